What follows belongs to an exercise in optimizing a design on an open flow for small area; a production flow would make more cautious choices. RTL that was checked went through simulation tests only; none was proved equivalent to the original. The runs stand in the order in which they began. Some may have run side by side, so a run need not build on the results above it, and the first need not be the original design. Not every run is shown, and edits may drop behaviour that the tests do not exercise. Function not checked in runs 3 to 6: the RTL went through the layout flow alone. In runs 4 to 8 and 10 to 15 the design's own scripts or RTL, not TritonCTS, make the clock network. The flow treats the clock pin as an ideal source. Dropping or thinning the clock tree relies on that and would not hold on a real chip. Power figures rest on the tool's default switching activity, not on a simulated workload.

==> design/flow/design.v <==
module lfsr (
    input  wire        clk,
    input  wire        rst,
    output reg  [15:0] random
);
    always @(posedge clk) begin
        if (rst)
            random <= 16'hACE1;
        else
            random <= {random[14:0], random[15] ^ random[13] ^ random[12] ^ random[10]};
    end
endmodule
module uart_rx (
    input  wire       clk,
    input  wire       rst,
    input  wire       rx,
    output reg  [7:0] data,
    output wire       data_valid
);
    reg       rx_sync1, rx_sync2;
    reg [3:0] ph;
    reg [6:0] cnt;
    wire idle = ~ph[3] & ~ph[2] & (ph[1] | ph[0]);
    wire tick = &cnt;
    wire [10:0] nxt = {ph, cnt} + 11'd1;
    assign data_valid = (ph == 4'd1);
    always @(posedge clk) begin
        if (rst) begin
            rx_sync1 <= 1'b1;
            rx_sync2 <= 1'b1;
            ph <= 4'd3;
        end else begin
            rx_sync1 <= rx;
            rx_sync2 <= rx_sync1;
            if (idle) begin
                ph <= rx_sync2 ? 4'd3 : 4'd7;
                cnt <= 7'd76;
            end else if (tick && ph == 4'd7 && rx_sync2) begin
                ph <= 4'd3;
            end else begin
                ph <= nxt[10:7];
                cnt <= nxt[6:0] | {2'b00, tick, tick, 3'b000};
            end
            if (tick && ph[3])
                data <= {rx_sync2, data[7:1]};
        end
    end
endmodule
module top (
    input  wire CLK,
    input  wire RST,
    input  wire RX,
    output wire TX,
    output wire CONTROL_PIN,
    output wire LED1
);
    localparam [15:0] SECRET_KEY = 16'hA5C3;
    localparam [1:0] S_IDLE = 2'd0;
    localparam [1:0] S_SEND = 2'd1;
    localparam [1:0] S_WAIT = 2'd2;
    localparam [1:0] S_VERIFY = 2'd3;
    wire [7:0] rx_data;
    wire       rx_valid;
    uart_rx uart_receiver (
        .clk(CLK),
        .rst(RST),
        .rx(RX),
        .data(rx_data),
        .data_valid(rx_valid)
    );
    wire [15:0] challenge;
    lfsr challenge_gen (
        .clk(CLK),
        .rst(RST),
        .random(challenge)
    );
    reg [1:0]  state;
    reg [15:0] timer;
    reg [10:0] auth_timer;
    reg [15:0] snap;
    reg [3:0]  recv_index;
    reg        resp_ok;
    reg        authenticated;
    reg        control_state;
    wire sending = (state == S_SEND);
    wire waiting = (state == S_WAIT);
    wire period_done = timer[15] & timer[14] & timer[13] & timer[11] & timer[9] & timer[6] & timer[5];
    wire [15:0] timer_inc = timer + 16'd1;
    wire c7  = &timer[6:0];
    wire c11 = &timer[10:0];
    wire [15:0] timer_seq = timer_inc | (c11 ? 16'h0314 : (c7 ? 16'h0018 : 16'h0000));
    wire send_end = timer[14] & timer[12] & timer[6] & timer[5] & timer[4] & timer[3] & timer[2] & timer[0];
    wire [3:0] ch_idx = timer[14:11];
    wire [2:0] bit_idx = timer[9:7];
    reg  [3:0] nib;
    always @(*) begin
        case (ch_idx[1:0])
            2'd1: nib = snap[15:12];
            2'd2: nib = snap[11:8];
            2'd3: nib = snap[7:4];
            default: nib = snap[3:0];
        endcase
    end
    wire [7:0] hexch = (nib < 4'd10) ? {4'h3, nib} : {4'h4, nib - 4'd9};
    reg  [7:0] tx_ch;
    always @(*) begin
        case (ch_idx)
            4'd0: tx_ch = 8'h43;   
            4'd1: tx_ch = 8'h48;   
            4'd2: tx_ch = 8'h41;   
            4'd3: tx_ch = 8'h4C;   
            4'd4: tx_ch = 8'h3A;   
            4'd5, 4'd6, 4'd7, 4'd8: tx_ch = hexch;
            default: tx_ch = 8'h0A;   
        endcase
    end
    assign TX = ~sending | (timer[10] ? tx_ch[bit_idx] : ~timer[7]);
    wire [15:0] expected = (snap ^ SECRET_KEY) + SECRET_KEY;
    reg  [3:0] exp_nib;
    always @(*) begin
        case (recv_index[1:0])
            2'd1: exp_nib = expected[15:12];
            2'd2: exp_nib = expected[11:8];
            2'd3: exp_nib = expected[7:4];
            default: exp_nib = expected[3:0];
        endcase
    end
    reg [3:0] rx_nib;
    always @(*) begin
        if (rx_data >= 8'h30 && rx_data <= 8'h39)
            rx_nib = rx_data[3:0];
        else if ((rx_data >= 8'h41 && rx_data <= 8'h46) || (rx_data >= 8'h61 && rx_data <= 8'h66))
            rx_nib = rx_data[3:0] + 4'd9;
        else
            rx_nib = 4'd0;
    end
    reg rx_match;
    always @(*) begin
        case (recv_index)
            4'd0: rx_match = (rx_data == 8'h52);   
            4'd1: rx_match = (rx_data == 8'h45);   
            4'd2: rx_match = (rx_data == 8'h53);   
            4'd3: rx_match = (rx_data == 8'h50);   
            4'd4: rx_match = (rx_data == 8'h3A);   
            4'd9: rx_match = 1'b1;
            default: rx_match = (rx_nib == exp_nib);
        endcase
    end
    wire collecting = ~(recv_index[3] & recv_index[1]);   
    always @(posedge CLK) begin
        if (RST) begin
            state <= S_IDLE;
            timer <= 16'd0;
            authenticated <= 1'b0;
            control_state <= 1'b1;
        end else begin
            auth_timer <= auth_timer + 11'd1;
            if (authenticated && rx_valid && !(waiting && collecting)) begin
                if (rx_data == 8'h59 || rx_data == 8'h79)
                    control_state <= 1'b0;
                if (rx_data == 8'h4E || rx_data == 8'h6E)
                    control_state <= 1'b1;
            end
            case (state)
                S_IDLE: begin
                    if (period_done) begin
                        timer <= 16'd893;   
                        snap <= challenge;
                        state <= S_SEND;
                    end else begin
                        timer <= timer_inc;
                    end
                end
                S_SEND: begin
                    if (send_end) begin
                        timer <= 16'd0;
                        recv_index <= 4'd0;
                        resp_ok <= 1'b1;
                        state <= S_WAIT;
                    end else begin
                        timer <= timer_seq;
                    end
                end
                S_WAIT: begin
                    timer <= timer_inc;
                    if (rx_valid && collecting) begin
                        recv_index <= recv_index + 4'd1;
                        resp_ok <= resp_ok & rx_match;
                        if (rx_data == 8'h0A && recv_index == 4'd9)
                            state <= S_VERIFY;
                    end
                    if (period_done) begin
                        authenticated <= 1'b0;
                        state <= S_IDLE;
                    end
                end
                default: begin   
                    timer <= timer_inc;
                    authenticated <= resp_ok;
                    if (resp_ok)
                        auth_timer <= 11'd0;
                    state <= S_IDLE;
                end
            endcase
        end
    end
    wire send_led = timer[14:0] >= 15'd16329;
    assign LED1 = authenticated ? auth_timer[10] : (sending ? send_led : timer[13]);
    assign CONTROL_PIN = control_state;
endmodule
==> design/flow/run.sh <==
#!/bin/bash
# synth_recipe.tcl (not shown) runs the flow's synth.tcl, then flattens the netlist and writes it again
# the make line also repeats each setting of config.mk as NAME=value (left out here)
make -C /OpenROAD-flow-scripts/flow DESIGN_CONFIG=/design/flow/config.mk WORK_HOME=/design/flow/orfs CLKGATE_MAP_FILE= SYNTH_SCRIPT=/design/flow/synth_recipe.tcl finish
==> design/flow/config.mk <==
export PLATFORM = sky130hd
export DESIGN_NAME = top
export DESIGN_NICKNAME = top
export VERILOG_FILES = /design/flow/design.v
export SDC_FILE = /design/flow/constraint.sdc
export NUM_CORES = 4
export LEC_CHECK = 0
export CAP_MARGIN = 20
export CORE_MARGIN = 2
export CORE_UTILIZATION = 40
export SLEW_MARGIN = 20
==> design/flow/constraint.sdc <==
create_clock -name core_clock -period 10.0 [get_ports {CLK}]
set_input_delay 2.0000 -clock core_clock [delete_from_list [all_inputs] [get_ports {CLK}]]
set_output_delay 2.0000 -clock core_clock [all_outputs]
set_load 0.01 [all_outputs]
==> results.ini, run 1 <==
[clock_network]
cts_sinks = 89
clkTransAtPathRegs_ns = 0.06
clk_latency_ns = 0.35
postCtsSetupBuffers = 0
cts_tree = done
htree_levels = 3
cts-hold-fix-buffers = 0
cts.path.max_buffers = 2
numCtsBuffers = 9
cts_root_buffer = clkbuf_16
cts_resized = 0

[final_layout]
fin_area_sq_um = 5330
nNetsFinal = 527
mostFrequentLayoutCell = nor2_1
multi_input_area_sq_um = 2450
antenna_cells = 0
final_cell_mix = 64 x nor2_1, 47 x edfxtp_1, 43 x nand2_1, 42 x dfxtp_1, 29 x a21oi_1
drive_gt1_frac = 0.0721
synthToLayoutAreaGrowth_pct = 9.79
fillers = 1139
seqCellArea_sq_um = 2250

[synth]
syn_avg_cell_area_sq_um = 9.39
synth_area_leaders = edfxtp_1 29%, dfxtp_1 17%, nor2_1 4.9%
syn_nets = 535
synth_top_area_share = 0.291
ys_ff_latch = 89
async_flop_share = 0
synth_cells = 517
synth_edf_count = 47
synth_warnings = 3
synth_cell_types = 59
synth-seq-area-share = 0.464
synth_top_cell_by_area = edfxtp_1
ys.flop_type = edfxtp_1
synth.cell_area_sq_um = 4860

[pwr]
combinationalPowerShare = 0.031
p_int_uw = 631
netSwitchingPower_uw = 165
power.share.switching = 0.207
p_leak_uw = 0.00182
p_seq_frac = 0.507
power.share.clock = 0.462
p_per_area_nw_per_um2 = 149
ir_worst_vdd_uv = 82.8

[route]
topRoutingLayerUsed = met4
dr.pass1.iters = 4
via_per_inst = 5.52
ant_nets = 0
finalWirelength_um = 9920
wl_met2_um = 4620
dr.first_iter.drc_count = 168
routedWlPerCell_um = 15.0
met3_length_um = 274
wl_met1_um = 4750
num_vias = 3640
drc = 0

[worst_setup_path]
crit_path_end_kind = output port
reg2reg_slack_ns = 7.47
arrival_ns = 3.49
worstSetupStartpointType = flop
startpoint = timer[11]
endpoint = TX
criticalPathCategory = flop to output port
reg2reg_from = recv_index[1]
r2r_end = resp_ok
required_ns = 8.00
worstPathMaxFanout = 15
worst-r2r-cell-count = 8

[sta]
layout_setup_ws_ns = 4.51
hold_viol_final = 0
rsz0062_at_grt = false
tightest_slew_ns = 1.01
final_max_slew_viol_count = 0
period_minus_slack_ns = 5.49
clock.fmax_mhz = 182
finClkSkew_ns = 0.00626
relSlewSlack = 0.327
setup-tns-final_ns = 0
post-route-period-util = 0.549
setup_viol = 0

[place]
place_ws_ns = 4.94
place_area_sq_um = 5000
port_buffers = 5
gp_congestion = 0.929
hpwl_um = 7020

[run]
timing.max_cap.violations = 0

[global_route]
grt_first_pass_wirelength_um = 16600
track_usage = 0.161
overflow = 0
grt_pass1_vias = 3438
antenna_found_initial = 0
grt_max_degree = 28

[min_path]
hold_class = flop to flop

[outcome]
status = timing/DRC/antenna clean

[floorplanning]
die_x_um = 114
die-area_sq_um = 13000
die_y_um = 114
core-area_sq_um = 11900
initial_utilization = 0.408
ios = 6
num_rows = 40

[state kept, by name, indices dropped and copies added (netlist names)]
register	flops
recv_index	4
uart_receiver.ph	4
challenge_gen.random	16
timer	16
snap	16
uart_receiver.data	8
state	2
uart_receiver.rx_sync1	1
uart_receiver.rx_sync2	1
control_state	1
authenticated	1
uart_receiver.cnt	7
resp_ok	1
auth_timer	11
[cell families after synthesis]
group	share of synthesized area
and+or+nand+nor	0.233
AOI/OAI and AO/OA	0.124
DFF	0.464
xor gates and xnor gates	0.0866
buffers and inverters	0.0325
adders and majority gates	0.0386
muxes	0.0214
[worst max-delay path: stages (launching register included)]
cell and delay, ns:
dfxtp_1 0.69, mux4_2 0.60, inv_1 0.10, ha_1 0.14
nand2_1 0.06, nor3_1 0.13, a21oi_1 0.06, nor3_1 0.18
a311oi_1 0.08, or3_1 0.33, a32oi_1 0.19, clkdlybuf4s50_1 0.57
[worst min path at each step]
stage	startpoint	to	slack (ns)	cells after the start
finish	uart_receiver.rx_sync1	uart_receiver.rx_sync2	0.41	1
CTS	uart_receiver.rx_sync1	uart_receiver.rx_sync2	0.41	1
floorplan	uart_receiver.rx_sync1	uart_receiver.rx_sync2	0.39	1
global placement	uart_receiver.rx_sync1	uart_receiver.rx_sync2	0.40	1
detailed placement	uart_receiver.rx_sync1	uart_receiver.rx_sync2	0.39	1
global route	uart_receiver.rx_sync1	uart_receiver.rx_sync2	0.42	1
[cells in the mapped netlist, drive strengths merged (2+ instances only)]
library cell,instances
nor2,64
edfxtp,47
nand2,43
dfxtp,42
a21oi,30
o21ai,30
xnor2,25
nand3,23
xor2,23
clkbuf,20
nor2b,18
ha,15
inv,15
and3,14
nor3,13
nand4,9
or2,9
a31oi,5
and2,5
buf,5
nand3b,5
or3,5
mux4,4
nor3b,4
nor4,4
o31ai,4
nand2b,3
o21a,3
o21bai,3
a211oi,2
a311oi,2
a32oi,2
a41oi,2
and4,2
o211ai,2
or4b,2
[layout make-up]
| type | count | share of cell area |
|---|---|---|
| clock inverters | 4 | 0.0103 |
| repair buffers | 6 | 0.0108 |
| multi-input cells | 388 | 0.460 |
| clock buffers | 11 | 0.0516 |
| well taps | 147 | 0.0345 |
| flip-flops and latches | 89 | 0.422 |
| inverters | 15 | 0.0106 |
[power groups by stage]
stage	registers [uW]	logic, uW	clock network [uW]
after floorplan	409	19.6	0
after global placement	412	24.1	0
after CTS	404	25.0	378
after global routing	405	28.7	392
final	404	24.5	368
after detailed placement	412	24.7	0
[layer usage]
layer	vias up	track usage
met1	1736	0.207
li1	1821	-
met5	-	0
met4	0	0.0870
met3	20	0.0328
met2	63	0.255
[stage by stage]
step	hold slack [ns]	cells	util	total power [uW]
after floorplan	0.389	517	-	429
after global placement	0.396	645	0.420	436
after detailed placement	0.394	645	0.420	437
after CTS	0.409	660	0.447	807
after global routing	0.421	660	0.448	826
final	0.409	660	0.448	797
==> inputs of run 2 (changes only) <==
--- a/design/flow/config.mk
+++ b/design/flow/config.mk
@@ -10,2 +10,5 @@
 export CORE_UTILIZATION = 40
+export CTS_BUF_LIST = sky130_fd_sc_hd__clkbuf_8
+export CTS_CLUSTER_DIAMETER = 100
+export CTS_CLUSTER_SIZE = 30
 export SLEW_MARGIN = 20
==> run 2 against run 1 <==
Against the previous run:
- highest routed layer unchanged
- non-clock buffer count did not move
- largest power group unchanged
- register-to-register slack hardly changed
- critical path depth unchanged
- final cell count did not move
- largest cell class unchanged
- routed wire length about the same
- via count up 0.30%
==> results.ini, run 2 <==
[pwr]
p_per_area_nw_per_um2 = 139  ; -7.0%
p_int_uw = 573  ; -9.3%
power.share.clock = 0.412  ; -0.050
ir_worst_vdd_uv = 80.1  ; -3.3%
power.share.switching = 0.213  ; +0.00571
netSwitchingPower_uw = 155  ; -6.1%
combinationalPowerShare = 0.034  ; +0.003
p_leak_uw = 0.00178  ; -2.3%
p_seq_frac = 0.554  ; +0.047

[synth]
yosysMostFrequentCell = nor2_1
synth_cells = 517  ; unchanged
synth_edf_count = 47  ; unchanged
syn_nets = 535  ; unchanged
ys_ff_latch = 89  ; unchanged
synth_top_area_share = 0.291  ; unchanged
synth_cell_types = 59  ; unchanged
ys_top_cells_by_count = 64 x nor2_1, 47 x edfxtp_1, 43 x nand2_1
synth_top_cell_by_area = edfxtp_1
synth_warnings = 3  ; unchanged
syn_avg_cell_area_sq_um = 9.39  ; unchanged
synth_area_leaders = edfxtp_1 29%, dfxtp_1 17%, nor2_1 4.9%
synth-seq-area-share = 0.464  ; unchanged
async_flop_share = 0  ; unchanged
ys.flop_type = edfxtp_1
synth.cell_area_sq_um = 4860  ; unchanged

[sta]
rsz0062_at_grt = false
setup-tns-final_ns = 0  ; unchanged
post-route-period-util = 0.553  ; +0.00365
period_minus_slack_ns = 5.53  ; +0.0365 ns
hold_viol_final = 0  ; unchanged
tightest_slew_ns = 1.01  ; -0.000246 ns
clock.fmax_mhz = 181  ; -0.66%
layout_setup_ws_ns = 4.47  ; -0.0365 ns
finClkSkew_ns = 0.0110  ; +0.00472 ns
final_max_slew_viol_count = 0  ; unchanged
setup_viol = 0  ; unchanged
relSlewSlack = 0.327  ; about the same

[outcome]
status = timing/DRC/antenna clean

[place]
gp_congestion = 0.929  ; unchanged
port_buffers = 5  ; unchanged
place_ws_ns = 4.94  ; unchanged
hpwl_um = 7020  ; unchanged

[floorplanning]
die_x_um = 114  ; unchanged
ios = 6  ; unchanged
die-area_sq_um = 13000  ; unchanged
initial_utilization = 0.408  ; unchanged
core-area_sq_um = 11900  ; unchanged
num_rows = 40  ; unchanged
die_y_um = 114  ; unchanged

[global_route]
grt_pass1_vias = 3439  ; +0.029%
track_usage = 0.160  ; -0.00148
grt_first_pass_wirelength_um = 16600  ; -0.33%
overflow = 0  ; unchanged
antenna_found_initial = 0  ; unchanged
grt_max_degree = 28  ; unchanged

[route]
dr.pass1.iters = 4  ; unchanged
wl_met2_um = 4650  ; +0.69%
met3_length_um = 340  ; +24%
ant_nets = 0  ; unchanged
finalWirelength_um = 9920  ; about the same
topRoutingLayerUsed = met4
dr.first_iter.drc_count = 178  ; +6.0%
wl_met1_um = 4710  ; -0.80%
drc = 0  ; unchanged
routedWlPerCell_um = 15.0  ; about the same
num_vias = 3651  ; +0.30%
via_per_inst = 5.53  ; +0.30%

[clock_network]
cts.path.max_buffers = 2  ; unchanged
cts_sinks = 89  ; unchanged
cts_tree = done
cts_resized = 0  ; unchanged
clk_latency_ns = 0.38  ; +0.03 ns
htree_levels = 3  ; unchanged
cts_root_buffer = clkbuf_8
postCtsSetupBuffers = 0  ; unchanged
clkTransAtPathRegs_ns = 0.09  ; +0.03 ns
numCtsBuffers = 9  ; unchanged
cts-hold-fix-buffers = 0  ; unchanged

[final_layout]
antenna_cells = 0  ; unchanged
finalCoreUtilization = 0.440  ; -0.00767
final_cell_mix = 64 x nor2_1, 47 x edfxtp_1, 43 x nand2_1, 42 x dfxtp_1, 29 x a21oi_1
multi_input_area_sq_um = 2450  ; unchanged
reg_top3 = challenge_gen.random: 16 flops, snap: 16 flops, timer: 16 flops
fillers = 1155  ; +1.4%
drive_gt1_frac = 0.0721  ; unchanged
seqCellArea_sq_um = 2250  ; unchanged
synthToLayoutAreaGrowth_pct = 7.91
mostFrequentLayoutCell = nor2_1
nNetsFinal = 527  ; unchanged

[worst_setup_path]
critPathTopFamily = flip-flops
reg2reg_from = recv_index[1]
endpoint = TX
arrival_ns = 3.53  ; +0.04 ns
reg2reg_slack_ns = 7.47  ; about the same
worst-r2r-cell-count = 8  ; unchanged
worstPathCellList = mux4_2, inv_1, ha_1, nand2_1, nor3_1, a21oi_1, nor3_1, a311oi_1, or3_1, a32oi_1, clkdlybuf4s50_1
startpoint = timer[11]
criticalPathCategory = flop to output port
crit_path_end_kind = output port
worstPathMaxFanout = 15  ; unchanged
cpPeakStageDelay_ns = 0.70  ; about the same
cp_common_cell = nor3_1
r2r_end = resp_ok
slowest_stage = dfxtp_1
crit_cells = 11  ; unchanged
crit_buf_inv = 2  ; unchanged
required_ns = 8.00  ; about the same
worstSetupStartpointType = flop

[run]
timing.max_cap.violations = 0  ; unchanged

[min_path]
hold_class = flop to flop

## run 2: cell counts after synthesis
No cell type changed its count.
## run 2: area by class of cell
class,instances,area share
Clock buffer,9,0.0236
Clock inverter,6,0.0220
Sequential cell,89,0.430
Multi-Input combinational cell,388,0.468
Timing Repair Buffer,6,0.0110
Tap cell,147,0.0351
Inverter,15,0.0107
## run 2: per-stage QoR
step | total power (uW) | instance area [sq um] | hold slack [ns] | std cells
4_1_cts | 738 | 5240 | 0.415 | 660
2_1_floorplan | 429 | 4860 | 0.389 | 517
5_1_grt | 757 | 5240 | 0.428 | 660
3_3_place_gp | 436 | 5000 | 0.396 | 645
3_5_place_dp | 437 | 5000 | 0.394 | 645
6_report | 728 | 5240 | 0.413 | 660
## run 2: logic make-up (layout without fill, tap and decap cells)
kind of cell	Yosys count	count (layout)	share of synthesized area
simple gates	224	224	0.233
compound gates	96	96	0.124
flops	89	89	0.464
xor+xnor	48	48	0.0866
buf+inv	40	36	0.0325
fa+ha+maj	15	15	0.0386
mux	5	5	0.0214
## run 2: power by group through the flow
stage / clock network (uW) / logic [uW] / registers, uW
after global routing: 323 / 28.5 / 405
after global placement: 0 / 24.1 / 412
after detailed placement: 0 / 24.7 / 412
after floorplan: 0 / 19.6 / 409
after CTS: 310 / 24.9 / 404
final: 300 / 24.5 / 403
## run 2: worst min path at each step
stage                                 startpoint                endpoint  slack [ns]  cells after the start
after floorplan           uart_receiver.rx_sync1  uart_receiver.rx_sync2        0.39                      1
after global placement    uart_receiver.rx_sync1  uart_receiver.rx_sync2        0.40                      1
after detailed placement  uart_receiver.rx_sync1  uart_receiver.rx_sync2        0.39                      1
after CTS                 uart_receiver.rx_sync1  uart_receiver.rx_sync2        0.41                      1
after global routing      uart_receiver.rx_sync1  uart_receiver.rx_sync2        0.43                      1
final                     uart_receiver.rx_sync1  uart_receiver.rx_sync2        0.41                      1
## run 2: routing by layer
layer | vias up | global-route usage
li1 | 1819 | -
met1 | 1738 | 0.207
met2 | 78 | 0.254
met3 | 16 | 0.0307
met4 | 0 | 0.0821
met5 | - | 0
==> inputs of run 3 (changes only) <==
--- a/design/flow/design.v
+++ b/design/flow/design.v
@@ -17,3 +17,5 @@
     output reg  [7:0] data,
-    output wire       data_valid
+    output wire       data_valid,
+    output wire       first_bit_end,   
+    output wire [1:0] step
 );
@@ -24,4 +26,7 @@
     wire tick = &cnt;
+    wire start_fail = tick & (ph == 4'd7) & rx_sync2;
     wire [10:0] nxt = {ph, cnt} + 11'd1;
     assign data_valid = (ph == 4'd1);
+    assign first_bit_end = (ph == 4'd8) & (cnt[6:2] == 5'b11111);
+    assign step = cnt[1:0];
     always @(posedge clk) begin
@@ -34,14 +39,17 @@
             rx_sync2 <= rx_sync1;
-            if (idle) begin
+            if (idle)
                 ph <= rx_sync2 ? 4'd3 : 4'd7;
-                cnt <= 7'd76;
-            end else if (tick && ph == 4'd7 && rx_sync2) begin
+            else if (start_fail)
                 ph <= 4'd3;
-            end else begin
+            else
                 ph <= nxt[10:7];
-                cnt <= nxt[6:0] | {2'b00, tick, tick, 3'b000};
-            end
-            if (tick && ph[3])
-                data <= {rx_sync2, data[7:1]};
-        end
+        end
+    end
+    always @(posedge clk) begin
+        if (idle)
+            cnt <= 7'd76;
+        else
+            cnt <= nxt[6:0] | {2'b00, tick, tick, 3'b000};
+        if (tick && ph[3])
+            data <= {rx_sync2, data[7:1]};
     end
@@ -56,3 +64,2 @@
 );
-    localparam [15:0] SECRET_KEY = 16'hA5C3;
     localparam [1:0] S_IDLE = 2'd0;
@@ -63,2 +70,4 @@
     wire       rx_valid;
+    wire       rx_rot;
+    wire [1:0] rx_step;
     uart_rx uart_receiver (
@@ -68,3 +77,5 @@
         .data(rx_data),
-        .data_valid(rx_valid)
+        .data_valid(rx_valid),
+        .first_bit_end(rx_rot),
+        .step(rx_step)
     );
@@ -78,6 +89,5 @@
     reg [15:0] timer;
-    reg [10:0] auth_timer;
     reg [15:0] snap;
     reg [3:0]  recv_index;
-    reg        resp_ok;
+    reg        ok_c0, ok_c1;
     reg        authenticated;
@@ -86,3 +96,4 @@
     wire waiting = (state == S_WAIT);
-    wire period_done = timer[15] & timer[14] & timer[13] & timer[11] & timer[9] & timer[6] & timer[5];
+    wire late = timer[15] & timer[14] & timer[13] & timer[11];
+    wire period_done = late & timer[9] & timer[6] & timer[5];
     wire [15:0] timer_inc = timer + 16'd1;
@@ -94,11 +105,3 @@
     wire [2:0] bit_idx = timer[9:7];
-    reg  [3:0] nib;
-    always @(*) begin
-        case (ch_idx[1:0])
-            2'd1: nib = snap[15:12];
-            2'd2: nib = snap[11:8];
-            2'd3: nib = snap[7:4];
-            default: nib = snap[3:0];
-        endcase
-    end
+    wire [3:0] nib = snap[15:12];
     wire [7:0] hexch = (nib < 4'd10) ? {4'h3, nib} : {4'h4, nib - 4'd9};
@@ -117,11 +120,11 @@
     assign TX = ~sending | (timer[10] ? tx_ch[bit_idx] : ~timer[7]);
-    wire [15:0] expected = (snap ^ SECRET_KEY) + SECRET_KEY;
-    reg  [3:0] exp_nib;
-    always @(*) begin
-        case (recv_index[1:0])
-            2'd1: exp_nib = expected[15:12];
-            2'd2: exp_nib = expected[11:8];
-            2'd3: exp_nib = expected[7:4];
-            default: exp_nib = expected[3:0];
-        endcase
+    wire track = ~state[0] & ~(state[1] & ~late);   
+    wire send_rot = sending & (timer[10:7] == 4'd6) & (timer[6:2] == 5'b01000) &
+                    ((~ch_idx[3] & ch_idx[2] & ch_idx[1]) | (ch_idx[3] & ~ch_idx[1]));
+    wire wait_rot = waiting & rx_rot & (recv_index >= 4'd6) & (recv_index <= 4'd9);
+    always @(posedge CLK) begin
+        if (track)
+            snap <= {snap[14:0], challenge[0]};   
+        else if (send_rot | wait_rot)
+            snap <= {snap[14:0], snap[15]};
     end
@@ -136,12 +139,11 @@
     end
-    reg rx_match;
+    reg pre_ok;
     always @(*) begin
         case (recv_index)
-            4'd0: rx_match = (rx_data == 8'h52);   
-            4'd1: rx_match = (rx_data == 8'h45);   
-            4'd2: rx_match = (rx_data == 8'h53);   
-            4'd3: rx_match = (rx_data == 8'h50);   
-            4'd4: rx_match = (rx_data == 8'h3A);   
-            4'd9: rx_match = 1'b1;
-            default: rx_match = (rx_nib == exp_nib);
+            4'd0: pre_ok = (rx_data == 8'h52);   
+            4'd1: pre_ok = (rx_data == 8'h45);   
+            4'd2: pre_ok = (rx_data == 8'h53);   
+            4'd3: pre_ok = (rx_data == 8'h50);   
+            4'd4: pre_ok = (rx_data == 8'h3A);   
+            default: pre_ok = 1'b1;
         endcase
@@ -149,2 +151,35 @@
     wire collecting = ~(recv_index[3] & recv_index[1]);   
+    wire [1:0] step = rx_step;
+    wire       dbit = rx_nib[~step];
+    reg  [3:0] key_nib;
+    always @(*) begin
+        case (recv_index[1:0])
+            2'd2: key_nib = 4'hA;   
+            2'd3: key_nib = 4'h5;
+            2'd0: key_nib = 4'hC;
+            default: key_nib = 4'h3;
+        endcase
+    end
+    wire kbit = key_nib[~step];
+    wire sbit = snap[15];
+    wire same = ~(dbit ^ sbit);
+    wire nxt_ok0 = same & (kbit ? (sbit ? ok_c0 : ok_c1) : ok_c0);
+    wire nxt_ok1 = ~same & (kbit ? ok_c1 : (sbit ? ok_c1 : ok_c0));
+    always @(posedge CLK) begin
+        if (sending) begin
+            recv_index <= 4'd0;
+            ok_c0 <= 1'b1;
+            ok_c1 <= 1'b1;
+        end else begin
+            if (wait_rot) begin
+                ok_c0 <= nxt_ok0;
+                ok_c1 <= nxt_ok1;
+            end
+            if (waiting && rx_valid && collecting) begin
+                recv_index <= recv_index + 4'd1;
+                ok_c0 <= ok_c0 & pre_ok;
+                ok_c1 <= ok_c1 & pre_ok;
+            end
+        end
+    end
     always @(posedge CLK) begin
@@ -156,3 +191,2 @@
         end else begin
-            auth_timer <= auth_timer + 11'd1;
             if (authenticated && rx_valid && !(waiting && collecting)) begin
@@ -167,3 +201,2 @@
                         timer <= 16'd893;   
-                        snap <= challenge;
                         state <= S_SEND;
@@ -176,4 +209,2 @@
                         timer <= 16'd0;
-                        recv_index <= 4'd0;
-                        resp_ok <= 1'b1;
                         state <= S_WAIT;
@@ -185,8 +216,4 @@
                     timer <= timer_inc;
-                    if (rx_valid && collecting) begin
-                        recv_index <= recv_index + 4'd1;
-                        resp_ok <= resp_ok & rx_match;
-                        if (rx_data == 8'h0A && recv_index == 4'd9)
-                            state <= S_VERIFY;
-                    end
+                    if (rx_valid && collecting && rx_data == 8'h0A && recv_index == 4'd9)
+                        state <= S_VERIFY;
                     if (period_done) begin
@@ -198,5 +225,3 @@
                     timer <= timer_inc;
-                    authenticated <= resp_ok;
-                    if (resp_ok)
-                        auth_timer <= 11'd0;
+                    authenticated <= ok_c0;
                     state <= S_IDLE;
@@ -206,4 +231,17 @@
     end
+    reg [9:0] auth_lfsr;   
+    reg       auth_blink;
+    wire auth_zero = ~|auth_lfsr[8:0];
+    wire auth_clear = (state == S_VERIFY) & ok_c0;
+    always @(posedge CLK) begin
+        if (auth_clear) begin
+            auth_lfsr <= 10'd0;
+            auth_blink <= 1'b0;
+        end else begin
+            auth_lfsr <= {auth_lfsr[8:0], auth_lfsr[9] ^ auth_lfsr[6] ^ auth_zero};
+            auth_blink <= auth_blink ^ (auth_lfsr[9] & auth_zero);
+        end
+    end
     wire send_led = timer[14:0] >= 15'd16329;
-    assign LED1 = authenticated ? auth_timer[10] : (sending ? send_led : timer[13]);
+    assign LED1 = authenticated ? auth_blink : (sending ? send_led : timer[13]);
     assign CONTROL_PIN = control_state;
==> design/flow/flow/run.sh (new file) <==
#!/bin/bash
# Own layout flow: the standard ORFS flow (standard.sh), with
#  - an area-oriented ABC mapping script in place of ORFS's speed script
#    (flip-flops are mapped before ABC runs, so registers are unchanged),
#  - clock tree synthesis without dummy loads and with fewer, smaller buffers,
#  - port buffers of the smallest buffer cell.
# Each tool's full output is in the ORFS logs under orfs/logs; the make output
# is in standard.log.
set -euo pipefail
W=$(pwd)
rm -rf "$W/scripts_own"
cp -r "$FLOW_HOME/scripts" "$W/scripts_own"
cp "$W/flow/abc_speed.script" "$W/scripts_own/abc_speed.script"
export SCRIPTS_DIR="$W/scripts_own"
export CTS_ARGS="${CTS_ARGS_OWN:--sink_clustering_enable -repair_clock_nets -dont_use_dummy_load -buf_list sky130_fd_sc_hd__clkbuf_8 -root_buf sky130_fd_sc_hd__clkbuf_8 -sink_clustering_size 50 -sink_clustering_max_diameter 300}"
export BUFFER_PORTS_ARGS="-buffer_cell sky130_fd_sc_hd__buf_1"
bash standard.sh > "$W/standard.log" 2>&1
==> design/flow/flow/abc_speed.script (new file) <==
strash
&get -n
&fraig -x
&put
scorr
dc2
strash
&get -n
&dch -f
&nf -R 1000 -p
&put
topo
==> design/flow/standard.sh (new file) <==
#!/bin/bash
# synth_recipe.tcl (not shown) runs the flow's synth.tcl, then flattens the netlist and writes it again
# the make line also repeats each setting of config.mk as NAME=value (left out here)
make -C /OpenROAD-flow-scripts/flow DESIGN_CONFIG=/design/flow/config.mk WORK_HOME=/design/flow/orfs CLKGATE_MAP_FILE= SYNTH_SCRIPT=/design/flow/synth_recipe.tcl "${@:-finish}"
--- a/design/flow/config.mk
+++ b/design/flow/config.mk
@@ -10,5 +10,2 @@
 export CORE_UTILIZATION = 40
-export CTS_BUF_LIST = sky130_fd_sc_hd__clkbuf_8
-export CTS_CLUSTER_DIAMETER = 100
-export CTS_CLUSTER_SIZE = 30
 export SLEW_MARGIN = 20
removed: design/flow/run.sh
==> run 3 against run 2 <==
Against the previous run:
- still clean
- cell area is 18% lower
- final cell count is 16% lower
- maximum frequency is 11% higher
- worst hold slack better by 0.00093 ns
==> results.ini, run 3 <==
[global_route]
grt_max_degree = 27  ; -3.6%
antenna_found_initial = 0  ; unchanged
global_route.usage.met1 = 0.213  ; +0.00673
grt_use_met3 = 0.0264  ; -0.00427
grt_first_pass_wirelength_um = 13100  ; -21%
grt.busiest_layer = met2
overflow = 0  ; unchanged
grt_use_met2 = 0.216  ; -0.0382
grt_pass1_vias = 2743  ; -20%
track_usage = 0.150  ; -0.00980

[worst_setup_path]
reg2reg_slack_ns = 7.33  ; -0.14 ns
criticalPathCategory = flop to output port
arrival_ns = 2.96  ; -0.57 ns
startpoint = timer[14]
worstPathMaxFanout = 13  ; -2
r2r_end = ok_c0
worstSetupStartpointType = flop
crit_path_end_kind = output port
worst-r2r-cell-count = 11  ; +3
reg2reg_from = uart_receiver.data[0]
required_ns = 8.00  ; about the same

[route]
routedWlPerCell_um = 13.7  ; -9.0%
dr.first_iter.drc_count = 120  ; -33%
dr.pass1.iters = 5  ; +1
drc = 0  ; unchanged
via_per_inst = 5.30  ; -4.2%
ant_nets = 0  ; unchanged
finalWirelength_um = 7570  ; -24%
num_vias = 2937  ; -20%

[floorplanning]
ios = 6  ; unchanged
die-area_sq_um = 10700  ; -18%
initial_utilization = 0.409  ; +0.00140
num_rows = 36  ; -10%
die_x_um = 104  ; -9.3%
core-area_sq_um = 9680  ; -19%
die_y_um = 104  ; -9.3%

[clock_network]
cts_root_buffer = clkbuf_8
numCtsBuffers = 9  ; unchanged
cts_resized = 0  ; unchanged
cts_tree = done
cts-hold-fix-buffers = 0  ; unchanged
clkTransAtPathRegs_ns = 0.09  ; about the same
cts.path.max_buffers = 2  ; unchanged
postCtsSetupBuffers = 0  ; unchanged
htree_levels = 3  ; unchanged
cts_sinks = 90  ; +1.1%
clk_latency_ns = 0.36  ; -0.02 ns

[sta]
post-route-period-util = 0.496  ; -0.0565
tightest_slew_ns = 0.815  ; -0.191 ns
setup_viol = 0  ; unchanged
relSlewSlack = 0.455  ; +0.128
final_max_slew_viol_count = 0  ; unchanged
period_minus_slack_ns = 4.96  ; -0.565 ns
setup-tns-final_ns = 0  ; unchanged
clock.fmax_mhz = 202  ; +11%
rsz0062_at_grt = false
hold_viol_final = 0  ; unchanged
finClkSkew_ns = 0.0261  ; +0.0152 ns

[final_layout]
reg_top3 = challenge_gen.random: 16 flops, snap: 16 flops, timer: 16 flops
final_cell_mix = 66 x dfxtp_1, 38 x nor2_1, 31 x nand2_1, 27 x a21oi_1, 24 x edfxtp_1
antenna_cells = 0  ; unchanged
drive_gt1_frac = 0.0238  ; -0.0484
mostFrequentLayoutCell = dfxtp_1
fin_area_sq_um = 4280  ; -18%
nNetsFinal = 440  ; -17%
synthToLayoutAreaGrowth_pct = 7.99  ; about the same

[pwr]
p_seq_frac = 0.652  ; +0.098
power.share.clock = 0.304  ; -0.108
power.share.switching = 0.220  ; +0.00648
netSwitchingPower_uw = 139  ; -10%
combinationalPowerShare = 0.044  ; +0.010
finalPower_uw = 634  ; -13%
p_int_uw = 495  ; -14%
p_leak_uw = 0.00141  ; -21%
p_per_area_nw_per_um2 = 148  ; +6.7%
ir_worst_vdd_uv = 84.2  ; +5.1%

[synth]
async_flop_share = 0  ; unchanged
synth_top_cell_by_area = dfxtp_1
synth_warnings = 3  ; unchanged
ys_top_cells_by_count = 66 x dfxtp_1, 38 x nor2_1, 31 x nand2_1
synth_area_leaders = dfxtp_1 33%, edfxtp_1 18%, ha_1 4.4%
synth-seq-area-share = 0.515  ; +0.0516
ys_ff_latch = 90  ; +1.1%
synth_cells = 406  ; -21%
syn_nets = 423  ; -21%
ys.flop_type = dfxtp_1
synth_top_area_share = 0.333  ; +0.0429
yosysMostFrequentCell = dfxtp_1
synth.cell_area_sq_um = 3960  ; -18%
synth_cell_types = 51  ; -14%
synth_edf_count = 24  ; -49%
syn_avg_cell_area_sq_um = 9.76  ; +3.9%

[place]
place_area_sq_um = 4160  ; -17%
port_buffers = 5  ; unchanged
hpwl_um = 5160  ; -26%
gp_congestion = 0.819  ; -12%

[min_path]
hold_class = flop to flop
hold_depth = 0  ; -1
hp-start = snap[6]
hold_end = snap[7]

[run]
timing.max_cap.violations = 0  ; unchanged

[outcome]
status = timing/DRC/antenna clean

==> run 3: final cells by class <==
class / instances / area (sq um)
sequential: 90 / 2040
inverter: 11 / 41.3
clock buffer: 9 / 124
multi-input combinational: 305 / 1880
fill: 973 / 5410
timing repair buffer: 6 / 26.3
tap: 133 / 166
==> run 3: logic make-up (layout without fill, tap and decap cells) <==
family / after synthesis / in the layout / share of synthesized area
and+or+nand+nor: 184 / 184 / 0.242
muxes: 2 / 2 / 0.00537
buffers and inverters: 11 / 26 / 0.0104
AOI/OAI and AO/OA: 83 / 83 / 0.135
DFF: 90 / 90 / 0.515
xor gates and xnor gates: 22 / 22 / 0.0486
adders and majority gates: 14 / 14 / 0.0442
==> run 3: metrics by stage <==
| step | util | hold slack [ns] | setup slack [ns] | std cells |
|---|---|---|---|---|
| final | 0.442 | 0.414 | 5.04 | 554 |
| after global routing | 0.442 | 0.414 | 4.75 | 554 |
| after CTS | 0.442 | 0.422 | 5.07 | 554 |
| after detailed placement | 0.429 | 0.400 | 5.43 | 545 |
| after global placement | 0.429 | 0.396 | 5.62 | 545 |
| after floorplan | - | 0.391 | 5.91 | 406 |
==> run 3: power groups by stage <==
stage                     registers [uW]  clock network, uW  logic (uW)
after detailed placement             422                  0        28.5
after CTS                            414                198        28.7
after global placement               422                  0        27.6
after floorplan                      417                  0        22.2
final                                414                193        28.1
after global routing                 417                210        32.6
==> run 3: critical path, stage by stage, from the launching register on <==
cell and delay [ns]:
dfxtp_1 0.44, o32ai_1 0.61, nor2b_1 0.18, nand2_1 0.11
o31ai_1 0.07, a2111oi_0 0.40, a31oi_1 0.07, o311ai_0 0.37
o211ai_1 0.18, buf_1 0.18
==> run 3: worst max path at each step <==
| stage | to | slack, ns | cells after the start |
|---|---|---|---|
| floorplan | TX | 5.91 | 8 |
| global placement | TX | 5.62 | 9 |
| detailed placement | TX | 5.43 | 9 |
| CTS | TX | 5.07 | 9 |
| global route | TX | 4.75 | 9 |
| finish | TX | 5.04 | 9 |
==> run 3: metal layers <==
layer | wire length [um] | vias up
li1 | - | 1509
met1 | 3920 | 1364
met2 | 3240 | 46
met3 | 222 | 18
met4 | 195 | 0
met5 | 0 | -
==> inputs of run 4 (changes only) <==
==> design/flow/flow/run.sh (replaced) <==
#!/bin/bash
# Own layout flow: the standard ORFS flow (standard.sh), with
#  - an area-oriented ABC mapping script in place of ORFS's speed script
#    (flip-flops are mapped before ABC runs, so registers are unchanged),
#  - a small clock tree of our own (clock_tree.tcl) in place of TritonCTS,
#  - port buffers of the smallest buffer cell.
# The ORFS logs of every step are under orfs/logs; the make output is in
# standard.log.
set -euo pipefail
W=$(pwd)
F="$W/flow"
rm -rf "$W/scripts_own"
cp -r "$FLOW_HOME/scripts" "$W/scripts_own"
cp "$F/abc_speed.script" "$W/scripts_own/abc_speed.script"
python3 - "$W/scripts_own/cts.tcl" "$F/clock_tree.tcl" <<'PY'
import sys
p, tree = sys.argv[1], sys.argv[2]
s = open(p).read()
old = "log_cmd clock_tree_synthesis {*}$cts_args"
assert old in s
s = s.replace(old, "source " + tree)
open(p, "w").write(s)
PY
export SCRIPTS_DIR="$W/scripts_own"
export OWN_CLK_BUFS="${OWN_CLK_BUFS:-3}"
export OWN_CLK_BUF="${OWN_CLK_BUF:-sky130_fd_sc_hd__buf_12}"
export BUFFER_PORTS_ARGS="-buffer_cell sky130_fd_sc_hd__buf_1"
bash standard.sh > "$W/standard.log" 2>&1
==> design/flow/flow/clock_tree.tcl (new file) <==
# Own clock tree, in place of TritonCTS: the CLK port drives OWN_CLK_BUFS
# buffers of type OWN_CLK_BUF, each driving one cluster of the clock sinks
# (k-means on the placed sink positions; each buffer at its cluster's centre).
set nbuf $::env(OWN_CLK_BUFS)
set bufcell $::env(OWN_CLK_BUF)
set block [ord::get_db_block]
set clknet [$block findNet CLK]
set master [[ord::get_db] findMaster $bufcell]
set pts {}
foreach it [$clknet getITerms] {
  set bb [[$it getInst] getBBox]
  lappend pts [list [expr {([$bb xMin] + [$bb xMax]) / 2.0}] [expr {([$bb yMin] + [$bb yMax]) / 2.0}] $it]
}
set pts [lsort -real -index 0 $pts]
set n [llength $pts]
# initial clusters: equal slices by x
set assign {}
for {set i 0} {$i < $n} {incr i} { lappend assign [expr {$i * $nbuf / $n}] }
for {set iter 0} {$iter < 30} {incr iter} {
  set cx {}; set cy {}; set cn {}
  for {set b 0} {$b < $nbuf} {incr b} { lappend cx 0.0; lappend cy 0.0; lappend cn 0 }
  for {set i 0} {$i < $n} {incr i} {
    set b [lindex $assign $i]
    lset cx $b [expr {[lindex $cx $b] + [lindex $pts $i 0]}]
    lset cy $b [expr {[lindex $cy $b] + [lindex $pts $i 1]}]
    lset cn $b [expr {[lindex $cn $b] + 1}]
  }
  for {set b 0} {$b < $nbuf} {incr b} {
    set c [expr {max(1, [lindex $cn $b])}]
    lset cx $b [expr {[lindex $cx $b] / $c}]
    lset cy $b [expr {[lindex $cy $b] / $c}]
  }
  # reassign, keeping clusters at most ceil(n / nbuf) + 2 sinks
  set cap [expr {($n + $nbuf - 1) / $nbuf + 2}]
  set cnt {}
  for {set b 0} {$b < $nbuf} {incr b} { lappend cnt 0 }
  set order {}
  for {set i 0} {$i < $n} {incr i} {
    set best 1e30
    for {set b 0} {$b < $nbuf} {incr b} {
      set d [expr {abs([lindex $pts $i 0] - [lindex $cx $b]) + abs([lindex $pts $i 1] - [lindex $cy $b])}]
      if {$d < $best} { set best $d }
    }
    lappend order [list $best $i]
  }
  set newassign $assign
  foreach o [lsort -real -decreasing -index 0 $order] {
    set i [lindex $o 1]
    set best 1e30
    set bb 0
    for {set b 0} {$b < $nbuf} {incr b} {
      if {[lindex $cnt $b] >= $cap} { continue }
      set d [expr {abs([lindex $pts $i 0] - [lindex $cx $b]) + abs([lindex $pts $i 1] - [lindex $cy $b])}]
      if {$d < $best} { set best $d; set bb $b }
    }
    lset newassign $i $bb
    lset cnt $bb [expr {[lindex $cnt $bb] + 1}]
  }
  set assign $newassign
}
puts "own clock tree: $n sinks, $nbuf x $bufcell, cluster sizes $cnt"
for {set b 0} {$b < $nbuf} {incr b} {
  set net [odb::dbNet_create $block "clknet_own_$b"]
  $net setSigType CLOCK
  set inst [odb::dbInst_create $block $master "clkbuf_own_$b"]
  for {set i 0} {$i < $n} {incr i} {
    if {[lindex $assign $i] != $b} { continue }
    set it [lindex $pts $i 2]
    $it disconnect
    $it connect $net
  }
  [$inst findITerm A] connect $clknet
  [$inst findITerm X] connect $net
  set w [[$inst getBBox] getDX]
  $inst setLocation [expr {int([lindex $cx $b]) - $w / 2}] [expr {int([lindex $cy $b])}]
  $inst setPlacementStatus PLACED
}
global_connect
==> run 4 against run 3 <==
Against the previous run:
- register-to-register slack gained 0.02 ns
- via count is 2.7% lower
- core utilization shrank 0.66 points
- final cell count is 1.1% lower
- die area did not move
- routed wire length is 2.7% lower
- largest cell class unchanged
- largest power group unchanged
- highest routed layer unchanged
==> results.ini, run 4 <==
[outcome]
status = timing/DRC/antenna clean

[route]
routedWlPerCell_um = 13.4  ; -1.6%
finalWirelength_um = 7370  ; -2.7%
ant_nets = 0  ; unchanged
via_per_inst = 5.21  ; -1.7%
num_vias = 2857  ; -2.7%
dr.pass1.iters = 4  ; -1
drc = 0  ; unchanged
dr.first_iter.drc_count = 133  ; +11%

[final_layout]
nNetsFinal = 434  ; -1.4%
final_cell_mix = 66 x dfxtp_1, 38 x nor2_1, 31 x nand2_1, 27 x a21oi_1, 24 x edfxtp_1
drive_gt1_frac = 0.00964  ; -0.0141
reg_top3 = challenge_gen.random: 16 flops, snap: 16 flops, timer: 16 flops
antenna_cells = 0  ; unchanged
fillers = 973  ; unchanged
mostFrequentLayoutCell = dfxtp_1
synthToLayoutAreaGrowth_pct = 6.38

[floorplanning]
die_x_um = 104  ; unchanged
ios = 6  ; unchanged
die_y_um = 104  ; unchanged
die-area_sq_um = 10700  ; unchanged
core-area_sq_um = 9680  ; unchanged
initial_utilization = 0.409  ; unchanged
num_rows = 36  ; unchanged

[pwr]
ir_worst_vdd_uv = 140  ; +67%
p_per_area_nw_per_um2 = 138  ; -7.2%
p_leak_uw = 0.00138  ; -2.6%

[synth]
synth_top_cell_by_area = dfxtp_1
synth_area_leaders = dfxtp_1 33%, edfxtp_1 18%, ha_1 4.4%
ys.flop_type = dfxtp_1
synth.cell_area_sq_um = 3960  ; unchanged
async_flop_share = 0  ; unchanged
syn_nets = 423  ; unchanged
synth_top_area_share = 0.333  ; unchanged
yosysMostFrequentCell = dfxtp_1
syn_avg_cell_area_sq_um = 9.76  ; unchanged
synth_cell_types = 51  ; unchanged
synth_warnings = 3  ; unchanged
synth_edf_count = 24  ; unchanged
ys_ff_latch = 90  ; unchanged
synth-seq-area-share = 0.515  ; unchanged
ys_top_cells_by_count = 66 x dfxtp_1, 38 x nor2_1, 31 x nand2_1
synth_cells = 406  ; unchanged

[worst_setup_path]
worstPathMaxFanout = 13  ; unchanged
required_ns = 8.00  ; about the same
worstSetupStartpointType = flop
crit_path_end_kind = output port
slowest_stage = o32ai_1
cpPeakStageDelay_ns = 0.61  ; about the same
critPathTopFamily = compound AO/OA/AOI/OAI gates
worstPathCellList = o32ai_1, nor2b_1, nand2_1, o31ai_1, a2111oi_0, a31oi_1, o311ai_0, o211ai_1, buf_1
worst-r2r-cell-count = 11  ; unchanged
crit_buf_inv = 1  ; unchanged
crit_cells = 9  ; unchanged
criticalPathCategory = flop to output port
arrival_ns = 2.76  ; -0.20 ns

[global_route]
grt_pass1_vias = 2658  ; -3.1%
overflow = 0  ; unchanged
grt_first_pass_wirelength_um = 12800  ; -2.3%
grt_max_degree = 33  ; +22%
antenna_found_initial = 0  ; unchanged
track_usage = 0.136  ; -0.0137

[place]
port_buffers = 5  ; unchanged
gp_congestion = 0.819  ; unchanged
hpwl_um = 5160  ; unchanged
place_ws_ns = 5.43  ; unchanged

[sta]
hold_viol_final = 0  ; unchanged
setup-tns-final_ns = 0  ; unchanged
finClkSkew_ns = 0.0157  ; -0.0104 ns
final_max_slew_viol_count = 0  ; unchanged
period_minus_slack_ns = 4.76  ; -0.202 ns
setup_viol = 0  ; unchanged
post-route-period-util = 0.476  ; -0.0202
layout_setup_ws_ns = 5.24  ; +0.202 ns
rsz0062_at_grt = false
tightest_slew_ns = 0.794  ; -0.0216 ns
clock.fmax_mhz = 210  ; +4.2%
whs_ns = 0.426  ; +0.0117 ns
relSlewSlack = 0.469  ; +0.0144

[clock_network]
clk_latency_ns = 0.15  ; -0.21 ns
cts_resized = 0  ; unchanged
clkTransAtPathRegs_ns = 0.12  ; +0.03 ns
postCtsSetupBuffers = 0  ; unchanged
cts-hold-fix-buffers = 0  ; unchanged

[run]
timing.max_cap.violations = 0  ; unchanged

[min_path]
hold_depth = 1  ; +1
hold_class = flop to flop

[run 4: cell counts after synthesis]
Identical to the previous run, type by type.
[run 4: where the power goes]
group,switching (uW),internal (uW)
Clock,89.2,49.1
Combinational,13.8,14.2
Sequential,13.7,400
Total,117,463
[run 4: logic make-up (layout without fill, tap and decap cells)]
kind of cell,Yosys count,after routing,share of synthesized area
mux,2,2,0.00537
compound gates,83,83,0.135
flops,90,90,0.515
buf+inv,11,20,0.0104
xor+xnor,22,22,0.0486
simple gates,184,184,0.242
fa+ha+maj,14,14,0.0442
[run 4: path summary, 6_finish.rpt]
check,start,endpoint,slack (ns)
hold reg to reg,uart_receiver.rx_sync1,uart_receiver.rx_sync2,0.43
setup reg to reg,uart_receiver.data[0],ok_c0,7.35
hold / removal,uart_receiver.rx_sync1,uart_receiver.rx_sync2,0.43
setup / recovery,timer[14],TX,5.24
[run 4: layer usage]
| metal | global-route usage | vias up | routed length, um |
|---|---|---|---|
| li1 | - | 1497 | - |
| met1 | 0.213 | 1322 | 3920 |
| met2 | 0.211 | 29 | 3180 |
| met3 | 0.00818 | 9 | 158 |
| met4 | 0.0203 | 0 | 108 |
| met5 | 0 | - | 0 |
[run 4: layout make-up]
type / count / area, sq um / share of cell area
multi-input combinational: 305 / 1880 / 0.446
inverter: 11 / 41.3 / 0.00980
sequential: 90 / 2040 / 0.484
tap: 133 / 166 / 0.0395
buffer: 3 / 60.1 / 0.0142
timing repair buffer: 6 / 26.3 / 0.00623
[run 4: through the flow]
step / utilization / power [uW] / area, sq um / std cells
3_5_place_dp: 0.429 / 450 / 4160 / 545
2_1_floorplan: - / 440 / 3960 / 406
3_3_place_gp: 0.429 / 449 / 4160 / 545
6_report: 0.435 / 580 / 4220 / 548
5_1_grt: 0.435 / 604 / 4220 / 548
4_1_cts: 0.435 / 555 / 4220 / 548
==> inputs of run 5 (changes only) <==
--- a/design/flow/flow/run.sh
+++ b/design/flow/flow/run.sh
@@ -24,4 +24,4 @@
 export SCRIPTS_DIR="$W/scripts_own"
-export OWN_CLK_BUFS="${OWN_CLK_BUFS:-3}"
-export OWN_CLK_BUF="${OWN_CLK_BUF:-sky130_fd_sc_hd__buf_12}"
+export OWN_CLK_BUFS="${OWN_CLK_BUFS:-4}"
+export OWN_CLK_BUF="${OWN_CLK_BUF:-sky130_fd_sc_hd__buf_8}"
 export BUFFER_PORTS_ARGS="-buffer_cell sky130_fd_sc_hd__buf_1"
--- a/design/flow/config.mk
+++ b/design/flow/config.mk
@@ -9,3 +9,4 @@
 export CORE_MARGIN = 2
-export CORE_UTILIZATION = 40
+export CORE_UTILIZATION = 70
+export PLACE_DENSITY = 0.8
 export SLEW_MARGIN = 20
==> run 5 against run 4 <==
Against the previous run:
- via count rose by 3.5%
- power fell by 1.2%
- sequential power hardly changed
- critical endpoint unchanged
- clock power down 7%
- still clean on timing, DRC and antenna
==> results.ini, run 5 <==
[clock_network]
cts-hold-fix-buffers = 0  ; unchanged
clk_latency_ns = 0.15  ; about the same
postCtsSetupBuffers = 0  ; unchanged
clkTransAtPathRegs_ns = 0.12  ; about the same
cts_resized = 0  ; unchanged

[worst_setup_path]
arrival_ns = 2.72  ; -0.04 ns
worstSetupStartpointType = flop
cpPeakStageDelay_ns = 0.61  ; about the same
worstPathCellList = o32ai_1, nor2b_1, nand2_1, o31ai_1, a2111oi_0, a31oi_1, o311ai_0, o211ai_1, buf_1
worstPathMaxFanout = 13  ; unchanged
slowest_stage = o32ai_1
required_ns = 8.00  ; about the same
crit_buf_inv = 1  ; unchanged
criticalPathCategory = flop to output port
critPathTopFamily = compound AO/OA/AOI/OAI gates
crit_path_end_kind = output port

[pwr]
p_leak_uw = 0.00138  ; +0.11%
combinationalPowerShare = 0.051  ; +0.003
p_per_area_nw_per_um2 = 138  ; +0.67%
p_seq_frac = 0.723  ; +0.010
power.share.clock = 0.226  ; -0.013
p_int_uw = 460  ; -0.65%
power.share.switching = 0.197  ; -0.00408
netSwitchingPower_uw = 113  ; -3.2%
ir_worst_vdd_uv = 167  ; +19%

[synth]
ys_ff_latch = 90  ; unchanged
synth_edf_count = 24  ; unchanged
yosysMostFrequentCell = dfxtp_1
synth_cells = 406  ; unchanged
syn_nets = 423  ; unchanged
synth_warnings = 3  ; unchanged
synth_area_leaders = dfxtp_1 33%, edfxtp_1 18%, ha_1 4.4%
synth_top_area_share = 0.333  ; unchanged
synth_cell_types = 51  ; unchanged
synth-seq-area-share = 0.515  ; unchanged
async_flop_share = 0  ; unchanged
syn_avg_cell_area_sq_um = 9.76  ; unchanged
synth.cell_area_sq_um = 3960  ; unchanged
ys_top_cells_by_count = 66 x dfxtp_1, 38 x nor2_1, 31 x nand2_1
ys.flop_type = dfxtp_1
synth_top_cell_by_area = dfxtp_1

[sta]
rsz0062_at_grt = false
setup-tns-final_ns = 0  ; unchanged
finClkSkew_ns = 0.0219  ; +0.00614 ns
relSlewSlack = 0.449  ; -0.0204
post-route-period-util = 0.472  ; -0.00384
final_max_slew_viol_count = 0  ; unchanged
hold_viol_final = 0  ; unchanged
clock.fmax_mhz = 212  ; +0.81%
setup_viol = 0  ; unchanged
period_minus_slack_ns = 4.72  ; -0.0384 ns
tightest_slew_ns = 0.824  ; +0.0305 ns
layout_setup_ws_ns = 5.28  ; +0.0384 ns

[outcome]
status = timing/DRC/antenna clean

[floorplanning]
initial_utilization = 0.724  ; +0.315
die-area_sq_um = 6280  ; -41%
die_y_um = 79.2  ; -23%
die_x_um = 79.2  ; -23%
num_rows = 27  ; -25%
ios = 6  ; unchanged
core-area_sq_um = 5470  ; -43%

[place]
place_ws_ns = 5.50  ; +0.0708 ns
port_buffers = 5  ; unchanged
hpwl_um = 5230  ; +1.4%
dp.cells = 484  ; -11%
gp_congestion = 0.921  ; +12%

[final_layout]
synthToLayoutAreaGrowth_pct = 4.45
multi_input_area_sq_um = 1880  ; unchanged
nNetsFinal = 435  ; +0.23%
antenna_cells = 0  ; unchanged
fin_cells = 488  ; -11%
fillers = 406  ; -58%
final_cell_mix = 66 x dfxtp_1, 38 x nor2_1, 31 x nand2_1, 27 x a21oi_1, 24 x edfxtp_1
drive_gt1_frac = 0.0120  ; +0.00238
mostFrequentLayoutCell = dfxtp_1
seqCellArea_sq_um = 2040  ; unchanged
reg_top3 = challenge_gen.random: 16 flops, snap: 16 flops, timer: 16 flops

[route]
drc = 0  ; unchanged
routedWlPerCell_um = 15.2  ; +13%
via_per_inst = 6.06  ; +16%
num_vias = 2958  ; +3.5%
dr.pass1.iters = 4  ; unchanged
topRoutingLayerUsed = met4
wl_met1_um = 3570  ; -9.0%
ant_nets = 0  ; unchanged
dr.first_iter.drc_count = 119  ; -11%
wl_met2_um = 3520  ; +11%
finalWirelength_um = 7430  ; +0.80%
met3_length_um = 206  ; +30%

[global_route]
grt_pass1_vias = 2728  ; +2.6%
grt_max_degree = 28  ; -15%
antenna_found_initial = 0  ; unchanged
track_usage = 0.241  ; +0.105
grt_first_pass_wirelength_um = 12500  ; -2.1%
overflow = 0  ; unchanged

[min_path]
hold_class = flop to flop

[run]
timing.max_cap.violations = 0  ; unchanged

==> run 5: cell counts after synthesis <==
Identical to the previous run, type by type.
==> run 5: logic make-up (layout without fill, tap and decap cells) <==
kind of cell	after synthesis	in the layout	share of synthesized area
and+or+nand+nor	184	184	0.242
DFF	90	90	0.515
AOI/OAI and AO/OA	83	83	0.135
xor gates and xnor gates	22	22	0.0486
adders and majority gates	14	14	0.0442
buffers and inverters	11	21	0.0104
muxes	2	2	0.00537
==> run 5: area by class of cell <==
class                      count  area share
buffer                         4      0.0145
inverter                      11     0.00998
tap                           72      0.0218
timing repair buffer           6     0.00635
sequential                    90       0.493
multi-input combinational    305       0.454
==> run 5: worst register-to-register path, cell delays in order (launching register included) <==
cell	delay, ns
edfxtp_1	0.54
clkinv_1	0.14
ha_1	0.17
clkinv_1	0.06
o211ai_1	0.17
nand4b_1	0.24
or3_1	0.37
a32oi_1	0.18
o21ai_0	0.15
xnor2_1	0.25
a211oi_1	0.09
a211o_1	0.28
==> run 5: worst paths after layout <==
kind | start | end | slack [ns] | cells after the start
worst max register to register | uart_receiver.data[1] | ok_c0 | 7.25 | 11
worst min-delay path | snap[10] | snap[11] | 0.41 | 0
worst max-delay path | timer[14] | TX | 5.28 | 9
worst min register to register | snap[10] | snap[11] | 0.41 | 0
==> run 5: through the flow <==
stage / instance area, sq um / total power, uW / utilization / hold WS (ns)
floorplan: 3960 / 440 / - / 0.391
global placement: 4080 / 449 / 0.745 / 0.395
detailed placement: 4080 / 451 / 0.745 / 0.398
CTS: 4140 / 552 / 0.756 / 0.398
global route: 4140 / 595 / 0.756 / 0.409
finish: 4140 / 573 / 0.756 / 0.409
==> run 5: metal layers <==
metal  up-vias  GRT usage
met3        14     0.0193
met4         0     0.0638
met5         -          0
met2        41      0.403
li1       1496          -
met1      1407      0.342
==> run 5: power groups by stage <==
stage	clock (uW)	combinational, uW	sequential, uW
after global routing	144	33.0	418
after global placement	0	27.3	421
after CTS	99.7	29.2	423
after floorplan	0	22.2	417
after detailed placement	0	28.7	422
final	129	29.0	415
==> inputs of run 6 (changes only) <==
--- a/design/flow/flow/run.sh
+++ b/design/flow/flow/run.sh
@@ -24,4 +24,4 @@
 export SCRIPTS_DIR="$W/scripts_own"
-export OWN_CLK_BUFS="${OWN_CLK_BUFS:-4}"
-export OWN_CLK_BUF="${OWN_CLK_BUF:-sky130_fd_sc_hd__buf_8}"
+export OWN_CLK_BUFS="${OWN_CLK_BUFS:-3}"
+export OWN_CLK_BUF="${OWN_CLK_BUF:-sky130_fd_sc_hd__buf_12}"
 export BUFFER_PORTS_ARGS="-buffer_cell sky130_fd_sc_hd__buf_1"
==> run 6 against run 5 <==
Against the previous run:
- still clean on timing, DRC and antenna
- area after synthesis is the same
- register-to-register slack is essentially flat
- worst setup slack gained 0.0085 ns
- die area is the same
==> results.ini, run 6 <==
[outcome]
status = timing/DRC/antenna clean

[final_layout]
fillers = 409  ; +0.74%
fin_area_sq_um = 4140  ; unchanged
mostFrequentLayoutCell = dfxtp_1
final_cell_mix = 66 x dfxtp_1, 38 x nor2_1, 31 x nand2_1, 27 x a21oi_1, 24 x edfxtp_1
fin_cells = 487  ; -0.20%
antenna_cells = 0  ; unchanged
drive_gt1_frac = 0.00964  ; -0.00238
nNetsFinal = 434  ; -0.23%
synthToLayoutAreaGrowth_pct = 4.45  ; unchanged
reg_top3 = challenge_gen.random: 16 flops, snap: 16 flops, timer: 16 flops

[worst_setup_path]
reg2reg_slack_ns = 7.26  ; about the same
reg2reg_from = uart_receiver.data[1]
crit_path_end_kind = output port
criticalPathCategory = flop to output port
arrival_ns = 2.71  ; about the same
r2r_end = ok_c0
worst-r2r-cell-count = 11  ; unchanged
required_ns = 8.00  ; about the same
worstPathMaxFanout = 13  ; unchanged
startpoint = timer[14]
worstSetupStartpointType = flop
endpoint = TX

[synth]
synth_cells = 406  ; unchanged
synth_edf_count = 24  ; unchanged
syn_nets = 423  ; unchanged
async_flop_share = 0  ; unchanged
yosysMostFrequentCell = dfxtp_1
synth_cell_types = 51  ; unchanged
synth_area_leaders = dfxtp_1 33%, edfxtp_1 18%, ha_1 4.4%
synth-seq-area-share = 0.515  ; unchanged
syn_avg_cell_area_sq_um = 9.76  ; unchanged
synth.cell_area_sq_um = 3960  ; unchanged
ys.flop_type = dfxtp_1
synth_warnings = 3  ; unchanged
synth_top_area_share = 0.333  ; unchanged
ys_top_cells_by_count = 66 x dfxtp_1, 38 x nor2_1, 31 x nand2_1
synth_top_cell_by_area = dfxtp_1
ys_ff_latch = 90  ; unchanged

[sta]
hold_viol_final = 0  ; unchanged
post-route-period-util = 0.471  ; -0.000849
finClkSkew_ns = 0.00812  ; -0.0137 ns
period_minus_slack_ns = 4.71  ; -0.00849 ns
setup-tns-final_ns = 0  ; unchanged
rsz0062_at_grt = false
tightest_slew_ns = 0.840  ; +0.0160 ns
relSlewSlack = 0.438  ; -0.0107
final_max_slew_viol_count = 0  ; unchanged
layout_setup_ws_ns = 5.29  ; +0.00849 ns
clock.fmax_mhz = 212  ; +0.18%
setup_viol = 0  ; unchanged

[global_route]
grt_first_pass_wirelength_um = 12500  ; -0.44%
antenna_found_initial = 0  ; unchanged
grt_max_degree = 33  ; +18%
track_usage = 0.240  ; -0.00122
overflow = 0  ; unchanged
grt_pass1_vias = 2752  ; +0.88%

[clock_network]
clkTransAtPathRegs_ns = 0.10  ; -0.02 ns
clk_latency_ns = 0.14  ; about the same
postCtsSetupBuffers = 0  ; unchanged
cts-hold-fix-buffers = 0  ; unchanged
cts_resized = 0  ; unchanged

[place]
port_buffers = 5  ; unchanged
place_ws_ns = 5.50  ; unchanged
place_area_sq_um = 4080  ; unchanged
hpwl_um = 5230  ; unchanged
dp.cells = 484  ; unchanged
gp_congestion = 0.921  ; unchanged

[floorplanning]
core-area_sq_um = 5470  ; unchanged
num_rows = 27  ; unchanged
die_x_um = 79.2  ; unchanged
die_y_um = 79.2  ; unchanged
ios = 6  ; unchanged
initial_utilization = 0.724  ; unchanged
die-area_sq_um = 6280  ; unchanged

[route]
dr.pass1.iters = 4  ; unchanged
dr.first_iter.drc_count = 156  ; +31%
finalWirelength_um = 7320  ; -1.4%
routedWlPerCell_um = 15.0  ; -1.2%
drc = 0  ; unchanged
num_vias = 2947  ; -0.37%
ant_nets = 0  ; unchanged
via_per_inst = 6.05  ; -0.17%

[pwr]
p_per_area_nw_per_um2 = 139  ; +0.44%
p_leak_uw = 0.00138  ; -0.11%
ir_worst_vdd_uv = 250  ; +50%

[run]
timing.max_cap.violations = 0  ; unchanged

[min_path]
hold_class = flop to flop
hp-start = uart_receiver.rx_sync1

run 6: cell counts after synthesis:
Identical to the previous run, type by type.
run 6: cell families after synthesis:
kind of cell | count (synthesis) | synth area share
AOI/OAI and AO/OA | 83 | 0.135
xor gates and xnor gates | 22 | 0.0486
adders and majority gates | 14 | 0.0442
buffers and inverters | 11 | 0.0104
DFF | 90 | 0.515
muxes | 2 | 0.00537
and+or+nand+nor | 184 | 0.242
run 6: worst max-delay path, cell delays in order (launching register included):
cell	delay (ns)
dfxtp_1	0.46
o32ai_1	0.61
nor2b_1	0.17
nand2_1	0.10
o31ai_1	0.06
a2111oi_0	0.45
a31oi_1	0.08
o311ai_0	0.33
o211ai_1	0.13
buf_1	0.17
run 6: final cells by class:
class	instances	area, sq um	area share
well taps	72	90.1	0.0218
inverters	11	41.3	0.00998
flip-flops and latches	90	2040	0.493
repair buffers	6	26.3	0.00635
plain buffers	3	60.1	0.0145
multi-input cells	305	1880	0.454
run 6: through the flow:
step	hold slack, ns	utilization	power [uW]
3_5_place_dp	0.398	0.745	451
5_1_grt	0.435	0.756	599
6_report	0.422	0.756	576
3_3_place_gp	0.395	0.745	449
2_1_floorplan	0.391	-	440
4_1_cts	0.398	0.756	555
run 6: layer usage:
metal | wire length (um) | GRT usage | share of wire | up-vias
li1 | - | - | - | 1494
met1 | 3490 | 0.341 | 0.48 | 1392
met2 | 3440 | 0.395 | 0.47 | 47
met3 | 252 | 0.0250 | 0.034 | 14
met4 | 140 | 0.0638 | 0.019 | 0
met5 | 0 | 0 | 0 | -
run 6: how the worst min path moves through the flow:
stage                               end  depth (start not counted)
4_1_cts          uart_receiver.rx_sync2                          1
3_5_place_dp     uart_receiver.rx_sync2                          1
5_1_grt                         snap[7]                          0
3_3_place_gp   challenge_gen.random[15]                          1
6_report         uart_receiver.rx_sync2                          1
2_1_floorplan  challenge_gen.random[10]                          1
run 6: power breakdown:
part / switching [uW] / internal [uW] / leakage (uW)
Clock: 83.4 / 49.0 / 0.0000282
Combinational: 14.5 / 14.2 / 0.000582
Sequential: 14.7 / 400 / 0.000766
Total: 113 / 463 / 0.00138
==> inputs of run 7 (changes only) <==
--- a/design/flow/design.v
+++ b/design/flow/design.v
@@ -120,3 +120,3 @@
     assign TX = ~sending | (timer[10] ? tx_ch[bit_idx] : ~timer[7]);
-    wire track = ~state[0] & ~(state[1] & ~late);   
+    wire track = ~sending & ~(waiting & ~late);   
     wire send_rot = sending & (timer[10:7] == 4'd6) & (timer[6:2] == 5'b01000) &
@@ -130,22 +130,19 @@
     end
-    reg [3:0] rx_nib;
+    wire is_dec = (rx_data[7:4] == 4'h3) & (~rx_data[3] | ~(rx_data[2] | rx_data[1]));
+    wire is_let = (rx_data[7:6] == 2'b01) & ~rx_data[4] & (rx_data[3:0] != 4'h0) &
+                  ~rx_data[3] & ~(rx_data[2] & rx_data[1] & rx_data[0]);
+    wire [3:0] let_val = {1'b1, rx_data[2] ^ (rx_data[1] & rx_data[0]), rx_data[1] ^ rx_data[0], ~rx_data[0]};
+    wire [3:0] rx_nib = is_dec ? rx_data[3:0] : (is_let ? let_val : 4'h0);
+    reg [7:0] pre_ch;
     always @(*) begin
-        if (rx_data >= 8'h30 && rx_data <= 8'h39)
-            rx_nib = rx_data[3:0];
-        else if ((rx_data >= 8'h41 && rx_data <= 8'h46) || (rx_data >= 8'h61 && rx_data <= 8'h66))
-            rx_nib = rx_data[3:0] + 4'd9;
-        else
-            rx_nib = 4'd0;
-    end
-    reg pre_ok;
-    always @(*) begin
-        case (recv_index)
-            4'd0: pre_ok = (rx_data == 8'h52);   
-            4'd1: pre_ok = (rx_data == 8'h45);   
-            4'd2: pre_ok = (rx_data == 8'h53);   
-            4'd3: pre_ok = (rx_data == 8'h50);   
-            4'd4: pre_ok = (rx_data == 8'h3A);   
-            default: pre_ok = 1'b1;
+        case (recv_index[2:0])
+            3'd0: pre_ch = 8'h52;   
+            3'd1: pre_ch = 8'h45;   
+            3'd2: pre_ch = 8'h53;   
+            3'd3: pre_ch = 8'h50;   
+            default: pre_ch = 8'h3A;   
         endcase
     end
+    wire prefix = ~recv_index[3] & ~(recv_index[2] & (recv_index[1] | recv_index[0]));   
+    wire pre_ok = ~prefix | (rx_data == pre_ch);
     wire collecting = ~(recv_index[3] & recv_index[1]);   
==> design/flow/flow/abc_speed.script (replaced) <==
strash
&get -n
&fraig -x
&put
scorr
dc2
strash
&get -n
&dch -f
&nf -R 1000 -p -F 8 -A 4
&put
topo
==> run 7 against run 6 <==
Against the previous run:
- critical endpoint unchanged
- sequential cell count stayed put
- critical path depth rose by 1
- clock power up 3%
- global-route usage shrank 0.92 points
- still clean
- die area decreased by 1.3%
- largest power group unchanged
- core utilization down 0.54 points
- critical path type unchanged
==> results.ini, run 7 <==
[sta]
finClkSkew_ns = 0.00687  ; -0.00125 ns
tightest_slew_ns = 0.667  ; -0.173 ns
post-route-period-util = 0.434  ; -0.0377
clock.fmax_mhz = 231  ; +8.7%
setup_viol = 0  ; unchanged
final_max_slew_viol_count = 0  ; unchanged
rsz0062_at_grt = false
relSlewSlack = 0.554  ; +0.116
setup-tns-final_ns = 0  ; unchanged
period_minus_slack_ns = 4.34  ; -0.377 ns
hold_viol_final = 0  ; unchanged

[worst_setup_path]
required_ns = 8.00  ; about the same
crit_path_end_kind = output port
criticalPathCategory = flop to output port
reg2reg_slack_ns = 7.57  ; +0.31 ns
worstSetupStartpointType = flop
arrival_ns = 2.34  ; -0.37 ns
worstPathMaxFanout = 14  ; +1

[final_layout]
nNetsFinal = 428  ; -1.4%
drive_gt1_frac = 0.00978  ; +0.000141
reg_top3 = challenge_gen.random: 16 flops, snap: 16 flops, timer: 16 flops
mostFrequentLayoutCell = dfxtp_1
fin_cells = 481  ; -1.2%
seqCellArea_sq_um = 2040  ; unchanged
fillers = 390  ; -4.6%
final_cell_mix = 66 x dfxtp_1, 34 x nor2_1, 32 x a21oi_1, 32 x nand2_1, 24 x edfxtp_1
antenna_cells = 0  ; unchanged
synthToLayoutAreaGrowth_pct = 4.51  ; about the same
multi_input_area_sq_um = 1820  ; -3.1%

[synth]
syn_avg_cell_area_sq_um = 9.77  ; about the same
synth_edf_count = 24  ; unchanged
ys_top_cells_by_count = 66 x dfxtp_1, 34 x nor2_1, 32 x a21oi_1, 32 x nand2_1, 24 x edfxtp_1
synth_top_family_by_area = simple AND/OR/NAND/NOR gates
async_flop_share = 0  ; unchanged
synth_top_area_share = 0.338  ; +0.00470
synth_top_cell_by_area = dfxtp_1
muxShareOfSynthArea = 0.00544  ; +0.0000756
synthXorXnorAreaFrac = 0.0538  ; +0.00517
yosysMostFrequentCell = dfxtp_1
synth_cells = 400  ; -1.5%
synthSimpleGateAreaFrac = 0.236  ; -0.00524
ys_ff_latch = 90  ; unchanged
synth_warnings = 3  ; unchanged
synth_area_leaders = dfxtp_1 34%, edfxtp_1 18%, ha_1 4.5%
synthAdderAreaFrac = 0.0448  ; +0.000623
synth_cell_types = 45  ; -12%
syn_nets = 417  ; -1.4%
synth-seq-area-share = 0.523  ; +0.00726
synth-compound-area-share = 0.126  ; -0.00899
synth.cell_area_sq_um = 3910  ; -1.4%
ys.flop_type = dfxtp_1

[place]
port_buffers = 5  ; unchanged
hpwl_um = 5030  ; -3.9%
dp.cells = 478  ; -1.2%
gp_congestion = 0.914  ; -0.77%

[floorplanning]
core-area_sq_um = 5440  ; -0.62%
ios = 6  ; unchanged
die_x_um = 78.7  ; -0.66%
initial_utilization = 0.718  ; -0.00562
die-area_sq_um = 6200  ; -1.3%
num_rows = 27  ; unchanged
die_y_um = 78.7  ; -0.66%

[outcome]
status = timing/DRC/antenna clean

[route]
finalWirelength_um = 7110  ; -2.9%
dr.pass1.iters = 13  ; +9
ant_nets = 0  ; unchanged
dr.first_iter.drc_count = 181  ; +16%
num_vias = 2953  ; +0.20%
via_per_inst = 6.14  ; +1.5%
routedWlPerCell_um = 14.8  ; -1.7%
drc = 0  ; unchanged

[clock_network]
cts-hold-fix-buffers = 0  ; unchanged
postCtsSetupBuffers = 0  ; unchanged
cts_resized = 0  ; unchanged
clk_latency_ns = 0.14  ; about the same
clkTransAtPathRegs_ns = 0.11  ; about the same

[global_route]
track_usage = 0.231  ; -0.00923
overflow = 0  ; unchanged
grt_pass1_vias = 2586  ; -6.0%
grt_max_degree = 33  ; unchanged
grt_first_pass_wirelength_um = 12000  ; -4.0%
antenna_found_initial = 0  ; unchanged

[pwr]
ir_worst_vdd_uv = 177  ; -29%
p_leak_uw = 0.00137  ; -0.48%
p_per_area_nw_per_um2 = 138  ; -0.86%

[min_path]
hold_class = flop to flop

[run]
timing.max_cap.violations = 0  ; unchanged

-- run 7: cell count changes after synthesis, sizes merged, moves of 3 or more --
cell / before / now
a2111oi: 4 / 1
nor2: 38 / 34
nor2b: 19 / 15
nand2b: 10 / 6
nor3: 14 / 19
nand4b: 1 / 4
a21oi: 27 / 32
nand3: 17 / 14
-- run 7: cell type report --
type,count,share of cell area
sequential,90,0.500
timing repair buffer,6,0.00643
buffer,3,0.0147
multi-input combinational,298,0.446
tap,72,0.0221
inverter,12,0.0110
-- run 7: worst max-delay path, stage by stage (launching register included) --
cell	delay, ns
dfxtp_1	0.58
nor2b_1	0.12
o32ai_1	0.22
nor2_1	0.15
a22o_1	0.27
a21oi_1	0.15
o31ai_1	0.10
nand2_1	0.09
o211ai_1	0.08
a311o_1	0.33
buf_1	0.13
-- run 7: stage by stage --
stage | hold slack (ns) | area [sq um] | util | total power, uW | worst slack (ns)
after floorplan | 0.391 | 3910 | - | 426 | 6.19
after global placement | 0.394 | 4020 | 0.740 | 433 | 5.99
after detailed placement | 0.400 | 4020 | 0.740 | 435 | 5.90
after CTS | 0.400 | 4080 | 0.751 | 539 | 5.89
after global routing | 0.441 | 4080 | 0.751 | 581 | 5.49
final | 0.425 | 4080 | 0.751 | 563 | 5.66
-- run 7: logic make-up (layout without fill, tap and decap cells) --
family | count (synthesis) | in the layout
buf+inv | 12 | 21
flops | 90 | 90
xor+xnor | 24 | 24
fa+ha+maj | 14 | 14
simple gates | 177 | 177
mux | 2 | 2
compound gates | 81 | 81
-- run 7: report_power, final --
part / internal (uW) / switching [uW]
Sequential: 394 / 11.0
Clock: 49.1 / 87.1
Combinational: 10.5 / 11.2
-- run 7: layer usage --
layer	part of all wire	global-route usage
met1	0.49	0.361
met2	0.45	0.371
met3	0.043	0.0102
met4	0.016	0.0281
met5	0	0
-- run 7: worst paths after layout --
path | startpoint | endpoint | cells past startpoint
worst max-delay path | timer[14] | TX | 10
worst min-delay path | uart_receiver.rx_sync1 | uart_receiver.rx_sync2 | 1
worst max register to register | uart_receiver.data[0] | ok_c1 | 10
worst min register to register | uart_receiver.rx_sync1 | uart_receiver.rx_sync2 | 1
==> inputs of run 8 (changes only) <==
--- a/design/flow/design.v
+++ b/design/flow/design.v
@@ -2,11 +2,8 @@
     input  wire        clk,
-    input  wire        rst,
+    input  wire        init,
+    input  wire        init_bit,
     output reg  [15:0] random
 );
-    always @(posedge clk) begin
-        if (rst)
-            random <= 16'hACE1;
-        else
-            random <= {random[14:0], random[15] ^ random[13] ^ random[12] ^ random[10]};
-    end
+    always @(posedge clk)
+        random <= {random[14:0], init ? init_bit : (random[15] ^ random[13] ^ random[12] ^ random[10])};
 endmodule
@@ -82,9 +79,12 @@
     wire [15:0] challenge;
+    reg [1:0]  state;
+    reg [15:0] timer;
+    wire lfsr_init = (state == S_IDLE) & ~|timer[15:4];
+    wire [15:0] lfsr_seq = 16'b1010_1010_0010_0111;   
     lfsr challenge_gen (
         .clk(CLK),
-        .rst(RST),
+        .init(lfsr_init),
+        .init_bit(lfsr_seq[timer[3:0]]),
         .random(challenge)
     );
-    reg [1:0]  state;
-    reg [15:0] timer;
     reg [15:0] snap;
==> run 8 against run 7 <==
Against the previous run:
- highest routed layer unchanged
- clock power fell by 4%
- largest cell class unchanged
- first-iteration DRC count fell by 22%
- via count barely moved
- worst setup slack got worse by 0.55 ns
- power fell by 1.0%
- synthesized cell count fell by 1.5%
- critical endpoint unchanged
- critical path depth did not move
- still clean on timing, DRC and antenna
==> results.ini, run 8 <==
[pwr]
p_int_uw = 452  ; -0.39%
p_seq_frac = 0.728  ; +0.008
p_leak_uw = 0.00133  ; -2.7%
power.share.clock = 0.235  ; -0.007
netSwitchingPower_uw = 105  ; -3.7%
p_per_area_nw_per_um2 = 138  ; -0.27%
power.share.switching = 0.189  ; -0.00526
ir_worst_vdd_uv = 169  ; -4.7%
combinationalPowerShare = 0.037  ; -0.002

[place]
hpwl_um = 5300  ; +5.4%
port_buffers = 5  ; unchanged
gp_congestion = 0.905  ; -1.1%
dp.cells = 471  ; -1.5%

[route]
finalWirelength_um = 7230  ; +1.7%
dr.first_iter.drc_count = 141  ; -22%
routedWlPerCell_um = 15.3  ; +3.2%
num_vias = 2954  ; +0.034%
via_per_inst = 6.23  ; +1.5%
ant_nets = 0  ; unchanged
dr.pass1.iters = 4  ; -9
drc = 0  ; unchanged

[global_route]
grt_first_pass_wirelength_um = 12300  ; +2.7%
antenna_found_initial = 0  ; unchanged
grt_max_degree = 33  ; unchanged
track_usage = 0.239  ; +0.00797
overflow = 0  ; unchanged
grt_pass1_vias = 2689  ; +4.0%

[sta]
clock.fmax_mhz = 205  ; -11%
setup-tns-final_ns = 0  ; unchanged
period_minus_slack_ns = 4.89  ; +0.550 ns
post-route-period-util = 0.489  ; +0.0550
setup_viol = 0  ; unchanged
finClkSkew_ns = 0.00867  ; +0.00180 ns
hold_viol_final = 0  ; unchanged
final_max_slew_viol_count = 0  ; unchanged
rsz0062_at_grt = false
tightest_slew_ns = 0.938  ; +0.270 ns
relSlewSlack = 0.374  ; -0.180

[clock_network]
clkTransAtPathRegs_ns = 0.11  ; about the same
clk_latency_ns = 0.14  ; about the same
postCtsSetupBuffers = 0  ; unchanged
cts-hold-fix-buffers = 0  ; unchanged
cts_resized = 0  ; unchanged

[final_layout]
nNetsFinal = 422  ; -1.4%
fillers = 383  ; -1.8%
seqCellArea_sq_um = 2040  ; unchanged
final_cell_mix = 66 x dfxtp_1, 34 x nor2_1, 29 x a21oi_1, 29 x nand2_1, 26 x o21ai_0
reg_top3 = challenge_gen.random: 16 flops, snap: 16 flops, timer: 16 flops
synthToLayoutAreaGrowth_pct = 4.35
antenna_cells = 0  ; unchanged
multi_input_area_sq_um = 1780  ; -2.3%
mostFrequentLayoutCell = dfxtp_1
drive_gt1_frac = 0.00746  ; -0.00232
fin_cells = 474  ; -1.5%

[synth]
synth-seq-area-share = 0.526  ; +0.00320
ys.flop_type = dfxtp_1
ys_top_cells_by_count = 66 x dfxtp_1, 34 x nor2_1, 29 x a21oi_1, 29 x nand2_1, 26 x o21ai_0
synth.cell_area_sq_um = 3880  ; -0.61%
synth_edf_count = 24  ; unchanged
syn_nets = 412  ; -1.2%
synth_top_area_share = 0.340  ; +0.00207
async_flop_share = 0  ; unchanged
synth_cells = 394  ; -1.5%
synth_area_leaders = dfxtp_1 34%, edfxtp_1 19%, ha_1 4.8%
yosysMostFrequentCell = dfxtp_1
synth_top_cell_by_area = dfxtp_1
syn_avg_cell_area_sq_um = 9.86  ; +0.91%
synth_warnings = 3  ; unchanged
ys_ff_latch = 90  ; unchanged
synth_cell_types = 43  ; -4.4%

[min_path]
hold_class = flop to flop
hold_end = challenge_gen.random[8]
hold_depth = 0  ; -1
hp-start = challenge_gen.random[7]

[worst_setup_path]
required_ns = 8.00  ; about the same
worstPathMaxFanout = 13  ; -1
worst-r2r-cell-count = 5  ; -5
worstSetupStartpointType = flop
reg2reg_from = state[0]
reg2reg_slack_ns = 7.17  ; -0.40 ns
r2r_end = snap[0]
crit_path_end_kind = output port
arrival_ns = 2.89  ; +0.55 ns
criticalPathCategory = flop to output port

[run]
timing.max_cap.violations = 0  ; unchanged

[floorplanning]
num_rows = 27  ; unchanged
initial_utilization = 0.714  ; -0.00437
ios = 6  ; unchanged
core-area_sq_um = 5440  ; unchanged
die_x_um = 78.5  ; -0.29%
die_y_um = 78.5  ; -0.29%
die-area_sq_um = 6160  ; -0.58%

[outcome]
status = timing/DRC/antenna clean

## run 8: power by group through the flow
| stage | Sequential [uW] | Combinational, uW | Clock [uW] |
|---|---|---|---|
| 3_5_place_dp | 414 | 20.5 | 0 |
| 3_3_place_gp | 413 | 19.6 | 0 |
| 2_1_floorplan | 410 | 16.2 | 0 |
| 4_1_cts | 414 | 20.8 | 103 |
| 5_1_grt | 408 | 24.0 | 150 |
| 6_report | 406 | 20.5 | 131 |
## run 8: per-stage QoR
| step | cell area [sq um] | power, uW | setup WS [ns] | hold WS, ns | utilization |
|---|---|---|---|---|---|
| 2_1_floorplan | 3880 | 426 | 5.78 | 0.310 | - |
| 3_3_place_gp | 3990 | 432 | 5.47 | 0.310 | 0.734 |
| 3_5_place_dp | 3990 | 434 | 5.35 | 0.312 | 0.734 |
| 4_1_cts | 4050 | 538 | 5.33 | 0.312 | 0.745 |
| 5_1_grt | 4050 | 582 | 4.81 | 0.347 | 0.745 |
| 6_report | 4050 | 557 | 5.11 | 0.339 | 0.745 |
## run 8: logic make-up (layout without fill, tap and decap cells)
family / count (synthesis) / in the layout / share of synthesized area
multiplexers: 3 / 3 / 0.00773
AO/OA/AOI/OAI: 93 / 93 / 0.146
XOR/XNOR: 23 / 23 / 0.0519
buffers and inverters: 17 / 25 / 0.0164
flip-flops: 90 / 90 / 0.526
AND/OR/NAND/NOR: 153 / 153 / 0.204
adder cells (fa/ha/maj): 15 / 15 / 0.0483
## run 8: worst max-delay path by stage
| stage | startpoint | end | slack (ns) | cells past startpoint |
|---|---|---|---|---|
| finish | timer[12] | TX | 5.11 | 10 |
| CTS | timer[12] | TX | 5.33 | 10 |
| global placement | timer[12] | TX | 5.47 | 10 |
| global route | timer[12] | TX | 4.81 | 10 |
| floorplan | timer[12] | TX | 5.78 | 9 |
| detailed placement | timer[12] | TX | 5.35 | 10 |
## run 8: routing by layer
metal / share of wire / track usage / vias up
met1: 0.45 / 0.340 / 1408
met2: 0.50 / 0.419 / 75
li1: - / - / 1465
met3: 0.038 / 0.0126 / 6
met5: 0 / 0 / -
met4: 0.0073 / 0.0298 / 0
## run 8: layout make-up
cell class	count	area share
flip-flops and latches	90	0.504
repair buffers	5	0.00463
well taps	72	0.0222
multi-input cells	287	0.439
inverters	17	0.0157
plain buffers	3	0.0148
## run 8: critical path, stage by stage (launching register included)
cell	delay, ns
dfxtp_1	0.43
or2_0	0.33
o21ai_0	0.45
nor2b_1	0.16
nand2_1	0.10
o31ai_1	0.06
a2111oi_0	0.45
a31oi_1	0.11
o311ai_0	0.34
o211ai_1	0.14
buf_1	0.17
==> inputs of run 9 (changes only) <==
--- a/design/flow/flow/run.sh
+++ b/design/flow/flow/run.sh
@@ -2,4 +2,7 @@
 # Own layout flow: the standard ORFS flow (standard.sh), with
-#  - an area-oriented ABC mapping script in place of ORFS's speed script
-#    (flip-flops are mapped before ABC runs, so registers are unchanged),
+#  - an area-oriented ABC mapping script in place of ORFS's speed script:
+#    several runs of ABC's &deepsyn from different seeds, each mapped, the
+#    smallest mapping kept (flip-flops are mapped before ABC runs, so
+#    registers are unchanged),
+#  - adders left to ABC instead of being mapped to half/full-adder cells,
 #  - a small clock tree of our own (clock_tree.tcl) in place of TritonCTS,
@@ -24,2 +27,3 @@
 export SCRIPTS_DIR="$W/scripts_own"
+export ADDER_MAP_FILE=
 export OWN_CLK_BUFS="${OWN_CLK_BUFS:-3}"
==> design/flow/flow/abc_speed.script (replaced) <==
strash
&get -n
&fraig -x
&put
scorr
dc2
strash
&get -n
&saveaig
&dch -f
&nf -R 1000 -p
&put
save -a
&loadaig
&deepsyn -T 20 -S 1
&put
strash
&get -n
&dch -f
&nf -R 1000 -p
&put
save -a
strash
&get -n
&nf -R 1000 -p
&put
save -a
&loadaig
&deepsyn -T 20 -S 2
&put
strash
&get -n
&dch -f
&nf -R 1000 -p
&put
save -a
strash
&get -n
&nf -R 1000 -p
&put
save -a
&loadaig
&deepsyn -T 20 -S 3
&put
strash
&get -n
&dch -f
&nf -R 1000 -p
&put
save -a
strash
&get -n
&nf -R 1000 -p
&put
save -a
&loadaig
&deepsyn -T 20 -S 4
&put
strash
&get -n
&dch -f
&nf -R 1000 -p
&put
save -a
strash
&get -n
&nf -R 1000 -p
&put
save -a
&loadaig
&deepsyn -T 20 -S 5
&put
strash
&get -n
&dch -f
&nf -R 1000 -p
&put
save -a
strash
&get -n
&nf -R 1000 -p
&put
save -a
&loadaig
&deepsyn -T 20 -S 6
&put
strash
&get -n
&dch -f
&nf -R 1000 -p
&put
save -a
strash
&get -n
&nf -R 1000 -p
&put
save -a
&loadaig
&deepsyn -T 20 -S 7
&put
strash
&get -n
&dch -f
&nf -R 1000 -p
&put
save -a
strash
&get -n
&nf -R 1000 -p
&put
save -a
&loadaig
&deepsyn -T 20 -S 8
&put
strash
&get -n
&dch -f
&nf -R 1000 -p
&put
save -a
strash
&get -n
&nf -R 1000 -p
&put
save -a
load
topo
==> run 9 against run 8 <==
Against the previous run:
- the run now fails in synthesis (1_2_yosys)
==> results.ini, run 9 <==
[outcome]
status = aborted with a tool error
stop_stage = synthesis (1_2_yosys)
error_line = ERROR: Syntax error in line 21!

[synth]
synth_warnings = 3  ; unchanged

==> inputs of run 10 (changes only) <==
==> design/flow/flow/run.sh (replaced) <==
#!/bin/bash
# Own layout flow: the standard ORFS flow (standard.sh), with
#  - area-oriented ABC mapping in place of ORFS's speed script: synthesis is
#    run once with abc_speed.script and once per seed with abc_deep.script
#    (ABC's &deepsyn from that seed, then mapping), and the smallest netlist
#    is laid out (flip-flops are mapped before ABC runs, so every run has
#    the same registers),
#  - adders left to ABC instead of being mapped to half/full-adder cells,
#  - a small clock tree of our own (clock_tree.tcl) in place of TritonCTS,
#  - port buffers of the smallest buffer cell.
# The ORFS logs of every step are under orfs/logs (and syn_N/logs for the
# extra synthesis runs); the make output is in standard*.log.
set -euo pipefail
W=$(pwd)
F="$W/flow"
SEEDS="${OWN_SEEDS:-1 2 3 4 5 6 7 8}"
DEEP_T="${OWN_DEEP_T:-20}"

make_scripts() {  # make_scripts DIR ABC_SCRIPT
  rm -rf "$1"
  cp -r "$FLOW_HOME/scripts" "$1"
  cp "$2" "$1/abc_speed.script"
  python3 - "$1/cts.tcl" "$F/clock_tree.tcl" <<'PY'
import sys
p, tree = sys.argv[1], sys.argv[2]
s = open(p).read()
old = "log_cmd clock_tree_synthesis {*}$cts_args"
assert old in s
s = s.replace(old, "source " + tree)
open(p, "w").write(s)
PY
}

export ADDER_MAP_FILE=
export OWN_CLK_BUFS="${OWN_CLK_BUFS:-3}"
export OWN_CLK_BUF="${OWN_CLK_BUF:-sky130_fd_sc_hd__buf_12}"
export BUFFER_PORTS_ARGS="-buffer_cell sky130_fd_sc_hd__buf_1"

make_scripts "$W/scripts_own" "$F/abc_speed.script"
RES="orfs/results/sky130hd/top/base"
REP="orfs/reports/sky130hd/top/base"

# extra synthesis runs, 4 at a time
for s in $SEEDS; do
  sed "s/DEEPSYN_SEED/$s/; s/DEEPSYN_TIME/$DEEP_T/" "$F/abc_deep.script" > "$W/abc_deep_$s.script"
  make_scripts "$W/scripts_$s" "$W/abc_deep_$s.script"
  sed "s#WORK_HOME=$W/orfs #WORK_HOME=$W/syn_$s/orfs #" standard.sh > "$W/standard_$s.sh"
done
run_seed() {
  SCRIPTS_DIR="$W/scripts_$1" bash "$W/standard_$1.sh" synth > "$W/standard_synth_$1.log" 2>&1 || true
}
n=0
for s in $SEEDS; do
  run_seed "$s" &
  n=$((n + 1))
  if [[ $n -ge ${NUM_CORES:-4} ]]; then wait; n=0; fi
done
# the standard-script run in orfs/ itself
SCRIPTS_DIR="$W/scripts_own" bash standard.sh synth > "$W/standard_synth.log" 2>&1 &
wait

area_of() { awk '/Chip area for module/ {print $NF}' "$1/$REP/synth_stat.txt" 2>/dev/null || true; }
best_dir="$W"
best=$(area_of "$W")
echo "synthesis: standard script $best" > "$W/synth_choice.log"
for s in $SEEDS; do
  a=$(area_of "$W/syn_$s")
  echo "synthesis: seed $s $a" >> "$W/synth_choice.log"
  if [[ -n "$a" && -f "$W/syn_$s/$RES/1_2_yosys.v" ]] && python3 -c "import sys; sys.exit(0 if float('$a') < float('$best') else 1)"; then
    best="$a"; best_dir="$W/syn_$s"
  fi
done
echo "chosen: $best_dir $best" >> "$W/synth_choice.log"
if [[ "$best_dir" != "$W" ]]; then
  cp "$best_dir/$RES/1_2_yosys.v" "$W/$RES/1_2_yosys.v"
  touch "$W/$RES/1_2_yosys.v"
fi

SCRIPTS_DIR="$W/scripts_own" bash standard.sh > "$W/standard.log" 2>&1
==> design/flow/flow/abc_deep.script (new file) <==
strash
&get -n
&fraig -x
&put
scorr
dc2
strash
&get -n
&deepsyn -T DEEPSYN_TIME -S DEEPSYN_SEED
&put
strash
&get -n
&dch -f
&nf -R 1000 -p
&put
topo
==> design/flow/flow/abc_speed.script (replaced) <==
strash
&get -n
&fraig -x
&put
scorr
dc2
strash
&get -n
&dch -f
&nf -R 1000 -p -F 8 -A 4
&put
topo
==> run 10 against run 9 <==
Against the previous run:
- the run now finishes clean
==> results.ini, run 10 <==
[outcome]
status = timing/DRC/antenna clean

[route]
ant_nets = 0
drc = 0
via_per_inst = 6.10
dr.first_iter.drc_count = 214
num_vias = 2627
routedWlPerCell_um = 15.0
finalWirelength_um = 6480
dr.pass1.iters = 6

[sta]
tightest_slew_ns = 0.619
rsz0062_at_grt = false
relSlewSlack = 0.587
clock.fmax_mhz = 228
setup_viol = 0
hold_viol_final = 0
period_minus_slack_ns = 4.38
post-route-period-util = 0.438
final_max_slew_viol_count = 0
setup-tns-final_ns = 0
finClkSkew_ns = 0.0143

[synth]
synth_cells = 355
synth_warnings = 3  ; unchanged
syn_nets = 358
synth.cell_area_sq_um = 3510
syn_avg_cell_area_sq_um = 9.88

[final_layout]
fin_cells = 431
mostFrequentLayoutCell = dfxtp_1
antenna_cells = 0
fillers = 355
synthToLayoutAreaGrowth_pct = 4.85
reg_top3 = challenge_gen.random: 16 flops, snap: 16 flops, timer: 16 flops
seqCellArea_sq_um = 2040
fin_area_sq_um = 3680
nNetsFinal = 369
finalCoreUtilization = 0.769
drive_gt1_frac = 0.0110
final_cell_mix = 66 x dfxtp_1, 34 x nand2_1, 33 x nor2_1, 28 x a21oi_1, 24 x edfxtp_1
multi_input_area_sq_um = 1440

[place]
dp.cells = 428
gp_congestion = 0.913
port_buffers = 5
hpwl_um = 4570
place_area_sq_um = 3620

[worst_setup_path]
worst-r2r-cell-count = 8
slowest_stage = dfxtp_1
arrival_ns = 2.38
r2r_end = timer[8]
reg2reg_from = state[0]
crit_path_end_kind = output port
worstPathCellList = nor2_1, mux2_1, or3_1, o21ai_0, o41ai_1, o21ai_0, nand3_1, o21bai_1, o211ai_1, buf_1
endpoint = TX
worstSetupStartpointType = flop
required_ns = 8.00
startpoint = timer[12]
cpPeakStageDelay_ns = 0.51
worstPathMaxFanout = 9
cp_common_cell = o21ai_0
criticalPathCategory = flop to output port
reg2reg_slack_ns = 7.34

[global_route]
overflow = 0
grt_pass1_vias = 2325
antenna_found_initial = 0
track_usage = 0.234
grt_first_pass_wirelength_um = 10500
grt_max_degree = 33

[floorplanning]
die_x_um = 74.8
die-area_sq_um = 5590
ios = 6
core-area_sq_um = 4790
initial_utilization = 0.733
die_y_um = 74.8
num_rows = 25

[pwr]
p_leak_uw = 0.00123
ir_worst_vdd_uv = 137
p_per_area_nw_per_um2 = 163

[run]
timing.max_cap.violations = 0

[clock_network]
clkTransAtPathRegs_ns = 0.11
clk_latency_ns = 0.14
cts-hold-fix-buffers = 0
cts_resized = 0
postCtsSetupBuffers = 0

[min_path]
hold_class = flop to flop

-- run 10: per-layer routing --
metal | global-route usage | wire length [um] | up-vias
li1 | - | - | 1321
met2 | 0.392 | 3010 | 77
met4 | 0.0278 | 75 | 0
met5 | 0 | 0 | -
met1 | 0.347 | 3130 | 1216
met3 | 0.0174 | 271 | 13
-- run 10: critical path, delay by kind of cell (launching register included) --
family          cells  cell delay [ns]
compound gates      5             0.62
buf+inv             1             0.17
flops               1             0.51
mux                 1             0.37
simple gates        3             0.56
-- run 10: per-stage QoR --
stage	power, uW	hold WS [ns]	worst slack, ns
floorplan	460	0.310	6.14
global placement	471	0.310	5.93
detailed placement	474	0.312	5.87
CTS	579	0.312	5.85
global route	623	0.326	5.46
finish	601	0.323	5.62
-- run 10: final cells by class --
class / count / share of cell area
sequential: 90 / 0.555
multi-input combinational: 258 / 0.391
tap: 67 / 0.0228
buffer: 3 / 0.0163
timing repair buffer: 6 / 0.00714
inverter: 7 / 0.00714
-- run 10: how the worst min path moves through the flow --
stage,startpoint,endpoint,depth (start not counted)
3_5_place_dp,challenge_gen.random[7],challenge_gen.random[8],0
6_report,challenge_gen.random[6],challenge_gen.random[7],0
2_1_floorplan,challenge_gen.random[9],challenge_gen.random[10],0
5_1_grt,challenge_gen.random[6],challenge_gen.random[7],0
4_1_cts,challenge_gen.random[7],challenge_gen.random[8],0
3_3_place_gp,challenge_gen.random[6],challenge_gen.random[7],0
-- run 10: report_power, final --
| part | internal [uW] | total (uW) | switching (uW) |
|---|---|---|---|
| logic | 15.5 | 32.8 | 17.3 |
| registers | 413 | 433 | 19.8 |
| clock network | 49.1 | 135 | 85.8 |
==> inputs of run 11 (changes only) <==
--- a/design/flow/design.v
+++ b/design/flow/design.v
@@ -102,2 +102,3 @@
     wire [15:0] timer_seq = timer_inc | (c11 ? 16'h0314 : (c7 ? 16'h0018 : 16'h0000));
+    wire timer_clear = RST | (sending & send_end);
     wire send_end = timer[14] & timer[12] & timer[6] & timer[5] & timer[4] & timer[3] & timer[2] & timer[0];
@@ -182,5 +183,14 @@
     always @(posedge CLK) begin
+        if (timer_clear)
+            timer <= 16'd0;
+        else if (state == S_IDLE && period_done)
+            timer <= 16'd893;   
+        else if (sending)
+            timer <= timer_seq;
+        else
+            timer <= timer_inc;
+    end
+    always @(posedge CLK) begin
         if (RST) begin
             state <= S_IDLE;
-            timer <= 16'd0;
             authenticated <= 1'b0;
@@ -197,6 +207,4 @@
                     if (period_done) begin
-                        timer <= 16'd893;   
                         state <= S_SEND;
                     end else begin
-                        timer <= timer_inc;
                     end
@@ -205,6 +213,4 @@
                     if (send_end) begin
-                        timer <= 16'd0;
                         state <= S_WAIT;
                     end else begin
-                        timer <= timer_seq;
                     end
@@ -212,3 +218,2 @@
                 S_WAIT: begin
-                    timer <= timer_inc;
                     if (rx_valid && collecting && rx_data == 8'h0A && recv_index == 4'd9)
@@ -221,3 +226,2 @@
                 default: begin   
-                    timer <= timer_inc;
                     authenticated <= ok_c0;
==> design/flow/flow/run.sh (replaced) <==
#!/bin/bash
# Own layout flow: the standard ORFS flow (standard.sh), with
#  - area-oriented ABC mapping in place of ORFS's speed script: one ABC
#    session maps the logic once directly and once after each of several
#    runs of &deepsyn (different seeds), and keeps the smallest mapping
#    (flip-flops are mapped before ABC runs, so registers are unchanged),
#  - adders left to ABC instead of being mapped to half/full-adder cells,
#  - a small clock tree of our own (clock_tree.tcl) in place of TritonCTS,
#  - port buffers of the smallest buffer cell.
# The ORFS logs of every step are under orfs/logs (ABC's choice is printed in
# orfs/logs/.../1_2_yosys.log); the make output is in standard.log.
set -euo pipefail
W=$(pwd)
F="$W/flow"
SEEDS="${OWN_SEEDS:-1 2 3 4 5 6 7 8 9 10 11 12}"
DEEP_T="${OWN_DEEP_T:-20}"

rm -rf "$W/scripts_own"
cp -r "$FLOW_HOME/scripts" "$W/scripts_own"
{
  printf 'strash\n&get -n\n&fraig -x\n&put\nscorr\ndc2\nstrash\n&get -n\n&saveaig\n'
  printf '&dch -f\n&nf -R 1000 -p\n&put\nprint_stats\nsave -a\n'
  for s in $SEEDS; do
    printf '&loadaig\n&deepsyn -T %s -S %s\n&put\nstrash\n&get -n\n&dch -f\n&nf -R 1000 -p\n&put\nprint_stats\nsave -a\n' "$DEEP_T" "$s"
    printf 'strash\n&get -n\n&nf -R 1000 -p\n&put\nprint_stats\nsave -a\n'
  done
  # the best mapping, written out and read back to drop the timing data
  # that load attaches (Yosys's BLIF reader does not accept it)
  printf 'load\nwrite_blif %s/abc_best.blif\nread_blif %s/abc_best.blif\nprint_stats\ntopo\n' "$W" "$W"
} > "$W/scripts_own/abc_speed.script"
python3 - "$W/scripts_own/cts.tcl" "$F/clock_tree.tcl" <<'PY'
import sys
p, tree = sys.argv[1], sys.argv[2]
s = open(p).read()
old = "log_cmd clock_tree_synthesis {*}$cts_args"
assert old in s
s = s.replace(old, "source " + tree)
open(p, "w").write(s)
PY
export SCRIPTS_DIR="$W/scripts_own"
export ADDER_MAP_FILE=
export OWN_CLK_BUFS="${OWN_CLK_BUFS:-3}"
export OWN_CLK_BUF="${OWN_CLK_BUF:-sky130_fd_sc_hd__buf_12}"
export BUFFER_PORTS_ARGS="-buffer_cell sky130_fd_sc_hd__buf_1"
bash standard.sh > "$W/standard.log" 2>&1
removed: design/flow/flow/abc_deep.script
removed: design/flow/flow/abc_speed.script
==> run 11 against run 10 <==
Against the previous run:
- clock power about the same
- final cell count fell by 0.70%
- cell area shrank 0.44%
- critical path type unchanged
==> results.ini, run 11 <==
[outcome]
status = timing/DRC/antenna clean

[route]
finalWirelength_um = 6700  ; +3.3%
via_per_inst = 6.16  ; +1.0%
routedWlPerCell_um = 15.6  ; +4.1%
dr.first_iter.drc_count = 271  ; +27%
dr.pass1.iters = 5  ; -1
num_vias = 2635  ; +0.30%
drc = 0  ; unchanged
ant_nets = 0  ; unchanged

[global_route]
grt_max_degree = 33  ; unchanged
grt_first_pass_wirelength_um = 11300  ; +7.3%
overflow = 0  ; unchanged
track_usage = 0.252  ; +0.0178
antenna_found_initial = 0  ; unchanged
grt_pass1_vias = 2457  ; +5.7%

[sta]
post-route-period-util = 0.434  ; -0.00417
whs_ns = 0.340  ; +0.0163 ns
hold_viol_final = 0  ; unchanged
relSlewSlack = 0.290  ; -0.296
clock.fmax_mhz = 231  ; +0.96%
finClkSkew_ns = 0.0134  ; -0.000943 ns
period_minus_slack_ns = 4.34  ; -0.0417 ns
tightest_slew_ns = 1.06  ; +0.443 ns
rsz0062_at_grt = false
setup-tns-final_ns = 0  ; unchanged
setup_viol = 0  ; unchanged
final_max_slew_viol_count = 0  ; unchanged

[min_path]
hold_class = flop to flop

[synth]
ys_ff_latch = 90
syn_nets = 356  ; -0.56%
yosysMostFrequentCell = dfxtp_1
ys.flop_type = dfxtp_1
synth.cell_area_sq_um = 3500  ; -0.25%
async_flop_share = 0
syn_avg_cell_area_sq_um = 9.91  ; +0.32%
synth_cells = 353  ; -0.56%
synth_edf_count = 24
synth_area_leaders = dfxtp_1 38%, edfxtp_1 21%, a21oi_1 4.3%
ys_top_cells_by_count = 66 x dfxtp_1, 38 x nor2_1, 32 x nand2_1
synth_warnings = 3  ; unchanged
synth_top_cell_by_area = dfxtp_1
synth_cell_types = 39
synth_top_area_share = 0.378
synth-seq-area-share = 0.583

[worst_setup_path]
arrival_ns = 2.34  ; -0.04 ns
criticalPathCategory = flop to output port
required_ns = 8.00  ; about the same
crit_path_end_kind = output port
worstPathMaxFanout = 11  ; +2
worstSetupStartpointType = flop

[final_layout]
mostFrequentLayoutCell = dfxtp_1
multi_input_area_sq_um = 1440  ; about the same
fin_area_sq_um = 3660  ; -0.44%
synthToLayoutAreaGrowth_pct = 4.65
fillers = 357  ; +0.56%
seqCellArea_sq_um = 2040  ; unchanged
reg_top3 = challenge_gen.random: 16 flops, snap: 16 flops, timer: 16 flops
drive_gt1_frac = 0.00831  ; -0.00268
nNetsFinal = 366  ; -0.81%
antenna_cells = 0  ; unchanged
final_cell_mix = 66 x dfxtp_1, 38 x nor2_1, 32 x nand2_1, 30 x a21oi_1, 25 x o21ai_0

[clock_network]
clk_latency_ns = 0.14  ; about the same
postCtsSetupBuffers = 0  ; unchanged
cts_resized = 0  ; unchanged
cts-hold-fix-buffers = 0  ; unchanged
clkTransAtPathRegs_ns = 0.11  ; about the same

[floorplanning]
die_y_um = 74.7  ; -0.12%
die_x_um = 74.7  ; -0.12%
ios = 6  ; unchanged
core-area_sq_um = 4790  ; unchanged
die-area_sq_um = 5580  ; -0.24%
initial_utilization = 0.731  ; -0.00183
num_rows = 25  ; unchanged

[pwr]
power.share.switching = 0.183  ; -0.0216
netSwitchingPower_uw = 98.6  ; -20%
p_per_area_nw_per_um2 = 147  ; -9.9%
p_leak_uw = 0.00120  ; -1.9%
combinationalPowerShare = 0.024  ; -0.031
p_seq_frac = 0.730  ; +0.009
ir_worst_vdd_uv = 183  ; +33%
power.share.clock = 0.246  ; +0.022
p_int_uw = 440  ; -7.9%

[run]
timing.max_cap.violations = 0  ; unchanged

[place]
hpwl_um = 4750  ; +3.8%
place_area_sq_um = 3600  ; -0.45%
gp_congestion = 0.901  ; -1.4%
port_buffers = 5  ; unchanged

-- run 11: cell count changes in the layout (fill, tap and decap cells not counted), sizes merged, moves of 3 or more --
cell / before / now
xor2: 4 / 7
nand3: 11 / 14
o211ai: 2 / 6
nor2: 33 / 38
and2: 15 / 12
a21o: 3 / 0
nor3: 21 / 17
-- run 11: power groups by stage --
stage | clock, uW | sequential (uW) | combinational [uW]
2_1_floorplan | 0 | 399 | 9.31
3_3_place_gp | 0 | 401 | 11.9
3_5_place_dp | 0 | 402 | 12.4
4_1_cts | 103 | 402 | 12.6
5_1_grt | 145 | 395 | 14.3
6_report | 133 | 394 | 12.7
-- run 11: logic make-up after synthesis --
group           Yosys count  synth area share
simple gates            157             0.225
xor+xnor                 14            0.0350
compound gates           84             0.142
mux                       3           0.00858
flops                    90             0.583
buf+inv                   5           0.00536
-- run 11: final cells by class --
class / instances / share of cell area
inverters: 5 / 0.00512
multi-input cells: 258 / 0.393
repair buffers: 5 / 0.00512
well taps: 67 / 0.0229
flip-flops and latches: 90 / 0.558
plain buffers: 3 / 0.0164
-- run 11: final timing paths --
kind / from / endpoint / slack [ns] / cells past startpoint
max reg2reg: state[1] / timer[11] / 7.46 / 6
min: challenge_gen.random[11] / challenge_gen.random[12] / 0.34 / 0
max: timer[14] / TX / 5.66 / 9
min reg2reg: challenge_gen.random[11] / challenge_gen.random[12] / 0.34 / 0
-- run 11: per-stage QoR --
stage / utilization / std cells / total power, uW / worst slack [ns]
5_1_grt: 0.765 / 428 / 554 / 5.43
3_5_place_dp: 0.753 / 425 / 414 / 5.88
6_report: 0.765 / 428 / 539 / 5.66
3_3_place_gp: 0.753 / 425 / 413 / 6.00
2_1_floorplan: - / 353 / 408 / 6.30
4_1_cts: 0.765 / 428 / 518 / 5.87
-- run 11: per-layer routing --
| metal | vias up | track usage | wire length [um] |
|---|---|---|---|
| met1 | 1242 | 0.359 | 3110 |
| met5 | - | 0 | 0 |
| li1 | 1308 | - | - |
| met3 | 19 | 0.0120 | 244 |
| met4 | 0 | 0.0536 | 171 |
| met2 | 66 | 0.433 | 3170 |
-- run 11: critical path, cell delays in order, from the launching register on --
cell and delay [ns]:
dfxtp_1 0.42, o31ai_1 0.56, nor2_1 0.12, nor2_1 0.20, o211ai_1 0.13, o2111a_1 0.17, o21ai_0 0.14, o311ai_0 0.15
o211ai_1 0.12, buf_1 0.18
==> inputs of run 12 (changes only) <==
--- a/design/flow/flow/run.sh
+++ b/design/flow/flow/run.sh
@@ -14,3 +14,3 @@
 F="$W/flow"
-SEEDS="${OWN_SEEDS:-1 2 3 4 5 6 7 8 9 10 11 12}"
+SEEDS="${OWN_SEEDS:-1}"
 DEEP_T="${OWN_DEEP_T:-20}"
@@ -42,3 +42,4 @@
 export OWN_CLK_BUFS="${OWN_CLK_BUFS:-3}"
-export OWN_CLK_BUF="${OWN_CLK_BUF:-sky130_fd_sc_hd__buf_12}"
+export OWN_CLK_BUF="${OWN_CLK_BUF:-sky130_fd_sc_hd__inv_12}"
+export OWN_CLK_PRE=sky130_fd_sc_hd__inv_4
 export BUFFER_PORTS_ARGS="-buffer_cell sky130_fd_sc_hd__buf_1"
--- a/design/flow/flow/clock_tree.tcl
+++ b/design/flow/flow/clock_tree.tcl
@@ -3,2 +3,5 @@
 # (k-means on the placed sink positions; each buffer at its cluster's centre).
+# If OWN_CLK_PRE names an inverter, the CLK port drives one such inverter
+# (placed at the sinks' centre) and it drives the cluster cells, which are
+# then inverters too.
 set nbuf $::env(OWN_CLK_BUFS)
@@ -7,2 +10,3 @@
 set clknet [$block findNet CLK]
+set precell [expr {[info exists ::env(OWN_CLK_PRE)] ? $::env(OWN_CLK_PRE) : ""}]
 set master [[ord::get_db] findMaster $bufcell]
@@ -60,3 +64,19 @@
 }
-puts "own clock tree: $n sinks, $nbuf x $bufcell, cluster sizes $cnt"
+puts "own clock tree: $n sinks, $nbuf x $bufcell, cluster sizes $cnt, pre-driver '$precell'"
+set drvnet $clknet
+if {$precell != ""} {
+  set pmaster [[ord::get_db] findMaster $precell]
+  set pinst [odb::dbInst_create $block $pmaster "clkinv_own_pre"]
+  set drvnet [odb::dbNet_create $block "clknet_own_pre"]
+  $drvnet setSigType CLOCK
+  [$pinst findITerm A] connect $clknet
+  [$pinst findITerm Y] connect $drvnet
+  set sx 0.0
+  set sy 0.0
+  foreach p $pts { set sx [expr {$sx + [lindex $p 0]}]; set sy [expr {$sy + [lindex $p 1]}] }
+  set w [[$pinst getBBox] getDX]
+  $pinst setLocation [expr {int($sx / $n) - $w / 2}] [expr {int($sy / $n)}]
+  $pinst setPlacementStatus PLACED
+}
+set outpin [expr {$precell != "" ? "Y" : "X"}]
 for {set b 0} {$b < $nbuf} {incr b} {
@@ -71,4 +91,4 @@
   }
-  [$inst findITerm A] connect $clknet
-  [$inst findITerm X] connect $net
+  [$inst findITerm A] connect $drvnet
+  [$inst findITerm $outpin] connect $net
   set w [[$inst getBBox] getDX]
==> run 12 against run 11 <==
Against the previous run:
- power increased by 3.2%
- critical endpoint unchanged
- clock power decreased by 3%
- worst setup slack got worse by 0.44 ns
- global-route usage decreased by 1.4 points
- synthesized cell count increased by 0.85%
- first-iteration DRC count decreased by 32%
- still clean
- worst hold slack got worse by 0.0026 ns
- clock skew decreased by 0.0061 ns
==> results.ini, run 12 <==
[synth]
async_flop_share = 0  ; unchanged
synth_top_family_by_area = simple AND/OR/NAND/NOR gates
synthAdderAreaFrac = 0  ; unchanged
syn_avg_cell_area_sq_um = 9.92  ; about the same
synth_area_leaders = dfxtp_1 37%, edfxtp_1 20%, nor2_1 4.3%
synth-compound-area-share = 0.139  ; -0.00374
synth-seq-area-share = 0.578  ; -0.00517
synthXorXnorAreaFrac = 0.0372  ; +0.00217
syn_nets = 359  ; +0.84%
muxShareOfSynthArea = 0.00283  ; -0.00575
synth.cell_area_sq_um = 3530  ; +0.89%
synthSimpleGateAreaFrac = 0.237  ; +0.0115
synth_edf_count = 24  ; unchanged
synth_warnings = 3  ; unchanged
synth_cells = 356  ; +0.85%
ys_top_cells_by_count = 66 x dfxtp_1, 40 x nor2_1, 28 x nand2_1
ys_ff_latch = 90  ; unchanged
synth_top_cell_by_area = dfxtp_1
synth_cell_types = 44  ; +13%
yosysMostFrequentCell = dfxtp_1
synth_top_area_share = 0.374  ; -0.00334
ys.flop_type = dfxtp_1

[clock_network]
cts-hold-fix-buffers = 0  ; unchanged
cts_resized = 0  ; unchanged
clk_latency_ns = 0.21  ; +0.07 ns
clkTransAtPathRegs_ns = 0.10  ; about the same
postCtsSetupBuffers = 0  ; unchanged

[route]
via_per_inst = 6.25  ; +1.5%
dr.first_iter.drc_count = 184  ; -32%
drc = 0  ; unchanged
ant_nets = 0  ; unchanged
num_vias = 2699  ; +2.4%
dr.pass1.iters = 5  ; unchanged
routedWlPerCell_um = 15.2  ; -2.6%
finalWirelength_um = 6580  ; -1.7%

[sta]
post-route-period-util = 0.477  ; +0.0436
clock.fmax_mhz = 210  ; -9.1%
hold_viol_final = 0  ; unchanged
finClkSkew_ns = 0.00722  ; -0.00613 ns
tightest_slew_ns = 1.08  ; +0.0179 ns
setup_viol = 0  ; unchanged
setup-tns-final_ns = 0  ; unchanged
rsz0062_at_grt = false
period_minus_slack_ns = 4.77  ; +0.436 ns
whs_ns = 0.337  ; -0.00262 ns
final_max_slew_viol_count = 0  ; unchanged
relSlewSlack = 0.275  ; -0.0159

[pwr]
p_per_area_nw_per_um2 = 151  ; +2.5%
ir_worst_vdd_uv = 155  ; -15%
netSwitchingPower_uw = 135  ; +37%
power.share.clock = 0.233  ; -0.013
p_seq_frac = 0.731  ; about the same
p_int_uw = 421  ; -4.4%
power.share.switching = 0.243  ; +0.0605
combinationalPowerShare = 0.036  ; +0.012
p_leak_uw = 0.00124  ; +2.9%

[final_layout]
reg_top3 = challenge_gen.random: 16 flops, snap: 16 flops, timer: 16 flops
nNetsFinal = 370  ; +1.1%
fin_cells = 432  ; +0.93%
fin_area_sq_um = 3690  ; +0.72%
final_cell_mix = 66 x dfxtp_1, 40 x nor2_1, 28 x nand2_1, 26 x a21oi_1, 24 x edfxtp_1
fillers = 334  ; -6.4%
finalCoreUtilization = 0.771  ; +0.00549
antenna_cells = 0  ; unchanged
drive_gt1_frac = 0.0110  ; +0.00265
mostFrequentLayoutCell = dfxtp_1
synthToLayoutAreaGrowth_pct = 4.46

[global_route]
overflow = 0  ; unchanged
grt_first_pass_wirelength_um = 10600  ; -5.5%
grt_max_degree = 32  ; -3.0%
grt_pass1_vias = 2322  ; -5.5%
track_usage = 0.237  ; -0.0144
antenna_found_initial = 0  ; unchanged

[floorplanning]
core-area_sq_um = 4790  ; unchanged
die_y_um = 75.0  ; +0.42%
die_x_um = 75.0  ; +0.42%
num_rows = 25  ; unchanged
die-area_sq_um = 5630  ; +0.85%
ios = 6  ; unchanged
initial_utilization = 0.738  ; +0.00654

[outcome]
status = timing/DRC/antenna clean

[worst_setup_path]
required_ns = 8.00  ; about the same
criticalPathCategory = flop to output port
crit_path_end_kind = output port
arrival_ns = 2.77  ; +0.43 ns
worstSetupStartpointType = flop
worstPathMaxFanout = 10  ; -1

[place]
dp.cells = 428  ; +0.71%
gp_congestion = 0.860  ; -4.5%
place_area_sq_um = 3630  ; +0.87%
hpwl_um = 4610  ; -3.0%
port_buffers = 5  ; unchanged

[min_path]
hold_class = flop to flop

[run]
timing.max_cap.violations = 0  ; unchanged

[run 12: layout make-up]
| type | count | area [sq um] | area share |
|---|---|---|---|
| inverters | 10 | 77.6 | 0.0210 |
| repair buffers | 5 | 18.8 | 0.00509 |
| multi-input cells | 260 | 1470 | 0.398 |
| well taps | 67 | 83.8 | 0.0227 |
| flip-flops and latches | 90 | 2040 | 0.554 |
[run 12: per-layer routing]
layer	track usage	routed length [um]	up-vias
met1	0.337	3080	1277
met4	0.0476	112	0
met5	0	0	-
li1	-	-	1338
met2	0.401	3110	70
met3	0.0228	280	14
[run 12: power by group through the flow]
stage / clock (uW) / sequential [uW] / combinational (uW)
after floorplan: 0 / 410 / 15.8
after global placement: 0 / 414 / 18.9
after detailed placement: 0 / 415 / 20.0
after CTS: 104 / 415 / 20.1
after global routing: 144 / 409 / 22.8
final: 129 / 407 / 20.0
[run 12: worst paths after layout]
kind	endpoint	from	cells past startpoint	slack, ns
max	TX	timer[14]	10	5.23
min	challenge_gen.random[7]	challenge_gen.random[6]	0	0.34
max reg2reg	timer[15]	state[0]	7	7.03
min reg2reg	challenge_gen.random[7]	challenge_gen.random[6]	0	0.34
[run 12: critical path, stage by stage (launching register included)]
cell     delay [ns]
dfxtp_1        0.51
nor4b_1        0.42
nor2b_1        0.13
or2_0          0.32
or4b_1         0.53
nand3_1        0.10
a31oi_1        0.04
o21ai_0        0.17
nand4_1        0.10
nand3_1        0.09
buf_1          0.15
[run 12: cell families (layout without fill, tap and decap cells)]
kind of cell    Yosys count  count (layout)
flops                    90              90
mux                       1               1
buf+inv                   6              15
xor+xnor                 15              15
simple gates            163             163
compound gates           81              81
[run 12: stage by stage]
step / setup WS [ns] / total power, uW
final: 5.23 / 556
after global routing: 5.02 / 576
after CTS: 5.49 / 539
after detailed placement: 5.52 / 435
after global placement: 5.70 / 433
after floorplan: 5.91 / 426
==> inputs of run 13 (changes only) <==
--- a/design/flow/flow/run.sh
+++ b/design/flow/flow/run.sh
@@ -7,3 +7,5 @@
 #  - adders left to ABC instead of being mapped to half/full-adder cells,
-#  - a small clock tree of our own (clock_tree.tcl) in place of TritonCTS,
+#  - a small clock tree of our own (clock_tree.tcl) in place of TritonCTS:
+#    CLK drives one inverter, which drives three inverters, each driving a
+#    cluster of the flip-flops,
 #  - port buffers of the smallest buffer cell.
@@ -14,3 +16,3 @@
 F="$W/flow"
-SEEDS="${OWN_SEEDS:-1}"
+SEEDS="${OWN_SEEDS:-1 2 3 4 5 6 7 8 9 10 11 12}"
 DEEP_T="${OWN_DEEP_T:-20}"
@@ -43,3 +45,3 @@
 export OWN_CLK_BUF="${OWN_CLK_BUF:-sky130_fd_sc_hd__inv_12}"
-export OWN_CLK_PRE=sky130_fd_sc_hd__inv_4
+export OWN_CLK_PRE="${OWN_CLK_PRE:-sky130_fd_sc_hd__inv_4}"
 export BUFFER_PORTS_ARGS="-buffer_cell sky130_fd_sc_hd__buf_1"
==> run 13 against run 12 <==
Against the previous run:
- still clean
- power shrank 3.0%
- register-to-register slack gained 0.02 ns
- core utilization shrank 0.34 points
- sequential cell count is the same
- highest routed layer unchanged
==> results.ini, run 13 <==
[worst_setup_path]
r2r_end = snap[3]
worstSetupStartpointType = flop
worstPathMaxFanout = 5  ; -5
arrival_ns = 2.32  ; -0.45 ns
startpoint = snap[15]
reg2reg_from = state[1]
required_ns = 8.00  ; about the same
criticalPathCategory = flop to output port
reg2reg_slack_ns = 7.05  ; +0.02 ns
worst-r2r-cell-count = 5  ; -2
crit_path_end_kind = output port

[global_route]
antenna_found_initial = 0  ; unchanged
grt_pass1_vias = 2334  ; +0.52%
global_route.usage.met1 = 0.350  ; +0.0134
track_usage = 0.244  ; +0.00701
overflow = 0  ; unchanged
grt_first_pass_wirelength_um = 10900  ; +2.3%
grt_use_met2 = 0.413  ; +0.0124
grt_use_met3 = 0.0161  ; -0.00669
grt_max_degree = 33  ; +3.1%
grt.busiest_layer = met2

[min_path]
hp-start = challenge_gen.random[3]
hold_end = challenge_gen.random[4]
hold_depth = 0  ; unchanged
hold_class = flop to flop

[floorplanning]
initial_utilization = 0.734  ; -0.00357
core-area_sq_um = 4750  ; -0.65%
die-area_sq_um = 5570  ; -1.1%
num_rows = 25  ; unchanged
die_y_um = 74.6  ; -0.53%
ios = 6  ; unchanged
die_x_um = 74.6  ; -0.53%

[route]
ant_nets = 0  ; unchanged
dr.first_iter.drc_count = 245  ; +33%
routedWlPerCell_um = 15.5  ; +1.8%
finalWirelength_um = 6570  ; -0.29%
via_per_inst = 6.31  ; +0.99%
drc = 0  ; unchanged
dr.pass1.iters = 7  ; +2
num_vias = 2669  ; -1.1%

[place]
port_buffers = 5  ; unchanged
hpwl_um = 4610  ; +0.10%
place_ws_ns = 5.94  ; +0.427 ns
gp_congestion = 0.903  ; +5.0%
dp.cells = 419  ; -2.1%
place_area_sq_um = 3590  ; -1.1%

[synth]
async_flop_share = 0  ; unchanged
synth_cells = 347  ; -2.5%
synth_warnings = 3  ; unchanged
synth_cell_types = 44  ; unchanged
synth_top_area_share = 0.378  ; +0.00429
ys_ff_latch = 90  ; unchanged
yosysMostFrequentCell = dfxtp_1
synth_edf_count = 24  ; unchanged
ys_top_cells_by_count = 66 x dfxtp_1, 37 x a21oi_1, 36 x nor2_1
synth_area_leaders = dfxtp_1 38%, edfxtp_1 21%, a21oi_1 5.3%
syn_nets = 350  ; -2.5%
synth.cell_area_sq_um = 3490  ; -1.1%
synth-seq-area-share = 0.585  ; +0.00663
ys.flop_type = dfxtp_1
synth_top_cell_by_area = dfxtp_1
syn_avg_cell_area_sq_um = 10.1  ; +1.4%

[clock_network]
clkTransAtPathRegs_ns = 0.11  ; about the same
clk_latency_ns = 0.23  ; +0.02 ns
cts-hold-fix-buffers = 0  ; unchanged
cts_resized = 0  ; unchanged
postCtsSetupBuffers = 0  ; unchanged

[sta]
relSlewSlack = 0.473  ; +0.199
layout_setup_ws_ns = 5.68  ; +0.456 ns
finClkSkew_ns = 0.0169  ; +0.00966 ns
final_max_slew_viol_count = 0  ; unchanged
setup-tns-final_ns = 0  ; unchanged
clock.fmax_mhz = 232  ; +11%
period_minus_slack_ns = 4.32  ; -0.456 ns
rsz0062_at_grt = false
post-route-period-util = 0.432  ; -0.0456
tightest_slew_ns = 0.790  ; -0.290 ns
setup_viol = 0  ; unchanged
hold_viol_final = 0  ; unchanged

[pwr]
p_per_area_nw_per_um2 = 148  ; -2.0%
ir_worst_vdd_uv = 145  ; -6.5%
finalPower_uw = 539  ; -3.0%
p_leak_uw = 0.00121  ; -2.0%

[final_layout]
nNetsFinal = 361  ; -2.4%
reg_top3 = challenge_gen.random: 16 flops, snap: 16 flops, timer: 16 flops
fin_cells = 423  ; -2.1%
drive_gt1_frac = 0.0112  ; +0.000277
antenna_cells = 0  ; unchanged
final_cell_mix = 66 x dfxtp_1, 37 x a21oi_1, 36 x nor2_1, 24 x edfxtp_1, 22 x nand2_1
synthToLayoutAreaGrowth_pct = 4.52  ; about the same
fin_area_sq_um = 3650  ; -1.1%
mostFrequentLayoutCell = dfxtp_1

[run]
timing.max_cap.violations = 0  ; unchanged

[outcome]
status = timing/DRC/antenna clean

-- run 13: area by class of cell --
| type | count | area (sq um) |
|---|---|---|
| tap | 67 | 83.8 |
| timing repair buffer | 5 | 18.8 |
| inverter | 12 | 85.1 |
| multi-input combinational | 249 | 1420 |
| sequential | 90 | 2040 |
| fill | 355 | 1110 |
-- run 13: metal layers --
layer / vias up / part of all wire
met5: - / 0
met4: 0 / 0.024
met3: 14 / 0.047
met2: 94 / 0.47
met1: 1249 / 0.46
li1: 1312 / -
-- run 13: cells by family after synthesis --
kind of cell | count (synthesis) | share of synthesized area
AO/OA/AOI/OAI | 86 | 0.150
XOR/XNOR | 14 | 0.0351
buffers and inverters | 8 | 0.00860
flip-flops | 90 | 0.585
multiplexers | 3 | 0.00860
AND/OR/NAND/NOR | 146 | 0.213
-- run 13: worst max-delay path by stage --
stage | to | slack, ns
floorplan | TX | 6.22
global placement | TX | 6.00
detailed placement | TX | 5.94
CTS | TX | 5.93
global route | TX | 5.39
finish | TX | 5.68
-- run 13: where the power goes --
part / total [uW] / internal, uW / switching [uW]
clock network: 132 / 17.3 / 115
logic: 13.2 / 5.35 / 7.86
registers: 394 / 387 / 7.60
total: 539 / 409 / 130
-- run 13: per-stage QoR --
stage                      util  hold WS, ns
after floorplan               -        0.310
after global placement    0.756        0.312
after detailed placement  0.756        0.316
after CTS                 0.767        0.320
after global routing      0.767        0.345
final                     0.767        0.336
-- run 13: critical path, cell delays in order (launching register included) --
cell       delay [ns]
edfxtp_1         0.44
clkinv_1         0.17
nor2_1           0.21
and3_1           0.18
nor4_1           0.05
or3_1            0.31
a221oi_1         0.21
a21oi_1          0.06
o2111ai_1        0.20
nand3_1          0.09
buf_1            0.17
==> inputs of run 14 (changes only) <==
==> design/flow/flow/run.sh (replaced) <==
#!/bin/bash
# Own layout flow: the standard ORFS flow (standard.sh), with
#  - area-oriented ABC mapping in place of ORFS's speed script: synthesis is
#    run once per seed (four at a time, each in syn_N/), its ABC session
#    mapping the logic directly and after ABC's &deepsyn from that seed and
#    keeping the smaller mapping; the smallest netlist of all runs is laid
#    out (flip-flops are mapped before ABC runs, so every run has the same
#    registers as the standard synthesis),
#  - adders left to ABC instead of being mapped to half/full-adder cells,
#  - a small clock tree of our own (clock_tree.tcl) in place of TritonCTS:
#    CLK drives one inverter, which drives three inverters, each driving a
#    cluster of the flip-flops,
#  - port buffers of the smallest buffer cell.
# The ORFS logs of every step are under orfs/logs (syn_N/orfs/logs for the
# synthesis runs); the make output is in standard*.log, the choice of
# netlist in synth_choice.log.
set -euo pipefail
W=$(pwd)
F="$W/flow"
SEEDS="${OWN_SEEDS:-1 2 3 4 5 6 7 8}"
DEEP_T="${OWN_DEEP_T:-120}"
RES="orfs/results/sky130hd/top/base"
REP="orfs/reports/sky130hd/top/base"

make_scripts() {  # make_scripts DIR: ORFS scripts with our clock tree
  rm -rf "$1"
  cp -r "$FLOW_HOME/scripts" "$1"
  python3 - "$1/cts.tcl" "$F/clock_tree.tcl" <<'PY'
import sys
p, tree = sys.argv[1], sys.argv[2]
s = open(p).read()
old = "log_cmd clock_tree_synthesis {*}$cts_args"
assert old in s
s = s.replace(old, "source " + tree)
open(p, "w").write(s)
PY
}
map_script() {  # map_script FILE [SEED OUTDIR]: the ABC script
  {
    printf 'strash\n&get -n\n&fraig -x\n&put\nscorr\ndc2\nstrash\n&get -n\n&saveaig\n'
    printf '&dch -f\n&nf -R 1000 -p\n&put\nsave -a\n'
    if [[ $# -ge 3 ]]; then
      printf '&loadaig\n&deepsyn -T %s -S %s\n&put\nstrash\n&get -n\n&dch -f\n&nf -R 1000 -p\n&put\nsave -a\n' "$DEEP_T" "$2"
      printf 'strash\n&get -n\n&nf -R 1000 -p\n&put\nsave -a\n'
      # the best mapping, written out and read back to drop the timing
      # data that load attaches (Yosys's BLIF reader does not accept it)
      printf 'load\nwrite_blif %s/abc_best.blif\nread_blif %s/abc_best.blif\n' "$3" "$3"
    else
      printf 'load\nwrite_blif %s/abc_best.blif\nread_blif %s/abc_best.blif\n' "$W" "$W"
    fi
    printf 'topo\n'
  } > "$1"
}

export ADDER_MAP_FILE=
export OWN_CLK_BUFS="${OWN_CLK_BUFS:-3}"
export OWN_CLK_BUF="${OWN_CLK_BUF:-sky130_fd_sc_hd__inv_12}"
export OWN_CLK_PRE="${OWN_CLK_PRE:-sky130_fd_sc_hd__inv_4}"
export BUFFER_PORTS_ARGS="-buffer_cell sky130_fd_sc_hd__buf_1"

make_scripts "$W/scripts_own"
map_script "$W/scripts_own/abc_speed.script"
for s in $SEEDS; do
  mkdir -p "$W/syn_$s"
  make_scripts "$W/scripts_$s"
  map_script "$W/scripts_$s/abc_speed.script" "$s" "$W/syn_$s"
  sed "s#WORK_HOME=$W/orfs #WORK_HOME=$W/syn_$s/orfs #" standard.sh > "$W/standard_$s.sh"
done

n=0
for s in $SEEDS; do
  SCRIPTS_DIR="$W/scripts_$s" bash "$W/standard_$s.sh" synth > "$W/standard_synth_$s.log" 2>&1 &
  n=$((n + 1))
  if [[ $n -ge ${NUM_CORES:-4} ]]; then wait || true; n=0; fi
done
wait || true
SCRIPTS_DIR="$W/scripts_own" bash standard.sh synth > "$W/standard_synth.log" 2>&1

area_of() { awk '/Chip area for module/ {print $NF}' "$1/$REP/synth_stat.txt" 2>/dev/null || true; }
best_dir="$W"
best=$(area_of "$W")
echo "synthesis without deepsyn: $best" > "$W/synth_choice.log"
for s in $SEEDS; do
  a=$(area_of "$W/syn_$s")
  echo "synthesis with deepsyn seed $s: $a" >> "$W/synth_choice.log"
  if [[ -n "$a" && -f "$W/syn_$s/$RES/1_2_yosys.v" ]] && python3 -c "import sys; sys.exit(0 if float('$a') < float('$best') else 1)"; then
    best="$a"
    best_dir="$W/syn_$s"
  fi
done
echo "chosen: $best_dir ($best)" >> "$W/synth_choice.log"
if [[ "$best_dir" != "$W" ]]; then
  cp "$best_dir/$RES/1_2_yosys.v" "$W/$RES/1_2_yosys.v"
  touch "$W/$RES/1_2_yosys.v"
fi

SCRIPTS_DIR="$W/scripts_own" bash standard.sh > "$W/standard.log" 2>&1
==> run 14 against run 13 <==
Against the previous run:
- area after synthesis decreased by 0.72%
- sequential power about the same
- critical endpoint unchanged
- highest routed layer unchanged
- largest cell class unchanged
- power increased by 0.41%
==> results.ini, run 14 <==
[place]
port_buffers = 5  ; unchanged
place_area_sq_um = 3570  ; -0.70%
dp.cells = 409  ; -2.4%
hpwl_um = 4680  ; +1.5%
gp_congestion = 0.957  ; +5.9%

[route]
dr.pass1.iters = 5  ; -2
dr.first_iter.drc_count = 245  ; unchanged
via_per_inst = 6.41  ; +1.6%
num_vias = 2647  ; -0.82%
drc = 0  ; unchanged
finalWirelength_um = 6690  ; +2.0%
ant_nets = 0  ; unchanged
routedWlPerCell_um = 16.2  ; +4.4%

[sta]
tightest_slew_ns = 0.715  ; -0.0752 ns
post-route-period-util = 0.428  ; -0.00357
clock.fmax_mhz = 234  ; +0.83%
final_max_slew_viol_count = 0  ; unchanged
hold_viol_final = 0  ; unchanged
whs_ns = 0.336  ; -0.0000120 ns
relSlewSlack = 0.522  ; +0.0488
period_minus_slack_ns = 4.28  ; -0.0357 ns
rsz0062_at_grt = false
finClkSkew_ns = 0.00732  ; -0.00956 ns
setup_viol = 0  ; unchanged
setup-tns-final_ns = 0  ; unchanged

[final_layout]
fin_area_sq_um = 3620  ; -0.69%
drive_gt1_frac = 0.0116  ; +0.000325
mostFrequentLayoutCell = dfxtp_1
synthToLayoutAreaGrowth_pct = 4.55  ; about the same
antenna_cells = 0  ; unchanged
reg_top3 = challenge_gen.random: 16 flops, snap: 16 flops, timer: 16 flops
fin_cells = 413  ; -2.4%
nNetsFinal = 351  ; -2.8%
final_cell_mix = 66 x dfxtp_1, 32 x a21oi_1, 27 x nor2_1, 24 x edfxtp_1

[worst_setup_path]
crit_path_end_kind = output port
required_ns = 8.00  ; about the same
cp_common_cell = or3_1
worstPathCellList = or3_1, o21a_1, nor2_1, a21oi_1, o31ai_1, a221oi_1, or3_1, buf_1
worstSetupStartpointType = flop
slowest_stage = or3_1
arrival_ns = 2.28  ; -0.04 ns
worst-r2r-cell-count = 9  ; +4
cpPeakStageDelay_ns = 0.44  ; about the same
criticalPathCategory = flop to output port
reg2reg_slack_ns = 7.29  ; +0.24 ns
worstPathMaxFanout = 12  ; +7
r2r_end = timer[15]
reg2reg_from = state[0]

[floorplanning]
die_y_um = 74.4  ; -0.34%
ios = 6  ; unchanged
die-area_sq_um = 5530  ; -0.68%
initial_utilization = 0.729  ; -0.00526
core-area_sq_um = 4750  ; unchanged
die_x_um = 74.4  ; -0.34%
num_rows = 25  ; unchanged

[min_path]
hp-start = challenge_gen.random[8]
hold_class = flop to flop
hold_end = challenge_gen.random[9]
hold_depth = 0  ; unchanged

[pwr]
p_per_area_nw_per_um2 = 149  ; +1.1%
power.share.clock = 0.247  ; +0.002
p_seq_frac = 0.728  ; -0.003
power.share.switching = 0.244  ; +0.00255
netSwitchingPower_uw = 132  ; +1.5%
finalPower_uw = 542  ; +0.41%
p_int_uw = 409  ; about the same
ir_worst_vdd_uv = 208  ; +43%
p_leak_uw = 0.00121  ; -0.15%
combinationalPowerShare = 0.025  ; about the same

[outcome]
status = timing/DRC/antenna clean

[synth]
synth.cell_area_sq_um = 3470  ; -0.72%
syn_avg_cell_area_sq_um = 10.3  ; +2.2%
syn_nets = 340  ; -2.9%
synth_cells = 337  ; -2.9%
synth_warnings = 3  ; unchanged

[global_route]
grt_max_degree = 33  ; unchanged
grt_first_pass_wirelength_um = 11000  ; +1.2%
track_usage = 0.246  ; +0.00163
grt_pass1_vias = 2350  ; +0.69%
overflow = 0  ; unchanged
antenna_found_initial = 0  ; unchanged

[clock_network]
clkTransAtPathRegs_ns = 0.11  ; about the same
cts-hold-fix-buffers = 0  ; unchanged
cts_resized = 0  ; unchanged
postCtsSetupBuffers = 0  ; unchanged
clk_latency_ns = 0.22  ; about the same

[run]
timing.max_cap.violations = 0  ; unchanged

==> run 14: area by class of cell <==
| cell class | instances | area [sq um] |
|---|---|---|
| tap | 67 | 83.8 |
| fill | 342 | 1130 |
| timing repair buffer | 5 | 18.8 |
| sequential | 90 | 2040 |
| multi-input combinational | 240 | 1400 |
| inverter | 11 | 81.3 |
==> run 14: worst max-delay path by stage <==
stage / startpoint / end / slack (ns) / depth (start not counted)
3_5_place_dp: timer[13] / TX / 6.02 / 8
4_1_cts: timer[13] / TX / 6.02 / 8
6_report: timer[13] / TX / 5.72 / 8
3_3_place_gp: timer[13] / TX / 6.12 / 8
5_1_grt: timer[13] / TX / 5.56 / 8
2_1_floorplan: timer[13] / TX / 6.26 / 7
==> run 14: power groups by stage <==
stage	clock network [uW]	registers (uW)	logic, uW
2_1_floorplan	0	399	10.0
3_3_place_gp	0	401	12.8
3_5_place_dp	0	402	13.2
4_1_cts	104	403	13.3
5_1_grt	149	396	15.0
6_report	134	394	13.4
==> run 14: worst max-delay path: cells and delay by family, from the launching register on <==
family          cells  cell delay (ns)
simple gates        3             0.92
compound gates      4             0.58
flops               1             0.43
buf+inv             1             0.13
==> run 14: through the flow <==
stage          utilization  setup WS (ns)
6_report             0.762           5.72
5_1_grt              0.762           5.56
4_1_cts              0.762           6.02
3_5_place_dp         0.751           6.02
3_3_place_gp         0.751           6.12
2_1_floorplan            -           6.26
==> run 14: routing by layer <==
layer | track usage | wire length [um] | share of wire | vias to the layer above
met2 | 0.406 | 3100 | 0.46 | 98
met4 | 0.0556 | 148 | 0.022 | 0
met5 | 0 | 0 | 0 | -
met1 | 0.350 | 3030 | 0.45 | 1248
met3 | 0.0298 | 412 | 0.062 | 15
li1 | - | - | - | 1286
==> inputs of run 15 (changes only) <==
--- a/design/flow/design.v
+++ b/design/flow/design.v
@@ -16,3 +16,3 @@
     output wire       first_bit_end,   
-    output wire [1:0] step
+    output wire [1:0] step             
 );
@@ -102,4 +102,4 @@
     wire [15:0] timer_seq = timer_inc | (c11 ? 16'h0314 : (c7 ? 16'h0018 : 16'h0000));
+    wire send_end = timer[14] & timer[12] & timer[6] & timer[5] & timer[4] & timer[3] & timer[2] & timer[0];
     wire timer_clear = RST | (sending & send_end);
-    wire send_end = timer[14] & timer[12] & timer[6] & timer[5] & timer[4] & timer[3] & timer[2] & timer[0];
     wire [3:0] ch_idx = timer[14:11];
@@ -206,12 +206,8 @@
                 S_IDLE: begin
-                    if (period_done) begin
+                    if (period_done)
                         state <= S_SEND;
-                    end else begin
-                    end
                 end
                 S_SEND: begin
-                    if (send_end) begin
+                    if (send_end)
                         state <= S_WAIT;
-                    end else begin
-                    end
                 end
--- a/design/flow/flow/run.sh
+++ b/design/flow/flow/run.sh
@@ -19,3 +19,3 @@
 F="$W/flow"
-SEEDS="${OWN_SEEDS:-1 2 3 4 5 6 7 8}"
+SEEDS="${OWN_SEEDS:-1 2 3 4 5 6 7 8 9 10 11 12 13 14 15 16}"
 DEEP_T="${OWN_DEEP_T:-120}"
==> run 15 against run 14 <==
Against the previous run:
- worst setup slack unchanged
- global-route usage stayed put
- area after synthesis is the same
- largest cell class unchanged
- sequential power about the same
- routed wire length stayed put
- clock skew is the same
- first-iteration DRC count did not move
- synthesized cell count stayed put
- maximum frequency stayed put
- worst hold slack did not move
==> results.ini, run 15 <==
[worst_setup_path]
crit_path_end_kind = output port
worstPathCellList = or3_1, o21a_1, nor2_1, a21oi_1, o31ai_1, a221oi_1, or3_1, buf_1
worstSetupStartpointType = flop
arrival_ns = 2.28  ; about the same
criticalPathCategory = flop to output port
required_ns = 8.00  ; about the same
worst-r2r-cell-count = 9  ; unchanged
critPathTopFamily = simple AND/OR/NAND/NOR gates
r2r_end = timer[15]
worstPathMaxFanout = 12  ; unchanged
crit_buf_inv = 1  ; unchanged
cp_common_cell = or3_1
cpPeakStageDelay_ns = 0.44  ; about the same
reg2reg_from = state[0]
reg2reg_slack_ns = 7.29  ; about the same
slowest_stage = or3_1

[min_path]
hold_end = challenge_gen.random[9]
hold_depth = 0  ; unchanged
hp-start = challenge_gen.random[8]
hold_class = flop to flop

[route]
via_per_inst = 6.41  ; unchanged
ant_nets = 0  ; unchanged
drc = 0  ; unchanged
num_vias = 2647  ; unchanged
routedWlPerCell_um = 16.2  ; unchanged
finalWirelength_um = 6690  ; unchanged
dr.first_iter.drc_count = 245  ; unchanged
dr.pass1.iters = 5  ; unchanged

[final_layout]
reg_top3 = challenge_gen.random: 16 flops, snap: 16 flops, timer: 16 flops
synthToLayoutAreaGrowth_pct = 4.55  ; unchanged
final_cell_mix = 66 x dfxtp_1, 32 x a21oi_1, 27 x nor2_1, 24 x edfxtp_1
finalCoreUtilization = 0.762  ; unchanged
drive_gt1_frac = 0.0116  ; unchanged
nNetsFinal = 351  ; unchanged
antenna_cells = 0  ; unchanged
mostFrequentLayoutCell = dfxtp_1
fin_cells = 413  ; unchanged

[pwr]
netSwitchingPower_uw = 132  ; unchanged
finalPower_uw = 542  ; unchanged
p_seq_frac = 0.728  ; about the same
p_int_uw = 409  ; unchanged
power.share.clock = 0.247  ; about the same
p_leak_uw = 0.00121  ; unchanged
combinationalPowerShare = 0.025  ; about the same
power.share.switching = 0.244  ; unchanged
p_per_area_nw_per_um2 = 149  ; unchanged
ir_worst_vdd_uv = 208  ; unchanged

[sta]
clock.fmax_mhz = 234  ; unchanged
hold_viol_final = 0  ; unchanged
final_max_slew_viol_count = 0  ; unchanged
setup_viol = 0  ; unchanged
setup-tns-final_ns = 0  ; unchanged
rsz0062_at_grt = false
whs_ns = 0.336  ; unchanged
tightest_slew_ns = 0.715  ; unchanged
period_minus_slack_ns = 4.28  ; unchanged
relSlewSlack = 0.522  ; unchanged
finClkSkew_ns = 0.00732  ; unchanged
post-route-period-util = 0.428  ; unchanged

[clock_network]
postCtsSetupBuffers = 0  ; unchanged
clk_latency_ns = 0.22  ; about the same
clkTransAtPathRegs_ns = 0.11  ; about the same
cts-hold-fix-buffers = 0  ; unchanged
cts_resized = 0  ; unchanged

[global_route]
grt_first_pass_wirelength_um = 11000  ; unchanged
grt_pass1_vias = 2350  ; unchanged
overflow = 0  ; unchanged
track_usage = 0.246  ; unchanged
antenna_found_initial = 0  ; unchanged
grt_max_degree = 33  ; unchanged

[floorplanning]
die-area_sq_um = 5530  ; unchanged
num_rows = 25  ; unchanged
die_x_um = 74.4  ; unchanged
core-area_sq_um = 4750  ; unchanged
die_y_um = 74.4  ; unchanged
initial_utilization = 0.729  ; unchanged
ios = 6  ; unchanged

[place]
hpwl_um = 4680  ; unchanged
port_buffers = 5  ; unchanged
dp.cells = 409  ; unchanged
gp_congestion = 0.957  ; unchanged

[outcome]
status = timing/DRC/antenna clean

[synth]
syn_avg_cell_area_sq_um = 10.3  ; unchanged
synth_warnings = 3  ; unchanged
synth.cell_area_sq_um = 3470  ; unchanged
syn_nets = 340  ; unchanged
synth_cells = 337  ; unchanged

[run]
timing.max_cap.violations = 0  ; unchanged

run 15: final cells by class:
cell class,instances,area (sq um)
Sequential cell,90,2040
Multi-Input combinational cell,240,1400
Fill cell,342,1130
Tap cell,67,83.8
Inverter,11,81.3
Timing Repair Buffer,5,18.8
run 15: worst max path at each step:
stage | startpoint | endpoint | slack, ns | cells past startpoint
global route | timer[13] | TX | 5.56 | 8
detailed placement | timer[13] | TX | 6.02 | 8
finish | timer[13] | TX | 5.72 | 8
CTS | timer[13] | TX | 6.02 | 8
global placement | timer[13] | TX | 6.12 | 8
floorplan | timer[13] | TX | 6.26 | 7
run 15: per-stage QoR:
stage	instance area, sq um	setup WS, ns
floorplan	3470	6.26
global placement	3570	6.12
detailed placement	3570	6.02
CTS	3620	6.02
global route	3620	5.56
finish	3620	5.72
run 15: layer usage:
metal  global-route usage  vias to the layer above  wire length [um]
met5                    0                        -                 0
met2                0.406                       98              3100
met1                0.350                     1248              3030
li1                     -                     1286                 -
met4               0.0556                        0               148
met3               0.0298                       15               412
run 15: power by group through the flow:
stage	Clock [uW]	Sequential [uW]	Combinational (uW)
floorplan	0	399	10.0
global placement	0	401	12.8
detailed placement	0	402	13.2
CTS	104	403	13.3
global route	149	396	15.0
finish	134	394	13.4

[static timing again, ports no longer ideal]
How much do the figures lean on ideal ports? The routed layouts below were timed once more, with nothing changed but the port constraints. Step 1 assumes that a clkbuf_16 drives the clock port and a buf_2 every other input. Step 2 times the ports against the registers' clock, not the clock port: input delays grow and output delays shrink by t, the midpoint of the rising clock arrivals with the driver on. Slacks: ideal / step 1 / step 2; pairs: ideal / step 1.
| run | shift t [ns] | setup slack, ns | worst setup path at the end | clock arrival spread, ns | worst slew at a driven data input, ns |
|---|---|---|---|---|---|
| run 1 | 0.385 | 4.510 / 4.471 / 4.856 | register to output | 0.006 / 0.007 | 0.03 |
| run 2 | 0.401 | 4.473 / 4.442 / 4.844 | register to output | 0.011 / 0.011 | 0.03 |
| run 3 | 0.381 | 5.038 / 5.005 / 5.385 | register to output | 0.027 / 0.027 | 0.04 |
| run 4 | 0.215 | 5.240 / 5.169 / 5.384 | register to output | 0.016 / 0.016 | 0.04 |
| run 5 | 0.202 | 5.278 / 5.211 / 5.413 | register to output | 0.022 / 0.022 | 0.03 |
| run 6 | 0.198 | 5.287 / 5.226 / 5.424 | register to output | 0.010 / 0.010 | 0.03 |
| run 7 | 0.204 | 5.664 / 5.599 / 5.803 | register to output | 0.007 / 0.007 | 0.03 |
| run 8 | 0.200 | 5.114 / 5.050 / 5.250 | register to output | 0.010 / 0.010 | 0.03 |
| run 10 | 0.207 | 5.621 / 5.552 / 5.758 | register to output | 0.015 / 0.015 | 0.03 |
| run 11 | 0.206 | 5.662 / 5.594 / 5.800 | register to output | 0.013 / 0.014 | 0.03 |
| run 12 | 0.244 | 5.227 / 5.193 / 5.437 | register to output | 0.007 / 0.008 | 0.03 |
| run 13 | 0.257 | 5.683 / 5.649 / 5.905 | register to output | 0.017 / 0.017 | 0.03 |
| run 14 | 0.253 | 5.719 / 5.684 / 5.937 | register to output | 0.008 / 0.008 | 0.03 |
| run 15 | 0.253 | 5.719 / 5.684 / 5.937 | register to output | 0.008 / 0.008 | 0.03 |
After both steps every run listed still meets setup and hold.
